This is an optimization exercise on Yosys and OpenROAD, whose aim is small area, not a production implementation.
RTL that was checked went through simulation tests only; none was proved equivalent to the original.
The runs stand in the order in which they began. Some may have run side by side, so a run need not build on the results above it, and the first need not be the original design.
Not every run is shown, and edits may drop behaviour that the tests do not exercise.
Only the layout flow was run in runs 2 and 3; the RTL was not checked for function there.
No activity file was given, so power comes from the tool's default toggle rates.

`flow/run.sh`:
```
#!/bin/bash
# synth_recipe.tcl (not shown) runs the flow's synth.tcl, then flattens the netlist and writes it again
# the make line also repeats each setting of config.mk as NAME=value (left out here)
make -C /OpenROAD-flow-scripts/flow DESIGN_CONFIG=/design/flow/config.mk WORK_HOME=/design/flow/orfs CLKGATE_MAP_FILE= SYNTH_SCRIPT=/design/flow/synth_recipe.tcl finish
```
`flow/config.mk`:
```
export PLATFORM = sky130hd
export DESIGN_NAME = Processor
export DESIGN_NICKNAME = Processor
export VERILOG_FILES = /design/flow/design.v
export SDC_FILE = /design/flow/constraint.sdc
export NUM_CORES = 4
export LEC_CHECK = 0
export CAP_MARGIN = 20
export CORE_MARGIN = 2
export CORE_UTILIZATION = 40
export SLEW_MARGIN = 20
```
`flow/constraint.sdc`:
```
create_clock -name core_clock -period 12.0 [get_ports {clk}]
set_input_delay 2.4000 -clock core_clock [delete_from_list [all_inputs] [get_ports {clk}]]
set_output_delay 2.4000 -clock core_clock [all_outputs]
set_load 0.01 [all_outputs]
```
`flow/design.v`:
```
module mux #(parameter DATA_LENGTH = 8) (in1, in2, out, sel);
input  wire [DATA_LENGTH-1:0] in1;
input  wire [DATA_LENGTH-1:0] in2;
input  wire 				  sel;
output wire [DATA_LENGTH-1:0] out;
assign out =  sel? in1 : in2;
endmodule
module Incrementor  #(parameter WORD_LENGTH=32)(in,en,out);
input [WORD_LENGTH-1:0] in;
input en;
output [WORD_LENGTH-1:0] out;
assign out = (en)? in + 1 :in;
endmodule
module stackAdder(stack_op,push_pop,in,out);
input push_pop,stack_op;
input [31:0]in;
output reg [31:0]out;
always@(*) begin
	if(stack_op && push_pop)  
		out = in - 1;
	else if(stack_op && !push_pop)  
		out = in + 1;
	else
		out = in;	
end
endmodule
module ALU (op1,op2,func,result,inFlags,outFlags);
input [15:0] op1,op2;
input [3:0] func;
output reg [15:0] result;
input wire [4:0] inFlags;
output reg [4:0] outFlags;
always @(*) begin
    outFlags = inFlags;
    case (func)
    4'b0000: begin   
        result = 16'b0;
    end
     4'b0001: begin   
        result = 16'b0;
        outFlags[2] = 1; 
    end
    4'b0010: begin   
        result = 16'b0;
        outFlags[2] = 0; 
    end
    4'b0011: begin   
        result = op1;
    end
    4'b0100: begin   
        result = op2;
    end
    4'b0101: begin   
        result = ~ op1;
        outFlags[0] = 0;
        if(result == 0) begin
            outFlags[0] = 1; 
        end
        outFlags[1] = result[15]; 
    end
    4'b0110: begin   
        {outFlags[2] ,result} = op1 + 16'b0000_0000_0000_0001; 
        outFlags[0] = 0;
        if(result == 0) begin
            outFlags[0] = 1; 
        end
        outFlags[1] = result[15]; 
    end
    4'b0111: begin   
        {outFlags[2] ,result} = op1 - 16'b0000_0000_0000_0001; 
        outFlags[0] = 0;
        if(result == 0) begin
            outFlags[0] = 1; 
        end
        outFlags[1] = result[15]; 
    end
    4'b1000: begin   
        {outFlags[2] ,result} = op1 + op2 ; 
        outFlags[0] = 0;
        if(result == 0) begin
            outFlags[0] = 1; 
        end
        outFlags[1] = result[15]; 
    end
    4'b1001: begin   
        result = 16'b0;
        {outFlags[2] ,result} = op2 - op1 ; 
        outFlags[0] = 0;
        if(result == 0) begin
            outFlags[0] = 1; 
        end
        outFlags[1] = result[15]; 
    end
    4'b1010: begin  
        result = op1 & op2;
        outFlags[0] = 0;
        if(result == 0) begin
            outFlags[0] = 1; 
        end
        outFlags[1] = result[15]; 
    end
    4'b1011: begin   
        result = op1 | op2;
        outFlags[0] = 0;
        if(result == 0) begin
            outFlags[0] = 1; 
        end
        outFlags[1] = result[15]; 
    end
    4'b1100: begin    
        {outFlags[2],result} = {1'b0,op2} << op1;
        outFlags[0] = 0;
        if(result == 0) begin
            outFlags[0] = 1; 
        end
        outFlags[1] = result[15]; 
    end
    4'b1101: begin    
        {result,outFlags[2]} = {op2,1'b0} >> op1;
        outFlags[0] = 0;
        if(result == 0) begin
            outFlags[0] = 1; 
        end
        outFlags[1] = result[15]; 
    end
        default: 
            result = 16'b0;
    endcase
end
endmodule
module CU(opcode,int_flag,branch,data_read,data_write,DMR,DMW,IOE,IOR,IOW,stack_operation,push_pop,pass_immediate,write_sp,alu_function,rti,ret,call,branch_type);
	parameter NOP_OP = 9'b0;
	parameter SETC_OP = 9'b1;
	parameter CLRC_OP = 9'b10;
	parameter NOT_OP = 9'b001_000000;
	parameter INC_OP = 9'b001_000001;
	parameter DEC_OP = 9'b001_000010;
	parameter OUT_OP = 9'b001_000011;
	parameter IN_OP = 9'b001_000100;
	parameter MOV_OP = 9'b010_000000;
	parameter ADD_OP = 9'b010_000001;
	parameter SUB_OP = 9'b010_000010;
	parameter AND_OP = 9'b010_000011;
	parameter OR_OP = 9'b010_000100;
	parameter SHL_OP = 9'b010_000101;
	parameter SHR_OP = 9'b010_000110;
	parameter SHL_IMM_OP = 9'b010_000111;
	parameter SHR_IMM_OP = 9'b010_001000;
	parameter MOVI_OP = 9'b010_001001;
	parameter ADDI_OP = 9'b010_001010;
	parameter SUBI_OP = 9'b010_001011;
	parameter ANDI_OP = 9'b010_001100;
	parameter ORI_OP = 9'b010_001101;
	parameter PUSH_OP = 9'b011_000000;
	parameter POP_OP = 9'b011_000001;
	parameter LDM_OP = 9'b011_000010;
	parameter LDD_OP = 9'b011_000011;
	parameter STD_OP = 9'b011_000100;
	parameter JZ_OP = 9'b100_000000;
	parameter JN_OP = 9'b100_000001;
	parameter JC_OP = 9'b100_000010;
	parameter JMP_OP = 9'b100_000100;
	parameter JMPI_OP = 9'b100_000101;
	parameter CALL_OP = 9'b100_000110;
	parameter RET_OP = 9'b100_001000;
	parameter RTI_OP = 9'b100_001010;
	parameter NOP_ALU = 4'b0;
	parameter SETC_ALU = 4'b1;
	parameter CLRC_ALU = 4'b10;
	parameter NOT_ALU = 4'b0101;
	parameter INC_ALU = 4'b0110;
	parameter DEC_ALU = 4'b0111;
	parameter OUT_ALU = 4'b0011;  
	parameter IN_ALU = 4'b0000;
	parameter MOV_ALU = 4'b0011;
	parameter ADD_ALU = 4'b1000;
	parameter SUB_ALU = 4'b1001;
	parameter AND_ALU = 4'b1010;
	parameter OR_ALU = 4'b1011;
	parameter SHL_ALU = 4'b1100;
	parameter SHR_ALU = 4'b1101;
	parameter SHL_IMM_ALU = 4'b1100;
	parameter SHR_IMM_ALU = 4'b1101;
	parameter MOVI_ALU = 4'b0011;
	parameter ADDI_ALU = 4'b1000;
	parameter SUBI_ALU = 4'b1001;
	parameter ANDI_ALU = 4'b1010;
	parameter ORI_ALU = 4'b1011;
	parameter PUSH_ALU = 4'b0100;  
	parameter POP_ALU = 4'b0000;
	parameter LDM_ALU = 4'b0011;
	parameter LDD_ALU = 4'b0011;
	parameter STD_ALU = 4'b0011;
	parameter JZ_ALU = 4'b0100;  
	parameter JN_ALU = 4'b0100;  
	parameter JC_ALU = 4'b0100;  
	parameter JMP_ALU = 4'b0100;  
	parameter JMPI_ALU = 9'b0011;
	parameter CALL_ALU = 4'b0100;
	parameter RET_ALU = 4'b0000;
	parameter RTI_ALU = 4'b0000;
	input [8:0] opcode;
	input int_flag;
	output reg branch;
	output reg data_read;
	output reg data_write;
	output reg DMR;
	output reg DMW;
	output reg IOE;
	output reg IOR;
	output reg IOW;
	output reg stack_operation;
	output reg push_pop;
	output reg pass_immediate;
	output reg write_sp;
	output reg [3:0] alu_function;
	output reg rti;
	output reg ret;
	output reg call;
	output reg [1:0]branch_type;
	always @(*) begin
		branch = 0;
		data_read = 0;
	 	data_write = 0;
		DMR = 0;
		DMW = 0;
		IOE = 0;
		IOR = 0;
		IOW = 0;
	 	stack_operation = 0;
	 	push_pop = 0;
		pass_immediate = 0;
		write_sp = 0;
	 	alu_function = 0;
		rti = 0;
		ret = 0;
		call = 0;
		branch_type = 0;
		case(opcode)
			NOP_OP: begin
				alu_function = NOP_ALU;
			end
			SETC_OP: begin
				alu_function = SETC_ALU;
			end 
			CLRC_OP: begin
				alu_function = CLRC_ALU;
			end
			NOT_OP: begin
				alu_function = NOT_ALU;
				data_read = 1;
				data_write = 1;
			end 
 			INC_OP: begin
				alu_function = INC_ALU;
				data_read = 1;
				data_write = 1;
			end
			DEC_OP: begin
				alu_function = DEC_ALU;
				data_read = 1;
				data_write = 1;
			end 
			OUT_OP: begin
				alu_function = OUT_ALU;
				data_read = 1;
				IOE = 1;
				IOW = 1;
			end
			IN_OP: begin
				alu_function = IN_ALU;
				data_write = 1;
				IOE = 1;
				IOR = 1;
			end 
			MOV_OP: begin
				alu_function = MOV_ALU;
				data_read = 1;
				data_write = 1;
			end
			ADD_OP: begin
				alu_function = ADD_ALU;
				data_read = 1;
				data_write = 1;
			end 
			SUB_OP: begin
				alu_function = SUB_ALU;
				data_read = 1;
				data_write = 1;
			end
			AND_OP: begin
				alu_function = AND_ALU;
				data_read = 1;
				data_write = 1;
			end 
 			OR_OP: begin
				alu_function = OR_ALU;
				data_read = 1;
				data_write = 1;
			end
			SHL_OP: begin
				alu_function = SHL_ALU;
				data_read = 1;
				data_write = 1;
			end 
			SHR_OP: begin
				alu_function = SHR_ALU;
				data_read = 1;
				data_write = 1;
			end
			SHL_IMM_OP: begin
				alu_function = SHL_ALU;
				data_read = 1;
				data_write = 1;
				pass_immediate = 1;	
			end 
			SHR_IMM_OP: begin
				alu_function = SHR_ALU;
				data_read = 1;
				data_write = 1;
				pass_immediate = 1;
			end
			PUSH_OP: begin
				alu_function = PUSH_ALU;
				data_read = 1;
				DMW = 1;
				stack_operation = 1;
				push_pop = 1;
				write_sp = 1;
			end
			POP_OP: begin
				alu_function = POP_ALU;
				data_write = 1;
				DMR = 1;
				stack_operation = 1;
				write_sp = 1;
			end 
 			LDM_OP: begin
				alu_function = LDM_ALU;
				data_write = 1;
				DMR = 1;
				pass_immediate = 1;
			end
			LDD_OP: begin
				alu_function = LDD_ALU;
				data_read = 1;
				data_write = 1;
				DMR = 1;
			end 
			STD_OP: begin
				alu_function = STD_ALU;
				data_read = 1;
				DMW = 1;
			end
			JZ_OP: begin
				alu_function = JZ_ALU;
				branch = 1;
				data_read = 1;
				branch_type = 2'b00;
			end 
 			JN_OP: begin
				alu_function = JN_ALU;
				branch = 1;
				data_read = 1;
				branch_type = 2'b01;
			end
			JC_OP: begin
				alu_function = JC_ALU;
				branch = 1;
				data_read = 1;
				branch_type = 2'b10;
			end 
			JMP_OP: begin
				alu_function = JMP_ALU;
				branch = 1;
				branch_type = 2'b11;
			end
 			CALL_OP: begin
				alu_function = CALL_ALU;
				call = 1;
			end 
			RET_OP: begin
				alu_function = RET_ALU;
				ret = 1;
			end
			RTI_OP: begin
				alu_function = RTI_ALU;
				rti = 1;
			end
			JMPI_OP: begin
				alu_function = JMPI_ALU;
				branch = 1;
				branch_type = 2'b11;
				pass_immediate = 1;
			end
			MOVI_OP: begin
				alu_function = MOVI_ALU;
				data_read = 1;
				data_write = 1;
				pass_immediate = 1;
			end
			ADDI_OP: begin
				alu_function = ADDI_ALU;
				data_read = 1;
				data_write = 1;
				pass_immediate = 1;
			end
			SUBI_OP: begin
				alu_function = SUBI_ALU;
				data_read = 1;
				data_write = 1;
				pass_immediate = 1;
			end
			ANDI_OP: begin
				alu_function = ANDI_ALU;
				data_read = 1;
				data_write = 1;
				pass_immediate = 1;
			end
 			ORI_OP: begin
				alu_function = ORI_ALU;
				data_read = 1;
				data_write = 1;
				pass_immediate = 1;
			end
		endcase
	end		
endmodule
module BranchUnit (CCR,branch,jmp_type,is_taken);
input [3:0] CCR;
input branch;
input [1:0] jmp_type;
output reg is_taken;
always @ (*) begin
    is_taken =1'b0;
    if(branch) begin
        case (jmp_type)
        2'b00: begin  
            if( CCR[0] == 1'b1 ) begin
                is_taken = 1'b1;
            end
        end
        2'b01: begin  
            if( CCR[1] == 1'b1) begin
                is_taken = 1'b1;
            end
        end
        2'b10: begin  
            if(CCR[2]== 1'b1 ) begin
                is_taken = 1'b1;
            end
        end
        2'b11: begin  
            is_taken = 1'b1;
        end
        default: 
            is_taken = 1'b0;
        endcase
    end
end
endmodule
module regFile #(parameter REG_SIZE=16 , CCR_SIZE=16,parameter REG_NUMBER=8) (Data_write1,sp_write , Src1,Src2 , read_sp, read_pc ,read_ccr
,write_sp_data , write_pc_data , write_ccr , write_data1 , clk,rst , Opd1_Add , Opd2_Add , write_addr1 ,en);
input Data_write1,sp_write,clk,rst;
input [2:0] Opd2_Add;
input [3:0] Opd1_Add,write_addr1;
input [REG_SIZE-1:0] write_data1;
input [31:0] write_sp_data,write_pc_data;
input [CCR_SIZE-1 : 0] write_ccr;
input en;
output   [REG_SIZE-1:0] Src1,Src2;
output  [31:0] read_sp,read_pc;
output [CCR_SIZE-1 : 0] read_ccr;
reg [REG_SIZE-1:0] general_regester[0:(REG_NUMBER-1)];
reg [REG_SIZE-1:0] pc_low_reg, pc_high_reg, ccr_reg;
reg [31:0] SP ;
wire wb_pc_low  = Data_write1 && (write_addr1 == REG_NUMBER);
wire wb_pc_high = Data_write1 && (write_addr1 == REG_NUMBER+1);
wire wb_ccr     = Data_write1 && (write_addr1 == REG_NUMBER+2);
wire [REG_SIZE-1:0] pc_low_value  = wb_pc_low  ? write_data1 : pc_low_reg;
wire [REG_SIZE-1:0] pc_high_value = wb_pc_high ? write_data1 : pc_high_reg;
wire [REG_SIZE-1:0] ccr_value     = wb_ccr     ? write_data1 : ccr_reg;
reg [REG_SIZE-1:0] Src1_value;
always @(*) begin
	if (Opd1_Add < REG_NUMBER)
		Src1_value = general_regester[Opd1_Add[2:0]];
	else if (Opd1_Add == REG_NUMBER)
		Src1_value = pc_low_value;
	else if (Opd1_Add == REG_NUMBER+1)
		Src1_value = pc_high_value;
	else if (Opd1_Add == REG_NUMBER+2)
		Src1_value = ccr_value;
	else
		Src1_value = 0;
end
assign Src1 = Src1_value;
assign Src2 = general_regester[Opd2_Add];
assign read_sp = SP;
assign read_pc[31:16]= pc_high_value;
assign read_pc[15:0]= pc_low_value;
assign read_ccr=ccr_value[CCR_SIZE-1:0];
integer i;
always @ (negedge clk)begin
	if (rst == 0) begin
		for(i=0;i<REG_NUMBER;i=i+1)begin
			general_regester[i]<=0;
		end
		SP <= 4095;
	end 
	else begin
		if(Data_write1 == 1'b1 && write_addr1 < REG_NUMBER)begin 
			general_regester[write_addr1[2:0]]<= write_data1;
		end
		if( sp_write == 1)begin
			SP<=write_sp_data;
		end
	end
end
always @(posedge clk) begin
	if (rst == 0) begin
		pc_low_reg <= 32;
		pc_high_reg <= 0;
		ccr_reg <= 0;
	end 
	else begin
		ccr_reg <= write_ccr;
		pc_low_reg <= write_pc_data[15:0];
		pc_high_reg <= write_pc_data[31:16];
	end
end
endmodule
module FD_pipeline_register (IR_Reg_IN, IR_Reg_OUT, clk, reset,en);
input [15:0] IR_Reg_IN;
output [15:0] IR_Reg_OUT;
input clk;
input reset;
input en;
reg [15:0] FD_PIPELINE_REG;
assign IR_Reg_OUT = (en)? FD_PIPELINE_REG:0;
always @(posedge clk)
    begin
        if (!reset)
            begin
                FD_PIPELINE_REG <= 15;
            end
        else
            begin
                if(en)
                    FD_PIPELINE_REG <= IR_Reg_IN;
            end
    end
endmodule
module DE_pipeline_register #(parameter NUMBER_CONTROL_SIGNALS = 16) (control_sinals_IN, control_sinals_OUT, 
                             reg_dst_num_IN, reg_dst_num_OUT,
                             reg_dst_value_IN, reg_dst_value_OUT,
                             reg_src_1_num_IN, reg_src_1_num_OUT,
                             reg_src_1_value_IN, reg_src_1_value_OUT,
                             reg_src_2_num_IN, reg_src_2_num_OUT,
                             reg_src_2_value_IN, reg_src_2_value_OUT,
                             address_IN, address_OUT,
                             SP_value_IN, SP_value_OUT,
                             immediate_IN,immediate_OUT,
                             clk, reset,en);
input [20:0] control_sinals_IN;
output [20:0] control_sinals_OUT;
reg [20:0] control_sinals_REG;
input [3:0] reg_dst_num_IN;
output [3:0] reg_dst_num_OUT;
reg [3:0] reg_dst_num_REG;
input [15:0] reg_dst_value_IN;
output [15:0] reg_dst_value_OUT;
reg [15:0] reg_dst_value_REG;
input [2:0] reg_src_1_num_IN;
output [2:0] reg_src_1_num_OUT;
reg [2:0] reg_src_1_num_REG;
input [15:0] reg_src_1_value_IN;
output [15:0] reg_src_1_value_OUT;
reg [15:0] reg_src_1_value_REG;
input [3:0] reg_src_2_num_IN;
output [3:0] reg_src_2_num_OUT;
reg [3:0] reg_src_2_num_REG;
input [15:0] reg_src_2_value_IN;
output [15:0] reg_src_2_value_OUT;
reg [15:0] reg_src_2_value_REG;
input [15:0] address_IN;
output [15:0] address_OUT;
reg [15:0] address_REG;
input [31:0] SP_value_IN;
output [31:0] SP_value_OUT;
reg [31:0] SP_value_REG;
input [15:0] immediate_IN;
output [15:0] immediate_OUT;
reg [15:0] immediate_REG;
input clk;
input reset;
input en;
assign control_sinals_OUT = (en)? control_sinals_REG:0;
assign reg_dst_num_OUT = (en)? reg_dst_num_REG:0;
assign reg_dst_value_OUT = (en)? reg_dst_value_REG:0;
assign reg_src_1_num_OUT = (en)? reg_src_1_num_REG:0;
assign reg_src_1_value_OUT =(en)?  reg_src_1_value_REG:0;
assign reg_src_2_num_OUT = (en)? reg_src_2_num_REG:0;
assign reg_src_2_value_OUT = (en)? reg_src_2_value_REG:0;
assign address_OUT = (en)? address_REG:0;
assign SP_value_OUT = (en)? SP_value_REG:0;
assign immediate_OUT = (en)? immediate_REG:0;
always @(posedge clk)
    begin
        if (!reset)
            begin
                control_sinals_REG <= 0;
                reg_dst_num_REG <= 15;
                reg_dst_value_REG <= 0;
                reg_src_1_num_REG <= 0;
                reg_src_1_value_REG <= 0;
                reg_src_2_num_REG <= 15;
                reg_src_2_value_REG <= 0;
                address_REG <= 0;
                SP_value_REG <= 0;
                immediate_REG <= 0;
            end
        else
            begin
                if(en) begin
                    control_sinals_REG <= control_sinals_IN;
                    reg_dst_num_REG <= reg_dst_num_IN;
                    reg_dst_value_REG <= reg_dst_value_IN;
                    reg_src_1_num_REG <= reg_src_1_num_IN;
                    reg_src_1_value_REG <= reg_src_1_value_IN;
                    reg_src_2_num_REG <= reg_src_2_num_IN;
                    reg_src_2_value_REG <= reg_src_2_value_IN;
                    address_REG <= address_IN;
                    SP_value_REG <= SP_value_IN;
                    immediate_REG <= immediate_IN;
                end
            end
    end
endmodule
module EM_pipeline_register #(parameter NUMBER_CONTROL_SIGNALS = 16) (control_sinals_IN, control_sinals_OUT,
                             result_IN, result_OUT,
                             address_IN, address_OUT,
                             reg_dst_num_IN, reg_dst_num_OUT,
                             reg_dst_value_IN, reg_dst_value_OUT,
                             sp_Reg_IN, sp_Reg_OUT,
                             CCR_Reg_IN,CCR_Reg_OUT,
                             clk, reset);
input [20:0] control_sinals_IN;
output [20:0] control_sinals_OUT;
reg [20:0] control_sinals_REG;
input [15:0] result_IN;
output [15:0] result_OUT;
reg [15:0] result_REG;
input [15:0] address_IN;
output [15:0] address_OUT;
reg [15:0] address_REG;
input [3:0] reg_dst_num_IN;
output [3:0] reg_dst_num_OUT;
reg [3:0] reg_dst_num_REG;
input [15:0] reg_dst_value_IN;
output [15:0] reg_dst_value_OUT;
reg [15:0] reg_dst_value_REG;
input [31:0] sp_Reg_IN;
output [31:0] sp_Reg_OUT;
reg [31:0] sp_Reg_REG;
input [4:0] CCR_Reg_IN;
output [4:0] CCR_Reg_OUT;
reg [4:0] CCR_Reg_REG;
input clk;
input reset;
assign control_sinals_OUT = control_sinals_REG;
assign result_OUT = result_REG;
assign address_OUT = address_REG;
assign reg_dst_num_OUT = reg_dst_num_REG;
assign reg_dst_value_OUT = reg_dst_value_REG;
assign sp_Reg_OUT = sp_Reg_REG;
assign CCR_Reg_OUT = CCR_Reg_REG;
always @(posedge clk)
    begin
        if (!reset)
            begin
                control_sinals_REG <= 0;
                result_REG <= 0;
                address_REG <= 0;
                reg_dst_num_REG <= 0;
                reg_dst_value_REG <= 0;
                sp_Reg_REG <= 0;
                CCR_Reg_REG <= 0;
            end
        else
            begin
                control_sinals_REG <= control_sinals_IN;
                result_REG <= result_IN;
                address_REG <= address_IN;
                reg_dst_num_REG <= reg_dst_num_IN;
                reg_dst_value_REG <= reg_dst_value_IN;
                sp_Reg_REG <= sp_Reg_IN;
                CCR_Reg_REG <= CCR_Reg_IN;
            end
    end
endmodule
module MW_pipeline_register #(parameter NUMBER_CONTROL_SIGNALS = 16) (control_sinals_IN, control_sinals_OUT,
                             result_IN, result_OUT,
                             reg_dst_num_IN, reg_dst_num_OUT,
                             reg_dst_value_IN, reg_dst_value_OUT,
                             sp_Reg_IN, sp_Reg_OUT,
                             clk, reset);
input [20:0] control_sinals_IN;
output [20:0] control_sinals_OUT;
reg [20:0] control_sinals_REG;
input [15:0] result_IN;
output [15:0] result_OUT;
reg [15:0] result_REG;
input [3:0] reg_dst_num_IN;
output [3:0] reg_dst_num_OUT;
reg [3:0] reg_dst_num_REG;
input [15:0] reg_dst_value_IN;
output [15:0] reg_dst_value_OUT;
reg [15:0] reg_dst_value_REG;
input [31:0] sp_Reg_IN;
output [31:0] sp_Reg_OUT;
reg [31:0] sp_Reg_REG;
input clk;
input reset;
assign control_sinals_OUT = control_sinals_REG;
assign result_OUT = result_REG;
assign reg_dst_num_OUT = reg_dst_num_REG;
assign reg_dst_value_OUT = reg_dst_value_REG;
assign sp_Reg_OUT = sp_Reg_REG;
always @(posedge clk)
    begin
        if (!reset)
            begin
                control_sinals_REG <= 0;
                result_REG <= 0;
                reg_dst_num_REG <= 0;
                reg_dst_value_REG <= 0;
                sp_Reg_REG <= 0;
            end
        else
            begin
                control_sinals_REG <= control_sinals_IN;
                result_REG <= result_IN;
                reg_dst_num_REG <= reg_dst_num_IN;
                reg_dst_value_REG <= reg_dst_value_IN;
                sp_Reg_REG <= sp_Reg_IN;
            end
    end
endmodule
module Full_FU(Current_Src_1_NUM,
                  Current_Src_2_NUM,
                  Old_Dst_1_NUM, Old_Dst_1_VALUE,
                  Old_Dst_2_NUM, Old_Dst_2_VALUE,
                  Actual_Src_1_VALUE,
                  Actual_Src_2_VALUE,
                  M2R1, M2R2,
                  enable, clk,
                  forwardSrc1,forwardSrc2);
input [2:0] Current_Src_1_NUM;
input [3:0] Current_Src_2_NUM, Old_Dst_1_NUM, Old_Dst_2_NUM;
input [15:0] Old_Dst_1_VALUE, Old_Dst_2_VALUE;
output reg [15:0] Actual_Src_1_VALUE, Actual_Src_2_VALUE;
output reg forwardSrc1,forwardSrc2;
input M2R1, M2R2;
input enable, clk;
always @ (*)
    begin
        forwardSrc1 = 1'b0;
        forwardSrc2 = 1'b0;
        if (enable == 1)
            begin
                Actual_Src_1_VALUE = 16'b0;
                Actual_Src_2_VALUE = 16'b0;
                if (Old_Dst_2_NUM == Current_Src_1_NUM)
                    begin
                        Actual_Src_1_VALUE = Old_Dst_2_VALUE;
                        forwardSrc1  =1'b1;
                    end
                if (Old_Dst_2_NUM == Current_Src_2_NUM)  
                    begin
                        Actual_Src_2_VALUE = Old_Dst_2_VALUE;
                        forwardSrc2  =1'b1;
                    end
                if (Old_Dst_1_NUM == Current_Src_1_NUM)
                    begin
                        Actual_Src_1_VALUE = Old_Dst_1_VALUE;
                        forwardSrc1  =1'b1;
                    end
                if (Old_Dst_1_NUM == Current_Src_2_NUM)  
                    begin
                        Actual_Src_2_VALUE = Old_Dst_1_VALUE;
                        forwardSrc2  =1'b1;
                    end
            end
        else
            begin
                Actual_Src_1_VALUE = 16'b0;
                Actual_Src_2_VALUE = 16'b0;
            end
    end
endmodule
module HDU(
    Old_Dst_NUM,
    Current_Src_NUM,
    DMR,
    enable,
    clk,
    Stall
);
input [3:0] Old_Dst_NUM;
input [3:0] Current_Src_NUM;
input DMR, enable, clk;
output reg Stall;
always @(negedge clk) 
    begin
        if (enable == 1'b1)
            begin
                if (DMR == 1'b1)
                    begin
                        if (Current_Src_NUM == Old_Dst_NUM)
                            begin
                                Stall <= 1'b1;
                            end
                        else
                            begin
                                Stall <= 1'b0;
                            end
                    end
                else
                    begin
                        Stall <= 1'b0;
                    end
            end
        else
            begin
                Stall <= 1'b0;
            end
    end
endmodule
module IO(Result, PORTIN, PORTOUT, IN, IOR, IOW, IOE, reset, clk);
input [15:0] Result;
input [15:0] PORTIN;
input IOE, IOR, IOW;
input reset, clk;
output [15:0] PORTOUT;
output [15:0] IN;
reg [15:0] PORTIN_DATA;
reg [15:0] PORTOUT_DATA;
assign IN = PORTIN_DATA;
assign PORTOUT = PORTOUT_DATA;
always @(negedge clk) 
    begin
        if (!reset)
            begin
                PORTIN_DATA <= 16'b0;
                PORTOUT_DATA <= 16'b0;
            end
        else
            begin
                if (IOE & IOR)
                    begin
                        PORTIN_DATA <= PORTIN;
                    end
                if (IOE & IOW)
                    begin
                        PORTOUT_DATA <= Result;
                    end
            end
    end
endmodule
module call_fsm(reset,call,clk,rdst_value,out,pc,stall,change_pc_call);
parameter IDLE = 3'd0;
parameter PUSH_PC_LOW = 3'd1;
parameter PUSH_PC_HIGH = 3'd2;
parameter STALL = 3'd3;
parameter CHANGE_PC_CALL = 3'd4;
parameter PUSH_PC_LOW_OP = 16'b0110000000001000;
parameter PUSH_PC_HIGH_OP = 16'b0110000000001001;
input call,clk,reset;
input [15:0]rdst_value;
output reg [15:0]out;
output stall;
output [31:0]pc;
output change_pc_call;
reg [2:0]current_state;
reg [15:0]rdst_reg;
assign pc = {16'b0,rdst_reg};
assign stall = (current_state != IDLE);
assign change_pc_call = (current_state == CHANGE_PC_CALL);
always @(*) begin
	case (current_state)
		PUSH_PC_HIGH: out = PUSH_PC_HIGH_OP;
		STALL: out = 16'b0;
		CHANGE_PC_CALL: out = 16'b0;
		default: out = PUSH_PC_LOW_OP;
	endcase
end
always @(posedge clk) begin
	if(!reset)begin 
		current_state <= IDLE;
		rdst_reg <= 0;
	end
	else begin
		if(call)
			rdst_reg <= rdst_value;
		case (current_state)
			IDLE: if (call) current_state <= PUSH_PC_LOW;
			PUSH_PC_LOW: current_state <= PUSH_PC_HIGH;
			PUSH_PC_HIGH: current_state <= STALL;
			STALL: current_state <= CHANGE_PC_CALL;
			default: current_state <= IDLE;
		endcase
	end
end
endmodule
module ret_fsm(reset,ret,clk,out,stall);
parameter IDLE = 3'd0;
parameter POP_PC_HIGH = 3'd1;
parameter POP_PC_LOW = 3'd2;
parameter NOP_STATE_1 = 3'd3; 
parameter NOP_STATE_2 = 3'd4; 
parameter NOP_STATE_3 = 3'd5; 
parameter NOP_STATE_4 = 3'd6; 
parameter POP_PC_HIGH_OP = 16'b0110000010001001;
parameter POP_PC_LOW_OP = 16'b0110000010001000;
input ret,clk,reset;
output reg [15:0]out;
output stall;
reg [2:0]current_state;
assign stall = (current_state != IDLE);
always @(*) begin
	case (current_state)
		IDLE: out = POP_PC_HIGH_OP;
		POP_PC_HIGH: out = POP_PC_HIGH_OP;
		POP_PC_LOW: out = POP_PC_LOW_OP;
		default: out = 16'b0;
	endcase
end
always @(posedge clk) begin
	if(!reset)
		current_state <= IDLE;
	else begin
		case (current_state)
			IDLE: if (ret) current_state <= POP_PC_HIGH;
			POP_PC_HIGH: current_state <= POP_PC_LOW;
			POP_PC_LOW: current_state <= NOP_STATE_1;
			NOP_STATE_1: current_state <= NOP_STATE_2;
			NOP_STATE_2: current_state <= NOP_STATE_3;
			NOP_STATE_3: current_state <= NOP_STATE_4;
			default: current_state <= IDLE;
		endcase
	end
end
endmodule
module rti_fsm(reset,rti,clk,out,stall);
parameter IDLE = 3'd0;
parameter POP_PC_HIGH = 3'd1;
parameter POP_PC_LOW = 3'd2;
parameter POP_CCR = 3'd3;
parameter NOP_STATE_1 = 3'd4; 
parameter NOP_STATE_2 = 3'd5; 
parameter NOP_STATE_3 = 3'd6; 
parameter NOP_STATE_4 = 3'd7; 
parameter POP_PC_HIGH_OP = 16'b0110000010001001;
parameter POP_PC_LOW_OP = 16'b0110000010001000;
parameter POP_CCR_OP = 16'b0110000010001010;
input rti,clk,reset;
output reg [15:0]out;
output stall;
reg [2:0]current_state;
assign stall = (current_state != IDLE);
always @(*) begin
	case (current_state)
		IDLE: out = POP_PC_HIGH_OP;
		POP_PC_HIGH: out = POP_PC_HIGH_OP;
		POP_PC_LOW: out = POP_PC_LOW_OP;
		POP_CCR: out = POP_CCR_OP;
		default: out = 16'b0;
	endcase
end
always @(posedge clk) begin
	if(!reset)
		current_state <= IDLE;
	else begin
		if (current_state == IDLE) begin
			if (rti) current_state <= POP_PC_HIGH;
		end
		else
			current_state <= current_state + 3'd1;
	end
end
endmodule
module ICU(int_flag, ack, pc_stop, instruction, PC_VALUE, clk, enable, reset, pc_change);
localparam NUM_STATES = 6;
localparam IDLE_STATE = 3'd0;
localparam STALL_1_STATE = 3'd1;
localparam PUSH_CCR_STATE = 3'd2;
localparam PUSH_PCL_STATE = 3'd3;
localparam PUSH_PCH_STATE = 3'd4;
localparam PC_CHANGE_STATE = 3'd5;
localparam NOP_OP = 16'b0000000000000000;
localparam PUSH_CCR_OP = 16'b0110000000001010;
localparam PUSH_PCL_OP = 16'b0110000000001000;
localparam PUSH_PCH_OP = 16'b0110000000001001;
input int_flag;
output reg ack;
output reg pc_stop;
output reg [15:0] instruction;
output reg [31:0] PC_VALUE;
output reg pc_change;
input clk, enable, reset;
reg int_flag_signal;
reg ack_reg;     
reg [2:0] state_reg;
reg [2:0] state_next;
always @(posedge clk)
    begin
        if (enable == 1)
            begin
                int_flag_signal <= int_flag;
                if (reset == 0)
                    begin
                        state_reg <= IDLE_STATE;
                        ack_reg <= 1'b0;
                    end
                else
                    begin
                        state_reg <= state_next;
                        ack_reg <= ack;
                    end
            end
        else
            begin
                state_reg <= IDLE_STATE;
                int_flag_signal <= 0;
                ack_reg <= 1'b0;
            end        
    end
always @(*)
    begin
        ack = 1'b0;
        pc_stop = 1'b1;
        instruction = NOP_OP;
        PC_VALUE = 32'b0;
        pc_change = 1'b0;
        state_next = IDLE_STATE;
        case (state_reg)
            IDLE_STATE:
                begin
                    pc_stop = 1'b0;
                    if ((int_flag_signal == 1) && (ack_reg == 0))        
                        begin
                            pc_stop = 1;
                            state_next = STALL_1_STATE;
                        end
                    else if ((int_flag_signal == 1) && (ack_reg == 1))   
                        begin
                            ack = 1'b1;
                        end
                end
            STALL_1_STATE:
                begin
                    state_next = PUSH_CCR_STATE;
                end
            PUSH_CCR_STATE:
                begin
                    instruction = PUSH_CCR_OP;
                    state_next = PUSH_PCL_STATE;
                end
            PUSH_PCL_STATE:
                begin
                    instruction = PUSH_PCL_OP;
                    state_next = PUSH_PCH_STATE;
                end
            PUSH_PCH_STATE:
                begin
                    instruction = PUSH_PCH_OP;
                    state_next = PC_CHANGE_STATE;
                end
            PC_CHANGE_STATE:
                begin
                    ack = 1'b1;
                    pc_change = 1'b1;
                end
            default:
                begin
                    pc_stop = 1'b0;
                end
        endcase
    end
endmodule
module Processor (clk,reset,portIn,portOut,int_flag,ack,
                  imem_addr,imem_data,
                  dmem_addr,dmem_wdata,dmem_we,dmem_re,dmem_rdata);
input clk,reset,int_flag;
output ack;
input [15:0]portIn;
output [15:0]portOut;
output [20:0] imem_addr;
input  [15:0] imem_data;
output [11:0] dmem_addr;
output [15:0] dmem_wdata;
output dmem_we;
output dmem_re;
input  [15:0] dmem_rdata;
wire [31:0] PC_in,PC_out,PC_branch;
wire [15:0] IR_in;
wire [15:0] IR_out;
wire [8:0] opcode;
wire [15:0] address_IN;
wire [31:0] SP_value_in;
wire [2:0] Opd2_Add;
wire [3:0] Opd1_Add,write_addr1;
wire [15:0] write_data1;
wire [31:0] write_pc_data;
wire [4:0]  write_ccr,write_back_ccr;
wire [15:0] Src1,Src2,final_Src;
wire [31:0] read_pc;
wire [4:0] read_ccr;
wire branch;
wire data_read;
wire data_write;
wire DMR;
wire DMW;
wire IOE;
wire IOR;
wire IOW;
wire stack_operation;
wire push_pop;
wire pass_immediate;
wire write_sp;
wire [3:0] alu_function;
wire rti;
wire ret;
wire call;
wire [1:0]branch_type;
wire [20:0] control_signals_IN,control_signals_OUT;
wire [15:0]call_fsm_instruction,IR_in_call;
wire [31:0]call_pc,PC_call;
wire call_stall,change_pc_call;
wire [15:0]ret_fsm_instruction;
wire ret_stall;
wire [15:0]IR_in_ret;
wire int_flag,int_pc_stop,int_change_pc;
wire [15:0]int_instruction,IR_in_int;
wire [31:0]int_pc,PC_int;
wire rti_stall;
wire [15:0]rti_instruction;
wire [15:0] IR_in_rti;
wire loadUseStall;
wire [3:0] reg_dst_num_OUT;
wire [15:0] reg_dst_value_OUT;
wire [2:0] reg_src_1_num_OUT;
wire [15:0] reg_src_1_value_OUT;
wire [3:0] reg_src_2_num_OUT;
wire [15:0] reg_src_2_value_OUT;
wire [15:0] address_OUT;
wire [15:0] alu_address;
wire [15:0] decode_address;
wire [15:0] memory_address;
wire [15:0] final_memory_address;
wire [15:0] immediate_shift;
wire [31:0] SP_value_OUT;
wire [31:0] SP_address;
wire [31:0] SP_corrected_address;
wire forwardSrc1,forwardSrc2;
wire [15:0] Actual_Src_1_VALUE,Actual_Src_2_VALUE;
wire [15:0] forwardSrc1_VALUE,forwardSrc2_VALUE;
wire [15:0] result;
wire branch_taken;
wire [20:0] control_signals_OUT_Data;
wire [15:0] result_OUT_Data;
wire [15:0] address_OUT_Data;
wire [3:0] reg_dst_num_OUT_Data;
wire [15:0] reg_dst_value_OUT_Data;
wire [31:0] sp_Reg_OUT_Data;
wire memory_enable;
wire [15:0] MDR_out;
wire [15:0] write_back_output;
wire write_back_enable;
wire [20:0] control_signals_OUT_WB;
wire [15:0] result_OUT_WB;
wire [3:0] reg_dst_num_OUT_WB;
wire [15:0] reg_dst_value_OUT_WB;
wire [31:0] sp_Reg_OUT_WB;
wire [15:0] in;
wire [15:0] write_back_output_IO;
assign imem_addr = PC_in[20:0];
assign IR_in = imem_data;
Incrementor  #(32) PC_INC(.in(PC_in),.en(!loadUseStall & !call_stall & !call & !ret_stall & !ret & !int_pc_stop & !rti & !rti_stall),.out(PC_out));
mux #(16) callMux (.in1(call_fsm_instruction),.in2(IR_in), .out(IR_in_call), .sel(call_stall) );
mux #(16) retMux (.in1(ret_fsm_instruction),.in2(IR_in_call), .out(IR_in_ret), .sel(ret_stall) );
mux #(16) intMux (.in1(int_instruction),.in2(IR_in_ret), .out(IR_in_int), .sel(int_pc_stop) );
mux #(16) rtiMux (.in1(rti_instruction),.in2(IR_in_int), .out(IR_in_rti), .sel(rti_stall) );
FD_pipeline_register FD_pipe (IR_in_rti, IR_out, clk, reset & !branch_taken & !call & !ret & !rti & !pass_immediate,!loadUseStall);
assign opcode[8:0] = IR_out[15:7];
CU  ControlUnit (opcode,1'b0,branch,data_read,data_write,DMR,DMW,IOE,IOR,IOW,stack_operation,push_pop,pass_immediate,write_sp,alu_function,rti,ret,call,branch_type);
assign Opd1_Add =  IR_out[3:0];     
assign Opd2_Add =  IR_out[6:4];     
regFile #(16,5,8) registers (.Data_write1(control_signals_OUT_WB[13]),.sp_write(control_signals_OUT[4]),
     .Src1(Src1),.Src2(Src2),.read_sp(SP_value_in),.read_pc(PC_in),.read_ccr(read_ccr),
     .write_sp_data(SP_address) , .write_pc_data(PC_int) , .write_ccr(write_ccr),.write_data1(result_OUT_WB),
      .clk(clk),.rst(reset),.Opd1_Add(Opd1_Add),.Opd2_Add(Opd2_Add),.write_addr1(reg_dst_num_OUT_WB),.en(loadUseStall));
assign control_signals_IN = {rti,ret,call,branch_type,branch,data_read,data_write,DMR,DMW,IOE,IOR,IOW,stack_operation,push_pop,pass_immediate,write_sp,alu_function};
DE_pipeline_register #(16) DE_pipe ( .control_sinals_IN(control_signals_IN), .control_sinals_OUT(control_signals_OUT), 
                             .reg_dst_num_IN(Opd1_Add), .reg_dst_num_OUT(reg_dst_num_OUT),
                             .reg_dst_value_IN(Src1), .reg_dst_value_OUT(reg_dst_value_OUT),
                             .reg_src_1_num_IN(Opd2_Add), .reg_src_1_num_OUT(reg_src_1_num_OUT),
                             .reg_src_1_value_IN(Src2), .reg_src_1_value_OUT(reg_src_1_value_OUT),
                             .reg_src_2_num_IN(Opd1_Add), .reg_src_2_num_OUT(reg_src_2_num_OUT),
                             .reg_src_2_value_IN(Src1), .reg_src_2_value_OUT(reg_src_2_value_OUT),
                             .address_IN(IR_in), .address_OUT(address_OUT),
                             .SP_value_IN(SP_value_in),.SP_value_OUT(SP_value_OUT),
                             .immediate_IN(IR_in),.immediate_OUT(immediate_shift) ,
                             .clk(clk), .reset(reset & !branch_taken),.en(!loadUseStall));
mux #(16) forwardSrc1Mux (.in1(Actual_Src_1_VALUE),.in2(reg_src_1_value_OUT), .out(forwardSrc1_VALUE), .sel(forwardSrc1) );
mux #(16) forwardSrc2Mux (.in1(Actual_Src_2_VALUE),.in2(reg_src_2_value_OUT), .out(forwardSrc2_VALUE), .sel(forwardSrc2) );
mux #(16) imediate_shift(.in1(immediate_shift),.in2(forwardSrc1_VALUE), .out(final_Src), .sel(control_signals_OUT[5]) );
stackAdder SP_Value(.stack_op(control_signals_OUT[7]),.push_pop(control_signals_OUT[6]),.in(SP_value_OUT),.out(SP_address));
mux #(32) SP_mux (.in1(SP_value_OUT),.in2(SP_address), .out(SP_corrected_address), .sel(control_signals_OUT[6]) );
ALU alu( .op1(final_Src), .op2(forwardSrc2_VALUE), .func(control_signals_OUT[3:0]), .result(result),.inFlags(read_ccr) ,.outFlags(write_ccr) );
BranchUnit BU (.CCR(read_ccr[3:0]) ,.branch(control_signals_OUT[15]) ,.jmp_type(control_signals_OUT[17:16]) ,.is_taken(branch_taken) );
mux #(32) branch_mux (.in1({16'b0,result}),.in2(PC_out), .out(PC_branch), .sel(branch_taken) );
mux #(32) call_mux (.in1(call_pc),.in2(PC_branch), .out(PC_call), .sel(change_pc_call) );
mux #(32) int_mux (.in1(int_pc),.in2(PC_call), .out(PC_int), .sel(int_change_pc) );
mux #(16) address_load (.in1(immediate_shift),.in2(reg_src_1_value_OUT), .out(alu_address), .sel(control_signals_OUT[5]) );
EM_pipeline_register #(16) EM_pipe (.control_sinals_IN(control_signals_OUT), .control_sinals_OUT(control_signals_OUT_Data),
                             .result_IN(result), .result_OUT(result_OUT_Data),
                             .address_IN(alu_address), .address_OUT(address_OUT_Data),
                             .reg_dst_num_IN(reg_dst_num_OUT), .reg_dst_num_OUT(reg_dst_num_OUT_Data),
                             .reg_dst_value_IN(forwardSrc2_VALUE), .reg_dst_value_OUT(reg_dst_value_OUT_Data),  
                             .sp_Reg_IN(SP_corrected_address), .sp_Reg_OUT(sp_Reg_OUT_Data),
                             .CCR_Reg_IN(write_ccr),.CCR_Reg_OUT(write_back_ccr),
                             .clk(clk), .reset(reset));
assign memory_enable = control_signals_OUT_Data[11] | control_signals_OUT_Data[12] ;
mux #(16) address_mem (.in1(reg_dst_value_OUT_Data),.in2(address_OUT_Data), .out(memory_address), .sel(control_signals_OUT_Data[11]) );
mux #(16) stack_address_mux (.in1(sp_Reg_OUT_Data[15:0]),.in2(memory_address), .out(final_memory_address), .sel(control_signals_OUT_Data[7]) );
assign dmem_addr = final_memory_address[11:0];
assign dmem_wdata = result_OUT_Data;
assign dmem_we = memory_enable & !control_signals_OUT_Data[12];
assign dmem_re = memory_enable & control_signals_OUT_Data[12];
assign MDR_out = dmem_rdata;
assign write_back_enable = control_signals_OUT_Data[12];
mux #(16) MUX1 (.in1(MDR_out),.in2(result_OUT_Data), .out(write_back_output), .sel(write_back_enable) );
mux #(16) MUX2 (.in1(in),.in2(write_back_output), .out(write_back_output_IO), .sel(control_signals_OUT_Data[9] & control_signals_OUT_Data[10]) );
MW_pipeline_register #(16) MW_pipe(.control_sinals_IN(control_signals_OUT_Data), .control_sinals_OUT(control_signals_OUT_WB),
                             .result_IN(write_back_output_IO), .result_OUT(result_OUT_WB),
                             .reg_dst_num_IN(reg_dst_num_OUT_Data), .reg_dst_num_OUT(reg_dst_num_OUT_WB),
                             .reg_dst_value_IN(reg_dst_value_OUT_Data), .reg_dst_value_OUT(reg_dst_value_OUT_WB),
                             .sp_Reg_IN(sp_Reg_OUT_Data), .sp_Reg_OUT(sp_Reg_OUT_WB),
                             .clk(clk), .reset(reset));
Full_FU FU (.Current_Src_1_NUM(reg_src_1_num_OUT),.Current_Src_2_NUM(reg_src_2_num_OUT),
            .Old_Dst_1_NUM(reg_dst_num_OUT_Data), .Old_Dst_1_VALUE(write_back_output_IO),
            .Old_Dst_2_NUM(reg_dst_num_OUT_WB), .Old_Dst_2_VALUE(result_OUT_WB),
            .Actual_Src_1_VALUE(Actual_Src_1_VALUE),
            .Actual_Src_2_VALUE(Actual_Src_2_VALUE),
            .M2R1(control_signals_OUT_Data[12]), .M2R2(control_signals_OUT_WB[12]),
            .enable(1'b1), .clk(clk),
            .forwardSrc1(forwardSrc1),.forwardSrc2(forwardSrc2));
HDU load_use_stall(
    .Old_Dst_NUM(Opd1_Add),
    .Current_Src_NUM(reg_dst_num_OUT),
    .DMR(control_signals_OUT[12] | control_signals_OUT[9]),
    .enable(1'b1),
    .clk(clk),
    .Stall(loadUseStall)
);
IO io(.Result(result_OUT_Data),
    .PORTIN(portIn),
    .PORTOUT(portOut),
    .IN(in),
    .IOR(control_signals_OUT_Data[9]),
    .IOW(control_signals_OUT_Data[8]),
    .IOE(control_signals_OUT_Data[10]),
    .reset(reset),
    .clk(clk));
call_fsm callFsm(.reset(reset),
    .call(call),
    .clk(clk),
    .rdst_value(Src1),
    .out(call_fsm_instruction),
    .pc(call_pc),
    .stall(call_stall),
    .change_pc_call(change_pc_call));
ret_fsm retFsm(.reset(reset),
               .ret(ret),
               .clk(clk),
               .out(ret_fsm_instruction),
               .stall(ret_stall));
ICU icu(.int_flag(int_flag), 
    .ack(ack), 
    .pc_stop(int_pc_stop), 
    .instruction(int_instruction), 
    .PC_VALUE(int_pc), 
    .clk(clk), 
    .enable(1'b1), 
    .reset(reset),
    .pc_change(int_change_pc));
rti_fsm rtiFsm(.reset(reset),
        .rti(rti),
        .clk(clk),
        .out(rti_instruction),
        .stall(rti_stall));
endmodule
```
==> impl_metrics.ini, run 1 <==
[logic_synthesis]
ys_seq_area_share_pct = 36.6
yosysWarnings = 16
syn-num-nets = 3238
synth-edff-count = 128
async_flop_share_pct = 0
synthTopCellsByCount = nor2_1, nand2_1, dfxtp_1, mux2i_1, a21oi_1
synth_ff_type = dfxtp_1
synth_area_leader_cell = dfxtp_1
synthesis.area_mm2 = 0.0267
yosysMostFrequentCell = nor2_1
yosysUniqueCellTypes = 103
syn_inst = 3125
ys_seq_elements = 423
avgSynthCellArea_um2 = 8.53
synth_top_area_share_pct = 22.1
synth_area_leaders = dfxtp_1, edfxtp_1, mux2i_1, nor2_1, a21oi_1

[clock_network]
cts_tree = yes
cts.sinks = 423
clockRootBuffer = clkbuf_16
postCtsSetupRepairBufs = 0
clkLatencyLatePin_ns = 0.68
cts.reportedPaths.clkPinSlew_ns = 0.06
clockBufferDepth = 3
cts_buffers = 50
htreeDepth = 2

[power]
leakagePower_nw = 12.3
powerDensity_mw_per_mm2 = 166
switching_share_pct = 40.3
p_int_mw = 3.09
comb_power_share_pct = 33.2
peakVddDrop_mv = 0.129
finalPower_mw = 5.17
pwr-share-clk_pct = 34.6
p_switching_mw = 2.08
power_frac_seq_pct = 32.2

[finish]
final_util_pct = 47.4
register_area_mm2 = 0.00976
multi_input_area_mm2 = 0.0156
fillCellCount = 6382
synthToLayoutAreaGrowth_pct = 17.2
largest_reg_flops = 128
drive_gt1_share_pct = 9.99
final_nets = 3464
regMostFlops = registers.general_regester
final_cell_area_mm2 = 0.0312

[sta]
slew_violations = 0
setup_viol = 0
tns_ns = 0
timing.slew.headroom_pct = 19.3
skew_ns = 0.0643
tightest_slew_ns = 1.21
hold_violations = 0
fin_ws_ns = 0.325
grt_setup_unrepaired = no

[global_routing]
grt_max_degree = 55
grt_pass1_vias = 24634
globalRouteTotalUtil_pct = 33.2
antenna_found_initial = 0
grt_overflow = 0
grt_pass1_wl_um = 168000

[job]
cap_violations = 0

[setup_path]
worst_r2r_endpoint = registers.pc_low_reg[14]
arrival_ns = 12.17
r2r_start = load_use_stall.Stall
cp-end-kind = flip-flop
worst_setup_path_start_kind = flip-flop
crit_type = flip-flop to flip-flop
crit_fanout = 29
reg2reg_slack_ns = 0.32
rr_worst_depth = 21
required_ns = 12.50

[die]
start_util_pct = 40.5
core_mm2 = 0.0659
die_h_um = 262
fp-row-count = 94
die_w_um = 262
die-area_mm2 = 0.0687
ioPinCount = 119

[routing]
wl_um = 117000
drtIter0Drc = 3291
vias = 26127
drt-vias-per-instance = 6.14
remaining_drc_errors = 0
ant_nets = 0
drt-pass1-iter-count = 7
wire_per_inst_um = 27.5

[placed_design]
dpl_cell_area_mm2 = 0.0289
dpl.hpwl_um = 86900
gp_congestion = 1.01
io_buffers = 118
dpl_worst_slack_ns = 0.396

[worst_hold_path]
worstHoldPathCells = 2
hold_path_end = io.PORTOUT_DATA[0]
hold_path.class = flip-flop to flip-flop
hp-start = io.PORTOUT_DATA[0]

[outcome]
outcome = complete, no violations
metal layers:
metal  up-vias  global-route usage, %  wire (µm)  part of all wire (%)
li1      11687                      -          -                     -
met1     12775                   46.8      51900                    44
met2      1465                   50.4      50200                    43
met3       200                   7.69      11700                    10
met4         0                   9.97       3320                   2.8
met5         -                      0          0                     0
worst max-delay path by stage:
stage                              start                  endpoint  cells after the start
floorplan           load_use_stall.Stall      registers.ccr_reg[0]                     24
finish              load_use_stall.Stall  registers.pc_low_reg[14]                     21
CTS                 load_use_stall.Stall   registers.pc_low_reg[9]                     18
global route        load_use_stall.Stall  registers.pc_low_reg[14]                     21
detailed placement  load_use_stall.Stall   registers.pc_low_reg[9]                     18
global placement    load_use_stall.Stall   registers.pc_low_reg[9]                     18
stage by stage:
stage | std cells | hold slack (ns)
final | 4258 | 0.450
after global routing | 4257 | 0.462
after CTS | 4256 | 0.450
after detailed placement | 3990 | 0.423
after global placement | 3989 | 0.438
after floorplan | 3125 | 0.412
what timing repair did:
action                                  4_1_cts  5_1_grt
resized for setup                             0        1
endpoints found under the setup margin        0        1
hold buffers                                  0        0
critical path: stages (launching register included):
cell	delay (ns)
dfxtp_4	0.45
or4_4	0.59
a21oi_2	0.53
o311ai_1	0.23
and2_1	0.23
inv_2	0.08
ha_1	0.18
inv_1	0.07
fa_1	0.47
nor2b_1	0.17
o21a_1	0.19
o21ai_0	0.16
a21oi_1	0.13
o21ai_0	0.15
a21boi_0	0.22
o31a_1	0.34
o41ai_1	0.45
xnor2_1	0.21
nor2_1	0.08
nor3_1	0.35
buf_4	0.19
a211oi_1	0.06
logic make-up (layout without fill, tap and decap cells):
| family | Yosys count | after routing | synth area share, % |
|---|---|---|---|
| simple gates | 1166 | 1166 | 21.1 |
| compound gates | 723 | 723 | 18.2 |
| flops | 423 | 423 | 36.6 |
| buf+inv | 338 | 606 | 5.11 |
| mux | 311 | 311 | 12.7 |
| xor+xnor | 102 | 102 | 3.35 |
| fa+ha+maj | 62 | 62 | 2.97 |
| other cells | 0 | 1 | 0 |
layout make-up:
cell class | instances | share of cell area (%)
Inverter | 90 | 1.09
Clock buffer | 59 | 4.31
Multi-Input combinational cell | 2364 | 49.9
Sequential cell | 423 | 31.2
Timing Repair Buffer | 249 | 6.92
Tap cell | 864 | 3.46
Clock inverter | 208 | 3.05
Antenna cell | 1 | 0.00801
layout by cell type, fill, tap and decap left out, types with 11 or more instances in the layout:
| master | Yosys | layout |
|---|---|---|
| o22ai_1 | 19 | 19 |
| dfxtp_1 | 295 | 291 |
| nand2_1 | 298 | 297 |
| clkdlybuf4s50_1 | 0 | 117 |
| o21ai_1 | 13 | 18 |
| clkbuf_16 | 0 | 51 |
| a31oi_1 | 24 | 24 |
| a221oi_1 | 36 | 36 |
| nand3_1 | 68 | 68 |
| nor2_1 | 367 | 366 |
| nor3_1 | 68 | 67 |
| buf_4 | 8 | 129 |
| ha_1 | 60 | 60 |
| mux2i_1 | 249 | 249 |
| xnor2_1 | 83 | 83 |
| and3_1 | 21 | 21 |
| and2_1 | 163 | 163 |
| nor4_1 | 20 | 20 |
| nand2b_1 | 26 | 25 |
| edfxtp_1 | 128 | 128 |
| or3_1 | 16 | 16 |
| o21ai_0 | 96 | 90 |
| mux4_2 | 17 | 17 |
| o31ai_1 | 15 | 15 |
| o211ai_1 | 30 | 30 |
| nand4_1 | 28 | 28 |
| mux2_2 | 42 | 42 |
| nor2b_1 | 33 | 27 |
| a211oi_1 | 47 | 46 |
| a311oi_1 | 15 | 15 |
| a21oi_1 | 230 | 229 |
| a22oi_1 | 55 | 55 |
| inv_1 | 80 | 254 |
| xor2_1 | 19 | 19 |
| a211o_1 | 11 | 11 |
power groups by stage:
stage                     combinational (mW)  sequential [mW]  clock [mW]
after floorplan                         1.06             1.62      0.0863
after global placement                  1.66             1.69      0.0863
after detailed placement                1.65             1.69      0.0863
after CTS                               1.66             1.66        1.80
after global routing                    1.80             1.67        1.91
final                                   1.72             1.67        1.79
==> run 2, diff against run 1 <==
==> flow/design.v (replaced) <==
module Processor (clk,reset,portIn,portOut,int_flag,ack,
                  imem_addr,imem_data,
                  dmem_addr,dmem_wdata,dmem_we,dmem_re,dmem_rdata);
input clk,reset,int_flag;
output ack;
input [15:0] portIn;
output [15:0] portOut;
output [20:0] imem_addr;
input  [15:0] imem_data;
output [11:0] dmem_addr;
output [15:0] dmem_wdata;
output dmem_we;
output dmem_re;
input  [15:0] dmem_rdata;
reg  [15:0] fd;                  
reg         stall;               
reg  [3:0]  de_func;
reg         de_pimm, de_br, de_sop, de_push, de_dmr, de_dmw, de_ior, de_iow, de_dw;
reg  [1:0]  de_bt;
reg  [3:0]  de_dst;
reg  [2:0]  de_src;
reg  [15:0] de_dv;               
reg  [15:0] de_op1;              
reg  [11:0] de_sp;
reg         em_dw, em_dmr, em_dmw, em_ior, em_iow;
reg  [3:0]  em_dst;
reg  [15:0] em_res;
reg  [11:0] em_addr;
reg         mw_dw;
reg  [3:0]  mw_dst;
reg  [15:0] mw_res;
reg  [15:0] gpr [0:7];           
reg  [11:0] sp;                  
reg  [15:0] pcl, pch;
reg  [4:0]  ccr;
reg  [15:0] port_out;            
reg  [2:0]  call_st;
reg  [15:0] call_dst;
reg  [2:0]  ret_st;
reg  [2:0]  rti_st;
reg         int_sig, ack_q;
reg  [2:0]  int_st;
wire wb8  = mw_dw & (mw_dst == 4'd8);
wire wb9  = mw_dw & (mw_dst == 4'd9);
wire wb10 = mw_dw & (mw_dst == 4'd10);
wire [15:0] pcl_v = wb8 ? mw_res : pcl;
wire [15:0] pch_v = wb9 ? mw_res : pch;
wire [15:0] ccr_v = wb10 ? mw_res : {11'b0, ccr};
wire [4:0]  flags = ccr_v[4:0];
wire [8:0] opc = fd[15:7];
reg  [3:0] c_func;
reg  c_pimm, c_br, c_sop, c_push, c_dmr, c_dmw, c_ior, c_iow, c_dw, c_call, c_ret, c_rti;
reg  [1:0] c_bt;
always @(*) begin
    c_func = 4'd0; c_pimm = 0; c_br = 0; c_sop = 0; c_push = 0; c_dmr = 0; c_dmw = 0;
    c_ior = 0; c_iow = 0; c_dw = 0; c_call = 0; c_ret = 0; c_rti = 0; c_bt = 2'b00;
    case (opc)
        9'b000_000001: c_func = 4'd1;                                    
        9'b000_000010: c_func = 4'd2;                                    
        9'b001_000000: begin c_func = 4'd5; c_dw = 1; end                
        9'b001_000001: begin c_func = 4'd6; c_dw = 1; end                
        9'b001_000010: begin c_func = 4'd7; c_dw = 1; end                
        9'b001_000011: begin c_func = 4'd3; c_iow = 1; end               
        9'b001_000100: begin c_func = 4'd0; c_dw = 1; c_ior = 1; end     
        9'b010_000000: begin c_func = 4'd3; c_dw = 1; end                
        9'b010_000001: begin c_func = 4'd8; c_dw = 1; end                
        9'b010_000010: begin c_func = 4'd9; c_dw = 1; end                
        9'b010_000011: begin c_func = 4'd10; c_dw = 1; end               
        9'b010_000100: begin c_func = 4'd11; c_dw = 1; end               
        9'b010_000101: begin c_func = 4'd12; c_dw = 1; end               
        9'b010_000110: begin c_func = 4'd13; c_dw = 1; end               
        9'b010_000111: begin c_func = 4'd12; c_dw = 1; c_pimm = 1; end   
        9'b010_001000: begin c_func = 4'd13; c_dw = 1; c_pimm = 1; end   
        9'b010_001001: begin c_func = 4'd3; c_dw = 1; c_pimm = 1; end    
        9'b010_001010: begin c_func = 4'd8; c_dw = 1; c_pimm = 1; end    
        9'b010_001011: begin c_func = 4'd9; c_dw = 1; c_pimm = 1; end    
        9'b010_001100: begin c_func = 4'd10; c_dw = 1; c_pimm = 1; end   
        9'b010_001101: begin c_func = 4'd11; c_dw = 1; c_pimm = 1; end   
        9'b011_000000: begin c_func = 4'd4; c_dmw = 1; c_sop = 1; c_push = 1; end  
        9'b011_000001: begin c_func = 4'd0; c_dw = 1; c_dmr = 1; c_sop = 1; end    
        9'b011_000010: begin c_func = 4'd3; c_dw = 1; c_dmr = 1; c_pimm = 1; end   
        9'b011_000011: begin c_func = 4'd3; c_dw = 1; c_dmr = 1; end    
        9'b011_000100: begin c_func = 4'd3; c_dmw = 1; end              
        9'b100_000000: begin c_func = 4'd4; c_br = 1; c_bt = 2'b00; end  
        9'b100_000001: begin c_func = 4'd4; c_br = 1; c_bt = 2'b01; end  
        9'b100_000010: begin c_func = 4'd4; c_br = 1; c_bt = 2'b10; end  
        9'b100_000100: begin c_func = 4'd4; c_br = 1; c_bt = 2'b11; end  
        9'b100_000101: begin c_func = 4'd3; c_br = 1; c_bt = 2'b11; c_pimm = 1; end  
        9'b100_000110: begin c_func = 4'd4; c_call = 1; end              
        9'b100_001000: c_ret = 1;                                        
        9'b100_001010: c_rti = 1;                                        
        default: ;
    endcase
end
wire d_call = c_call & ~stall;
wire d_ret  = c_ret  & ~stall;
wire d_rti  = c_rti  & ~stall;
wire d_pimm = c_pimm & ~stall;
reg [15:0] src1;                 
always @(*) begin
    case (fd[3:0])
        4'd8:  src1 = pcl_v;
        4'd9:  src1 = pch_v;
        4'd10: src1 = ccr_v;
        default: src1 = fd[3] ? 16'd0 : gpr[fd[2:0]];
    endcase
end
wire [15:0] src2 = gpr[fd[6:4]];
wire call_stall = (call_st != 3'd0);
wire call_chpc  = (call_st == 3'd4);
wire ret_stall  = (ret_st != 3'd0);
wire rti_stall  = (rti_st != 3'd0);
reg  int_stop, int_chpc, ack_c;
reg  [2:0] int_nx;
reg  [15:0] int_ins;
always @(*) begin
    ack_c = 1'b0; int_stop = 1'b1; int_ins = 16'h0000; int_chpc = 1'b0; int_nx = 3'd0;
    case (int_st)
        3'd0: begin
            int_stop = 1'b0;
            if (int_sig & ~ack_q) begin int_stop = 1'b1; int_nx = 3'd1; end
            else if (int_sig & ack_q) ack_c = 1'b1;
        end
        3'd1: int_nx = 3'd2;
        3'd2: begin int_ins = 16'h600A; int_nx = 3'd3; end
        3'd3: begin int_ins = 16'h6008; int_nx = 3'd4; end
        3'd4: begin int_ins = 16'h6009; int_nx = 3'd5; end
        3'd5: begin ack_c = 1'b1; int_chpc = 1'b1; end
        default: int_stop = 1'b0;
    endcase
end
assign ack = ack_c;
reg [15:0] fetch_ins;
always @(*) begin
    if (rti_stall)
        fetch_ins = (rti_st == 3'd1) ? 16'h6089 : (rti_st == 3'd2) ? 16'h6088 :
                    (rti_st == 3'd3) ? 16'h608A : 16'h0000;
    else if (int_stop)
        fetch_ins = int_ins;
    else if (ret_stall)
        fetch_ins = (ret_st == 3'd1) ? 16'h6089 : (ret_st == 3'd2) ? 16'h6088 : 16'h0000;
    else if (call_stall)
        fetch_ins = (call_st == 3'd2) ? 16'h6009 : (call_st == 3'd1) ? 16'h6008 : 16'h0000;
    else
        fetch_ins = imem_data;
end
wire [3:0] x_func = stall ? 4'd0 : de_func;
wire x_br  = de_br  & ~stall;
wire x_sop = de_sop & ~stall;
wire x_dmr = de_dmr & ~stall;
wire x_dmw = de_dmw & ~stall;
wire x_ior = de_ior & ~stall;
wire x_iow = de_iow & ~stall;
wire x_dw  = de_dw  & ~stall;
wire [3:0] x_dst = stall ? 4'd0 : de_dst;
wire [15:0] mem_val = em_ior ? portIn : (em_dmr ? dmem_rdata : em_res);
wire m1 = ({1'b0, de_src} == em_dst) & ~de_pimm;
wire w1 = ({1'b0, de_src} == mw_dst) & ~de_pimm;
wire m2 = (de_dst == em_dst);
wire w2 = (de_dst == mw_dst);
wire [15:0] op1 = m1 ? mem_val : (w1 ? mw_res : de_op1);
wire [15:0] op2 = m2 ? mem_val : (w2 ? mw_res : de_dv);
wire f_inc = (x_func == 4'd6);
wire f_dec = (x_func == 4'd7);
wire f_add = (x_func == 4'd8);
wire f_sub = (x_func == 4'd9);
wire [15:0] add_a = op1 ^ {16{f_sub}};
wire [15:0] add_b = (f_add | f_sub) ? op2 : {16{f_dec}};
wire [16:0] add_s = {1'b0, add_a} + {1'b0, add_b} + {16'b0, f_inc | f_sub};
wire add_c = add_s[16] ^ (f_dec | f_sub);
wire f_shr = (x_func == 4'd13);
wire [15:0] op2_r;
genvar gi;
generate for (gi = 0; gi < 16; gi = gi + 1) begin : g_rev
    assign op2_r[gi] = op2[15-gi];
end endgenerate
wire [15:0] sh_in = f_shr ? op2_r : op2;
wire [16:0] sh_w = (|op1[15:5]) ? 17'd0 : ({1'b0, sh_in} << op1[4:0]);
wire [15:0] sh_wr;
generate for (gi = 0; gi < 16; gi = gi + 1) begin : g_rev2
    assign sh_wr[gi] = sh_w[15-gi];
end endgenerate
wire [15:0] sh_res = f_shr ? sh_wr : sh_w[15:0];
reg [3:0] lsel;
always @(*) begin
    case (x_func)
        4'd3:  lsel = 4'b1100;    
        4'd4:  lsel = 4'b1010;    
        4'd5:  lsel = 4'b0011;    
        4'd10: lsel = 4'b1000;    
        4'd11: lsel = 4'b1110;    
        default: lsel = 4'b0000;
    endcase
end
reg [15:0] log_res;
integer li;
always @(*) begin
    for (li = 0; li < 16; li = li + 1)
        log_res[li] = lsel[{op1[li], op2[li]}];
end
wire f_arith = f_inc | f_dec | f_add | f_sub;
wire f_shift = (x_func == 4'd12) | f_shr;
wire [15:0] result = f_arith ? add_s[15:0] : (f_shift ? sh_res : log_res);
reg [4:0] nflags;
always @(*) begin
    nflags = flags;
    if (x_func >= 4'd5 && x_func <= 4'd13) begin
        nflags[0] = (result == 16'd0);
        nflags[1] = result[15];
    end
    if (x_func == 4'd1) nflags[2] = 1'b1;
    else if (x_func == 4'd2) nflags[2] = 1'b0;
    else if (f_arith) nflags[2] = add_c;
    else if (f_shift) nflags[2] = sh_w[16];
end
wire taken = x_br & ((de_bt == 2'b00) ? flags[0] :
                     (de_bt == 2'b01) ? flags[1] :
                     (de_bt == 2'b10) ? flags[2] : 1'b1);
wire [11:0] sp_adj = de_push ? (de_sp - 12'd1) : (de_sp + 12'd1);
wire pc_en = ~(stall | call_stall | d_call | ret_stall | d_ret | int_stop | d_rti | rti_stall);
wire [31:0] pc_cur = {pch_v, pcl_v};
wire [31:0] pc_inc = pc_cur + {31'b0, pc_en};
wire [31:0] pc_nxt = int_chpc ? 32'd0 :
                     call_chpc ? {16'b0, call_dst} :
                     taken ? {16'b0, result} : pc_inc;
assign imem_addr = pc_cur[20:0];
wire fd_flush = ~reset | taken | d_call | d_ret | d_rti | d_pimm;
wire de_flush = ~reset | taken;
always @(posedge clk) begin
    if (fd_flush)
        fd <= 16'h000F;
    else if (~stall)
        fd <= fetch_ins;
    if (de_flush) begin
        {de_func, de_pimm, de_br, de_bt, de_sop, de_push, de_dmr, de_dmw, de_ior, de_iow, de_dw} <= 15'd0;
        de_dst <= 4'd15;
    end else if (~stall) begin
        {de_func, de_pimm, de_br, de_bt, de_sop, de_push, de_dmr, de_dmw, de_ior, de_iow, de_dw} <=
            {c_func, c_pimm, c_br, c_bt, c_sop, c_push, c_dmr, c_dmw, c_ior, c_iow, c_dw};
        de_dst <= fd[3:0];
    end
    if (~stall) begin
        de_src <= fd[6:4];
        de_dv  <= src1;
        de_op1 <= c_pimm ? imem_data : src2;
        de_sp  <= sp;
    end
    if (~reset)
        {em_dw, em_dmr, em_dmw, em_ior, em_iow} <= 5'd0;
    else
        {em_dw, em_dmr, em_dmw, em_ior, em_iow} <= {x_dw, x_dmr, x_dmw, x_ior, x_iow};
    em_dst  <= x_dst;
    em_res  <= result;
    em_addr <= de_sop ? (de_push ? de_sp : sp_adj) : (de_dmw ? op2[11:0] : de_op1[11:0]);
    if (~reset) mw_dw <= 1'b0; else mw_dw <= em_dw;
    mw_dst <= em_dst;
    mw_res <= mem_val;
    if (~reset) begin
        pcl <= 16'd32; pch <= 16'd0; ccr <= 5'd0;
    end else begin
        pcl <= pc_nxt[15:0]; pch <= pc_nxt[31:16]; ccr <= nflags;
    end
    if (~reset) call_st <= 3'd0;
    else case (call_st)
        3'd0: if (d_call) call_st <= 3'd1;
        3'd1: call_st <= 3'd2;
        3'd2: call_st <= 3'd3;
        3'd3: call_st <= 3'd4;
        default: call_st <= 3'd0;
    endcase
    if (reset & d_call) call_dst <= src1;
    if (~reset) ret_st <= 3'd0;
    else case (ret_st)
        3'd0: if (d_ret) ret_st <= 3'd1;
        3'd1: ret_st <= 3'd2;
        3'd2: ret_st <= 3'd3;
        3'd3: ret_st <= 3'd4;
        3'd4: ret_st <= 3'd5;
        3'd5: ret_st <= 3'd6;
        default: ret_st <= 3'd0;
    endcase
    if (~reset) rti_st <= 3'd0;
    else if (rti_st == 3'd0) begin
        if (d_rti) rti_st <= 3'd1;
    end else
        rti_st <= rti_st + 3'd1;
    int_sig <= int_flag;
    if (~reset) begin
        int_st <= 3'd0; ack_q <= 1'b0;
    end else begin
        int_st <= int_nx; ack_q <= ack_c;
    end
end
integer i;
wire [15:0] gpr_wd = mw_res & {16{reset}};
always @(negedge clk) begin
    stall <= ~stall & (de_dmr | de_ior) & (de_dst == fd[3:0]);
    for (i = 0; i < 8; i = i + 1)
        if (~reset | (mw_dw & (mw_dst == i))) gpr[i] <= gpr_wd;
    if (~reset) begin
        sp <= 12'hFFF;
        port_out <= 16'd0;
    end else begin
        if (x_sop) sp <= sp_adj;
        if (em_iow) port_out <= em_res;
    end
end
assign portOut    = port_out;
assign dmem_addr  = em_addr;
assign dmem_wdata = em_res;
assign dmem_we    = em_dmw;
assign dmem_re    = em_dmr;
endmodule
--- a/flow/config.mk
+++ b/flow/config.mk
@@ -8,4 +8,5 @@
 export CAP_MARGIN = 20
 export CORE_MARGIN = 2
-export CORE_UTILIZATION = 40
+export CORE_UTILIZATION = 60
+export CTS_BUF_LIST = sky130_fd_sc_hd__clkbuf_4
 export SLEW_MARGIN = 20
==> impl_metrics.ini, run 2 <==
[clock_network]
htreeDepth = 3
cts_tree = yes
clockBufferDepth = 3
postCtsSetupRepairBufs = 0
cts_buffers = 98
cts_hold_buf = 0
clockRootBuffer = clkbuf_4
cts_resized = 0
cts.sinks = 364
clkLatencyLatePin_ns = 0.82
cts.reportedPaths.clkPinSlew_ns = 0.08

[setup_path]
crit_family = compound AO/OA/AOI/OAI gates
slowest_stage = nor2_1
arrival_ns = 11.67
crit_path_max_incr_delay_ns = 0.53
required_ns = 12.72
worst_setup_path_start_kind = flip-flop
crit_fanout = 9
cp-end-kind = flip-flop
path_common_cell = o21ai_0
worstPathCellList = nor2_1 > nand2_1 > xor2_1 > fa_1 > fa_1 > nor2b_1 > o21a_1 > o21ai_0 > a21oi_1 > o41ai_1 > o21ai_0 > a21o_1 > nor3_1 > a41oi_1 > o21ai_0 > o21ai_0 > a211oi_1
crit_type = flip-flop to flip-flop
path_buf_inv = 0

[logic_synthesis]
synthesis.area_mm2 = 0.0208
ys_seq_elements = 364
yosysMostFrequentCell = nor2_1
syn_inst = 2178
synthTopCellsByCount = nor2_1, edfxtp_1, mux2i_1, dfxtp_1, nand2_1
async_flop_share_pct = 0
yosysUniqueCellTypes = 84
synth-edff-count = 191
yosysWarnings = 2
synth_area_leader_cell = edfxtp_1
syn-num-nets = 2264
avgSynthCellArea_um2 = 9.55
synth_top_area_share_pct = 27.6
ys_seq_area_share_pct = 44.2
synth_ff_type = edfxtp_1
synth_area_leaders = edfxtp_1, dfxtp_1, mux2i_1, nor2_1, a21oi_1

[finish]
drive_gt1_share_pct = 11.3
synthToLayoutAreaGrowth_pct = 16.9
final_nets = 2540
fillCellCount = 2596
regMostFlops = gpr
largest_reg_flops = 128
most-common-layout-cells = inv_1, nor2_1, edfxtp_1
final_util_pct = 70.7
final_common_cell = inv_1

[power]
powerDensity_mw_per_mm2 = 181
switching_share_pct = 38.8
comb_power_share_pct = 29.7
p_int_mw = 2.70
finalPower_mw = 4.40
pwr-share-clk_pct = 33.2
power_frac_seq_pct = 37.1
p_switching_mw = 1.71
peakVddDrop_mv = 0.172
leakagePower_nw = 10.2

[routing]
wl_um = 75300
vias = 19486
drt-pass1-iter-count = 11
drtIter0Drc = 2788
ant_nets = 0
wire_per_inst_um = 25.2
drt-vias-per-instance = 6.51
remaining_drc_errors = 0

[global_routing]
globalRouteTotalUtil_pct = 41.3
grt_pass1_wl_um = 112000
antenna_found_initial = 7
grt_overflow = 0
grt_max_degree = 63
grt_pass1_vias = 18740

[sta]
tightest_slew_ns = 1.06
tns_ns = 0
slew_violations = 0
setup_viol = 0
grt_setup_unrepaired = no
timing.slew.headroom_pct = 29.2
skew_ns = 0.0879
hold_violations = 0

[die]
core_mm2 = 0.0344
fp-row-count = 68
ioPinCount = 119
die_w_um = 190
start_util_pct = 60.5
die_h_um = 190
die-area_mm2 = 0.0362

[job]
cap_violations = 0

[placed_design]
dpl.hpwl_um = 52800
io_buffers = 118
gp_congestion = 1.09

[worst_hold_path]
hold_path.class = flip-flop to flip-flop

[outcome]
outcome = complete, no violations
run 2: power groups by stage:
stage / Sequential (mW) / Combinational [mW] / Clock, mW
after floorplan: 1.56 / 0.823 / 0.0783
after global placement: 1.64 / 1.24 / 0.0783
after detailed placement: 1.64 / 1.25 / 0.0783
after CTS: 1.62 / 1.26 / 1.48
after global routing: 1.64 / 1.37 / 1.57
final: 1.63 / 1.31 / 1.46
run 2: per-layer routing:
| layer | share of wire [%] | wire length [µm] | global-route usage, % |
|---|---|---|---|
| met5 | 0.031 | 23 | 0 |
| met4 | 5.7 | 4270 | 25.6 |
| met3 | 12 | 9160 | 11.5 |
| met2 | 45 | 34000 | 64.4 |
| met1 | 37 | 27800 | 51.1 |
run 2: path summary, 6_finish.rpt:
kind | startpoint | end | slack (ns) | cells after the start
setup / recovery | stall | pcl[14] | 1.05 | 17
setup reg to reg | stall | pcl[14] | 1.05 | 17
hold / removal | em_dst[2] | mw_dst[2] | 0.38 | 0
hold reg to reg | em_dst[2] | mw_dst[2] | 0.38 | 0
run 2: worst reg2reg max path, stage by stage (launching register included):
cell	delay (ns)
dfxtp_2	0.30
nor2_1	0.53
nand2_1	0.47
xor2_1	0.34
fa_1	0.26
fa_1	0.24
nor2b_1	0.06
o21a_1	0.17
o21ai_0	0.28
a21oi_1	0.15
o41ai_1	0.42
o21ai_0	0.29
a21o_1	0.25
nor3_1	0.13
a41oi_1	0.07
o21ai_0	0.49
o21ai_0	0.20
a211oi_1	0.25
run 2: cell type report:
cell class | instances | area (µm²) | area share [%]
Antenna cell | 4 | 10.0 | 0.0412
Clock buffer | 126 | 946 | 3.89
Clock inverter | 209 | 1040 | 4.30
Timing Repair Buffer | 162 | 1510 | 6.20
Inverter | 95 | 357 | 1.47
Multi-Input combinational cell | 1576 | 10700 | 43.9
Sequential cell | 364 | 9200 | 37.8
Tap cell | 455 | 569 | 2.34
run 2: metrics by stage:
step	hold WS [ns]	worst slack, ns	instance area (µm²)	cells
6_report	0.379	1.05	24300	2991
5_1_grt	0.398	0.701	24300	2988
4_1_cts	0.371	1.15	24300	2986
3_5_place_dp	0.380	1.09	22300	2652
3_3_place_gp	0.378	1.32	22300	2652
2_1_floorplan	0.362	1.05	20800	2178
run 2: cell families after synthesis:
group / Yosys count / synth area share (%)
xor+xnor: 87 / 3.74
compound gates: 572 / 17.8
fa+ha+maj: 35 / 2.21
mux: 246 / 13.3
buf+inv: 238 / 4.62
flops: 364 / 44.2
simple gates: 636 / 14.1
==> run 3, diff against run 2 <==
--- a/flow/config.mk
+++ b/flow/config.mk
@@ -8,5 +8,4 @@
 export CAP_MARGIN = 20
 export CORE_MARGIN = 2
-export CORE_UTILIZATION = 60
-export CTS_BUF_LIST = sky130_fd_sc_hd__clkbuf_4
+export CORE_UTILIZATION = 40
 export SLEW_MARGIN = 20
==> impl_metrics.ini, run 3 <==
[clock_network]
postCtsSetupRepairBufs = 0
cts.sinks = 364
clockBufferDepth = 3
clockRootBuffer = clkbuf_16
cts_hold_buf = 0
cts_resized = 0
cts.reportedPaths.clkPinSlew_ns = 0.06
cts_tree = yes
htreeDepth = 2
cts_buffers = 43
clkLatencyLatePin_ns = 0.63

[finish]
synthToLayoutAreaGrowth_pct = 19.2
final_common_cell = inv_1
largest_reg_flops = 128
final_nets = 2494
final_util_pct = 48.2
most-common-layout-cells = inv_1, nor2_1, edfxtp_1
drive_gt1_share_pct = 8.72
regMostFlops = gpr
final_cell_area_mm2 = 0.0248

[die]
die-area_mm2 = 0.0538
fp-row-count = 83
die_h_um = 232
die_w_um = 232
core_mm2 = 0.0514
start_util_pct = 40.5
ioPinCount = 119

[sta]
fin_ws_ns = 0.891
slew_violations = 0
hold_violations = 0
skew_ns = 0.0629
setup_viol = 0
tightest_slew_ns = 1.22
tns_ns = 0
grt_setup_unrepaired = no
timing.slew.headroom_pct = 16.1

[power]
leakagePower_nw = 10.2
peakVddDrop_mv = 0.137
powerDensity_mw_per_mm2 = 185

[placed_design]
dpl_worst_slack_ns = 1.03
io_buffers = 118
gp_congestion = 0.983
dpl_cell_area_mm2 = 0.0227
dpl.hpwl_um = 57500

[logic_synthesis]
ys_seq_elements = 364
syn_inst = 2178
synthesis.area_mm2 = 0.0208
synth_ff_type = edfxtp_1
yosysUniqueCellTypes = 84
synth-edff-count = 191
async_flop_share_pct = 0
yosysWarnings = 2
syn-num-nets = 2264
synth_area_leaders = edfxtp_1, dfxtp_1, mux2i_1, nor2_1, a21oi_1
synthTopCellsByCount = nor2_1, edfxtp_1, mux2i_1, dfxtp_1, nand2_1
ys_seq_area_share_pct = 44.2
synth_area_leader_cell = edfxtp_1
synth_top_area_share_pct = 27.6
yosysMostFrequentCell = nor2_1
avgSynthCellArea_um2 = 9.55

[setup_path]
worst_setup_path_start_kind = flip-flop
crit_type = flip-flop to flip-flop
arrival_ns = 11.60
cp-end-kind = flip-flop
required_ns = 12.49
crit_fanout = 10

[routing]
wl_um = 78600
wire_per_inst_um = 25.2
ant_nets = 0
remaining_drc_errors = 0
drt-vias-per-instance = 5.94
drt-pass1-iter-count = 8
vias = 18565
drtIter0Drc = 1975

[global_routing]
grt_overflow = 0
antenna_found_initial = 2
globalRouteTotalUtil_pct = 28.9
grt_pass1_vias = 18066
grt_max_degree = 63
grt_pass1_wl_um = 116000

[job]
cap_violations = 0

[worst_hold_path]
hold_path.class = flip-flop to flip-flop

[outcome]
outcome = complete, no violations
-- run 3: cell counts after synthesis --
No cell type changed its count.
-- run 3: layer usage --
metal	global-route usage [%]	wire, µm	vias up
met5	0	0	-
met1	36.9	31900	8923
met2	46.8	35800	947
met4	14.5	4040	0
li1	-	-	8503
met3	5.54	6830	192
-- run 3: path summary, 6_finish.rpt --
path,from,to,slack (ns),cells past startpoint
setup / recovery,stall,pcl[14],0.89,17
hold / removal,em_dst[3],mw_dst[3],0.39,0
setup reg to reg,stall,pcl[14],0.89,17
hold reg to reg,em_dst[3],mw_dst[3],0.39,0
-- run 3: kinds of logic after synthesis --
kind of cell | Yosys count | synth area share, %
AO/OA/AOI/OAI | 572 | 17.8
XOR/XNOR | 87 | 3.74
adder cells (fa/ha/maj) | 35 | 2.21
multiplexers | 246 | 13.3
flip-flops | 364 | 44.2
buffers and inverters | 238 | 4.62
AND/OR/NAND/NOR | 636 | 14.1
-- run 3: area by class of cell --
type,instances,area [µm²]
Antenna cell,2,5.00
Clock buffer,49,1140
Clock inverter,187,975
Fill cell,4914,26600
Inverter,95,357
Multi-Input combinational cell,1576,10700
Sequential cell,364,9200
Tap cell,680,851
Timing Repair Buffer,171,1570
-- run 3: per-stage QoR --
stage	hold slack, ns	power [mW]	instances
2_1_floorplan	0.362	2.46	2178
3_3_place_gp	0.377	3.02	2887
3_5_place_dp	0.378	3.02	2887
4_1_cts	0.383	4.57	3122
5_1_grt	0.395	4.79	3122
6_report	0.385	4.58	3124
-- run 3: critical path, cell delays in order, from the launching register on --
cell,delay (ns)
dfxtp_2,0.37
nor2_1,0.54
nand2_1,0.47
xor2_1,0.34
fa_1,0.25
fa_1,0.22
nor2b_1,0.06
o21a_1,0.18
o21ai_0,0.28
a21oi_1,0.15
o41ai_1,0.50
o21ai_0,0.33
a21o_1,0.26
nor3_1,0.14
a41oi_1,0.06
o21ai_0,0.41
o21ai_0,0.16
a211oi_1,0.27
-- run 3: where the power goes --
part	switching (mW)	total, mW	internal [mW]
registers	0.154	1.62	1.47
clock network	0.684	1.62	0.939
logic	0.858	1.33	0.475
total	1.70	4.58	2.88
==> run 4, diff against run 3 <==
--- a/flow/design.v
+++ b/flow/design.v
@@ -16,5 +16,5 @@
 reg         stall;               
 reg  [3:0]  de_func;
-reg         de_pimm, de_br, de_sop, de_push, de_dmr, de_dmw, de_ior, de_iow, de_dw;
+reg         de_pimm, de_br, de_sop, de_dmr, de_dmw, de_ior, de_iow, de_dw;
 reg  [1:0]  de_bt;
 reg  [3:0]  de_dst;
@@ -30,9 +30,9 @@
 reg  [3:0]  mw_dst;
 reg  [15:0] mw_res;
-reg  [15:0] gpr [0:7];           
-reg  [11:0] sp;                  
+reg  [15:0] gpr [0:7];
+reg  [11:0] sp;
 reg  [15:0] pcl, pch;
 reg  [4:0]  ccr;
-reg  [15:0] port_out;            
+reg  [15:0] port_out;
 reg  [2:0]  call_st;
 reg  [15:0] call_dst;
@@ -145,7 +145,6 @@
         fetch_ins = imem_data;
 end
-wire [3:0] x_func = stall ? 4'd0 : de_func;
+wire [3:0] x_func = de_func;
 wire x_br  = de_br  & ~stall;
-wire x_sop = de_sop & ~stall;
 wire x_dmr = de_dmr & ~stall;
 wire x_dmw = de_dmw & ~stall;
@@ -161,45 +160,39 @@
 wire [15:0] op1 = m1 ? mem_val : (w1 ? mw_res : de_op1);
 wire [15:0] op2 = m2 ? mem_val : (w2 ? mw_res : de_dv);
-wire f_inc = (x_func == 4'd6);
+genvar gi;
+wire f_a1  = (x_func == 4'd3) | (x_func == 4'd5) | (x_func == 4'd6) |
+             (x_func == 4'd7) | (x_func == 4'd8) | (x_func == 4'd9);
+wire f_inv = (x_func == 4'd5) | (x_func == 4'd9);
+wire f_b2  = (x_func == 4'd4) | (x_func == 4'd8) | (x_func == 4'd9);
 wire f_dec = (x_func == 4'd7);
-wire f_add = (x_func == 4'd8);
-wire f_sub = (x_func == 4'd9);
-wire [15:0] add_a = op1 ^ {16{f_sub}};
-wire [15:0] add_b = (f_add | f_sub) ? op2 : {16{f_dec}};
-wire [16:0] add_s = {1'b0, add_a} + {1'b0, add_b} + {16'b0, f_inc | f_sub};
-wire add_c = add_s[16] ^ (f_dec | f_sub);
+wire f_cin = (x_func == 4'd6) | (x_func == 4'd9);
+wire f_arith = (x_func == 4'd6) | (x_func == 4'd7) | (x_func == 4'd8) | (x_func == 4'd9);
+wire [15:0] add_a = (op1 & {16{f_a1}}) ^ {16{f_inv}};
+wire [15:0] add_b = (op2 & {16{f_b2}}) | {16{f_dec}};
+wire [16:0] add_c_;
+wire [15:0] add_s;
+assign add_c_[0] = f_cin;
+generate for (gi = 0; gi < 16; gi = gi + 1) begin : g_add
+    assign add_s[gi] = add_a[gi] ^ add_b[gi] ^ add_c_[gi];
+    assign add_c_[gi+1] = (add_a[gi] & add_b[gi]) | (add_c_[gi] & (add_a[gi] ^ add_b[gi]));
+end endgenerate
+wire add_c = add_c_[16] ^ (f_dec | (x_func == 4'd9));
+wire f_shl = (x_func == 4'd12);
 wire f_shr = (x_func == 4'd13);
-wire [15:0] op2_r;
-genvar gi;
+wire f_shift = f_shl | f_shr;
+wire sh_big = |op1[15:5];
+wire [15:0] sh_in;
 generate for (gi = 0; gi < 16; gi = gi + 1) begin : g_rev
-    assign op2_r[gi] = op2[15-gi];
+    assign sh_in[gi] = ~sh_big & ((f_shl & op2[gi]) | (f_shr & op2[15-gi]));
 end endgenerate
-wire [15:0] sh_in = f_shr ? op2_r : op2;
-wire [16:0] sh_w = (|op1[15:5]) ? 17'd0 : ({1'b0, sh_in} << op1[4:0]);
-wire [15:0] sh_wr;
+wire [16:0] sh_w = {1'b0, sh_in} << op1[4:0];
+wire [15:0] sh_res;
 generate for (gi = 0; gi < 16; gi = gi + 1) begin : g_rev2
-    assign sh_wr[gi] = sh_w[15-gi];
+    assign sh_res[gi] = f_shr ? sh_w[15-gi] : sh_w[gi];
 end endgenerate
-wire [15:0] sh_res = f_shr ? sh_wr : sh_w[15:0];
-reg [3:0] lsel;
-always @(*) begin
-    case (x_func)
-        4'd3:  lsel = 4'b1100;    
-        4'd4:  lsel = 4'b1010;    
-        4'd5:  lsel = 4'b0011;    
-        4'd10: lsel = 4'b1000;    
-        4'd11: lsel = 4'b1110;    
-        default: lsel = 4'b0000;
-    endcase
-end
-reg [15:0] log_res;
-integer li;
-always @(*) begin
-    for (li = 0; li < 16; li = li + 1)
-        log_res[li] = lsel[{op1[li], op2[li]}];
-end
-wire f_arith = f_inc | f_dec | f_add | f_sub;
-wire f_shift = (x_func == 4'd12) | f_shr;
-wire [15:0] result = f_arith ? add_s[15:0] : (f_shift ? sh_res : log_res);
+wire f_and = (x_func == 4'd10);
+wire f_or  = (x_func == 4'd11);
+wire [15:0] log_res = ((op1 & op2) & {16{f_and | f_or}}) | ((op1 | op2) & {16{f_or}});
+wire [15:0] result = add_s | sh_res | log_res;
 reg [4:0] nflags;
 always @(*) begin
@@ -217,5 +210,5 @@
                      (de_bt == 2'b01) ? flags[1] :
                      (de_bt == 2'b10) ? flags[2] : 1'b1);
-wire [11:0] sp_adj = de_push ? (de_sp - 12'd1) : (de_sp + 12'd1);
+wire [11:0] sp_adj = c_push ? (sp - 12'd1) : (sp + 12'd1);
 wire pc_en = ~(stall | call_stall | d_call | ret_stall | d_ret | int_stop | d_rti | rti_stall);
 wire [31:0] pc_cur = {pch_v, pcl_v};
@@ -233,16 +226,16 @@
         fd <= fetch_ins;
     if (de_flush) begin
-        {de_func, de_pimm, de_br, de_bt, de_sop, de_push, de_dmr, de_dmw, de_ior, de_iow, de_dw} <= 15'd0;
+        {de_func, de_pimm, de_br, de_bt, de_sop, de_dmr, de_dmw, de_ior, de_iow, de_dw} <= 14'd0;
         de_dst <= 4'd15;
     end else if (~stall) begin
-        {de_func, de_pimm, de_br, de_bt, de_sop, de_push, de_dmr, de_dmw, de_ior, de_iow, de_dw} <=
-            {c_func, c_pimm, c_br, c_bt, c_sop, c_push, c_dmr, c_dmw, c_ior, c_iow, c_dw};
+        {de_func, de_pimm, de_br, de_bt, de_sop, de_dmr, de_dmw, de_ior, de_iow, de_dw} <=
+            {c_func, c_pimm, c_br, c_bt, c_sop, c_dmr, c_dmw, c_ior, c_iow, c_dw};
         de_dst <= fd[3:0];
     end
+    de_src <= fd[6:4];
+    de_dv  <= src1;
     if (~stall) begin
-        de_src <= fd[6:4];
-        de_dv  <= src1;
         de_op1 <= c_pimm ? imem_data : src2;
-        de_sp  <= sp;
+        de_sp  <= c_push ? sp : sp_adj;
     end
     if (~reset)
@@ -251,6 +244,6 @@
         {em_dw, em_dmr, em_dmw, em_ior, em_iow} <= {x_dw, x_dmr, x_dmw, x_ior, x_iow};
     em_dst  <= x_dst;
-    em_res  <= result;
-    em_addr <= de_sop ? (de_push ? de_sp : sp_adj) : (de_dmw ? op2[11:0] : de_op1[11:0]);
+    em_res  <= stall ? 16'd0 : result;
+    em_addr <= de_sop ? de_sp : (de_dmw ? op2[11:0] : de_op1[11:0]);
     if (~reset) mw_dw <= 1'b0; else mw_dw <= em_dw;
     mw_dst <= em_dst;
@@ -259,5 +252,5 @@
         pcl <= 16'd32; pch <= 16'd0; ccr <= 5'd0;
     end else begin
-        pcl <= pc_nxt[15:0]; pch <= pc_nxt[31:16]; ccr <= nflags;
+        pcl <= pc_nxt[15:0]; pch <= pc_nxt[31:16]; ccr <= stall ? flags : nflags;
     end
     if (~reset) call_st <= 3'd0;
@@ -293,17 +286,19 @@
 end
 integer i;
-wire [15:0] gpr_wd = mw_res & {16{reset}};
-always @(negedge clk) begin
-    stall <= ~stall & (de_dmr | de_ior) & (de_dst == fd[3:0]);
+wire [15:0] gpr_wd = mem_val & {16{reset}};
+always @(posedge clk) begin
     for (i = 0; i < 8; i = i + 1)
-        if (~reset | (mw_dw & (mw_dst == i))) gpr[i] <= gpr_wd;
-    if (~reset) begin
+        if (~reset | (em_dw & (em_dst == i))) gpr[i] <= gpr_wd;
+    if (~reset)
         sp <= 12'hFFF;
+    else if (~stall & ~taken & c_sop)
+        sp <= sp_adj;
+    if (~reset)
         port_out <= 16'd0;
-    end else begin
-        if (x_sop) sp <= sp_adj;
-        if (em_iow) port_out <= em_res;
-    end
+    else if (x_iow)
+        port_out <= result;
 end
+always @(negedge clk)
+    stall <= ~stall & (de_dmr | de_ior) & (de_dst == fd[3:0]);
 assign portOut    = port_out;
 assign dmem_addr  = em_addr;
==> flow/flow/run.sh (new file) <==
#!/bin/bash
# Layout flow: the standard ORFS flow (standard.sh) with three changes:
#  - synthesis: synth_recipe.tcl unchanged, but ABC maps with an area script
#    (flow/area.abc); registers are mapped before ABC and are unaffected;
#  - clock tree: small clock buffers, larger sink clusters, no dummy loads;
#  - port buffers: every input and output port still gets its own buffer,
#    of the smallest buffer cell.
# make's full output goes to flow.log in this folder; ORFS keeps each
# step's log under orfs/logs/.
set -euo pipefail
export FLOW_WORK="$PWD"
export FLOW_ABC_SCRIPT="$PWD/flow/area.abc"
export CTS_ARGS="-sink_clustering_enable -repair_clock_nets -buf_list sky130_fd_sc_hd__clkbuf_4 -dont_use_dummy_load -sink_clustering_size 8 -sink_clustering_max_diameter 40"
export BUFFER_PORTS_ARGS="-buffer_cell sky130_fd_sc_hd__buf_1"
bash standard.sh SYNTH_SCRIPT="$PWD/flow/synth.tcl" finish > flow.log 2>&1
==> flow/flow/area.abc (new file) <==
&get -n
&st
&dch -f
&nf -a -R 1000
&put
topo
dnsize -c
==> flow/flow/synth.tcl (new file) <==
# The standard synthesis (synth_recipe.tcl, unchanged) with one change:
# ABC maps the combinational logic with an area-oriented script.
proc abc {args} {
  set i [lsearch -exact $args -script]
  if {$i >= 0} { lset args [expr {$i + 1}] $::env(FLOW_ABC_SCRIPT) }
  yosys abc {*}$args
}
source $::env(FLOW_WORK)/synth_recipe.tcl
==> flow/standard.sh (new file) <==
#!/bin/bash
# synth_recipe.tcl (not shown) runs the flow's synth.tcl, then flattens the netlist and writes it again
# the make line also repeats each setting of config.mk as NAME=value (left out here)
make -C /OpenROAD-flow-scripts/flow DESIGN_CONFIG=/design/flow/config.mk WORK_HOME=/design/flow/orfs CLKGATE_MAP_FILE= SYNTH_SCRIPT=/design/flow/synth_recipe.tcl "${@:-finish}"
--- a/flow/config.mk
+++ b/flow/config.mk
@@ -6,6 +6,7 @@
 export NUM_CORES = 4
 export LEC_CHECK = 0
+export ABC_AREA = 1
 export CAP_MARGIN = 20
 export CORE_MARGIN = 2
-export CORE_UTILIZATION = 40
+export CORE_UTILIZATION = 60
 export SLEW_MARGIN = 20
removed: flow/run.sh
==> impl_metrics.ini, run 4 <==
[setup_path]
rr_worst_depth = 14
cp-end-kind = flip-flop
r2r_start = stall
arrival_ns = 11.01
crit_start = dmem_rdata[0]
required_ns = 12.78
crit_cells = 37
slowest_stage = o21a_1
reg2reg_slack_ns = 2.05
crit_type = input port to flip-flop
worst_r2r_endpoint = pch[12]
worst_setup_path_start_kind = input port
path_common_cell = fa_1
crit_fanout = 17
path_buf_inv = 8
crit_family = adder cells
crit_path_max_incr_delay_ns = 0.49
crit_path_end = ccr[0]

[power]
p_int_mw = 2.07
comb_power_share_pct = 31.4
leakagePower_nw = 7.40
p_switching_mw = 1.29
switching_share_pct = 38.3
pwr-share-clk_pct = 19.0
power_frac_seq_pct = 49.6
powerDensity_mw_per_mm2 = 168
peakVddDrop_mv = 0.123

[finish]
fillCellCount = 2388
largest_reg_flops = 128
final_util_pct = 67.5
final_common_cell = nand2_1
drive_gt1_share_pct = 6.77
regMostFlops = gpr
most-common-layout-cells = nand2_1, dfxtp_1, nor2_1
synthToLayoutAreaGrowth_pct = 10.8
final_nets = 2185
final_cell_area_mm2 = 0.0200

[sta]
tns_ns = 0
timing.slew.headroom_pct = 21.2
hold_violations = 0
period_share_pct = 85.3
fin_crit_ns = 10.24
slew_violations = 0
grt_setup_unrepaired = no
max_freq_mhz = 97.7
setup_viol = 0
whs_ns = 0.427
skew_ns = 0.132
tightest_slew_ns = 1.17

[die]
core_mm2 = 0.0296
ioPinCount = 119
fp-row-count = 63
start_util_pct = 60.9
die_h_um = 178
die_w_um = 178
die-area_mm2 = 0.0315

[routing]
drt-vias-per-instance = 6.79
wire_per_inst_um = 25.3
drtIter0Drc = 2197
remaining_drc_errors = 0
ant_nets = 0
vias = 16912
drt-pass1-iter-count = 7
wl_um = 62900

[logic_synthesis]
syn-num-nets = 1939
ys_seq_elements = 362
avgSynthCellArea_um2 = 9.74
syn_inst = 1854
yosysUniqueCellTypes = 61
synth_area_leaders = edfxtp_1, dfxtp_1, mux2i_1, o21ai_0, a21oi_1
yosysWarnings = 2
synth-compound-area-share_pct = 20.1
synth_area_leader_cell = edfxtp_1
synth-edff-count = 172
ys_seq_area_share_pct = 49.7
yosys.area_share.simple_pct = 16.2
synth_fa_ha_area_share_pct = 3.06
synth_top_family_by_area = compound AO/OA/AOI/OAI gates
synth.area.mux_share_pct = 6.43
synthesis.area_mm2 = 0.0181
synth_top_area_share_pct = 28.6
synthTopCellsByCount = nand2_1, dfxtp_1, nor2_1, o21ai_0, edfxtp_1
synth_ff_type = dfxtp_1
synth_xor_area_share_pct = 3.64
async_flop_share_pct = 0
yosysMostFrequentCell = nand2_1

[placed_design]
gp_congestion = 1.02
dpl_cell_area_mm2 = 0.0196
io_buffers = 118
dpl.hpwl_um = 45000

[clock_network]
cts.sinks = 362
clockRootBuffer = clkbuf_4
cts_tree = yes
cts_resized = 0
postCtsSetupRepairBufs = 0
cts_hold_buf = 0
cts_buffers = 59
htreeDepth = 2
cts.reportedPaths.clkPinSlew_ns = 0.10
clkLatencyLatePin_ns = 0.86
clockBufferDepth = 3

[outcome]
outcome = complete, no violations

[global_routing]
globalRouteTotalUtil_pct = 39.6
grt_overflow = 0
grt_pass1_vias = 15788
grt_max_degree = 69
grt_pass1_wl_um = 93200
antenna_found_initial = 2

[worst_hold_path]
hold_path.class = flip-flop to flip-flop
hp-start = em_dst[3]

[job]
cap_violations = 0
-- run 4: logic make-up after synthesis --
kind of cell,Yosys count
simple gates,637
compound gates,586
flops,362
mux,115
xor+xnor,75
buf+inv,45
fa+ha+maj,34
-- run 4: area by class of cell --
| class | count | area (µm²) | share of cell area, % |
|---|---|---|---|
| Inverter | 44 | 165 | 0.825 |
| Antenna cell | 1 | 2.50 | 0.0125 |
| Clock buffer | 59 | 443 | 2.21 |
| Sequential cell | 362 | 8970 | 44.8 |
| Tap cell | 390 | 488 | 2.44 |
| Timing Repair Buffer | 185 | 947 | 4.73 |
| Multi-Input combinational cell | 1447 | 8990 | 44.9 |
| Clock inverter | 1 | 3.75 | 0.0188 |
-- run 4: worst min-delay path by stage --
| stage | slack [ns] | endpoint | cells after the start |
|---|---|---|---|
| 6_report | 0.43 | mw_dst[3] | 0 |
| 5_1_grt | 0.44 | mw_dst[3] | 0 |
| 4_1_cts | 0.43 | mw_dst[3] | 0 |
| 3_5_place_dp | 0.41 | mw_dst[3] | 0 |
| 3_3_place_gp | 0.40 | mw_dst[3] | 0 |
| 2_1_floorplan | 0.38 | mw_dst[3] | 0 |
-- run 4: per-stage QoR --
step	instances	setup WS, ns	power [mW]
6_report	2489	1.76	3.36
5_1_grt	2489	1.22	3.50
4_1_cts	2488	1.89	3.33
3_5_place_dp	2429	1.03	2.70
3_3_place_gp	2429	1.17	2.68
2_1_floorplan	1854	1.30	2.24
-- run 4: power by group through the flow --
| stage | logic [mW] | registers [mW] | clock network [mW] |
|---|---|---|---|
| floorplan | 0.595 | 1.64 | 0.00113 |
| global placement | 0.996 | 1.68 | 0.00113 |
| detailed placement | 1.01 | 1.69 | 0.00113 |
| CTS | 1.02 | 1.66 | 0.649 |
| global route | 1.12 | 1.68 | 0.692 |
| finish | 1.05 | 1.67 | 0.639 |
-- run 4: per-layer routing --
| metal | up-vias | share of wire, % | track usage, % | routed length [µm] |
|---|---|---|---|---|
| li1 | 7524 | - | - | - |
| met1 | 7979 | 38 | 51.4 | 24000 |
| met2 | 1164 | 45 | 62.4 | 28400 |
| met3 | 243 | 11 | 7.69 | 6800 |
| met4 | 2 | 5.9 | 22.1 | 3700 |
| met5 | - | 0.021 | 0 | 13 |
==> run 5, diff against run 4 <==
--- a/flow/design.v
+++ b/flow/design.v
@@ -235,8 +235,8 @@
     de_src <= fd[6:4];
     de_dv  <= src1;
-    if (~stall) begin
-        de_op1 <= c_pimm ? imem_data : src2;
-        de_sp  <= c_push ? sp : sp_adj;
-    end
+    de_op1[15:12] <= c_pimm ? imem_data[15:12] : src2[15:12];
+    if (~stall)
+        de_op1[11:0] <= c_pimm ? imem_data[11:0] : src2[11:0];
+    de_sp  <= (stall | c_push) ? sp : sp_adj;
     if (~reset)
         {em_dw, em_dmr, em_dmw, em_ior, em_iow} <= 5'd0;
==> impl_metrics.ini, run 5 <==
[outcome]
outcome = complete, no violations

[setup_path]
crit_fanout = 4
cp-end-kind = flip-flop
worst_setup_path_start_kind = flip-flop
crit_type = flip-flop to flip-flop
arrival_ns = 11.67
required_ns = 12.65
rr_worst_depth = 16

[die]
die_h_um = 177
die_w_um = 177
ioPinCount = 119
core_mm2 = 0.0296
start_util_pct = 60.6
die-area_mm2 = 0.0313
fp-row-count = 63

[finish]
fillCellCount = 2430
drive_gt1_share_pct = 6.33
largest_reg_flops = 128
final_util_pct = 67.0
most-common-layout-cells = dfxtp_1, nor2_1, nand2_1
synthToLayoutAreaGrowth_pct = 10.5
regMostFlops = gpr
final_common_cell = dfxtp_1
final_nets = 2189

[logic_synthesis]
synth_area_leaders = edfxtp_1, dfxtp_1, mux2i_1, o21ai_0, a21oi_1
synth_area_leader_cell = edfxtp_1
ys_seq_area_share_pct = 49.1
synth-edff-count = 156
synthTopCellsByCount = dfxtp_1, nor2_1, nand2_1, o21ai_0, a21oi_1
syn-num-nets = 1956
yosysWarnings = 2
avgSynthCellArea_um2 = 9.58
syn_inst = 1871
yosysMostFrequentCell = dfxtp_1
yosysUniqueCellTypes = 53
synth_ff_type = dfxtp_1
synthesis.area_mm2 = 0.0179
ys_seq_elements = 362
synth_top_area_share_pct = 26.1
async_flop_share_pct = 0

[placed_design]
io_buffers = 118
dpl.hpwl_um = 44900
gp_congestion = 1.03
dpl_worst_slack_ns = 0.987

[clock_network]
clockBufferDepth = 3
cts.sinks = 362
cts_hold_buf = 0
cts_tree = yes
htreeDepth = 2
cts_resized = 0
cts.reportedPaths.clkPinSlew_ns = 0.10
postCtsSetupRepairBufs = 0
clockRootBuffer = clkbuf_4
cts_buffers = 55
clkLatencyLatePin_ns = 0.78

[power]
comb_power_share_pct = 31.3
peakVddDrop_mv = 0.110
switching_share_pct = 38.3
powerDensity_mw_per_mm2 = 166
leakagePower_nw = 7.28
finalPower_mw = 3.29
pwr-share-clk_pct = 18.5
p_int_mw = 2.03
p_switching_mw = 1.26
power_frac_seq_pct = 50.3

[routing]
drt-pass1-iter-count = 9
ant_nets = 0
remaining_drc_errors = 0
drtIter0Drc = 2528
wl_um = 62400
drt-vias-per-instance = 6.77
wire_per_inst_um = 25.0
vias = 16889

[sta]
whs_ns = 0.405
hold_violations = 0
skew_ns = 0.143
grt_setup_unrepaired = no
tightest_slew_ns = 1.14
timing.slew.headroom_pct = 23.2
setup_viol = 0
fin_ws_ns = 0.989
tns_ns = 0
slew_violations = 0

[global_routing]
globalRouteTotalUtil_pct = 39.5
grt_overflow = 0
grt_pass1_wl_um = 93000
grt_max_degree = 69
grt_pass1_vias = 15849
antenna_found_initial = 1

[worst_hold_path]
worstHoldPathCells = 2
hold_path.class = flip-flop to flip-flop

[job]
cap_violations = 0
[run 5: changes by cell type after synthesis, sizes merged, moves of 6 or more]
cell    change
nor4       +10
nand2      -14
xnor2       -6
dfxtp      +16
a21oi       +9
nor2       +20
edfxtp     -16
nor3       -21
mux2i       -9
xor2        +8
nand4       +8
nand3      +11
[run 5: through the flow]
step / std cells / cell area (µm²)
2_1_floorplan: 1871 / 17900
3_3_place_gp: 2437 / 19400
3_5_place_dp: 2437 / 19400
4_1_cts: 2492 / 19800
5_1_grt: 2493 / 19800
6_report: 2493 / 19800
[run 5: power groups by stage]
stage	clock, mW	combinational, mW	sequential [mW]
2_1_floorplan	0.00113	0.581	1.62
3_5_place_dp	0.00113	0.987	1.67
3_3_place_gp	0.00113	0.972	1.66
6_report	0.607	1.03	1.65
5_1_grt	0.660	1.09	1.66
4_1_cts	0.614	0.993	1.64
[run 5: cell families after synthesis]
logic type	synth area share (%)
buffers and inverters	1.05
flip-flops	49.1
multiplexers	5.85
AO/OA/AOI/OAI	20.2
adder cells (fa/ha/maj)	3.09
AND/OR/NAND/NOR	16.9
XOR/XNOR	3.76
[run 5: routing by layer]
| layer | up-vias | wire length [µm] | track usage [%] |
|---|---|---|---|
| met4 | 0 | 3540 | 21.2 |
| met5 | - | 0 | 0 |
| met1 | 7934 | 23600 | 51.3 |
| li1 | 7533 | - | - |
| met3 | 238 | 6890 | 7.07 |
| met2 | 1184 | 28400 | 63.1 |
[run 5: final timing paths]
check	startpoint	endpoint	slack, ns
worst max-delay path	stall	pch[12]	0.99
worst min-delay path	call_dst[9]	pcl[9]	0.40
worst max register to register	stall	pch[12]	0.99
worst min register to register	call_dst[9]	pcl[9]	0.40
[run 5: worst max-delay path: stages, from the launching register on]
cell      delay (ns)
dfxtp_2         0.35
nor2_1          0.08
a21oi_1         0.26
nand3b_1        0.11
nor4b_1         0.68
ha_1            0.33
ha_1            0.19
nand3_1         0.12
or3_1           0.38
or3_1           0.36
or3_1           0.39
or4_1           0.52
nor4_1          0.45
nand3_1         0.20
nor4_1          0.28
xor2_1          0.18
nor2_1          0.05
[run 5: area by class of cell]
class | count | area [µm²] | share of cell area [%]
Tap cell | 390 | 488 | 2.46
Sequential cell | 362 | 8810 | 44.5
Inverter | 49 | 184 | 0.929
Timing Repair Buffer | 176 | 880 | 4.44
Antenna cell | 1 | 2.50 | 0.0126
Clock buffer | 55 | 413 | 2.08
Multi-Input combinational cell | 1459 | 9030 | 45.6
Clock inverter | 1 | 3.75 | 0.0190
==> run 6, diff against run 5 <==
--- a/flow/design.v
+++ b/flow/design.v
@@ -15,7 +15,5 @@
 reg  [15:0] fd;                  
 reg         stall;               
-reg  [3:0]  de_func;
-reg         de_pimm, de_br, de_sop, de_dmr, de_dmw, de_ior, de_iow, de_dw;
-reg  [1:0]  de_bt;
+reg  [8:0]  de_opc;              
 reg  [3:0]  de_dst;
 reg  [2:0]  de_src;
@@ -35,8 +33,7 @@
 reg  [4:0]  ccr;
 reg  [15:0] port_out;
-reg  [2:0]  call_st;
+reg  [1:0]  seq_t;               
+reg  [2:0]  seq_c;               
 reg  [15:0] call_dst;
-reg  [2:0]  ret_st;
-reg  [2:0]  rti_st;
 reg         int_sig, ack_q;
 reg  [2:0]  int_st;
@@ -107,8 +104,10 @@
 end
 wire [15:0] src2 = gpr[fd[6:4]];
-wire call_stall = (call_st != 3'd0);
-wire call_chpc  = (call_st == 3'd4);
-wire ret_stall  = (ret_st != 3'd0);
-wire rti_stall  = (rti_st != 3'd0);
+wire seq_busy   = (seq_c != 3'd0);
+wire rti_stall  = seq_busy & (seq_t == 2'd3);
+wire call_chpc  = (seq_t == 2'd1) & (seq_c == 3'd4);
+wire [15:0] seq_ins = (seq_c == 3'd1) ? ((seq_t == 2'd1) ? 16'h6008 : 16'h6089) :
+                      (seq_c == 3'd2) ? ((seq_t == 2'd1) ? 16'h6009 : 16'h6088) :
+                      (seq_c == 3'd3 && seq_t == 2'd3) ? 16'h608A : 16'h0000;
 reg  int_stop, int_chpc, ack_c;
 reg  [2:0] int_nx;
@@ -134,26 +133,65 @@
 always @(*) begin
     if (rti_stall)
-        fetch_ins = (rti_st == 3'd1) ? 16'h6089 : (rti_st == 3'd2) ? 16'h6088 :
-                    (rti_st == 3'd3) ? 16'h608A : 16'h0000;
+        fetch_ins = seq_ins;
     else if (int_stop)
         fetch_ins = int_ins;
-    else if (ret_stall)
-        fetch_ins = (ret_st == 3'd1) ? 16'h6089 : (ret_st == 3'd2) ? 16'h6088 : 16'h0000;
-    else if (call_stall)
-        fetch_ins = (call_st == 3'd2) ? 16'h6009 : (call_st == 3'd1) ? 16'h6008 : 16'h0000;
+    else if (seq_busy)
+        fetch_ins = seq_ins;
     else
         fetch_ins = imem_data;
 end
-wire [3:0] x_func = de_func;
-wire x_br  = de_br  & ~stall;
-wire x_dmr = de_dmr & ~stall;
-wire x_dmw = de_dmw & ~stall;
-wire x_ior = de_ior & ~stall;
-wire x_iow = de_iow & ~stall;
-wire x_dw  = de_dw  & ~stall;
+reg  [3:0] e_func;
+reg  e_pimm, e_br, e_sop, e_push, e_dmr, e_dmw, e_ior, e_iow, e_dw;
+reg  [1:0] e_bt;
+always @(*) begin
+    e_func = 4'd0; e_pimm = 0; e_br = 0; e_sop = 0; e_push = 0; e_dmr = 0; e_dmw = 0;
+    e_ior = 0; e_iow = 0; e_dw = 0; e_bt = 2'b00;
+    case (de_opc)
+        9'b000_000001: e_func = 4'd1;                                    
+        9'b000_000010: e_func = 4'd2;                                    
+        9'b001_000000: begin e_func = 4'd5; e_dw = 1; end                
+        9'b001_000001: begin e_func = 4'd6; e_dw = 1; end                
+        9'b001_000010: begin e_func = 4'd7; e_dw = 1; end                
+        9'b001_000011: begin e_func = 4'd3; e_iow = 1; end               
+        9'b001_000100: begin e_func = 4'd0; e_dw = 1; e_ior = 1; end     
+        9'b010_000000: begin e_func = 4'd3; e_dw = 1; end                
+        9'b010_000001: begin e_func = 4'd8; e_dw = 1; end                
+        9'b010_000010: begin e_func = 4'd9; e_dw = 1; end                
+        9'b010_000011: begin e_func = 4'd10; e_dw = 1; end               
+        9'b010_000100: begin e_func = 4'd11; e_dw = 1; end               
+        9'b010_000101: begin e_func = 4'd12; e_dw = 1; end               
+        9'b010_000110: begin e_func = 4'd13; e_dw = 1; end               
+        9'b010_000111: begin e_func = 4'd12; e_dw = 1; e_pimm = 1; end   
+        9'b010_001000: begin e_func = 4'd13; e_dw = 1; e_pimm = 1; end   
+        9'b010_001001: begin e_func = 4'd3; e_dw = 1; e_pimm = 1; end    
+        9'b010_001010: begin e_func = 4'd8; e_dw = 1; e_pimm = 1; end    
+        9'b010_001011: begin e_func = 4'd9; e_dw = 1; e_pimm = 1; end    
+        9'b010_001100: begin e_func = 4'd10; e_dw = 1; e_pimm = 1; end   
+        9'b010_001101: begin e_func = 4'd11; e_dw = 1; e_pimm = 1; end   
+        9'b011_000000: begin e_func = 4'd4; e_dmw = 1; e_sop = 1; e_push = 1; end  
+        9'b011_000001: begin e_func = 4'd0; e_dw = 1; e_dmr = 1; e_sop = 1; end    
+        9'b011_000010: begin e_func = 4'd3; e_dw = 1; e_dmr = 1; e_pimm = 1; end   
+        9'b011_000011: begin e_func = 4'd3; e_dw = 1; e_dmr = 1; end    
+        9'b011_000100: begin e_func = 4'd3; e_dmw = 1; end              
+        9'b100_000000: begin e_func = 4'd4; e_br = 1; e_bt = 2'b00; end  
+        9'b100_000001: begin e_func = 4'd4; e_br = 1; e_bt = 2'b01; end  
+        9'b100_000010: begin e_func = 4'd4; e_br = 1; e_bt = 2'b10; end  
+        9'b100_000100: begin e_func = 4'd4; e_br = 1; e_bt = 2'b11; end  
+        9'b100_000101: begin e_func = 4'd3; e_br = 1; e_bt = 2'b11; e_pimm = 1; end  
+        9'b100_000110: e_func = 4'd4;              
+                        default: ;
+    endcase
+end
+wire [3:0] x_func = e_func;
+wire x_br  = e_br  & ~stall;
+wire x_dmr = e_dmr & ~stall;
+wire x_dmw = e_dmw & ~stall;
+wire x_ior = e_ior & ~stall;
+wire x_iow = e_iow & ~stall;
+wire x_dw  = e_dw  & ~stall;
 wire [3:0] x_dst = stall ? 4'd0 : de_dst;
 wire [15:0] mem_val = em_ior ? portIn : (em_dmr ? dmem_rdata : em_res);
-wire m1 = ({1'b0, de_src} == em_dst) & ~de_pimm;
-wire w1 = ({1'b0, de_src} == mw_dst) & ~de_pimm;
+wire m1 = ({1'b0, de_src} == em_dst) & ~e_pimm;
+wire w1 = ({1'b0, de_src} == mw_dst) & ~e_pimm;
 wire m2 = (de_dst == em_dst);
 wire w2 = (de_dst == mw_dst);
@@ -207,9 +245,10 @@
     else if (f_shift) nflags[2] = sh_w[16];
 end
-wire taken = x_br & ((de_bt == 2'b00) ? flags[0] :
-                     (de_bt == 2'b01) ? flags[1] :
-                     (de_bt == 2'b10) ? flags[2] : 1'b1);
+wire [15:0] res_g = result & {16{~stall & reset}};
+wire taken = x_br & ((e_bt == 2'b00) ? flags[0] :
+                     (e_bt == 2'b01) ? flags[1] :
+                     (e_bt == 2'b10) ? flags[2] : 1'b1);
 wire [11:0] sp_adj = c_push ? (sp - 12'd1) : (sp + 12'd1);
-wire pc_en = ~(stall | call_stall | d_call | ret_stall | d_ret | int_stop | d_rti | rti_stall);
+wire pc_en = ~(stall | seq_busy | d_call | d_ret | d_rti | int_stop);
 wire [31:0] pc_cur = {pch_v, pcl_v};
 wire [31:0] pc_inc = pc_cur + {31'b0, pc_en};
@@ -226,9 +265,8 @@
         fd <= fetch_ins;
     if (de_flush) begin
-        {de_func, de_pimm, de_br, de_bt, de_sop, de_dmr, de_dmw, de_ior, de_iow, de_dw} <= 14'd0;
+        de_opc <= 9'd0;
         de_dst <= 4'd15;
     end else if (~stall) begin
-        {de_func, de_pimm, de_br, de_bt, de_sop, de_dmr, de_dmw, de_ior, de_iow, de_dw} <=
-            {c_func, c_pimm, c_br, c_bt, c_sop, c_dmr, c_dmw, c_ior, c_iow, c_dw};
+        de_opc <= opc;
         de_dst <= fd[3:0];
     end
@@ -244,6 +282,6 @@
         {em_dw, em_dmr, em_dmw, em_ior, em_iow} <= {x_dw, x_dmr, x_dmw, x_ior, x_iow};
     em_dst  <= x_dst;
-    em_res  <= stall ? 16'd0 : result;
-    em_addr <= de_sop ? de_sp : (de_dmw ? op2[11:0] : de_op1[11:0]);
+    em_res  <= res_g;
+    em_addr <= e_sop ? de_sp : (e_dmw ? op2[11:0] : de_op1[11:0]);
     if (~reset) mw_dw <= 1'b0; else mw_dw <= em_dw;
     mw_dst <= em_dst;
@@ -254,28 +292,14 @@
         pcl <= pc_nxt[15:0]; pch <= pc_nxt[31:16]; ccr <= stall ? flags : nflags;
     end
-    if (~reset) call_st <= 3'd0;
-    else case (call_st)
-        3'd0: if (d_call) call_st <= 3'd1;
-        3'd1: call_st <= 3'd2;
-        3'd2: call_st <= 3'd3;
-        3'd3: call_st <= 3'd4;
-        default: call_st <= 3'd0;
-    endcase
+    if (~reset)
+        seq_c <= 3'd0;
+    else if (~seq_busy) begin
+        if (d_call | d_ret | d_rti) seq_c <= 3'd1;
+        seq_t <= {d_ret | d_rti, d_call | d_rti};
+    end else if ((seq_t == 2'd1 && seq_c == 3'd4) || (seq_t == 2'd2 && seq_c == 3'd6))
+        seq_c <= 3'd0;
+    else
+        seq_c <= seq_c + 3'd1;
     if (reset & d_call) call_dst <= src1;
-    if (~reset) ret_st <= 3'd0;
-    else case (ret_st)
-        3'd0: if (d_ret) ret_st <= 3'd1;
-        3'd1: ret_st <= 3'd2;
-        3'd2: ret_st <= 3'd3;
-        3'd3: ret_st <= 3'd4;
-        3'd4: ret_st <= 3'd5;
-        3'd5: ret_st <= 3'd6;
-        default: ret_st <= 3'd0;
-    endcase
-    if (~reset) rti_st <= 3'd0;
-    else if (rti_st == 3'd0) begin
-        if (d_rti) rti_st <= 3'd1;
-    end else
-        rti_st <= rti_st + 3'd1;
     int_sig <= int_flag;
     if (~reset) begin
@@ -294,11 +318,9 @@
     else if (~stall & ~taken & c_sop)
         sp <= sp_adj;
-    if (~reset)
-        port_out <= 16'd0;
-    else if (x_iow)
-        port_out <= result;
+    if (~reset | x_iow)
+        port_out <= res_g;
 end
 always @(negedge clk)
-    stall <= ~stall & (de_dmr | de_ior) & (de_dst == fd[3:0]);
+    stall <= ~stall & (e_dmr | e_ior) & (de_dst == fd[3:0]);
 assign portOut    = port_out;
 assign dmem_addr  = em_addr;
==> impl_metrics.ini, run 6 <==
[clock_network]
cts_resized = 0
clockRootBuffer = clkbuf_4
postCtsSetupRepairBufs = 0
cts_hold_buf = 0
cts.sinks = 353
clkLatencyLatePin_ns = 0.73
cts_tree = yes
cts.reportedPaths.clkPinSlew_ns = 0.10
clockBufferDepth = 3
htreeDepth = 2
cts_buffers = 53

[setup_path]
path_buf_inv = 2
worst_setup_path_start_kind = flip-flop
reg2reg_slack_ns = 0.88
crit_family = simple AND/OR/NAND/NOR gates
slowest_stage = nor4_1
cp-end-kind = flip-flop
crit_start = stall
r2r_start = stall
required_ns = 12.61
crit_type = flip-flop to flip-flop
rr_worst_depth = 18
crit_path_end = pch[15]
crit_path_max_incr_delay_ns = 0.81
arrival_ns = 11.72
crit_fanout = 16
worst_r2r_endpoint = pch[15]
worstPathCellList = clkinv_1 > buf_4 > nand2_1 > nor4_1 > or2_0 > nor4_1 > ha_1 > nand3_1 > or3_1 > or3_1 > or3_1 > nor3_1 > and3_1 > nand3_1 > nor4_1 > nand3_1 > xnor2_1 > nor2_1
crit_cells = 18

[placed_design]
gp_congestion = 0.970
io_buffers = 118
dpl_worst_slack_ns = 0.718
dpl_cell_area_mm2 = 0.0191
dpl.hpwl_um = 42600
place_inst = 2344

[logic_synthesis]
yosysMostFrequentCell = nor2_1
synth_xor_area_share_pct = 3.67
synthTopCellsByCount = nor2_1, a21oi_1, dfxtp_1, edfxtp_1, nand2_1
yosysUniqueCellTypes = 54
synth_area_leader_cell = edfxtp_1
synth.area.mux_share_pct = 7.28
synth-compound-area-share_pct = 18.8
synth_ff_type = dfxtp_1
synth_area_leaders = edfxtp_1, dfxtp_1, mux2i_1, a21oi_1, nor2_1
syn-num-nets = 1873
async_flop_share_pct = 0
synth_top_family_by_area = compound AO/OA/AOI/OAI gates
synth_fa_ha_area_share_pct = 3.13
synth_top_area_share_pct = 29.6
avgSynthCellArea_um2 = 9.87
synth-edff-count = 174
yosys.area_share.simple_pct = 16.3
yosysWarnings = 2
ys_seq_area_share_pct = 49.9
ys_seq_elements = 353
syn_inst = 1788
synthesis.area_mm2 = 0.0177

[global_routing]
grt_pass1_wl_um = 90100
globalRouteTotalUtil_pct = 38.6
grt_pass1_vias = 15163
grt_max_degree = 51
antenna_found_initial = 2
grt_overflow = 0

[routing]
ant_nets = 0
wl_um = 60000
drt-pass1-iter-count = 9
highest_layer = met5
remaining_drc_errors = 0
drt-vias-per-instance = 6.79
wirelength_met1_um = 23100
drtIter0Drc = 2432
vias = 16288
met2_length_um = 25900
wire_per_inst_um = 25.0
met3_length_um = 7460

[power]
p_int_mw = 1.99
comb_power_share_pct = 32.7
power_frac_seq_pct = 49.2
pwr-share-clk_pct = 18.1
leakagePower_nw = 7.07
p_switching_mw = 1.27
switching_share_pct = 38.8
finalPower_mw = 3.26
peakVddDrop_mv = 0.103
powerDensity_mw_per_mm2 = 167

[worst_hold_path]
hold_path.class = flip-flop to flip-flop

[finish]
final_cell_area_mm2 = 0.0195
final_util_pct = 67.6
drive_gt1_share_pct = 6.36
largest_reg_flops = 128
final_nets = 2100
regMostFlops = gpr
layoutNonFillerInstCount = 2400
synthToLayoutAreaGrowth_pct = 10.4
final_common_cell = nor2_1
most-common-layout-cells = nor2_1, a21oi_1, dfxtp_1

[die]
start_util_pct = 61.2
core_mm2 = 0.0289
die_w_um = 176
die_h_um = 176
die-area_mm2 = 0.0308
fp-row-count = 62
ioPinCount = 119

[sta]
tightest_slew_ns = 1.13
whs_ns = 0.435
setup_viol = 0
tns_ns = 0
slew_violations = 0
timing.slew.headroom_pct = 23.8
hold_violations = 0
skew_ns = 0.123
grt_setup_unrepaired = no
fin_ws_ns = 0.883

[job]
cap_violations = 0

[outcome]
outcome = complete, no violations
==> run 6: changes by cell type after synthesis, moves of 8 or more <==
cell / change
dfxtp_1: -27
o21ai_0: -61
edfxtp_1: +18
nor2b_1: -12
a22oi_1: +21
mux2_1: +13
o221a_1: -8
nand2_1: -22
mux2i_1: +9
a221oi_1: +8
o21a_1: -10
o22ai_1: -8
==> run 6: logic make-up (layout without fill, tap and decap cells) <==
group	after synthesis	in the layout
simple gates	623	623
compound gates	532	532
flops	353	353
mux	126	126
xor+xnor	74	74
buf+inv	46	271
fa+ha+maj	34	34
other cells	0	3
==> run 6: final cells by class <==
cell class | instances | area, µm²
fillers | 2336 | 9360
flip-flops and latches | 353 | 8810
multi-input cells | 1389 | 8780
repair buffers | 172 | 850
well taps | 384 | 480
clock buffers | 53 | 398
inverters | 45 | 169
diodes | 3 | 7.51
clock inverters | 1 | 3.75
==> run 6: worst min path at each step <==
stage | start | to | slack [ns] | cells past startpoint
3_3_place_gp | em_dst[3] | mw_dst[3] | 0.40 | 0
5_1_grt | em_dst[2] | mw_dst[2] | 0.45 | 0
6_report | em_dst[2] | mw_dst[2] | 0.44 | 0
4_1_cts | em_dst[2] | mw_dst[2] | 0.43 | 0
2_1_floorplan | em_dst[3] | mw_dst[3] | 0.38 | 0
3_5_place_dp | em_dst[3] | mw_dst[3] | 0.41 | 0
==> run 6: power by group through the flow <==
stage	Clock (mW)	Sequential [mW]	Combinational, mW
2_1_floorplan	0.00113	1.58	0.618
3_3_place_gp	0.00113	1.62	1.02
3_5_place_dp	0.00113	1.62	1.03
4_1_cts	0.598	1.60	1.03
5_1_grt	0.640	1.62	1.14
6_report	0.589	1.60	1.07
==> run 6: worst register-to-register path: stages (launching register included) <==
cell and delay (ns):
dfxtp_2 0.31, clkinv_1 0.06, buf_4 0.20, nand2_1 0.15
nor4_1 0.08, or2_0 0.31, nor4_1 0.81, ha_1 0.33
nand3_1 0.12, or3_1 0.37, or3_1 0.35, or3_1 0.39
nor3_1 0.43, and3_1 0.29, nand3_1 0.14, nor4_1 0.36
nand3_1 0.16, xnor2_1 0.16, nor2_1 0.06
==> run 6: routing by layer <==
layer	track usage [%]	vias to the layer above
li1	-	7261
met1	53.7	7603
met2	57.7	1192
met3	7.23	230
met4	20.0	2
met5	0	-
==> run 7, diff against run 6 <==
--- a/flow/design.v
+++ b/flow/design.v
@@ -20,5 +20,4 @@
 reg  [15:0] de_dv;               
 reg  [15:0] de_op1;              
-reg  [11:0] de_sp;
 reg         em_dw, em_dmr, em_dmw, em_ior, em_iow;
 reg  [3:0]  em_dst;
@@ -275,6 +274,6 @@
     de_op1[15:12] <= c_pimm ? imem_data[15:12] : src2[15:12];
     if (~stall)
-        de_op1[11:0] <= c_pimm ? imem_data[11:0] : src2[11:0];
-    de_sp  <= (stall | c_push) ? sp : sp_adj;
+        de_op1[11:0] <= c_pimm ? imem_data[11:0] :
+                        c_sop  ? (c_push ? sp : sp_adj) : src2[11:0];
     if (~reset)
         {em_dw, em_dmr, em_dmw, em_ior, em_iow} <= 5'd0;
@@ -283,5 +282,5 @@
     em_dst  <= x_dst;
     em_res  <= res_g;
-    em_addr <= e_sop ? de_sp : (e_dmw ? op2[11:0] : de_op1[11:0]);
+    em_addr <= (e_dmw & ~e_sop) ? op2[11:0] : de_op1[11:0];
     if (~reset) mw_dw <= 1'b0; else mw_dw <= em_dw;
     mw_dst <= em_dst;
--- a/flow/flow/run.sh
+++ b/flow/flow/run.sh
@@ -11,5 +11,5 @@
 export FLOW_WORK="$PWD"
 export FLOW_ABC_SCRIPT="$PWD/flow/area.abc"
-export CTS_ARGS="-sink_clustering_enable -repair_clock_nets -buf_list sky130_fd_sc_hd__clkbuf_4 -dont_use_dummy_load -sink_clustering_size 8 -sink_clustering_max_diameter 40"
+export CTS_ARGS="-sink_clustering_enable -repair_clock_nets -buf_list sky130_fd_sc_hd__clkbuf_4 -dont_use_dummy_load -sink_clustering_size 9 -sink_clustering_max_diameter 45"
 export BUFFER_PORTS_ARGS="-buffer_cell sky130_fd_sc_hd__buf_1"
 bash standard.sh SYNTH_SCRIPT="$PWD/flow/synth.tcl" finish > flow.log 2>&1
==> impl_metrics.ini, run 7 <==
[power]
finalPower_mw = 3.12
leakagePower_nw = 6.99
peakVddDrop_mv = 0.116
powerDensity_mw_per_mm2 = 162

[logic_synthesis]
synthTopCellsByCount = nor2_1, edfxtp_1, dfxtp_1, nand2_1, a21oi_1
synth_ff_type = edfxtp_1
synthesis.area_mm2 = 0.0174
yosysMostFrequentCell = nor2_1
ys_seq_elements = 341
synth_top_area_share_pct = 30.0
synth_area_leaders = edfxtp_1, dfxtp_1, mux2i_1, a21oi_1, o21ai_0
synth-edff-count = 174
avgSynthCellArea_um2 = 9.75
yosysUniqueCellTypes = 56
async_flop_share_pct = 0
syn_inst = 1788
syn-num-nets = 1873
synth_area_leader_cell = edfxtp_1
yosysWarnings = 2
ys_seq_area_share_pct = 49.1

[finish]
regMostFlops = gpr
largest_reg_flops = 128
most-common-layout-cells = nor2_1, edfxtp_1, dfxtp_1
layoutNonFillerInstCount = 2400
drive_gt1_share_pct = 6.45
synthToLayoutAreaGrowth_pct = 10.6
final_cell_area_mm2 = 0.0193
multi_input_area_mm2 = 0.00875
register_area_mm2 = 0.00857
final_common_cell = nor2_1
fillCellCount = 2380
final_nets = 2102

[routing]
ant_nets = 0
drt-vias-per-instance = 6.69
remaining_drc_errors = 0
wire_per_inst_um = 24.9
drt-pass1-iter-count = 12
vias = 16066
drtIter0Drc = 2200
wl_um = 59700

[clock_network]
htreeDepth = 2
clockBufferDepth = 3
cts_tree = yes
cts_resized = 0
cts_hold_buf = 0
cts.reportedPaths.clkPinSlew_ns = 0.10
cts_buffers = 47
clockRootBuffer = clkbuf_4
postCtsSetupRepairBufs = 0
cts.sinks = 341
clkLatencyLatePin_ns = 0.74

[sta]
fin_crit_ns = 11.02
timing.slew.headroom_pct = 16.2
setup_viol = 0
tightest_slew_ns = 1.24
max_freq_mhz = 90.8
whs_ns = 0.435
hold_violations = 0
skew_ns = 0.148
grt_setup_unrepaired = no
tns_ns = 0
period_share_pct = 91.8
slew_violations = 0

[die]
die-area_mm2 = 0.0304
core_mm2 = 0.0286
die_h_um = 174
fp-row-count = 62
start_util_pct = 60.9
die_w_um = 174
ioPinCount = 119

[setup_path]
arrival_ns = 11.67
cp-end-kind = flip-flop
crit_fanout = 16
worst_setup_path_start_kind = flip-flop
reg2reg_slack_ns = 0.98
crit_type = flip-flop to flip-flop
path_common_cell = fa_1
slowest_stage = dfxtp_1
crit_path_max_incr_delay_ns = 0.59
required_ns = 12.66

[placed_design]
place_inst = 2352
gp_congestion = 0.977
io_buffers = 118
dpl.hpwl_um = 42200
dpl_cell_area_mm2 = 0.0189

[outcome]
outcome = complete, no violations

[global_routing]
globalRouteTotalUtil_pct = 38.6
grt_pass1_vias = 14998
antenna_found_initial = 2
grt_pass1_wl_um = 88800
grt_overflow = 0
grt_max_degree = 47

[worst_hold_path]
hold_path.class = flip-flop to flip-flop

[job]
cap_violations = 0
run 7: cell count changes in the layout (fill, tap and decap cells not counted), sizes merged, moves of 12 or more:
cell / delta
o21ai: +33
a22oi: -21
dfxtp: -12
a21oi: -28
o21a: +13
run 7: per-stage QoR:
step | util, % | setup WS [ns]
after CTS | 67.3 | 1.06
after detailed placement | 66.1 | 0.666
after global routing | 67.4 | 0.441
final | 67.4 | 0.983
after floorplan | - | 0.153
after global placement | 66.1 | 0.949
run 7: final timing paths:
path / cells past startpoint / to / start
worst min register to register: 0 / mw_dst[3] / em_dst[3]
worst max register to register: 38 / ccr[0] / de_opc[8]
worst min-delay path: 0 / mw_dst[3] / em_dst[3]
worst max-delay path: 38 / ccr[0] / de_opc[8]
run 7: cell type report:
type / instances / share of cell area, %
repair buffers: 180 / 4.72
clock inverters: 1 / 0.0195
flip-flops and latches: 341 / 44.4
clock buffers: 47 / 1.83
diodes: 1 / 0.0130
inverters: 56 / 1.09
well taps: 384 / 2.49
multi-input cells: 1390 / 45.4
run 7: cells by family after synthesis:
logic type	count (synthesis)	share of synthesized area [%]
AND/OR/NAND/NOR	623	16.7
adder cells (fa/ha/maj)	34	3.17
AO/OA/AOI/OAI	543	19.4
XOR/XNOR	74	3.72
flip-flops	341	49.1
multiplexers	116	6.72
buffers and inverters	57	1.23
run 7: metal layers:
layer / global-route usage [%] / vias up / routed length (µm)
met5: 0 / - / 14
met4: 20.2 / 2 / 3230
met3: 6.52 / 219 / 6670
met2: 60.9 / 1113 / 27000
met1: 51.5 / 7481 / 22800
li1: - / 7251 / -
run 7: where the power goes:
part           leakage [nW]  switching [mW]  internal (mW)
Sequential             3.15           0.141           1.40
Combinational          3.62           0.700          0.332
Clock                 0.218           0.365          0.180
Total                  6.99            1.21           1.91
run 7: critical path, delay by kind of cell, from the launching register on:
kind            cells  cell delay [ns]
fa+ha+maj          16             5.88
simple gates        8             2.10
compound gates      5             1.20
xor+xnor            1             0.15
buf+inv             7             0.92
mux                 1             0.16
flops               1             0.59
==> run 8, diff against run 7 <==
--- a/flow/design.v
+++ b/flow/design.v
@@ -170,6 +170,6 @@
         9'b011_000000: begin e_func = 4'd4; e_dmw = 1; e_sop = 1; e_push = 1; end  
         9'b011_000001: begin e_func = 4'd0; e_dw = 1; e_dmr = 1; e_sop = 1; end    
-        9'b011_000010: begin e_func = 4'd3; e_dw = 1; e_dmr = 1; e_pimm = 1; end   
-        9'b011_000011: begin e_func = 4'd3; e_dw = 1; e_dmr = 1; end    
+        9'b011_000010: begin e_func = 4'd0; e_dw = 1; e_dmr = 1; e_pimm = 1; end   
+        9'b011_000011: begin e_func = 4'd0; e_dw = 1; e_dmr = 1; end    
         9'b011_000100: begin e_func = 4'd3; e_dmw = 1; end              
         9'b100_000000: begin e_func = 4'd4; e_br = 1; e_bt = 2'b00; end  
@@ -190,5 +190,5 @@
 wire x_dw  = e_dw  & ~stall;
 wire [3:0] x_dst = stall ? 4'd0 : de_dst;
-wire [15:0] mem_val = em_ior ? portIn : (em_dmr ? dmem_rdata : em_res);
+wire [15:0] mem_val = em_res | (portIn & {16{em_ior}}) | (dmem_rdata & {16{em_dmr}});
 wire m1 = ({1'b0, de_src} == em_dst) & ~e_pimm;
 wire w1 = ({1'b0, de_src} == mw_dst) & ~e_pimm;
==> impl_metrics.ini, run 8 <==
[setup_path]
rr_worst_depth = 37
reg2reg_slack_ns = 1.21
r2r_start = de_opc[8]
cp-end-kind = flip-flop
worst_setup_path_start_kind = input port
crit_fanout = 3
required_ns = 12.61
crit_path_max_incr_delay_ns = 0.72
crit_type = input port to flip-flop
path_common_cell = fa_1
slowest_stage = a221oi_1
worst_r2r_endpoint = ccr[0]
arrival_ns = 11.65

[clock_network]
cts_resized = 0
clockRootBuffer = clkbuf_4
cts.sinks = 341
clockBufferDepth = 3
postCtsSetupRepairBufs = 0
clkLatencyLatePin_ns = 0.75
cts_buffers = 49
cts_tree = yes
cts.reportedPaths.clkPinSlew_ns = 0.10
htreeDepth = 2
cts_hold_buf = 0

[routing]
remaining_drc_errors = 0
drt-pass1-iter-count = 6
wire_per_inst_um = 25.5
drt-vias-per-instance = 6.80
wl_um = 59800
vias = 15948
drtIter0Drc = 2347
ant_nets = 0

[logic_synthesis]
synthTopCellsByCount = nor2_1, edfxtp_1, dfxtp_1, nand2_1, a21oi_1
async_flop_share_pct = 0
syn-num-nets = 1820
yosysUniqueCellTypes = 54
synth_area_leader_cell = edfxtp_1
synth_top_area_share_pct = 30.2
synthesis.area_mm2 = 0.0173
synth_area_leaders = edfxtp_1, dfxtp_1, mux2i_1, nor2_1, a21oi_1
synth_ff_type = edfxtp_1
syn_inst = 1735
yosysWarnings = 2
avgSynthCellArea_um2 = 9.98
synth-edff-count = 174
ys_seq_area_share_pct = 49.5
ys_seq_elements = 341
yosysMostFrequentCell = nor2_1

[global_routing]
grt_pass1_vias = 14695
grt_overflow = 0
grt_pass1_wl_um = 88700
globalRouteTotalUtil_pct = 38.8
antenna_found_initial = 2
grt_max_degree = 47

[power]
peakVddDrop_mv = 0.0938
powerDensity_mw_per_mm2 = 156
finalPower_mw = 2.99
leakagePower_nw = 6.87

[sta]
tns_ns = 0
max_freq_mhz = 90.6
slew_violations = 0
skew_ns = 0.127
fin_ws_ns = 0.960
fin_crit_ns = 11.04
setup_viol = 0
period_share_pct = 92.0
grt_setup_unrepaired = no
tightest_slew_ns = 1.25
hold_violations = 0
timing.slew.headroom_pct = 16.9

[finish]
multi_input_area_mm2 = 0.00861
drive_gt1_share_pct = 6.43
final_common_cell = nor2_1
most-common-layout-cells = nor2_1, edfxtp_1, dfxtp_1
register_area_mm2 = 0.00857
regMostFlops = gpr
fillCellCount = 2361
final_nets = 2047
largest_reg_flops = 128
synthToLayoutAreaGrowth_pct = 10.6

[placed_design]
dpl.hpwl_um = 42400
dpl_worst_slack_ns = 0.333
gp_congestion = 0.990
io_buffers = 118

[die]
ioPinCount = 119
die-area_mm2 = 0.0302
start_util_pct = 60.6
core_mm2 = 0.0285
fp-row-count = 62
die_h_um = 174
die_w_um = 174

[worst_hold_path]
worstHoldPathCells = 0
hold_path_end = mw_dst[3]
hp-start = em_dst[3]
hold_path.class = flip-flop to flip-flop

[outcome]
outcome = complete, no violations

[job]
cap_violations = 0
run 8: cell types whose count changed after synthesis, moves of 11 or more:
| cell | previous run | this run |
|---|---|---|
| and2_0 | 25 | 4 |
| o22ai_1 | 29 | 6 |
| a22oi_1 | 63 | 76 |
| a211oi_1 | 8 | 24 |
| o21a_1 | 15 | 4 |
| nand2_1 | 164 | 145 |
| mux2_1 | 9 | 21 |
| a221oi_1 | 10 | 28 |
| o21ai_0 | 151 | 107 |
| nor2_1 | 194 | 215 |
run 8: power by group:
| group | internal, mW | leakage, nW | switching, mW |
|---|---|---|---|
| Sequential | 1.38 | 3.15 | 0.122 |
| Combinational | 0.290 | 3.49 | 0.629 |
| Clock | 0.187 | 0.227 | 0.378 |
| Total | 1.86 | 6.87 | 1.13 |
run 8: cells by family (layout without fill, tap and decap cells):
family / Yosys count / count (layout) / synth area share (%)
other: 0 / 2 / 0
AO/OA/AOI/OAI: 508 / 508 / 19.1
AND/OR/NAND/NOR: 592 / 592 / 15.7
flip-flops: 341 / 341 / 49.5
multiplexers: 125 / 125 / 7.38
XOR/XNOR: 77 / 77 / 3.90
adder cells (fa/ha/maj): 34 / 34 / 3.20
buffers and inverters: 58 / 283 / 1.26
run 8: area by class of cell:
cell class                      count  area share, %
Clock buffer                       49           1.92
Timing Repair Buffer              176           4.65
Antenna cell                        2         0.0261
Inverter                           57           1.12
Clock inverter                      1         0.0196
Multi-Input combinational cell   1336           45.0
Sequential cell                   341           44.8
Tap cell                          384           2.51
run 8: routing by layer:
layer / track usage (%) / wire length, µm
met5: 0 / 0
met4: 20.0 / 3320
met3: 7.13 / 6450
met2: 60.6 / 26900
met1: 51.9 / 23100
run 8: worst max path at each step:
stage               startpoint  slack, ns     end  cells after the start
detailed placement   portIn[0]       0.33  ccr[0]                     31
floorplan            de_opc[4]       0.15  ccr[0]                     36
CTS                  portIn[0]       1.03  ccr[0]                     31
global placement     portIn[0]       0.43  ccr[0]                     31
finish               portIn[0]       0.96  ccr[0]                     31
global route         portIn[0]       0.57  ccr[0]                     33
run 8: per-stage QoR:
stage          util (%)  instances  cell area (µm²)  hold WS (ns)
6_report           67.1       2346            19100         0.416
5_1_grt            67.0       2345            19100         0.419
4_1_cts            66.9       2341            19100         0.413
3_5_place_dp       65.6       2292            18700         0.412
3_3_place_gp       65.6       2291            18700         0.411
2_1_floorplan         -       1735            17300         0.383
run 8: critical path: cells and delay by family:
kind | cells | cell delay, ns
AND/OR/NAND/NOR | 3 | 1.00
buffers and inverters | 6 | 0.46
XOR/XNOR | 1 | 0.10
multiplexers | 1 | 0.16
adder cells (fa/ha/maj) | 15 | 6.13
AO/OA/AOI/OAI | 5 | 1.42
==> run 9, diff against run 8 <==
--- a/flow/design.v
+++ b/flow/design.v
@@ -37,11 +37,12 @@
 reg         int_sig, ack_q;
 reg  [2:0]  int_st;
-wire wb8  = mw_dw & (mw_dst == 4'd8);
-wire wb9  = mw_dw & (mw_dst == 4'd9);
+wire em_wb8  = em_dw & (em_dst == 4'd8);
+wire em_wb9  = em_dw & (em_dst == 4'd9);
+wire em_wb10 = em_dw & (em_dst == 4'd10);
 wire wb10 = mw_dw & (mw_dst == 4'd10);
-wire [15:0] pcl_v = wb8 ? mw_res : pcl;
-wire [15:0] pch_v = wb9 ? mw_res : pch;
-wire [15:0] ccr_v = wb10 ? mw_res : {11'b0, ccr};
-wire [4:0]  flags = ccr_v[4:0];
+wire [15:0] pcl_v = pcl;
+wire [15:0] pch_v = pch;
+wire [15:0] ccr_v = {mw_res[15:5] & {11{wb10}}, ccr};
+wire [4:0]  flags = ccr;
 wire [8:0] opc = fd[15:7];
 reg  [3:0] c_func;
@@ -289,5 +290,7 @@
         pcl <= 16'd32; pch <= 16'd0; ccr <= 5'd0;
     end else begin
-        pcl <= pc_nxt[15:0]; pch <= pc_nxt[31:16]; ccr <= stall ? flags : nflags;
+        pcl <= em_wb8  ? mem_val      : pc_nxt[15:0];
+        pch <= em_wb9  ? mem_val      : pc_nxt[31:16];
+        ccr <= em_wb10 ? mem_val[4:0] : (stall ? flags : nflags);
     end
     if (~reset)
@@ -300,5 +303,5 @@
     else
         seq_c <= seq_c + 3'd1;
-    if (reset & d_call) call_dst <= src1;
+    if (d_call) call_dst <= src1;
     int_sig <= int_flag;
     if (~reset) begin
==> flow/flow/area.abc (replaced) <==
&get -n
&st
&dch -f
&nf -a -R 1000 -C 32 -F 8 -A 8
&put
topo
dnsize -c
==> impl_metrics.ini, run 9 <==
[outcome]
outcome = complete, no violations

[finish]
synthToLayoutAreaGrowth_pct = 9.92
fillCellCount = 2306
most-common-layout-cells = nor2_1, edfxtp_1, dfxtp_1
regMostFlops = gpr
final_nets = 1995
drive_gt1_share_pct = 7.02
layoutNonFillerInstCount = 2287
final_cell_area_mm2 = 0.0189
final_common_cell = nor2_1
largest_reg_flops = 128

[sta]
period_share_pct = 95.5
slew_violations = 0
timing.slew.headroom_pct = 25.8
tightest_slew_ns = 1.11
hold_violations = 0
grt_setup_unrepaired = no
skew_ns = 0.119
fin_crit_ns = 11.46
setup_viol = 0
max_freq_mhz = 87.2
fin_ws_ns = 0.538

[power]
powerDensity_mw_per_mm2 = 163
peakVddDrop_mv = 0.144
leakagePower_nw = 6.70
finalPower_mw = 3.08

[routing]
vias = 15921
wirelength_met1_um = 22400
wl_um = 58900
met3_length_um = 6770
highest_layer = met4
drt-vias-per-instance = 6.96
ant_nets = 0
wire_per_inst_um = 25.8
drt-pass1-iter-count = 9
met2_length_um = 26100
drtIter0Drc = 2608
remaining_drc_errors = 0

[logic_synthesis]
synth_top_area_share_pct = 30.4
syn-num-nets = 1789
synth_area_leader_cell = edfxtp_1
ys_seq_area_share_pct = 49.8
yosys.area_share.simple_pct = 14.7
synth.area.mux_share_pct = 4.22
synthesis.area_mm2 = 0.0172
synth_xor_area_share_pct = 3.11
synth-compound-area-share_pct = 22.6
avgSynthCellArea_um2 = 10.1
synth_top_family_by_area = compound AO/OA/AOI/OAI gates
synth_area_leaders = edfxtp_1, dfxtp_1, a21oi_1, mux2i_1, nor2_1
yosysMostFrequentCell = nor2_1
syn_inst = 1704
synth_ff_type = edfxtp_1
synth-edff-count = 174
synth_fa_ha_area_share_pct = 3.22
ys_seq_elements = 341
async_flop_share_pct = 0
yosysWarnings = 2
synthTopCellsByCount = nor2_1, edfxtp_1, dfxtp_1, a21oi_1, o21ai_0
yosysUniqueCellTypes = 64

[die]
ioPinCount = 119
die_h_um = 173
die_w_um = 173
core_mm2 = 0.0280
start_util_pct = 61.4
die-area_mm2 = 0.0300
fp-row-count = 61

[placed_design]
place_inst = 2235
dpl.hpwl_um = 42000
dpl_worst_slack_ns = -0.0722
io_buffers = 118
dpl_cell_area_mm2 = 0.0185
gp_congestion = 0.998

[setup_path]
crit_path_max_incr_delay_ns = 0.50
required_ns = 12.55
slowest_stage = fa_1
cp-end-kind = flip-flop
arrival_ns = 12.01
path_common_cell = fa_1
crit_fanout = 3
crit_type = input port to flip-flop
worst_setup_path_start_kind = input port

[global_routing]
grt_overflow = 0
grt_pass1_wl_um = 88900
antenna_found_initial = 2
grt_max_degree = 46
grt_pass1_vias = 15043
globalRouteTotalUtil_pct = 38.4

[clock_network]
clockBufferDepth = 3
cts_buffers = 47
cts_hold_buf = 0
htreeDepth = 2
clkLatencyLatePin_ns = 0.70
clockRootBuffer = clkbuf_4
cts.reportedPaths.clkPinSlew_ns = 0.09
cts_tree = yes
cts.sinks = 341

[worst_hold_path]
hold_path.class = flip-flop to flip-flop

[job]
cap_violations = 0
==> run 9: cell types whose count changed in the layout (fill, tap and decap cells not counted), sizes merged, moves of 20 or more <==
cell	before	now
mux2i	104	68
o21ai	107	127
nor2	215	180
nand2	145	106
a222oi	26	51
a211oi	24	3
==> run 9: final cells by class <==
| type | instances | area (µm²) | area share (%) |
|---|---|---|---|
| antenna | 1 | 2.50 | 0.0132 |
| timing repair buffer | 178 | 895 | 4.73 |
| clock inverter | 1 | 3.75 | 0.0199 |
| clock buffer | 47 | 353 | 1.87 |
| inverter | 65 | 244 | 1.29 |
| tap | 378 | 473 | 2.50 |
| multi-input combinational | 1276 | 8360 | 44.2 |
| sequential | 341 | 8570 | 45.4 |
==> run 9: cell families after synthesis <==
| kind of cell | Yosys count |
|---|---|
| buffers and inverters | 87 |
| and+or+nand+nor | 527 |
| AOI/OAI and AO/OA | 582 |
| muxes | 72 |
| adders and majority gates | 34 |
| DFF | 341 |
| xor gates and xnor gates | 61 |
==> run 9: per-stage QoR <==
step | hold WS [ns] | util (%) | TNS (ns)
detailed placement | 0.424 | 66.0 | -0.0722
global route | 0.448 | 67.5 | 0
CTS | 0.426 | 67.2 | 0
floorplan | 0.390 | - | 0
global placement | 0.425 | 66.0 | 0
finish | 0.429 | 67.5 | 0
==> run 9: what timing repair did <==
action,4_1_cts,5_1_grt
setup endpoints to repair,0,2
resized for setup,0,10
setup buffers,0,4
==> run 9: path summary, 6_finish.rpt <==
check,start,end,slack [ns],cells past startpoint
max,portIn[0],ccr[0],0.54,31
min,em_dst[2],mw_dst[2],0.43,0
max reg2reg,de_opc[4],ccr[0],0.62,37
min reg2reg,em_dst[2],mw_dst[2],0.43,0
==> run 9: where the power goes <==
part | leakage [nW] | internal, mW | switching, mW
registers | 3.15 | 1.39 | 0.137
clock network | 0.218 | 0.180 | 0.371
logic | 3.33 | 0.321 | 0.673
total | 6.70 | 1.90 | 1.18
==> run 9: metal layers <==
metal / vias up / global-route usage (%)
met1: 7410 / 51.1
met4: 0 / 21.5
met5: - / 0
met2: 1170 / 59.7
li1: 7106 / -
met3: 235 / 6.75
==> run 9: worst max-delay path, delay by kind of cell <==
kind / cells / cell delay [ns]
AO/OA/AOI/OAI: 6 / 1.14
adder cells (fa/ha/maj): 16 / 7.19
buffers and inverters: 3 / 0.25
multiplexers: 1 / 0.09
AND/OR/NAND/NOR: 5 / 0.96
